What follows belongs to an exercise in optimizing a design on an open flow for small area, a short achievable clock period and few clock cycles; a production flow would make more cautious choices. The RTL was checked by simulation tests, not by an equivalence proof against the original design. The runs stand in the order in which they began. Some may have run side by side, so a run need not build on the results above it, and the first need not be the original design. Not every run is shown, and edits may drop behaviour that the tests do not exercise. Power and IR drop assume default switching activity.

File: flow/constraint.sdc
create_clock -name core_clock -period 10.0 [get_ports {clk}]
set_input_delay 2.0000 -clock core_clock [delete_from_list [all_inputs] [get_ports {clk}]]
set_output_delay 2.0000 -clock core_clock [all_outputs]
set_load 0.01 [all_outputs]
File: flow/config.mk
export PLATFORM = sky130hd
export DESIGN_NAME = VCU
export DESIGN_NICKNAME = VCU
export VERILOG_FILES = /design/flow/design.v
export SDC_FILE = /design/flow/constraint.sdc
export NUM_CORES = 4
export LEC_CHECK = 0
export CAP_MARGIN = 20
export CORE_MARGIN = 2
export CORE_UTILIZATION = 40
export PLACE_DENSITY = 0.6
export SLEW_MARGIN = 20
File: flow/run.sh
#!/bin/bash
# synth_recipe.tcl (not shown) runs the flow's synth.tcl, then flattens the netlist and writes it again
# the make line also repeats each setting of config.mk as NAME=value (left out here)
make -C /OpenROAD-flow-scripts/flow DESIGN_CONFIG=/design/flow/config.mk WORK_HOME=/design/flow/orfs CLKGATE_MAP_FILE= SYNTH_SCRIPT=/design/flow/synth_recipe.tcl finish
File: flow/design.v
`timescale 1ns / 1ps
module PE (
    input  [15:0] one, two, neg,           
    input  [31:0] a,                       
    output [3:0][31:0] rows                
);
  wire [31:0] pp [0:16];
  wire [31:0] negrow;
  genvar i;
  generate for (i = 0; i < 16; i = i + 1) begin : g_pp
    wire [31:0] mag = ({32{one[i]}} & a) | ({32{two[i]}} & {a[30:0], 1'b0});
    assign pp[i] = ({32{neg[i]}} ^ mag) << (2 * i);
    assign negrow[2*i]   = neg[i];
    assign negrow[2*i+1] = 1'b0;
  end endgenerate
  assign pp[16] = negrow;
  wire [31:0] l1 [0:11];
  wire [31:0] l2 [0:7];
  wire [31:0] l3 [0:5];
  generate for (i = 0; i < 5; i = i + 1) begin : g_l1
  assign l1[2*i] = (pp[3*i]) ^ (pp[3*i+1]) ^ (pp[3*i+2]); 
  assign l1[2*i+1] = (((pp[3*i]) & (pp[3*i+1])) | ((pp[3*i]) & (pp[3*i+2])) | ((pp[3*i+1]) & (pp[3*i+2]))) << 1;
  end endgenerate
  assign l1[10] = pp[15];
  assign l1[11] = pp[16];
  generate for (i = 0; i < 4; i = i + 1) begin : g_l2
  assign l2[2*i] = (l1[3*i]) ^ (l1[3*i+1]) ^ (l1[3*i+2]); 
  assign l2[2*i+1] = (((l1[3*i]) & (l1[3*i+1])) | ((l1[3*i]) & (l1[3*i+2])) | ((l1[3*i+1]) & (l1[3*i+2]))) << 1;
  end endgenerate
  generate for (i = 0; i < 2; i = i + 1) begin : g_l3
  assign l3[2*i] = (l2[3*i]) ^ (l2[3*i+1]) ^ (l2[3*i+2]); 
  assign l3[2*i+1] = (((l2[3*i]) & (l2[3*i+1])) | ((l2[3*i]) & (l2[3*i+2])) | ((l2[3*i+1]) & (l2[3*i+2]))) << 1;
  end endgenerate
  assign l3[4] = l2[6];
  assign l3[5] = l2[7];
  assign rows[0] = (l3[0]) ^ (l3[1]) ^ (l3[2]); 
  assign rows[1] = (((l3[0]) & (l3[1])) | ((l3[0]) & (l3[2])) | ((l3[1]) & (l3[2]))) << 1;
  assign rows[2] = (l3[3]) ^ (l3[4]) ^ (l3[5]); 
  assign rows[3] = (((l3[3]) & (l3[4])) | ((l3[3]) & (l3[5])) | ((l3[4]) & (l3[5]))) << 1;
endmodule
`timescale 1ns / 1ps
module VCU#(
    parameter NoOfElem = 4,
    parameter wordSize = 32,
    parameter memDepthC = 32,
    localparam memDepth = memDepthC - 2,
    localparam insSpace = 8  
)
(
    input clk,
    input RESET,
    input memWRTDone,
    input [wordSize - 1:0] BRAMdataIn,  
    output logic [wordSize-1: 0] BRAMDataOut,  
    output logic [memDepth-1+2:0]BRAMaddrByte,
    output logic [3:0]BRAMWREN,
    output logic BRAMENMEM,
    output logic done
);
    localparam [2:0] C_NOP = 3'd0, C_TERM = 3'd1, C_LDRF = 3'd2, C_LDROW = 3'd3,
                     C_MUL = 3'd4, C_AS = 3'd5, C_JMP = 3'd6;
    logic        mwd_r;      
    logic        run;        
    logic [2:0]  cls;        
    logic [23:0] fld;        
    logic [2:0]  ncls;       
    logic [23:0] nfld;
    logic [6:0]  cnt;        
    logic [3:0]  ph;         
    logic [29:0] pc;
    logic [29:0] addr;       
    logic        we;         
    logic        rf_valid;   
    logic [3:0]  wcnt;       
    logic [2:0]  ldp;        
    logic [31:0] inreg;      
    logic [31:0] dout;       
    logic [15:0] d_one, d_two, d_neg;    
    logic [3:0][31:0] s1;    
    logic [31:0] accA, accB, accC, accD;
    logic [15:0][31:0] rf;   
    assign BRAMaddrByte = {addr, 2'b00};
    assign BRAMWREN = {4{we}};
    assign BRAMENMEM = 1'b1;
    assign BRAMDataOut = dout;
    logic [2:0] in_cls;      
    always_comb begin
        case (inreg[31:24])
            8'h01: in_cls = C_TERM;
            8'h04: in_cls = C_LDRF;
            8'h08: in_cls = C_LDROW;
            8'h0c: in_cls = C_MUL;
            8'h0f: in_cls = C_AS;
            8'h10: in_cls = C_JMP;
            default: in_cls = C_NOP;
        endcase
    end
    wire is_mul = (cls == C_MUL);
    wire is_as  = (cls == C_AS);
    wire [1:0] op = fld[23:22];
    wire [10:0] fr = fld[21:11];
    wire [10:0] fw = fld[10:0];
    wire aligned = is_mul ? (ph[1:0] == 2'd0) : (is_as ? (ph[1:0] == 2'd2) : 1'b1);
    wire stall = run && (cnt == 7'd0) && !aligned;
    logic [6:0] lastc;
    always_comb begin
        case (cls)
            C_LDRF:  lastc = 7'd17;
            C_LDROW: lastc = 7'd4;
            C_MUL:   lastc = 7'd69;
            C_AS:    lastc = 7'd35;
            default: lastc = 7'd3;   
        endcase
    end
    wire last = run && (cls != C_TERM) && (cnt == lastc);
    wire [6:0] mu = cnt - 7'd17;
    wire mul_wr = is_mul && (cnt >= 7'd17) && (cnt <= 7'd69) &&
                  (mu[3:0] == 4'd0 || mu[3:0] == 4'd1 || mu[3:0] == 4'd2 || mu[3:0] == 4'd4);
    wire as_rd = is_as && !stall && (cnt <= 7'd3 || (cnt >= 7'd8 && cnt <= 7'd11) ||
                 (cnt >= 7'd20 && cnt <= 7'd23) || (cnt >= 7'd28 && cnt <= 7'd31));
    wire as_wr = is_as && ((cnt >= 7'd4 && cnt <= 7'd7) || (cnt >= 7'd12 && cnt <= 7'd15) ||
                 (cnt >= 7'd24 && cnt <= 7'd27) || (cnt >= 7'd32 && cnt <= 7'd35));
    wire mul_rd = is_mul && !stall && (cnt[1:0] == 2'd0) && (cnt <= 7'd60);
    wire ldrf_rd = (cls == C_LDRF) && (cnt >= 7'd1) && (cnt <= 7'd16);
    wire ldrow_rd = (cls == C_LDROW) && (cnt >= 7'd1) && (cnt <= 7'd4);
    wire fetch = run && !stall &&
                 ((cnt == 7'd0 && (cls == C_NOP || cls == C_JMP || cls == C_LDRF || cls == C_LDROW)) ||
                  (cnt == 7'd1 && is_mul) || (cnt == 7'd16 && is_as));
    wire nload = run && (((cls == C_LDRF || cls == C_LDROW) && cnt == 7'd3) ||
                         (is_mul && cnt == 7'd4) || (is_as && cnt == 7'd19));
    wire wr = run && (mul_wr || as_wr);
    wire [3:0] e_p3 = ph + 4'd3;
    wire [3:0] e_p2 = ph + 4'd2;
    wire [3:0] e_m2 = ph - 4'd2;
    wire [1:0] jj = ph[3:2] + 2'd1;
    logic [29:0] base;
    logic [5:0]  off;
    always_comb begin
        base = pc;
        off = 6'd0;
        if (run) begin
            if (ldrf_rd) begin
                base = {6'd0, fld};
                off = {e_p3[3:2], 2'b00, e_p3[1:0]};
            end else if (ldrow_rd) begin
                base = {6'd0, fld};
                off = {4'd0, cnt[1:0] - 2'd1};
            end else if (mul_rd) begin
                base = {19'd0, fr};
                off = {cnt[5:4], 2'b00, ~jj};
            end else if (as_rd) begin
                base = {19'd0, fr};
                off = {e_p2[3:2], 2'b00, e_p2[1:0]};
            end else if (mul_wr) begin
                base = {19'd0, fw};
                off = {wcnt[3:2], 2'b00, wcnt[1:0]};
            end else if (as_wr) begin
                base = {19'd0, fw};
                off = {e_m2[3:2], 2'b00, e_m2[1:0]};
            end else if (cls == C_JMP) begin
                base = {20'd0, fld[9:0]};
            end
        end
    end
    always_ff @(posedge clk or negedge RESET) begin
        if (!RESET) begin
            mwd_r <= 1'b0;
            run <= 1'b0;
            done <= 1'b0;
            cls <= C_NOP;
            fld <= 24'd0;
            ncls <= C_NOP;
            nfld <= 24'd0;
            cnt <= 7'd0;
            ph <= 4'd0;
            pc <= 30'd0;
            addr <= 30'd0;
            we <= 1'b0;
            rf_valid <= 1'b0;
            wcnt <= 4'd0;
            ldp <= 3'd0;
        end else begin
            mwd_r <= memWRTDone;
            ph <= ph + 4'd1;
            addr <= base + {24'd0, off};
            we <= wr;
            ldp <= {ldp[1:0], run && ldrf_rd};
            if (!run) begin
                if (!done && mwd_r) begin
                    run <= 1'b1;
                    cls <= C_NOP;
                    cnt <= 7'd3;
                    pc <= 30'd1;
                end
            end else begin
                if (cls == C_TERM) begin
                    done <= 1'b1;
                    run <= 1'b0;
                end
                if (fetch)
                    pc <= base + 30'd1;
                if (nload) begin
                    ncls <= in_cls;
                    nfld <= inreg[23:0];
                end
                if (cls == C_LDRF && cnt == 7'd0)
                    rf_valid <= 1'b1;
                if (mul_wr)
                    wcnt <= wcnt + 4'd1;
                if (last) begin
                    cnt <= 7'd0;
                    wcnt <= 4'd0;
                    if (cls == C_NOP || cls == C_JMP) begin
                        cls <= in_cls;
                        fld <= inreg[23:0];
                    end else begin
                        cls <= ncls;
                        fld <= nfld;
                    end
                end else if (!stall) begin
                    cnt <= cnt + 7'd1;
                end
            end
        end
    end
    wire dig_mul = run && is_mul && (cnt[1:0] == 2'd3) && (cnt <= 7'd63);
    wire dig_as  = run && is_as && (cnt == 7'd0);
    logic [15:0] e_one, e_two, e_neg;
    wire [32:0] bx = {inreg, 1'b0};
    genvar gi;
    generate for (gi = 0; gi < 16; gi = gi + 1) begin : g_enc
        assign e_one[gi] = bx[2*gi+1] ^ bx[2*gi];
        assign e_two[gi] = (bx[2*gi+2] & ~bx[2*gi+1] & ~bx[2*gi]) |
                           (~bx[2*gi+2] & bx[2*gi+1] & bx[2*gi]);
        assign e_neg[gi] = bx[2*gi+2] & ~(bx[2*gi+1] & bx[2*gi]);
    end endgenerate
    always_ff @(posedge clk) begin
        if (dig_mul) begin
            d_one <= rf_valid ? e_one : 16'd0;
            d_two <= rf_valid ? e_two : 16'd0;
            d_neg <= rf_valid ? e_neg : 16'd0;
        end else if (dig_as) begin
            d_one <= {15'd0, rf_valid};
            d_two <= 16'd0;
            d_neg <= {15'd0, op == 2'd1 || op == 2'd2};
        end
    end
    logic [3:0][31:0] s1_d;
    PE pe (.one(d_one), .two(d_two), .neg(d_neg), .a(rf[0]), .rows(s1_d));
    wire [6:0] v = cnt - 7'd5;
    wire first = (v[3:2] == 2'd0);
    wire [31:0] acc_in = is_mul ? (first ? 32'd0 : accD) :
                         (is_as ? (inreg ^ {32{op[0]}}) : 32'd0);
    wire cin = is_as && op[0];
    wire [31:0] t1s = s1[0] ^ s1[1] ^ s1[2];
    wire [31:0] t1c = ((s1[0] & s1[1]) | (s1[0] & s1[2]) | (s1[1] & s1[2])) << 1;
    wire [31:0] t2s = t1s ^ t1c ^ s1[3];
    wire [31:0] t2c = ((t1s & t1c) | (t1s & s1[3]) | (t1c & s1[3])) << 1;
    wire [31:0] t3s = t2s ^ t2c ^ acc_in;
    wire [31:0] t3m = (t2s & t2c) | (t2s & acc_in) | (t2c & acc_in);
    wire [31:0] t3c = {t3m[30:0], cin};
    wire [31:0] s2out = t3s + t3c;
    wire sel_s2 = is_mul && !cnt[2];
    always_ff @(posedge clk) begin
        inreg <= BRAMdataIn;
        s1 <= s1_d;
        accA <= s2out;
        accB <= accA;
        accC <= accB;
        accD <= accC;
        dout <= sel_s2 ? s2out : accA;
        for (int i = 0; i < 15; i = i + 1)
            rf[i] <= rf[i + 1];
        rf[15] <= ldp[2] ? inreg : rf[0];
    end
endmodule
==> impl_metrics.csv, run 1 <==
group,metric,value,unit
outcome,status,"finished clean",
clocking,numCtsBuffers,98,
global_route,grt_pass1_vias,25425,
global_route,grt_overflow_total,0,
clocking,clkTransAtPathRegs,0.07,ns
sta,layout_setup_ws,3.83,ns
detailed_routing,wl,101000,um
final_layout,nets,3908,
min_path,hold_depth,0,
clocking,cts.path.max_buffers,3,
final_layout,mostFrequentLayoutCells,"dfxtp_1, a22oi_1, fa_1, inv_1, xnor2_1",
die,dieHeight,323,um
synthesis,synth_edf_count,48,
die,core_area,101000,um2
synthesis,yosysWarnings,2,
clocking,clock_sink_count,978,
critical_path,cp_top_family,"compound AO/OA/AOI/OAI gates",
power_and_ir_drop,clock_power_share,28.3,%
power_and_ir_drop,p_comb_share,33.0,%
place,placed_area,43100,um2
synthesis,ys_top_cells_by_area,"dfxtp_1, fa_1, dfrtp_1",
clocking,cts_max_level,3,
global_route,grt_util_all_layers,19.5,%
final_layout,layout-drive-gt1-share,10.5,%
sta,rsz0062_at_grt,"no",
power_and_ir_drop,seqPwrFrac,38.8,%
power_and_ir_drop,p_leak,19.0,nW
synthesis,syn_area,40800,um2
clocking,cts_resized,0,
synthesis,yosysUniqueCellTypes,97,
clocking,cts_tree,"built",
final_layout,final_common_cell,"dfxtp_1",
place,gp_congestion,0.892,
sta,hold_violations,0,
sta,final.setup.tns,0,ns
critical_path,slowest_delay,0.69,ns
power_and_ir_drop,intPower,0.00858,W
detailed_routing,ant_nets,0,
place,dp_worst_setup_slack,3.89,ns
sta,fin_crit,6.17,ns
sta,finClkSkew,0.0472,ns
sta,slew_viol_final,0,
run,maxCapViolCount,0,
final_layout,area_delta_synth_final,13.8,%
detailed_routing,viasPerCell,5.14,
detailed_routing,post-route-drc-count,0,
critical_path,cp_num_cells,19,
synthesis,synth_ff_type,"dfxtp_1",
critical_path,critPathLaunchType,"register",
power_and_ir_drop,netSwitchingPower,0.00450,W
global_route,grt_pass1_wl,155000,um
final_layout,num_antenna_cells,0,
critical_path,worstSetupPathType,"reg2reg",
synthesis,synthCells,3475,
synthesis,async_reset_ff_share,14.0,%
sta,finalCritPeriodShare,61.7,%
clocking,hold_buffers,0,
die,initial_core_util,40.2,%
critical_path,crit_chain,"nor3b_1 -> o31ai_1 -> a31oi_2 -> buf_4 -> nand2_1 -> o21ai_0 -> ha_1 -> ha_1 -> fa_1 -> a211oi_1 -> nor2_1 -> o311ai_0 -> a31oi_1 -> a221o_1 -> a21oi_1 -> o21ai_0 -> a21o_1 -> o32a_1 -> a21oi_1",
clocking,cts-root-buf,"clkbuf_16",
die,die_x,323,um
power_and_ir_drop,p_sw_share,34.4,%
sta,slew_headroom,29.8,%
synthesis,post-synth-top-area-fraction,38.9,%
critical_path,worstPathMaxFanout,32,
detailed_routing,wl_per_cell,20.4,um
final_layout,fin_area,46500,um2
detailed_routing,drtIter0Drc,2194,
synthesis,seq_area_frac_synth,50.8,%
global_route,grt_max_degree,90,
synthesis,synth_seq_cells,978,
clocking,cts_setup_buffers,0,
clocking,clk_latency,0.70,ns
power_and_ir_drop,vdd_ir_drop_max,239,uV
die,dieArea,105000,um2
critical_path,cp-end-kind,"register",
sta,worstMarginPinSlew,1.05,ns
final_layout,fillers,9247,
power_and_ir_drop,power_density,281,nW/um2
die,pin_count,105,
critical_path,crit_slowest_cell,"dfrtp_1",
critical_path,cp.buffers_inverters,1,
place,place.port_buffers,101,
global_route,antenna_found_initial,4,
min_path,hold_path.class,"reg2reg",
critical_path,reg2reg_depth,19,
place,dp_hpwl,68400,um
sta,setup_viol,0,
die,floorplan.rows,117,
detailed_routing,drt_first_pass_iters,6,
sta,fmax,162,MHz
final_layout,utilization,45.8,%
critical_path,worstPathArrival,6.78,ns
synthesis,yosysTopAreaCell,"dfxtp_1",
synthesis,synth_area_per_cell,11.7,um2
critical_path,required,10.61,ns
detailed_routing,vias,25498,
power by group through the flow:
stage	sequential, W	combinational, W	clock (W)
final	0.00507	0.00431	0.00370
after global routing	0.00514	0.00483	0.00395
after CTS	0.00508	0.00434	0.00379
after detailed placement	0.00515	0.00431	0
after global placement	0.00515	0.00428	0
after floorplan	0.00496	0.00311	0
layer usage:
layer	global-route usage (%)	share of wire, %
met3	4.60	7.7
met4	7.51	3.4
met2	30.7	46
met1	25.9	43
met5	0	0.0089
final cells by class:
| class | count | area [um2] | share of cell area (%) |
|---|---|---|---|
| sequential | 978 | 20700 | 44.6 |
| multi-input combinational | 2027 | 18300 | 39.3 |
| clock buffer | 138 | 2860 | 6.16 |
| tap | 1368 | 1710 | 3.68 |
| timing repair buffer | 173 | 1560 | 3.36 |
| inverter | 226 | 848 | 1.83 |
| clock inverter | 46 | 465 | 1.00 |
Yosys cell counts, types with 7 or more instances:
cell / number
dfxtp_1: 793
a22oi_1: 275
fa_1: 227
inv_1: 225
xnor2_1: 219
xor2_1: 202
clkbuf_1: 174
ha_1: 142
nand2_1: 138
dfrtp_1: 137
nor2_1: 123
o21ai_0: 98
mux2_2: 90
a21oi_1: 71
nand3_1: 60
edfxtp_1: 48
buf_1: 43
mux2i_1: 29
nor3_1: 26
nor3b_1: 23
and2_1: 22
a21o_1: 19
and3_1: 19
nand4_1: 16
a31oi_1: 15
buf_2: 15
o31ai_1: 13
a22o_1: 12
buf_4: 11
nand2b_1: 11
or3_1: 11
nor2b_1: 10
o21a_1: 10
a211oi_1: 9
o211ai_1: 8
nor4_1: 7
state kept, by name, indices dropped and copies added, names as in the netlist, 3 cells and up:
register,flops
wcnt,4
fld,24
dout,32
cnt,7
d_two,16
ldp,3
accA,32
inreg,32
rf,512
d_one,16
accC,32
d_neg,16
cls,3
nfld,24
ncls,3
accD,32
accB,32
ph,4
s1,89
addr,30
pc,30
path summary, 6_finish.rpt:
check	from	to	slack [ns]
max in group asynchronous	RESET	fld[22]$_DFFE_PN0P_	7.43
min in group asynchronous	RESET	addr[0]$_DFF_PN0_	1.38
max	cls[2]$_DFFE_PN0P_	dout[30]$_DFF_P_	3.83
max reg2reg	cls[2]$_DFFE_PN0P_	dout[30]$_DFF_P_	3.83
min	rf[247]$_DFF_P_	rf[215]$_DFF_P_	0.31
min reg2reg	rf[247]$_DFF_P_	rf[215]$_DFF_P_	0.31
logic make-up after synthesis:
family,Yosys count,share of synthesized area (%)
AO/OA/AOI/OAI,605,10.6
XOR/XNOR,421,9.03
other,2,0.0184
AND/OR/NAND/NOR,510,6.39
buffers and inverters,471,4.51
adder cells (fa/ha/maj),369,15.5
flip-flops,978,50.8
multiplexers,119,3.19
per-stage QoR:
step | hold slack (ns) | power (W) | cells
2_1_floorplan | 0.310 | 0.00807 | 3476
3_3_place_gp | 0.310 | 0.00942 | 4770
3_5_place_dp | 0.312 | 0.00946 | 4770
4_1_cts | 0.314 | 0.0132 | 4954
5_1_grt | 0.323 | 0.0139 | 4956
6_report | 0.315 | 0.0131 | 4956
Testbench counts, summed over its fixed seeds: cycles 42,819.
==> run 2: changes to the inputs <==
--- a/flow/design.v
+++ b/flow/design.v
@@ -59,9 +59,7 @@
 );
-    localparam [2:0] C_NOP = 3'd0, C_TERM = 3'd1, C_LDRF = 3'd2, C_LDROW = 3'd3,
-                     C_MUL = 3'd4, C_AS = 3'd5, C_JMP = 3'd6;
     logic        mwd_r;      
     logic        run;        
-    logic [2:0]  cls;        
+    logic        k_term, k_ldrf, k_ldrow, k_mul, k_as, k_jmp;
     logic [23:0] fld;        
-    logic [2:0]  ncls;       
+    logic [5:0]  nk;         
     logic [23:0] nfld;
@@ -75,2 +73,3 @@
     logic [2:0]  ldp;        
+    logic        sa_acc, sa_x, sa_xinv, sa_cin;   
     logic [31:0] inreg;      
@@ -85,16 +84,6 @@
     assign BRAMDataOut = dout;
-    logic [2:0] in_cls;      
-    always_comb begin
-        case (inreg[31:24])
-            8'h01: in_cls = C_TERM;
-            8'h04: in_cls = C_LDRF;
-            8'h08: in_cls = C_LDROW;
-            8'h0c: in_cls = C_MUL;
-            8'h0f: in_cls = C_AS;
-            8'h10: in_cls = C_JMP;
-            default: in_cls = C_NOP;
-        endcase
-    end
-    wire is_mul = (cls == C_MUL);
-    wire is_as  = (cls == C_AS);
+    wire [7:0] iop = inreg[31:24];
+    wire [5:0] in_k = {iop == 8'h01, iop == 8'h04, iop == 8'h08,
+                       iop == 8'h0c, iop == 8'h0f, iop == 8'h10};
+    wire k_nop = !(k_term || k_ldrf || k_ldrow || k_mul || k_as || k_jmp);
     wire [1:0] op = fld[23:22];
@@ -102,30 +91,23 @@
     wire [10:0] fw = fld[10:0];
-    wire aligned = is_mul ? (ph[1:0] == 2'd0) : (is_as ? (ph[1:0] == 2'd2) : 1'b1);
-    wire stall = run && (cnt == 7'd0) && !aligned;
-    logic [6:0] lastc;
-    always_comb begin
-        case (cls)
-            C_LDRF:  lastc = 7'd17;
-            C_LDROW: lastc = 7'd4;
-            C_MUL:   lastc = 7'd69;
-            C_AS:    lastc = 7'd35;
-            default: lastc = 7'd3;   
-        endcase
-    end
-    wire last = run && (cls != C_TERM) && (cnt == lastc);
-    wire [6:0] mu = cnt - 7'd17;
-    wire mul_wr = is_mul && (cnt >= 7'd17) && (cnt <= 7'd69) &&
-                  (mu[3:0] == 4'd0 || mu[3:0] == 4'd1 || mu[3:0] == 4'd2 || mu[3:0] == 4'd4);
-    wire as_rd = is_as && !stall && (cnt <= 7'd3 || (cnt >= 7'd8 && cnt <= 7'd11) ||
+    wire stall = (cnt == 7'd0) && ((k_mul && ph[1:0] != 2'd0) || (k_as && ph[1:0] != 2'd2));
+    wire last = run && ((k_ldrf && cnt == 7'd17) || (k_ldrow && cnt == 7'd4) ||
+                        (k_mul && cnt == 7'd69) || (k_as && cnt == 7'd35) ||
+                        ((k_nop || k_jmp) && cnt == 7'd3));
+    wire [6:0] mu = cnt - 7'd18;
+    wire mul_wr = k_mul && ((cnt >= 7'd18 && cnt <= 7'd54 &&
+                             (mu[3:0] == 4'd0 || mu[3:0] == 4'd1 || mu[3:0] == 4'd3 || mu[3:0] == 4'd4)) ||
+                            cnt >= 7'd66);
+    wire mul_selB = k_mul && cnt <= 7'd54 && (mu[3:0] == 4'd3 || mu[3:0] == 4'd4);
+    wire mul_rd = k_mul && !stall && (cnt[1:0] == 2'd0) && (cnt <= 7'd60);
+    wire as_rd = k_as && !stall && (cnt <= 7'd3 || (cnt >= 7'd8 && cnt <= 7'd11) ||
                  (cnt >= 7'd20 && cnt <= 7'd23) || (cnt >= 7'd28 && cnt <= 7'd31));
-    wire as_wr = is_as && ((cnt >= 7'd4 && cnt <= 7'd7) || (cnt >= 7'd12 && cnt <= 7'd15) ||
+    wire as_wr = k_as && ((cnt >= 7'd4 && cnt <= 7'd7) || (cnt >= 7'd12 && cnt <= 7'd15) ||
                  (cnt >= 7'd24 && cnt <= 7'd27) || (cnt >= 7'd32 && cnt <= 7'd35));
-    wire mul_rd = is_mul && !stall && (cnt[1:0] == 2'd0) && (cnt <= 7'd60);
-    wire ldrf_rd = (cls == C_LDRF) && (cnt >= 7'd1) && (cnt <= 7'd16);
-    wire ldrow_rd = (cls == C_LDROW) && (cnt >= 7'd1) && (cnt <= 7'd4);
+    wire ldrf_rd = k_ldrf && (cnt >= 7'd1) && (cnt <= 7'd16);
+    wire ldrow_rd = k_ldrow && (cnt >= 7'd1) && (cnt <= 7'd4);
     wire fetch = run && !stall &&
-                 ((cnt == 7'd0 && (cls == C_NOP || cls == C_JMP || cls == C_LDRF || cls == C_LDROW)) ||
-                  (cnt == 7'd1 && is_mul) || (cnt == 7'd16 && is_as));
-    wire nload = run && (((cls == C_LDRF || cls == C_LDROW) && cnt == 7'd3) ||
-                         (is_mul && cnt == 7'd4) || (is_as && cnt == 7'd19));
+                 ((cnt == 7'd0 && (k_nop || k_jmp || k_ldrf || k_ldrow)) ||
+                  (cnt == 7'd1 && k_mul) || (cnt == 7'd16 && k_as));
+    wire nload = ((k_ldrf || k_ldrow) && cnt == 7'd3) || (k_mul && cnt == 7'd4) ||
+                 (k_as && cnt == 7'd19);
     wire wr = run && (mul_wr || as_wr);
@@ -138,3 +120,3 @@
     always_comb begin
-        base = pc;
+        base = run ? pc : 30'd0;
         off = 6'd0;
@@ -159,3 +141,3 @@
                 off = {e_m2[3:2], 2'b00, e_m2[1:0]};
-            end else if (cls == C_JMP) begin
+            end else if (k_jmp) begin
                 base = {20'd0, fld[9:0]};
@@ -169,9 +151,4 @@
             done <= 1'b0;
-            cls <= C_NOP;
-            fld <= 24'd0;
-            ncls <= C_NOP;
-            nfld <= 24'd0;
-            cnt <= 7'd0;
+            {k_term, k_ldrf, k_ldrow, k_mul, k_as, k_jmp} <= 6'd0;
             ph <= 4'd0;
-            pc <= 30'd0;
             addr <= 30'd0;
@@ -179,4 +156,2 @@
             rf_valid <= 1'b0;
-            wcnt <= 4'd0;
-            ldp <= 3'd0;
         end else begin
@@ -186,3 +161,2 @@
             we <= wr;
-            ldp <= {ldp[1:0], run && ldrf_rd};
             if (!run) begin
@@ -190,8 +164,6 @@
                     run <= 1'b1;
-                    cls <= C_NOP;
-                    cnt <= 7'd3;
-                    pc <= 30'd1;
+                    {k_term, k_ldrf, k_ldrow, k_mul, k_as, k_jmp} <= 6'd0;
                 end
             end else begin
-                if (cls == C_TERM) begin
+                if (k_term) begin
                     done <= 1'b1;
@@ -199,30 +171,35 @@
                 end
-                if (fetch)
-                    pc <= base + 30'd1;
-                if (nload) begin
-                    ncls <= in_cls;
-                    nfld <= inreg[23:0];
-                end
-                if (cls == C_LDRF && cnt == 7'd0)
+                if (k_ldrf && cnt == 7'd0)
                     rf_valid <= 1'b1;
-                if (mul_wr)
-                    wcnt <= wcnt + 4'd1;
-                if (last) begin
-                    cnt <= 7'd0;
-                    wcnt <= 4'd0;
-                    if (cls == C_NOP || cls == C_JMP) begin
-                        cls <= in_cls;
-                        fld <= inreg[23:0];
-                    end else begin
-                        cls <= ncls;
-                        fld <= nfld;
-                    end
-                end else if (!stall) begin
-                    cnt <= cnt + 7'd1;
-                end
-            end
-        end
-    end
-    wire dig_mul = run && is_mul && (cnt[1:0] == 2'd3) && (cnt <= 7'd63);
-    wire dig_as  = run && is_as && (cnt == 7'd0);
+                if (last)
+                    {k_term, k_ldrf, k_ldrow, k_mul, k_as, k_jmp} <= (k_nop || k_jmp) ? in_k : nk;
+            end
+        end
+    end
+    always_ff @(posedge clk) begin
+        ldp <= {ldp[1:0], run && ldrf_rd};
+        dout <= mul_selB ? accB : accA;
+        if (!run) begin
+            cnt <= 7'd3;
+            pc <= 30'd1;
+        end else begin
+            if (fetch)
+                pc <= base + 30'd1;
+            if (nload) begin
+                nk <= in_k;
+                nfld <= inreg[23:0];
+            end
+            if (mul_wr)
+                wcnt <= wcnt + 4'd1;
+            if (last) begin
+                cnt <= 7'd0;
+                wcnt <= 4'd0;
+                fld <= (k_nop || k_jmp) ? inreg[23:0] : nfld;
+            end else if (!stall) begin
+                cnt <= cnt + 7'd1;
+            end
+        end
+    end
+    wire dig_mul = k_mul && (cnt[1:0] == 2'd3) && (cnt <= 7'd63);
+    wire dig_as  = k_as && (cnt == 7'd0);
     logic [15:0] e_one, e_two, e_neg;
@@ -249,7 +226,11 @@
     PE pe (.one(d_one), .two(d_two), .neg(d_neg), .a(rf[0]), .rows(s1_d));
-    wire [6:0] v = cnt - 7'd5;
-    wire first = (v[3:2] == 2'd0);
-    wire [31:0] acc_in = is_mul ? (first ? 32'd0 : accD) :
-                         (is_as ? (inreg ^ {32{op[0]}}) : 32'd0);
-    wire cin = is_as && op[0];
+    wire [6:0] v = cnt - 7'd4;
+    always_ff @(posedge clk) begin
+        s1 <= s1_d;
+        sa_acc <= k_mul && (v[3:2] != 2'd0);
+        sa_x <= k_as;
+        sa_xinv <= op[0];
+        sa_cin <= k_as && op[0];
+    end
+    wire [31:0] acc_in = ({32{sa_acc}} & accD) | ({32{sa_x}} & (inreg ^ {32{sa_xinv}}));
     wire [31:0] t1s = s1[0] ^ s1[1] ^ s1[2];
@@ -260,8 +241,6 @@
     wire [31:0] t3m = (t2s & t2c) | (t2s & acc_in) | (t2c & acc_in);
-    wire [31:0] t3c = {t3m[30:0], cin};
+    wire [31:0] t3c = {t3m[30:0], sa_cin};
     wire [31:0] s2out = t3s + t3c;
-    wire sel_s2 = is_mul && !cnt[2];
     always_ff @(posedge clk) begin
         inreg <= BRAMdataIn;
-        s1 <= s1_d;
         accA <= s2out;
@@ -270,3 +249,2 @@
         accD <= accC;
-        dout <= sel_s2 ? s2out : accA;
         for (int i = 0; i < 15; i = i + 1)
==> run 2 against run 1 <==
- setup slack improved by 0.55 ns
- combinational power rose by 100%
- hold slack got worse by 0.013 ns
- final cell count fell by 4.8%
==> impl_metrics.csv, run 2 <==
group,metric,value,unit
critical_path,required,10.60,ns
die,dieArea,103000,um2
global_route,grt_max_degree,74,
place,place.port_buffers,101,
final_layout,fillers,9090,
synthesis,synthCells,3313,
detailed_routing,post-route-drc-count,0,
sta,rsz0062_at_grt,"no",
final_layout,fin_area,45600,um2
critical_path,cp-end-kind,"register",
final_layout,largest_register,"rf",
detailed_routing,wl_per_cell,20.9,um
critical_path,crit_path_frequent_cell,"ha_1",
detailed_routing,wl,98600,um
detailed_routing,ant_nets,0,
sta,final.setup.tns,0,ns
power_and_ir_drop,p_leak,17.9,nW
final_layout,layout-drive-gt1-share,9.72,%
global_route,antenna_found_initial,1,
die,dieHeight,321,um
synthesis,yosysWarnings,2,
detailed_routing,drt_first_pass_iters,5,
clocking,clkTransAtPathRegs,0.07,ns
clocking,clk_latency,0.67,ns
clocking,cts_resized,0,
synthesis,synth_seq_cells,988,
synthesis,synth_area_per_cell,12.2,um2
clocking,cts_setup_buffers,0,
sta,fin_crit,5.62,ns
clocking,cts_max_level,3,
final_layout,regArea,21100,um2
place,gp_congestion,0.893,
power_and_ir_drop,vdd_ir_drop_max,268,uV
final_layout,area_delta_synth_final,13.2,%
min_path,hold_depth,0,
critical_path,crit_chain,"buf_4 -> xor2_1 -> a22o_1 -> ha_1 -> ha_1 -> fa_1 -> a211oi_1 -> o21ai_0 -> and3_1 -> a221o_1 -> a2111oi_0 -> nor4_1 -> o221ai_1 -> o2111ai_1 -> a21oi_1 -> xnor2_1",
synthesis,post-synth-top-area-fraction,41.6,%
final_layout,nets,3746,
die,core_area,100000,um2
synthesis,synth_ff_type,"dfxtp_1",
synthesis,async_reset_ff_share,4.55,%
sta,hold_violations,0,
sta,slew_headroom,19.8,%
critical_path,slowest_delay,1.00,ns
clocking,hold_buffers,0,
final_layout,multi_input_area,17600,um2
sta,finClkSkew,0.0326,ns
clocking,clock_sink_count,988,
final_layout,reg_top3,"rf: 512 flops, s1: 89 flops",
global_route,grt_pass1_wl,151000,um
sta,fmax,178,MHz
synthesis,syn_area,40300,um2
critical_path,worstPathMaxFanout,32,
global_route,grt_pass1_vias,24785,
synthesis,yosysUniqueCellTypes,96,
min_path,hold_path.class,"reg2reg",
critical_path,reg2reg_depth,16,
die,floorplan.rows,116,
synthesis,yosysTopAreaCell,"dfxtp_1",
clocking,cts.path.max_buffers,3,
run,maxCapViolCount,0,
clocking,numCtsBuffers,93,
sta,finalCritPeriodShare,56.2,%
detailed_routing,viasPerCell,5.25,
detailed_routing,vias,24764,
clocking,cts-root-buf,"clkbuf_16",
final_layout,mostFrequentLayoutCells,"dfxtp_1, a22oi_1, fa_1, xor2_1, xnor2_1",
synthesis,synth_common_cells,"dfxtp_1, a22oi_1, fa_1, xor2_1, xnor2_1",
outcome,status,"finished clean",
critical_path,critPathLaunchType,"register",
detailed_routing,drtIter0Drc,2357,
critical_path,worstSetupPathType,"reg2reg",
die,die_x,321,um
sta,setup_viol,0,
final_layout,largest_reg_flops,512,
synthesis,synth_edf_count,106,
global_route,grt_util_all_layers,19.1,%
synthesis,yosysMostFrequentCell,"dfxtp_1",
place,placed_area,42400,um2
final_layout,final_common_cell,"dfxtp_1",
global_route,grt_overflow_total,0,
synthesis,ys_top_cells_by_area,"dfxtp_1, fa_1, edfxtp_1",
synthesis,seq_area_frac_synth,52.3,%
critical_path,worstPathArrival,6.22,ns
clocking,cts_tree,"built",
critical_path,crit_slowest_cell,"a2111oi_0",
sta,slew_viol_final,0,
power_and_ir_drop,power_density,400,nW/um2
die,pin_count,105,
sta,worstMarginPinSlew,1.17,ns
place,dp_hpwl,66700,um
die,initial_core_util,40.3,%
run 2: through the flow:
step / power [W] / hold slack, ns / util, % / cells / setup WS (ns)
2_1_floorplan: 0.0120 / 0.310 / - / 3314 / 5.47
3_3_place_gp: 0.0147 / 0.310 / 42.4 / 4542 / 4.49
3_5_place_dp: 0.0147 / 0.312 / 42.4 / 4542 / 4.51
4_1_cts: 0.0184 / 0.310 / 45.6 / 4714 / 4.45
5_1_grt: 0.0197 / 0.321 / 45.6 / 4714 / 4.13
6_report: 0.0182 / 0.302 / 45.6 / 4716 / 4.38
run 2: worst max-delay path, delay by kind of cell (launching register included):
family	cells	cell delay, ns
compound gates	8	2.98
xor+xnor	2	0.27
fa+ha+maj	3	1.01
buf+inv	1	0.48
flops	1	0.31
simple gates	2	0.46
run 2: logic make-up (layout without fill, tap and decap cells):
group | after synthesis | in the layout | share of synthesized area, %
XOR/XNOR | 422 | 422 | 9.17
multiplexers | 96 | 96 | 2.66
adder cells (fa/ha/maj) | 372 | 372 | 15.8
AO/OA/AOI/OAI | 553 | 553 | 10.0
other | 2 | 5 | 0.0186
AND/OR/NAND/NOR | 470 | 470 | 6.03
buffers and inverters | 410 | 512 | 4.02
flip-flops | 988 | 988 | 52.3
run 2: area by class of cell:
type / instances / area share [%]
diodes: 2 / 0.0110
clock buffers: 123 / 5.62
clock inverters: 49 / 1.31
inverters: 187 / 1.54
multi-input cells: 1916 / 38.7
flip-flops and latches: 988 / 46.2
well taps: 1298 / 3.56
repair buffers: 153 / 3.07
run 2: final timing paths:
kind / startpoint / to / slack, ns
setup / recovery: sa_xinv$_DFF_P_ / accA[30]$_DFF_P_ / 4.38
hold / removal: accC[24]$_DFF_P_ / accD[24]$_DFF_P_ / 0.30
setup reg to reg: sa_xinv$_DFF_P_ / accA[30]$_DFF_P_ / 4.38
hold reg to reg: accC[24]$_DFF_P_ / accD[24]$_DFF_P_ / 0.30
max in group asynchronous: RESET / run$_DFF_PN0_ / 8.16
min in group asynchronous: RESET / addr[20]$_DFF_PN0_ / 1.37
run 2: layer usage:
metal  track usage (%)  wire length (um)
met5                 0                 0
met4              6.27              2750
met3              2.86              6480
met2              28.5             43000
met1              28.4             46400
run 2: where the power goes:
group          leakage [nW]  total, W  internal [W]  switching, W
clock                  1.55   0.00359       0.00206       0.00153
sequential             8.49   0.00598       0.00536      0.000626
combinational          7.82   0.00867       0.00374       0.00493
Testbench counts for the RTL of run 2, summed over its fixed seeds: cycles 42,819.
==> run 3: changes to the inputs <==
==> flow/design.v (replaced) <==
`timescale 1ns / 1ps
module PE (
    input  [15:0] one, two, neg,           
    input  [31:0] a,                       
    output [5:0][31:0] rows                
);
  wire [31:0] pp [0:16];
  wire [31:0] negrow;
  genvar i;
  generate for (i = 0; i < 16; i = i + 1) begin : g_pp
    wire [31:0] mag = ({32{one[i]}} & a) | ({32{two[i]}} & {a[30:0], 1'b0});
    assign pp[i] = ({32{neg[i]}} ^ mag) << (2 * i);
    assign negrow[2*i]   = neg[i];
    assign negrow[2*i+1] = 1'b0;
  end endgenerate
  assign pp[16] = negrow;
  wire [31:0] l1 [0:11];
  wire [31:0] l2 [0:7];
  generate for (i = 0; i < 5; i = i + 1) begin : g_l1
  assign l1[2*i] = (pp[3*i]) ^ (pp[3*i+1]) ^ (pp[3*i+2]); 
  assign l1[2*i+1] = (((pp[3*i]) & (pp[3*i+1])) | ((pp[3*i]) & (pp[3*i+2])) | ((pp[3*i+1]) & (pp[3*i+2]))) << 1;
  end endgenerate
  assign l1[10] = pp[15];
  assign l1[11] = pp[16];
  generate for (i = 0; i < 4; i = i + 1) begin : g_l2
  assign l2[2*i] = (l1[3*i]) ^ (l1[3*i+1]) ^ (l1[3*i+2]); 
  assign l2[2*i+1] = (((l1[3*i]) & (l1[3*i+1])) | ((l1[3*i]) & (l1[3*i+2])) | ((l1[3*i+1]) & (l1[3*i+2]))) << 1;
  end endgenerate
  assign rows[0] = (l2[0]) ^ (l2[1]) ^ (l2[2]); 
  assign rows[1] = (((l2[0]) & (l2[1])) | ((l2[0]) & (l2[2])) | ((l2[1]) & (l2[2]))) << 1;
  assign rows[2] = (l2[3]) ^ (l2[4]) ^ (l2[5]); 
  assign rows[3] = (((l2[3]) & (l2[4])) | ((l2[3]) & (l2[5])) | ((l2[4]) & (l2[5]))) << 1;
  assign rows[4] = l2[6];
  assign rows[5] = l2[7];
endmodule
`timescale 1ns / 1ps
module VCU#(
    parameter NoOfElem = 4,
    parameter wordSize = 32,
    parameter memDepthC = 32,
    localparam memDepth = memDepthC - 2,
    localparam insSpace = 8  
)
(
    input clk,
    input RESET,
    input memWRTDone,
    input [wordSize - 1:0] BRAMdataIn,  
    output logic [wordSize-1: 0] BRAMDataOut,  
    output logic [memDepth-1+2:0]BRAMaddrByte,
    output logic [3:0]BRAMWREN,
    output logic BRAMENMEM,
    output logic done
);
    localparam K_TERM = 5, K_LDRF = 4, K_LDROW = 3, K_MUL = 2, K_AS = 1, K_JMP = 0;
    logic        mwd_r;      
    logic        run;        
    logic [5:0]  k;          
    logic [23:0] fld;        
    logic [5:0]  nk;         
    logic [23:0] nfld;
    logic [6:0]  cnt;        
    logic [3:0]  ph;         
    logic [29:0] pc;
    logic [29:0] addr;       
    logic        we;         
    logic        rf_valid;   
    logic [3:0]  wcnt;       
    logic [2:0]  ldp;        
    logic        p_last, p_stall, p_fetch, p_nload, p_rda, p_rdr, p_wr, p_jmpf;
    logic        p_mulwr, p_selB, p_digm, p_diga, p_ldrd, p_term, p_rfv;
    logic [5:0]  p_off;
    logic        sa_acc;     
    logic [31:0] inreg;      
    logic [31:0] dout;       
    logic [15:0] d_one, d_two, d_neg;    
    logic [5:0][31:0] r1;    
    logic [31:0] r2s, r2c;   
    logic [31:0] accA, accB, accC;
    logic [15:0][31:0] rf;   
    assign BRAMaddrByte = {addr, 2'b00};
    assign BRAMWREN = {4{we}};
    assign BRAMENMEM = 1'b1;
    assign BRAMDataOut = dout;
    wire [7:0] iop = inreg[31:24];
    wire [5:0] in_k = {iop == 8'h01, iop == 8'h04, iop == 8'h08,
                       iop == 8'h0c, iop == 8'h0f, iop == 8'h10};
    wire k_nop = ~|k;
    wire [5:0] newk = (k_nop || k[K_JMP]) ? in_k : nk;
    wire [1:0] op = fld[23:22];
    logic        run_n;
    logic [5:0]  k_n;
    logic [6:0]  cnt_n;
    always_comb begin
        run_n = run;
        k_n = k;
        cnt_n = cnt;
        if (!run) begin
            if (!done && mwd_r) begin
                run_n = 1'b1;
                k_n = 6'd0;
                cnt_n = 7'd3;
            end
        end else begin
            if (p_term)
                run_n = 1'b0;
            if (p_last) begin
                k_n = newk;
                cnt_n = 7'd0;
            end else if (!p_stall) begin
                cnt_n = cnt + 7'd1;
            end
        end
    end
    wire [3:0] wcnt_n = p_last ? 4'd0 : (wcnt + {3'd0, p_mulwr});
    wire [3:0] ph_n = ph + 4'd1;
    wire n_nop = ~|k_n;
    wire n_mul = k_n[K_MUL], n_as = k_n[K_AS], n_ldrf = k_n[K_LDRF];
    wire n_ldrow = k_n[K_LDROW], n_jmp = k_n[K_JMP], n_term = k_n[K_TERM];
    wire c0 = (cnt_n == 7'd0);
    wire stall_n = run_n && c0 && ((n_mul && ph_n[1:0] != 2'd0) ||
                                   (n_as && (ph_n[1:0] != 2'd3 || ldp[0])));
    wire last_n = run_n && ((n_ldrf && cnt_n == 7'd17) || (n_ldrow && cnt_n == 7'd4) ||
                            (n_mul && cnt_n == 7'd70) || (n_as && cnt_n == 7'd35) ||
                            ((n_nop || n_jmp) && cnt_n == 7'd3));
    wire fetch_n = run_n && !stall_n &&
                   ((c0 && (n_nop || n_jmp || n_ldrf || n_ldrow)) ||
                    (cnt_n == 7'd1 && n_mul) || (cnt_n == 7'd16 && n_as));
    wire nload_n = run_n && (((n_ldrf || n_ldrow) && cnt_n == 7'd3) ||
                             (n_mul && cnt_n == 7'd4) || (n_as && cnt_n == 7'd19));
    wire ldrf_rd_n = run_n && n_ldrf && cnt_n >= 7'd1 && cnt_n <= 7'd16;
    wire ldrow_rd_n = run_n && n_ldrow && cnt_n >= 7'd1 && cnt_n <= 7'd4;
    wire mul_rd_n = run_n && n_mul && !stall_n && cnt_n[1:0] == 2'd0 && cnt_n <= 7'd60;
    wire as_rd_n = run_n && n_as && !stall_n &&
                   (cnt_n <= 7'd3 || (cnt_n >= 7'd8 && cnt_n <= 7'd11) ||
                    (cnt_n >= 7'd20 && cnt_n <= 7'd23) || (cnt_n >= 7'd28 && cnt_n <= 7'd31));
    wire as_wr_n = run_n && n_as &&
                   ((cnt_n >= 7'd4 && cnt_n <= 7'd7) || (cnt_n >= 7'd12 && cnt_n <= 7'd15) ||
                    (cnt_n >= 7'd24 && cnt_n <= 7'd27) || (cnt_n >= 7'd32 && cnt_n <= 7'd35));
    wire [6:0] mu_n = cnt_n - 7'd19;
    wire mu_b = (mu_n[3:0] == 4'd2 || mu_n[3:0] == 4'd3 || mu_n[3:0] == 4'd4);
    wire mul_wr_n = run_n && n_mul &&
                    ((cnt_n >= 7'd19 && cnt_n <= 7'd55 && (mu_n[3:0] == 4'd0 || mu_b)) ||
                     cnt_n >= 7'd67);
    wire selB_n = n_mul && cnt_n <= 7'd55 && mu_b;
    wire digm_n = run_n && n_mul && cnt_n[1:0] == 2'd3 && cnt_n <= 7'd63;
    wire diga_n = run_n && n_as && c0;
    wire [3:0] e_ldrf = ph_n + 4'd3;
    wire [3:0] e_asr = ph_n + 4'd1;
    wire [3:0] e_asw = ph_n - 4'd3;
    wire [1:0] jj = ph_n[3:2] + 2'd1;
    logic [5:0] off_n;
    always_comb begin
        off_n = 6'd0;
        if (ldrf_rd_n)
            off_n = {e_ldrf[3:2], 2'b00, e_ldrf[1:0]};
        else if (ldrow_rd_n)
            off_n = {4'd0, cnt_n[1:0] - 2'd1};
        else if (mul_rd_n)
            off_n = {cnt_n[5:4], 2'b00, ~jj};
        else if (as_rd_n)
            off_n = {e_asr[3:2], 2'b00, e_asr[1:0]};
        else if (mul_wr_n)
            off_n = {wcnt_n[3:2], 2'b00, wcnt_n[1:0]};
        else if (as_wr_n)
            off_n = {e_asw[3:2], 2'b00, e_asw[1:0]};
    end
    wire [29:0] fbase = p_jmpf ? {20'd0, fld[9:0]} : pc;
    wire [29:0] base = p_rda ? {6'd0, fld} :
                       p_rdr ? {19'd0, fld[21:11]} :
                       p_wr  ? {19'd0, fld[10:0]} :
                       (run ? fbase : 30'd0);
    always_ff @(posedge clk or negedge RESET) begin
        if (!RESET) begin
            mwd_r <= 1'b0;
            run <= 1'b0;
            done <= 1'b0;
            k <= 6'd0;
            ph <= 4'd0;
            addr <= 30'd0;
            we <= 1'b0;
            rf_valid <= 1'b0;
            {p_last, p_stall, p_fetch, p_nload, p_rda, p_rdr, p_wr, p_jmpf} <= 8'd0;
            {p_mulwr, p_selB, p_digm, p_diga, p_ldrd, p_term, p_rfv} <= 7'd0;
            p_off <= 6'd0;
        end else begin
            mwd_r <= memWRTDone;
            run <= run_n;
            k <= k_n;
            ph <= ph_n;
            addr <= base + {24'd0, p_off};
            we <= p_wr;
            if (p_term)
                done <= 1'b1;
            if (p_rfv)
                rf_valid <= 1'b1;
            p_last <= last_n;
            p_stall <= stall_n;
            p_fetch <= fetch_n;
            p_nload <= nload_n;
            p_rda <= ldrf_rd_n || ldrow_rd_n;
            p_rdr <= mul_rd_n || as_rd_n;
            p_wr <= mul_wr_n || as_wr_n;
            p_jmpf <= fetch_n && n_jmp;
            p_mulwr <= mul_wr_n;
            p_selB <= selB_n;
            p_digm <= digm_n;
            p_diga <= diga_n;
            p_ldrd <= ldrf_rd_n;
            p_term <= run_n && n_term;
            p_rfv <= run_n && n_ldrf && c0;
            p_off <= off_n;
        end
    end
    always_ff @(posedge clk) begin
        cnt <= cnt_n;
        wcnt <= wcnt_n;
        ldp <= {ldp[1:0], p_ldrd};
        dout <= p_selB ? accB : accA;
        if (!run)
            pc <= 30'd1;
        else if (p_fetch)
            pc <= fbase + 30'd1;
        if (p_nload) begin
            nk <= in_k;
            nfld <= inreg[23:0];
        end
        if (p_last)
            fld <= (k_nop || k[K_JMP]) ? inreg[23:0] : nfld;
    end
    logic [15:0] e_one, e_two, e_neg;
    wire [32:0] bx = {inreg, 1'b0};
    genvar gi;
    generate for (gi = 0; gi < 16; gi = gi + 1) begin : g_enc
        assign e_one[gi] = bx[2*gi+1] ^ bx[2*gi];
        assign e_two[gi] = (bx[2*gi+2] & ~bx[2*gi+1] & ~bx[2*gi]) |
                           (~bx[2*gi+2] & bx[2*gi+1] & bx[2*gi]);
        assign e_neg[gi] = bx[2*gi+2] & ~(bx[2*gi+1] & bx[2*gi]);
    end endgenerate
    always_ff @(posedge clk) begin
        if (p_digm) begin
            d_one <= rf_valid ? e_one : 16'd0;
            d_two <= rf_valid ? e_two : 16'd0;
            d_neg <= rf_valid ? e_neg : 16'd0;
        end else if (p_diga) begin
            d_one <= {15'd0, rf_valid};
            d_two <= 16'd0;
            d_neg <= {15'd0, op == 2'd1 || op == 2'd2};
        end
    end
    logic [5:0][31:0] r1_d;
    PE pe (.one(d_one), .two(d_two), .neg(d_neg), .a(rf[0]), .rows(r1_d));
    wire [6:0] v = cnt - 7'd4;
    wire [31:0] acc_in = {32{sa_acc}} & accC;
    wire [31:0] a0 = (r1[0]) ^ (r1[1]) ^ (r1[2]); 
    wire [31:0] a1 = (((r1[0]) & (r1[1])) | ((r1[0]) & (r1[2])) | ((r1[1]) & (r1[2]))) << 1;
    wire [31:0] a2 = (r1[3]) ^ (r1[4]) ^ (r1[5]); 
    wire [31:0] a3 = (((r1[3]) & (r1[4])) | ((r1[3]) & (r1[5])) | ((r1[4]) & (r1[5]))) << 1;
    wire [31:0] b0 = (a0) ^ (a1) ^ (a2); 
    wire [31:0] b1 = (((a0) & (a1)) | ((a0) & (a2)) | ((a1) & (a2))) << 1;
    wire [31:0] c0s = (b0) ^ (b1) ^ (a3); 
    wire [31:0] c1s = (((b0) & (b1)) | ((b0) & (a3)) | ((b1) & (a3))) << 1;
    wire [31:0] r2s_d = (c0s) ^ (c1s) ^ (acc_in); 
    wire [31:0] r2c_d = (((c0s) & (c1s)) | ((c0s) & (acc_in)) | ((c1s) & (acc_in))) << 1;
    wire [31:0] xin = {32{k[K_AS]}} & (inreg ^ {32{op[0]}});
    wire [31:0] d0s = r2s ^ r2c ^ xin;
    wire [31:0] d0m = (r2s & r2c) | (r2s & xin) | (r2c & xin);
    wire [31:0] d0c = {d0m[30:0], k[K_AS] && op[0]};
    wire [31:0] s3out = d0s + d0c;
    always_ff @(posedge clk) begin
        inreg <= BRAMdataIn;
        r1 <= r1_d;
        sa_acc <= k[K_MUL] && (v[3:2] != 2'd0);
        r2s <= r2s_d;
        r2c <= r2c_d;
        accA <= s3out;
        accB <= accA;
        accC <= accB;
        for (int i = 0; i < 15; i = i + 1)
            rf[i] <= rf[i + 1];
        rf[15] <= ldp[2] ? inreg : rf[0];
    end
endmodule
==> run 3 against run 2 <==
- highest routed layer is now met5
- critical path depth fell by 1
- area after synthesis rose by 7.5%
- cell area rose by 8.0%
- sequential cell count rose by 70
- clock power rose by 15%
- sequential power fell by 2%
- non-clock buffer count fell by 3
- global-route usage fell by 0.55 points
- final cell count rose by 10%
==> impl_metrics.csv, run 3 <==
group,metric,value,unit
clocking,cts_resized,0,
final_layout,largest_register,"rf",
detailed_routing,drt_first_pass_iters,8,
critical_path,crit_slowest_cell,"edfxtp_1",
synthesis,yosysTopAreaCell,"dfxtp_1",
final_layout,area_delta_synth_final,13.7,%
die,pin_count,105,
sta,rsz0062_at_grt,"no",
final_layout,layout-drive-gt1-share,9.49,%
place,place.port_buffers,101,
power_and_ir_drop,power_density,298,nW/um2
synthesis,seq_area_frac_synth,52.0,%
critical_path,required,10.57,ns
synthesis,yosysWarnings,2,
die,floorplan.rows,120,
final_layout,num_antenna_cells,0,
synthesis,yosysUniqueCellTypes,96,
final_layout,fillers,9805,
synthesis,synth_seq_cells,1058,
clocking,cts_max_level,3,
place,dp_hpwl,70900,um
outcome,status,"finished clean",
place,gp_congestion,0.859,
sta,fmax,197,MHz
die,dieHeight,333,um
synthesis,synth_area_per_cell,11.8,um2
synthesis,synth_common_cells,"dfxtp_1, inv_1, a22oi_1, fa_1, xor2_1",
detailed_routing,vias,26152,
global_route,grt_overflow_total,0,
critical_path,cp.buffers_inverters,3,
detailed_routing,ant_nets,0,
clocking,clk_latency,0.70,ns
critical_path,critPathLaunchType,"register",
critical_path,slowest_delay,1.08,ns
critical_path,worstPathMaxFanout,21,
sta,slew_viol_final,0,
global_route,antenna_found_initial,4,
final_layout,largest_reg_flops,512,
die,dieArea,111000,um2
synthesis,synth_edf_count,102,
global_route,grt_pass1_vias,26049,
synthesis,ys_top_cells_by_area,"dfxtp_1, fa_1, edfxtp_1",
final_layout,reg_top3,"rf: 512 flops, r1: 112 flops",
synthesis,async_reset_ff_share,6.05,%
final_layout,final_common_cell,"dfxtp_1",
clocking,cts-root-buf,"clkbuf_16",
global_route,grt_util_all_layers,18.6,%
power_and_ir_drop,vdd_ir_drop_max,298,uV
sta,fin_crit,5.07,ns
sta,setup_viol,0,
die,core_area,107000,um2
clocking,cts_setup_buffers,0,
detailed_routing,wl,104000,um
sta,hold_violations,0,
sta,finClkSkew,0.0425,ns
clocking,cts.path.max_buffers,3,
final_layout,mostFrequentLayoutCells,"dfxtp_1, inv_1, a22oi_1, fa_1, xor2_1",
clocking,cts_tree,"built",
sta,worstMarginPinSlew,1.16,ns
critical_path,crit_chain,"buf_4 -> xor2_1 -> nand2_1 -> fa_1 -> inv_1 -> ha_1 -> nand4_1 -> or3_1 -> o311ai_0 -> buf_4 -> nand2_1 -> o21ai_0 -> o31ai_1 -> o21ba_2 -> xnor2_1",
synthesis,syn_area,43300,um2
clocking,hold_buffers,0,
critical_path,cp_top_family,"compound AO/OA/AOI/OAI gates",
detailed_routing,wl_per_cell,20.0,um
synthesis,post-synth-top-area-fraction,41.2,%
detailed_routing,post-route-drc-count,0,
global_route,grt_pass1_wl,159000,um
critical_path,cp-end-kind,"register",
clocking,numCtsBuffers,102,
clocking,clock_sink_count,1058,
final_layout,multi_input_area,18500,um2
detailed_routing,drtIter0Drc,2256,
die,die_x,333,um
critical_path,worstPathArrival,5.64,ns
detailed_routing,viasPerCell,5.04,
min_path,hold_path.class,"reg2reg",
power_and_ir_drop,p_leak,20.3,nW
critical_path,worstSetupPathType,"reg2reg",
synthesis,yosysMostFrequentCell,"dfxtp_1",
sta,finalCritPeriodShare,50.7,%
sta,slew_headroom,22.3,%
clocking,clkTransAtPathRegs,0.07,ns
final_layout,regArea,22500,um2
sta,layout_setup_ws,4.93,ns
synthesis,synth_ff_type,"dfxtp_1",
sta,final.setup.tns,0,ns
synthesis,synthCells,3662,
final_layout,nets,4131,
run,maxCapViolCount,0,
place,dp_worst_setup_slack,4.87,ns
global_route,grt_max_degree,65,
die,initial_core_util,40.4,%
run 3: cell types whose count changed after synthesis, moves of 10 or more:
cell	previous run	this run
a22o_1	35	2
and2_1	12	63
dfrtp_1	45	64
dfxtp_1	837	892
fa_1	227	257
inv_1	187	365
mux2i_1	7	17
nand2_1	131	153
nand3_1	57	38
o21ai_0	46	64
xnor2_1	208	185
run 3: area by class of cell:
class,count,area share (%)
inverters,367,2.80
clock buffers,136,5.90
multi-input cells,2019,37.6
clock inverters,54,1.57
repair buffers,150,2.80
flip-flops and latches,1058,45.7
well taps,1403,3.56
run 3: kinds of logic (layout without fill, tap and decap cells):
group                    count (synthesis)  count (layout)  share of synthesized area (%)
flip-flops                            1058            1058                           52.0
XOR/XNOR                               408             408                           8.25
AO/OA/AOI/OAI                          560             560                           9.19
other                                    2               3                         0.0173
buffers and inverters                  586             707                           5.26
AND/OR/NAND/NOR                        541             541                           6.57
multiplexers                           109             109                           2.78
adder cells (fa/ha/maj)                398             398                           15.9
run 3: per-layer routing:
| metal | GRT usage [%] | share of wire [%] | up-vias |
|---|---|---|---|
| met5 | 0 | 0.014 | - |
| met3 | 3.48 | 6.4 | 161 |
| met2 | 28.8 | 45 | 852 |
| li1 | - | - | 12178 |
| met1 | 26.7 | 47 | 12959 |
| met4 | 4.75 | 2.1 | 2 |
run 3: final timing paths:
path,from,endpoint,slack (ns),cells after the start
min in group asynchronous,RESET,addr[27]$_DFF_PN0_,1.51,2
worst max-delay path,fld[22]$_DFFE_PP_,accA[29]$_DFF_P_,4.93,15
worst min register to register,rf[209]$_DFF_P_,rf[177]$_DFF_P_,0.31,0
worst min-delay path,rf[209]$_DFF_P_,rf[177]$_DFF_P_,0.31,0
worst max register to register,fld[22]$_DFFE_PP_,accA[29]$_DFF_P_,4.93,15
max in group asynchronous,RESET,p_jmpf$_DFF_PN0_,7.88,2
run 3: power by group:
group | internal, W | total, W | switching (W)
logic | 0.00195 | 0.00469 | 0.00274
registers | 0.00537 | 0.00586 | 0.000490
clock network | 0.00245 | 0.00412 | 0.00168
run 3: through the flow:
step | util [%] | hold slack, ns | cells | instance area (um2) | power, W
final | 45.9 | 0.313 | 5187 | 49300 | 0.0147
after global routing | 45.9 | 0.321 | 5187 | 49300 | 0.0156
after floorplan | - | 0.310 | 3663 | 43300 | 0.00892
after global placement | 42.5 | 0.310 | 4996 | 45600 | 0.0106
after detailed placement | 42.5 | 0.312 | 4997 | 45600 | 0.0107
after CTS | 45.9 | 0.306 | 5187 | 49300 | 0.0149
Testbench counts for the RTL of run 3, summed over its fixed seeds: cycles 43,236.
==> run 4: changes to the inputs <==
--- a/flow/config.mk
+++ b/flow/config.mk
@@ -11,2 +11,3 @@
 export PLACE_DENSITY = 0.6
+export SETUP_SLACK_MARGIN = 5
 export SLEW_MARGIN = 20
==> run 4 against run 3 <==
- still clean on timing, DRC and antenna
- clock power hardly changed
- total power hardly changed
- via count is 0.28% higher
- setup slack better by 0.39 ns
- register-to-register slack better by 0.39 ns
- non-clock buffer count is 7 higher
- routed wire length is 0.23% higher
- clock-buffer cell count stayed put
==> impl_metrics.csv, run 4 <==
group,metric,value,unit
power_and_ir_drop,p_leak,20.3,nW
detailed_routing,wl,104000,um
power_and_ir_drop,netSwitchingPower,0.00491,W
detailed_routing,post-route-drc-count,0,
global_route,grt_pass1_vias,26056,
critical_path,cp_top_family,"compound AO/OA/AOI/OAI gates",
die,floorplan.rows,120,
critical_path,worstSetupPathType,"reg2reg",
critical_path,crit_chain,"buf_4 -> nand2_1 -> fa_1 -> inv_1 -> ha_1 -> a211oi_1 -> o21ai_0 -> a211oi_1 -> o311ai_0 -> buf_4 -> nand2_1 -> o21ai_0 -> o31ai_1 -> o211ai_1 -> xnor2_1",
clocking,clk_latency,0.70,ns
synthesis,yosysTopAreaCell,"dfxtp_1",
final_layout,area_delta_synth_final,13.9,%
global_route,grt_util_all_layers,18.6,%
clocking,hold_buffers,0,
detailed_routing,drtIter0Drc,2274,
synthesis,synth_ff_type,"dfxtp_1",
power_and_ir_drop,clock_power_share,28.1,%
die,pin_count,105,
power_and_ir_drop,finalPower,0.0147,W
final_layout,mostFrequentLayoutCells,"dfxtp_1, inv_1, a22oi_1, fa_1, xor2_1",
place,place.port_buffers,101,
synthesis,synthCells,3662,
sta,hold_violations,0,
sta,final.setup.tns,0,ns
synthesis,ys_top_cells_by_area,"dfxtp_1, fa_1, edfxtp_1",
critical_path,critPathLaunchType,"register",
clocking,cts.path.max_buffers,3,
sta,fmax,214,MHz
clocking,numCtsBuffers,102,
synthesis,synth_area_per_cell,11.8,um2
critical_path,worstPathMaxFanout,25,
power_and_ir_drop,p_comb_share,32.0,%
final_layout,layout-drive-gt1-share,9.68,%
critical_path,crit_slowest_cell,"dfrtp_1",
die,initial_core_util,40.4,%
final_layout,nets,4138,
final_layout,largest_register,"rf",
power_and_ir_drop,seqPwrFrac,39.9,%
synthesis,async_reset_ff_share,6.05,%
synthesis,synth_edf_count,102,
global_route,grt_pass1_wl,159000,um
detailed_routing,wl_per_cell,20.0,um
detailed_routing,vias,26226,
synthesis,syn_area,43300,um2
sta,finClkSkew,0.0439,ns
power_and_ir_drop,intPower,0.00978,W
synthesis,yosysMostFrequentCell,"dfxtp_1",
synthesis,seq_area_frac_synth,52.0,%
sta,slew_headroom,22.3,%
sta,finalCritPeriodShare,46.8,%
detailed_routing,viasPerCell,5.05,
synthesis,yosysWarnings,2,
die,die_x,333,um
min_path,hold_path.class,"reg2reg",
critical_path,required,10.57,ns
clocking,clkTransAtPathRegs,0.06,ns
global_route,antenna_found_initial,4,
sta,rsz0062_at_grt,"yes",
global_route,grt_overflow_total,0,
synthesis,synth_common_cells,"dfxtp_1, inv_1, a22oi_1, fa_1, xor2_1",
sta,setup_viol,0,
global_route,grt_max_degree,65,
clocking,cts-root-buf,"clkbuf_16",
critical_path,cp.buffers_inverters,3,
final_layout,reg_top3,"rf: 512 flops, r1: 112 flops",
run,maxCapViolCount,0,
sta,worstMarginPinSlew,1.16,ns
critical_path,worstPathArrival,5.26,ns
sta,slew_viol_final,0,
clocking,clock_sink_count,1058,
sta,fin_crit,4.68,ns
final_layout,largest_reg_flops,512,
critical_path,cp-end-kind,"register",
synthesis,synth_seq_cells,1058,
die,dieArea,111000,um2
final_layout,num_antenna_cells,0,
synthesis,post-synth-top-area-fraction,41.2,%
outcome,status,"finished clean",
die,core_area,107000,um2
final_layout,final_common_cell,"dfxtp_1",
synthesis,yosysUniqueCellTypes,96,
power_and_ir_drop,vdd_ir_drop_max,302,uV
die,dieHeight,333,um
place,gp_congestion,0.859,
detailed_routing,ant_nets,0,
clocking,cts_tree,"built",
critical_path,slowest_delay,0.68,ns
power_and_ir_drop,power_density,298,nW/um2
place,dp_hpwl,70900,um
detailed_routing,drt_first_pass_iters,7,
power_and_ir_drop,p_sw_share,33.4,%
clocking,cts_max_level,3,
==> run 4: changes by cell type in the layout (fill, tap and decap cells not counted) <==
cell / delta
buf_4: +5
buf_12: +1
buf_6: +1
a31oi_2: +1
a31oi_1: -1
==> run 4: worst paths after layout <==
check | cells past startpoint | slack [ns] | to | startpoint
setup / recovery | 15 | 5.32 | accA[31]$_DFF_P_ | k[1]$_DFF_PN0_
hold / removal | 0 | 0.31 | rf[337]$_DFF_P_ | rf[369]$_DFF_P_
setup reg to reg | 15 | 5.32 | accA[31]$_DFF_P_ | k[1]$_DFF_PN0_
hold reg to reg | 0 | 0.31 | rf[337]$_DFF_P_ | rf[369]$_DFF_P_
max in group asynchronous | 2 | 7.87 | p_jmpf$_DFF_PN0_ | RESET
min in group asynchronous | 2 | 1.51 | addr[27]$_DFF_PN0_ | RESET
==> run 4: power groups by stage <==
stage          logic [W]  clock network, W  registers, W
2_1_floorplan    0.00315                 0       0.00576
3_3_place_gp     0.00465                 0       0.00593
3_5_place_dp     0.00474                 0       0.00595
4_1_cts          0.00478           0.00422       0.00587
5_1_grt          0.00530           0.00438       0.00596
6_report         0.00470           0.00412       0.00586
==> run 4: cell families (layout without fill, tap and decap cells) <==
family | Yosys count | count (layout) | share of synthesized area (%)
DFF | 1058 | 1058 | 52.0
buffers and inverters | 586 | 714 | 5.26
AOI/OAI and AO/OA | 560 | 560 | 9.19
and+or+nand+nor | 541 | 541 | 6.57
xor gates and xnor gates | 408 | 408 | 8.25
adders and majority gates | 398 | 398 | 15.9
muxes | 109 | 109 | 2.78
other | 2 | 3 | 0.0173
==> run 4: cell type report <==
class / instances / area, um2
inverters: 367 / 1380
clock inverters: 54 / 773
fillers: 9800 / 57900
clock buffers: 136 / 2900
repair buffers: 157 / 1450
multi-input cells: 2019 / 18500
flip-flops and latches: 1058 / 22500
well taps: 1403 / 1760
==> run 4: what timing repair did <==
action,in CTS,in global routing
endpoints found under the setup margin,2,3
setup buffers,1,6
gates resized for setup,0,1
==> run 4: layer usage <==
layer / global-route usage [%] / share of wire (%)
met1: 26.7 / 47
met2: 28.8 / 45
met3: 3.48 / 6.6
met4: 4.73 / 2.1
met5: 0 / 0.014
==> run 4: through the flow <==
step	cell area [um2]	instances	utilization (%)	worst slack, ns	hold WS [ns]
after CTS	49300	5188	46.0	5.19	0.306
after detailed placement	45600	4997	42.5	4.87	0.312
after global routing	49300	5194	46.0	4.97	0.321
after global placement	45600	4996	42.5	4.94	0.310
final	49300	5194	46.0	5.32	0.312
after floorplan	43300	3663	-	5.79	0.310
==> run 5: changes to the inputs <==
==> flow/flow/run.sh (new file) <==
#!/bin/bash
set -euo pipefail
bash standard.sh SETUP_SLACK_MARGIN=6.5 finish > standard_flow.log 2>&1
==> flow/standard.sh (new file) <==
#!/bin/bash
# synth_recipe.tcl (not shown) runs the flow's synth.tcl, then flattens the netlist and writes it again
# the make line also repeats each setting of config.mk as NAME=value (left out here)
make -C /OpenROAD-flow-scripts/flow DESIGN_CONFIG=/design/flow/config.mk WORK_HOME=/design/flow/orfs CLKGATE_MAP_FILE= SYNTH_SCRIPT=/design/flow/synth_recipe.tcl "${@:-finish}"
--- a/flow/config.mk
+++ b/flow/config.mk
@@ -11,3 +11,2 @@
 export PLACE_DENSITY = 0.6
-export SETUP_SLACK_MARGIN = 5
 export SLEW_MARGIN = 20
removed: flow/run.sh
==> run 5 against run 4 <==
- final cell count up 1.1%
- critical endpoint is now accA[29]$_DFF_P_
- sequential cell count unchanged
- via count up 0.58%
- largest power group unchanged
- non-clock buffer count up 52
==> impl_metrics.csv, run 5 <==
group,metric,value,unit
final_layout,area_delta_synth_final,16.0,%
final_layout,final_common_cell,"dfxtp_1",
sta,finClkSkew,0.0385,ns
critical_path,cp-end-kind,"register",
critical_path,crit_chain,"buf_6 -> bufbuf_16 -> xor2_1 -> nand2_1 -> fa_1 -> inv_1 -> ha_4 -> nand2_1 -> o21ai_2 -> a211oi_2 -> buf_4 -> o311ai_4 -> nand2_1 -> o21ai_2 -> o31ai_2 -> o21ba_2 -> xnor2_1",
final_layout,layout-drive-gt1-share,12.6,%
synthesis,synth_compound_area_share,9.19,%
critical_path,critPathLaunchType,"register",
place,place.port_buffers,101,
final_layout,reg_top3,"rf: 512 flops, r1: 112 flops",
critical_path,cp_num_cells,17,
synthesis,syn_area,43300,um2
die,die_x,333,um
min_path,hold_path.class,"reg2reg",
die,core_area,107000,um2
synthesis,synthCells,3662,
synthesis,ys_top_cells_by_area,"dfxtp_1, fa_1, edfxtp_1",
detailed_routing,wl_per_cell,19.7,um
final_layout,mostFrequentLayoutCells,"dfxtp_1, inv_1, a22oi_1, fa_1, xor2_1",
synthesis,synth_edf_count,102,
power_and_ir_drop,finalPower,0.0147,W
final_layout,nets,4192,
die,initial_core_util,40.4,%
synthesis,synth_xor_area_share,8.25,%
synthesis,synth_top_family_by_area,"adder cells",
synthesis,yosys.area_share.simple,6.57,%
global_route,grt_pass1_vias,26729,
detailed_routing,ant_nets,0,
synthesis,synth_ff_type,"dfxtp_1",
critical_path,required,10.59,ns
detailed_routing,vias,26379,
final_layout,largest_register,"rf",
power_and_ir_drop,p_leak,20.9,nW
sta,finalCritPeriodShare,36.9,%
global_route,grt_util_all_layers,18.5,%
detailed_routing,viasPerCell,5.02,
synthesis,seq_area_frac_synth,52.0,%
run,maxCapViolCount,0,
sta,worstMarginPinSlew,1.24,ns
min_path,hold_depth,0,
sta,final.setup.tns,0,ns
critical_path,cp_top_family,"compound AO/OA/AOI/OAI gates",
die,dieHeight,333,um
synthesis,async_reset_ff_share,6.05,%
final_layout,utilization,46.9,%
critical_path,crit_slowest_cell,"fa_1",
synthesis,synth_common_cells,"dfxtp_1, inv_1, a22oi_1, fa_1, xor2_1",
detailed_routing,wl,103000,um
clocking,numCtsBuffers,103,
synthesis,synthAdderAreaFrac,15.9,%
die,pin_count,105,
detailed_routing,drtIter0Drc,2045,
synthesis,synth.mux.area_fraction,2.78,%
clocking,cts-root-buf,"clkbuf_16",
detailed_routing,drt_first_pass_iters,6,
die,dieArea,111000,um2
power_and_ir_drop,vdd_ir_drop_max,326,uV
synthesis,post-synth-top-area-fraction,41.2,%
final_layout,fillers,9708,
global_route,antenna_found_initial,8,
outcome,status,"finished clean",
synthesis,synth_seq_cells,1058,
clocking,clkTransAtPathRegs,0.06,ns
critical_path,cp.buffers_inverters,4,
detailed_routing,post-route-drc-count,0,
critical_path,crit_path_frequent_cell,"nand2_1",
critical_path,worstSetupPathType,"reg2reg",
final_layout,num_antenna_cells,0,
place,dp_worst_setup_slack,5.38,ns
critical_path,worstPathArrival,4.28,ns
sta,slew_headroom,17.5,%
clocking,cts_max_level,3,
sta,fmax,271,MHz
clocking,cts_tree,"built",
place,dp_hpwl,68600,um
sta,layout_setup_ws,6.31,ns
critical_path,worstPathMaxFanout,6,
final_layout,largest_reg_flops,512,
synthesis,yosysUniqueCellTypes,96,
sta,fin_crit,3.69,ns
clocking,cts.path.max_buffers,3,
synthesis,yosysWarnings,2,
die,floorplan.rows,120,
sta,hold_violations,0,
clocking,clock_sink_count,1058,
synthesis,synth_area_per_cell,11.8,um2
critical_path,slowest_delay,0.50,ns
critical_path,reg2reg_depth,17,
clocking,clk_latency,0.70,ns
sta,slew_viol_final,0,
sta,setup_viol,0,
synthesis,yosysMostFrequentCell,"dfxtp_1",
global_route,grt_overflow_total,0,
place,gp_congestion,0.854,
global_route,grt_max_degree,65,
synthesis,yosysTopAreaCell,"dfxtp_1",
global_route,grt_pass1_wl,158000,um
power_and_ir_drop,power_density,293,nW/um2
sta,rsz0062_at_grt,"yes",
## run 5: cell counts after synthesis
No cell type changed its count.
## run 5: layout make-up
class	instances	area [um2]	area share, %
clock buffers	143	2990	5.96
clock inverters	51	672	1.34
inverters	367	1380	2.74
multi-input cells	2020	19000	37.8
flip-flops and latches	1058	22500	44.9
well taps	1403	1760	3.49
repair buffers	209	1900	3.77
## run 5: final timing paths
check	endpoint	from	slack (ns)
max	accA[29]$_DFF_P_	fld[22]$_DFFE_PP_	6.31
min	rf[326]$_DFF_P_	rf[358]$_DFF_P_	0.30
max reg2reg	accA[29]$_DFF_P_	fld[22]$_DFFE_PP_	6.31
min reg2reg	rf[326]$_DFF_P_	rf[358]$_DFF_P_	0.30
max in group asynchronous	p_rda$_DFF_PN0_	RESET	7.85
min in group asynchronous	addr[27]$_DFF_PN0_	RESET	1.52
## run 5: cell families after synthesis
| kind of cell | after synthesis |
|---|---|
| flip-flops | 1058 |
| buffers and inverters | 586 |
| AO/OA/AOI/OAI | 560 |
| AND/OR/NAND/NOR | 541 |
| XOR/XNOR | 408 |
| adder cells (fa/ha/maj) | 398 |
| multiplexers | 109 |
| other | 2 |
## run 5: layer usage
layer	vias to the layer above	wire (um)	global-route usage (%)
li1	12290	-	-
met1	12959	47000	25.9
met2	935	45800	28.5
met3	195	7310	3.79
met4	0	3200	6.01
met5	-	0	0
## run 5: stage by stage
step / std cells / area [um2] / hold WS, ns
finish: 5251 / 50200 / 0.305
global route: 5251 / 50200 / 0.304
detailed placement: 5007 / 45700 / 0.312
floorplan: 3663 / 43400 / 0.310
CTS: 5225 / 49800 / 0.291
global placement: 5006 / 45700 / 0.310
## run 5: timing repair
item	CTS	global route
gates cloned	2	3
setup endpoints to repair	119	45
hold buffers	0	0
buffers inserted	22	23
gates resized for setup	132	40
pin swaps	23	20
## run 5: power by group
part / total (W) / leakage, nW / switching [W] / internal (W)
combinational: 0.00482 / 9.89 / 0.00276 / 0.00206
clock: 0.00405 / 1.79 / 0.00169 / 0.00236
sequential: 0.00582 / 9.21 / 0.000451 / 0.00537
total: 0.0147 / 20.9 / 0.00491 / 0.00979
==> run 6: changes to the inputs <==
==> flow/flow/run.sh (replaced) <==
#!/bin/bash
set -euo pipefail
bash standard.sh SETUP_SLACK_MARGIN=7.2 finish > standard_flow.log 2>&1
==> run 6 against run 5 <==
- still clean on timing, DRC and antenna
- synthesized cell count stayed put
- routed wire length increased by 4.4%
- clock power shrank 1%
- maximum frequency decreased by 1.4%
- total power up 4.3%
- non-clock buffer count is 160 higher
- sequential cell count unchanged
- first-iteration DRC count grew 4.3%
- die area unchanged
- largest power group unchanged
- highest routed layer unchanged
==> impl_metrics.csv, run 6 <==
group,metric,value,unit
outcome,status,"finished clean",
final_layout,num_antenna_cells,0,
sta,finalCritPeriodShare,37.5,%
critical_path,worstPathMaxFanout,7,
final_layout,largest_reg_flops,512,
power_and_ir_drop,p_leak,22.1,nW
detailed_routing,drt_first_pass_iters,6,
global_route,grt_util_all_layers,19.2,%
detailed_routing,drtIter0Drc,2132,
synthesis,synth_common_cells,"dfxtp_1, inv_1, a22oi_1, fa_1, xor2_1",
die,core_area,107000,um2
critical_path,critPathLaunchType,"register",
power_and_ir_drop,power_density,285,nW/um2
synthesis,synth_seq_cells,1058,
die,pin_count,105,
synthesis,synthCells,3662,
min_path,hold_path.class,"reg2reg",
synthesis,seq_area_frac_synth,52.0,%
die,floorplan.rows,120,
place,place.port_buffers,101,
final_layout,final_common_cell,"dfxtp_1",
detailed_routing,post-route-drc-count,0,
final_layout,area_delta_synth_final,24.0,%
synthesis,async_reset_ff_share,6.05,%
power_and_ir_drop,clock_power_share,26.1,%
synthesis,yosysUniqueCellTypes,96,
power_and_ir_drop,seqPwrFrac,38.2,%
clocking,clkTransAtPathRegs,0.06,ns
sta,whs,0.310,ns
synthesis,ys_top_cells_by_area,"dfxtp_1, fa_1, edfxtp_1",
synthesis,yosysTopAreaCell,"dfxtp_1",
power_and_ir_drop,intPower,0.0102,W
detailed_routing,wl_met3,7510,um
place,gp_congestion,0.851,
detailed_routing,top_layer_used,"met4",
detailed_routing,vias,27293,
synthesis,synth_edf_count,102,
global_route,antenna_found_initial,0,
global_route,grt_overflow_total,0,
detailed_routing,wl_met2,49000,um
run,maxCapViolCount,0,
critical_path,cp-end-kind,"register",
clocking,cts_max_level,3,
die,die_x,333,um
power_and_ir_drop,vdd_ir_drop_max,315,uV
synthesis,yosysWarnings,2,
clocking,cts-root-buf,"clkbuf_16",
clocking,cts.path.max_buffers,3,
sta,hold_violations,0,
die,dieHeight,333,um
sta,fmax,267,MHz
final_layout,layout-drive-gt1-share,25.2,%
power_and_ir_drop,p_comb_share,35.7,%
global_route,grt_max_degree,65,
power_and_ir_drop,netSwitchingPower,0.00516,W
global_route,grt_pass1_wl,165000,um
synthesis,synth_area_per_cell,11.8,um2
sta,slew_headroom,33.6,%
final_layout,largest_register,"rf",
sta,final.setup.tns,0,ns
critical_path,worstSetupPathType,"reg2reg",
clocking,clock_sink_count,1058,
power_and_ir_drop,p_sw_share,33.7,%
final_layout,reg_top3,"rf: 512 flops, r1: 112 flops",
clocking,numCtsBuffers,102,
place,dp_hpwl,68600,um
synthesis,post-synth-top-area-fraction,41.2,%
synthesis,yosysMostFrequentCell,"dfxtp_1",
final_layout,mostFrequentLayoutCells,"dfxtp_1, inv_1, fa_1, xor2_1, a22oi_1",
sta,rsz0062_at_grt,"yes",
critical_path,required,10.57,ns
detailed_routing,wl_met1,48100,um
sta,setup_viol,0,
final_layout,fillers,9364,
detailed_routing,ant_nets,0,
synthesis,syn_area,43300,um2
critical_path,worstPathArrival,4.31,ns
detailed_routing,wl_per_cell,19.9,um
global_route,grt_pass1_vias,28094,
detailed_routing,viasPerCell,5.04,
sta,slew_viol_final,0,
final_layout,nets,4351,
sta,finClkSkew,0.0487,ns
detailed_routing,wl,108000,um
die,dieArea,111000,um2
clocking,clk_latency,0.70,ns
clocking,cts_tree,"built",
die,initial_core_util,40.4,%
synthesis,synth_ff_type,"dfxtp_1",
min_path,hold_depth,0,
sta,worstMarginPinSlew,0.995,ns
critical_path,reg2reg_depth,18,
sta,fin_crit,3.75,ns
run 6: changes by cell type in the layout (fill, tap and decap cells not counted), moves of 31 or more:
cell           delta
buf_6            +63
a22oi_2          +88
inv_1            -35
fa_2             +31
dlygate4sd2_1    -67
buf_4            +71
buf_2            +41
inv_2            +34
fa_1             -31
a22oi_1          -88
buf_12           +33
run 6: final timing paths:
check / from / end / slack [ns]
worst max-delay path: fld[22]$_DFFE_PP_ / accA[14]$_DFF_P_ / 6.25
worst max register to register: fld[22]$_DFFE_PP_ / accA[14]$_DFF_P_ / 6.25
max in group asynchronous: RESET / p_last$_DFF_PN0_ / 7.78
min in group asynchronous: RESET / addr[8]$_DFF_PN0_ / 1.53
worst min register to register: rf[68]$_DFF_P_ / rf[36]$_DFF_P_ / 0.31
worst min-delay path: rf[68]$_DFF_P_ / rf[36]$_DFF_P_ / 0.31
run 6: cells by family after synthesis:
kind of cell | count (synthesis) | synth area share, %
simple gates | 541 | 6.57
flops | 1058 | 52.0
other cells | 2 | 0.0173
fa+ha+maj | 398 | 15.9
xor+xnor | 408 | 8.25
mux | 109 | 2.78
buf+inv | 586 | 5.26
compound gates | 560 | 9.19
run 6: worst max-delay path, stage by stage (launching register included):
cell and delay [ns]:
edfxtp_1 0.38, buf_6 0.16, buf_12 0.15, xor2_2 0.15, nand2_1 0.09, fa_1 0.51
inv_2 0.05, fa_2 0.34, a21o_1 0.19, nand2_2 0.06, a21oi_2 0.06, o41a_1 0.43
buf_4 0.19, buf_6 0.12, a21o_1 0.16, a21oi_2 0.16, o21a_1 0.19, o21bai_1 0.08
xor2_1 0.14
run 6: stage by stage:
| stage | worst slack [ns] | util (%) | power (W) | std cells | cell area, um2 |
|---|---|---|---|---|---|
| 4_1_cts | 6.28 | 48.8 | 0.0152 | 5364 | 52400 |
| 5_1_grt | 6.13 | 50.1 | 0.0164 | 5410 | 53700 |
| 2_1_floorplan | 6.48 | - | 0.00907 | 3663 | 43700 |
| 3_3_place_gp | 5.31 | 42.8 | 0.0105 | 4999 | 45800 |
| 6_report | 6.25 | 50.1 | 0.0153 | 5410 | 53700 |
| 3_5_place_dp | 5.25 | 42.8 | 0.0106 | 4999 | 45800 |
run 6: power groups by stage:
stage	clock [W]	sequential [W]	combinational [W]
6_report	0.00401	0.00585	0.00548
3_3_place_gp	0	0.00593	0.00458
3_5_place_dp	0	0.00595	0.00465
5_1_grt	0.00428	0.00595	0.00615
2_1_floorplan	0	0.00577	0.00330
4_1_cts	0.00410	0.00586	0.00525
run 6: what timing repair did:
item                                    4_1_cts  5_1_grt
buffers inserted                            158       45
gates resized for setup                     582      233
gates cloned                                 14        1
endpoints found under the setup margin      220      189
hold buffers                                  0        0
pin swaps                                   176      180
run 6: layout make-up:
cell class,instances,area (um2),share of cell area [%]
clock buffers,127,2810,5.23
clock inverters,66,779,1.45
inverters,367,1380,2.57
multi-input cells,2020,20600,38.3
flip-flops and latches,1058,22600,42.1
well taps,1403,1760,3.27
repair buffers,369,3850,7.17
run 6: layer usage:
metal,global-route usage [%],up-vias
met3,4.13,216
met1,26.4,13539
met2,30.2,923
met5,0,-
met4,6.00,0
li1,-,12615
==> run 7: changes to the inputs <==
--- a/flow/design.v
+++ b/flow/design.v
@@ -73,2 +73,3 @@
     logic        sa_acc;     
+    logic        sx_x, sx_inv;   
     logic [31:0] inreg;      
@@ -122,3 +123,3 @@
                                    (n_as && (ph_n[1:0] != 2'd3 || ldp[0])));
-    wire last_n = run_n && ((n_ldrf && cnt_n == 7'd17) || (n_ldrow && cnt_n == 7'd4) ||
+    wire last_n = run_n && ((n_ldrf && cnt_n == 7'd16) || (n_ldrow && cnt_n == 7'd4) ||
                             (n_mul && cnt_n == 7'd70) || (n_as && cnt_n == 7'd35) ||
@@ -264,6 +265,6 @@
     wire [31:0] r2c_d = (((c0s) & (c1s)) | ((c0s) & (acc_in)) | ((c1s) & (acc_in))) << 1;
-    wire [31:0] xin = {32{k[K_AS]}} & (inreg ^ {32{op[0]}});
+    wire [31:0] xin = {32{sx_x}} & (inreg ^ {32{sx_inv}});
     wire [31:0] d0s = r2s ^ r2c ^ xin;
     wire [31:0] d0m = (r2s & r2c) | (r2s & xin) | (r2c & xin);
-    wire [31:0] d0c = {d0m[30:0], k[K_AS] && op[0]};
+    wire [31:0] d0c = {d0m[30:0], sx_x && sx_inv};
     wire [31:0] s3out = d0s + d0c;
@@ -273,2 +274,4 @@
         sa_acc <= k[K_MUL] && (v[3:2] != 2'd0);
+        sx_x <= k[K_AS];
+        sx_inv <= op[0];
         r2s <= r2s_d;
==> flow/flow/run.sh (replaced) <==
#!/bin/bash
set -euo pipefail
bash standard.sh SETUP_SLACK_MARGIN=6.5 \
  "CTS_ARGS=-sink_clustering_enable -repair_clock_nets -dont_use_dummy_load -sink_clustering_size 30 -sink_clustering_max_diameter 80" \
  finish > standard_flow.log 2>&1
==> run 7 against run 6 <==
- clock skew rose by 0.019 ns
- sequential power fell by 1%
- synthesized cell count decreased by 0.98%
- die area decreased by 0.26%
- hold slack got worse by 0.027 ns
- global-route usage down 1.2 points
- maximum frequency rose by 6.2%
- combinational power fell by 16%
- register-to-register slack better by 0.22 ns
- first-iteration DRC count up 1.0%
- sequential cell count is 2 higher
- critical endpoint is now accA[29]$_DFF_P_
- largest power group unchanged
==> impl_metrics.csv, run 7 <==
group,metric,value,unit
synthesis,synth.mux.area_fraction,2.70,%
synthesis,synth_area_per_cell,11.9,um2
die,die_x,333,um
sta,final.setup.tns,0,ns
synthesis,yosys.area_share.simple,6.36,%
final_layout,largest_register,"rf",
detailed_routing,post-route-drc-count,0,
clocking,clk_latency,0.66,ns
die,initial_core_util,40.4,%
synthesis,async_reset_ff_share,6.04,%
die,core_area,107000,um2
power_and_ir_drop,vdd_ir_drop_max,179,uV
synthesis,yosysWarnings,2,
synthesis,synth_edf_count,102,
sta,fin_crit,3.53,ns
critical_path,worstPathArrival,4.10,ns
sta,fmax,284,MHz
power_and_ir_drop,p_leak,19.5,nW
synthesis,seq_area_frac_synth,52.2,%
clocking,cts_tree,"built",
power_and_ir_drop,finalPower,0.0125,W
power_and_ir_drop,seqPwrFrac,46.1,%
global_route,grt_pass1_wl,154000,um
global_route,antenna_found_initial,10,
final_layout,reg_top3,"rf: 512 flops, r1: 112 flops",
outcome,status,"finished clean",
clocking,clkTransAtPathRegs,0.10,ns
synthesis,yosysMostFrequentCell,"dfxtp_1",
synthesis,yosysTopAreaCell,"dfxtp_1",
min_path,holdPathEnd,"rf[279]$_DFF_P_",
min_path,holdCritStartpoint,"rf[311]$_DFF_P_",
critical_path,worstPathMaxFanout,6,
run,maxCapViolCount,0,
die,dieHeight,333,um
sta,worstMarginPinSlew,0.954,ns
detailed_routing,ant_nets,0,
global_route,grt_util_all_layers,18.0,%
final_layout,nets,4089,
power_and_ir_drop,clock_power_share,17.1,%
detailed_routing,wl_met2,45700,um
detailed_routing,drtIter0Drc,2154,
power_and_ir_drop,intPower,0.00819,W
clocking,cts.path.max_buffers,3,
place,dp_hpwl,68700,um
global_route,grt_max_degree,65,
detailed_routing,wl_met1,45200,um
synthesis,synth_xor_area_share,8.84,%
clocking,cts-root-buf,"clkbuf_16",
sta,finalCritPeriodShare,35.3,%
critical_path,worstSetupPathType,"reg2reg",
clocking,clock_sink_count,1060,
critical_path,rrSetupSlack,6.47,ns
critical_path,r2r_end,"accA[29]$_DFF_P_",
detailed_routing,vias,25534,
die,dieArea,111000,um2
synthesis,syn_area,43200,um2
synthesis,synthCells,3626,
sta,rsz0062_at_grt,"yes",
final_layout,mostFrequentLayoutCells,"dfxtp_1, inv_1, a22oi_1, fa_1, xor2_1",
synthesis,synth_ff_type,"dfxtp_1",
min_path,hold_path.class,"reg2reg",
place,gp_congestion,0.886,
sta,finClkSkew,0.0676,ns
synthesis,ys_top_cells_by_area,"dfxtp_1, fa_1, edfxtp_1",
synthesis,synth_top_family_by_area,"adder cells",
power_and_ir_drop,power_density,264,nW/um2
power_and_ir_drop,netSwitchingPower,0.00434,W
synthesis,synth_compound_area_share,8.76,%
sta,setup_viol,0,
critical_path,required,10.58,ns
synthesis,post-synth-top-area-fraction,41.4,%
detailed_routing,drt_first_pass_iters,6,
synthesis,yosysUniqueCellTypes,102,
clocking,hold_buffers,0,
detailed_routing,viasPerCell,5.05,
final_layout,final_common_cell,"dfxtp_1",
critical_path,critPathLaunchType,"register",
place,place.port_buffers,101,
detailed_routing,top_layer_used,"met5",
power_and_ir_drop,p_comb_share,36.8,%
detailed_routing,wl_met3,7320,um
die,floorplan.rows,120,
critical_path,r2r-start,"sx_inv$_DFF_P_",
sta,whs,0.282,ns
critical_path,reg2reg_depth,13,
critical_path,cp-end-kind,"register",
sta,slew_headroom,36.4,%
clocking,numCtsBuffers,50,
final_layout,area_delta_synth_final,9.96,%
synthesis,synthAdderAreaFrac,16.0,%
synthesis,synth_seq_cells,1060,
synthesis,synth_common_cells,"dfxtp_1, inv_1, a22oi_1, fa_1, xor2_1",
sta,hold_violations,0,
min_path,hold_depth,0,
clocking,cts_max_level,2,
final_layout,layout-drive-gt1-share,10.0,%
detailed_routing,wl_per_cell,20.0,um
global_route,grt_pass1_vias,25626,
die,pin_count,105,
global_route,grt_overflow_total,0,
sta,slew_viol_final,0,
power_and_ir_drop,p_sw_share,34.6,%
detailed_routing,wl,101000,um
final_layout,largest_reg_flops,512,
run 7: changes by cell type in the layout (fill, tap and decap cells not counted), moves of 53 or more:
cell,change
a22oi_1,+99
clkbuf_16,-53
buf_6,-61
buf_4,-86
dlygate4sd2_1,+62
xnor2_1,+53
a22oi_2,-86
run 7: how the worst max path moves through the flow:
stage | start | endpoint | slack, ns | depth (start not counted)
after global routing | sx_inv$_DFF_P_ | accA[19]$_DFF_P_ | 6.35 | 15
after floorplan | sx_inv$_DFF_P_ | accA[25]$_DFF_P_ | 6.48 | 15
final | sx_inv$_DFF_P_ | accA[29]$_DFF_P_ | 6.47 | 13
after detailed placement | sx_inv$_DFF_P_ | accA[24]$_DFF_P_ | 5.30 | 14
after global placement | sx_inv$_DFF_P_ | accA[24]$_DFF_P_ | 5.33 | 14
after CTS | sx_inv$_DFF_P_ | accA[29]$_DFF_P_ | 6.50 | 13
run 7: per-stage QoR:
step	instance area (um2)	utilization [%]	worst slack, ns	cells
2_1_floorplan	43200	-	6.48	3627
3_3_place_gp	45600	42.6	5.33	4970
3_5_place_dp	45600	42.6	5.30	4970
4_1_cts	47100	44.0	6.50	5035
5_1_grt	47500	44.4	6.35	5059
6_report	47500	44.4	6.47	5061
run 7: per-layer routing:
metal	up-vias	GRT usage, %
li1	11897	-
met1	12672	24.5
met2	789	28.1
met3	170	4.35
met4	6	6.22
met5	-	0
run 7: cell type report:
class / count / area [um2]
multi-input cells: 1989 / 18700
repair inverters: 1 / 5.00
diodes: 3 / 7.51
flip-flops and latches: 1060 / 22600
inverters: 360 / 1360
well taps: 1403 / 1760
clock buffers: 50 / 1250
repair buffers: 195 / 1790
fillers: 9913 / 59500
run 7: logic make-up (layout without fill, tap and decap cells):
| group | after synthesis | after routing |
|---|---|---|
| other | 2 | 6 |
| adders and majority gates | 397 | 397 |
| and+or+nand+nor | 529 | 529 |
| buffers and inverters | 578 | 606 |
| xor gates and xnor gates | 436 | 436 |
| muxes | 104 | 104 |
| DFF | 1060 | 1060 |
| AOI/OAI and AO/OA | 520 | 520 |
run 7: critical path, stage by stage (launching register included):
cell	delay (ns)
dfxtp_4	0.41
buf_6	0.15
xor2_1	0.15
and2_1	0.15
fa_1	0.48
ha_4	0.20
or4_4	0.52
and3_4	0.20
a221o_2	0.47
a21oi_4	0.21
a211oi_4	0.10
a21o_1	0.18
a21oi_2	0.13
xnor2_1	0.12
run 7: timing repair:
action / 4_1_cts / 5_1_grt
gates cloned: 1 / 1
pin swaps: 15 / 24
resized for setup: 115 / 53
buffers inserted: 14 / 21
setup endpoints to repair: 94 / 36
run 7: power by group through the flow:
stage	Combinational (W)	Clock, W	Sequential (W)
6_report	0.00461	0.00215	0.00577
5_1_grt	0.00524	0.00237	0.00588
4_1_cts	0.00452	0.00223	0.00578
3_5_place_dp	0.00443	0	0.00589
3_3_place_gp	0.00439	0	0.00587
2_1_floorplan	0.00303	0	0.00574
Testbench counts for the RTL of run 7, summed over its fixed seeds: cycles 42,677.
==> run 8: changes to the inputs <==
==> flow/flow/run.sh (replaced) <==
#!/bin/bash
set -euo pipefail
bash standard.sh SETUP_SLACK_MARGIN=6.5 finish > standard_flow.log 2>&1
==> run 8 against run 7 <==
- register-to-register slack worse by 0.02 ns
- non-clock buffer count down 7
- setup slack worse by 0.024 ns
- die area unchanged
- total power up 15%
- critical endpoint is now accA[30]$_DFF_P_
- highest routed layer unchanged
==> impl_metrics.csv, run 8 <==
group,metric,value,unit
synthesis,async_reset_ff_share,6.04,%
synthesis,synth_ff_type,"dfxtp_1",
synthesis,synth_common_cells,"dfxtp_1, inv_1, a22oi_1, fa_1, xor2_1",
critical_path,reg2reg_depth,15,
clocking,numCtsBuffers,102,
clocking,cts_max_level,3,
die,initial_core_util,40.4,%
synthesis,synthAdderAreaFrac,16.0,%
sta,finalCritPeriodShare,35.5,%
synthesis,yosysMostFrequentCell,"dfxtp_1",
die,floorplan.rows,120,
synthesis,synthCells,3626,
place,place.port_buffers,101,
detailed_routing,vias,25999,
final_layout,reg_top3,"rf: 512 flops, r1: 112 flops",
die,die_x,333,um
synthesis,synth_seq_cells,1060,
synthesis,yosys.area_share.simple,6.36,%
synthesis,yosysUniqueCellTypes,102,
detailed_routing,viasPerCell,5.01,
detailed_routing,post-route-drc-count,0,
sta,hold_violations,0,
run,maxCapViolCount,0,
final_layout,mostFrequentLayoutCells,"dfxtp_1, inv_1, a22oi_1, fa_1, xor2_1",
critical_path,r2r_end,"accA[30]$_DFF_P_",
min_path,holdPathEnd,"rf[32]$_DFF_P_",
detailed_routing,wl_per_cell,19.8,um
final_layout,largest_reg_flops,512,
global_route,antenna_found_initial,8,
min_path,holdCritStartpoint,"rf[64]$_DFF_P_",
sta,setup_viol,0,
final_layout,area_delta_synth_final,15.5,%
die,dieArea,111000,um2
place,placed_area,45600,um2
final_layout,final_cells,5193,
critical_path,critPathLaunchType,"register",
outcome,status,"finished clean",
critical_path,worstPathMaxFanout,6,
sta,slew_headroom,28.4,%
critical_path,worstPathArrival,4.12,ns
sta,slew_viol_final,0,
synthesis,synth_area_per_cell,11.9,um2
clocking,cts-root-buf,"clkbuf_16",
power_and_ir_drop,power_density,290,nW/um2
critical_path,required,10.57,ns
synthesis,yosysWarnings,2,
synthesis,post-synth-top-area-fraction,41.4,%
synthesis,synth.mux.area_fraction,2.70,%
synthesis,synth_xor_area_share,8.84,%
clocking,cts.path.max_buffers,3,
place,gp_congestion,0.886,
power_and_ir_drop,vdd_ir_drop_max,181,uV
detailed_routing,ant_nets,0,
sta,fmax,282,MHz
power_and_ir_drop,finalPower,0.0145,W
critical_path,r2r-start,"sx_inv$_DFF_P_",
final_layout,layout-drive-gt1-share,12.7,%
clocking,cts_tree,"built",
synthesis,ys_top_cells_by_area,"dfxtp_1, fa_1, edfxtp_1",
sta,final.setup.tns,0,ns
synthesis,seq_area_frac_synth,52.2,%
global_route,grt_max_degree,65,
final_layout,final_common_cell,"dfxtp_1",
detailed_routing,drtIter0Drc,2125,
synthesis,synth_top_family_by_area,"adder cells",
global_route,grt_util_all_layers,18.4,%
detailed_routing,drt_first_pass_iters,6,
clocking,clock_sink_count,1060,
critical_path,rrSetupSlack,6.45,ns
die,dieHeight,333,um
critical_path,worstSetupPathType,"reg2reg",
synthesis,syn_area,43200,um2
synthesis,yosysTopAreaCell,"dfxtp_1",
sta,worstMarginPinSlew,1.07,ns
min_path,hold_depth,0,
power_and_ir_drop,p_leak,20.6,nW
clocking,clkTransAtPathRegs,0.07,ns
global_route,grt_pass1_wl,157000,um
detailed_routing,wl,103000,um
global_route,grt_pass1_vias,26231,
sta,finClkSkew,0.0397,ns
final_layout,utilization,46.6,%
min_path,hold_path.class,"reg2reg",
sta,rsz0062_at_grt,"yes",
sta,fin_crit,3.55,ns
final_layout,nets,4134,
place,placed_cells,4970,
synthesis,synth_compound_area_share,8.76,%
final_layout,fin_area,49900,um2
final_layout,largest_register,"rf",
die,core_area,107000,um2
place,dp_hpwl,68700,um
synthesis,synth_edf_count,102,
critical_path,cp-end-kind,"register",
die,pin_count,105,
global_route,grt_overflow_total,0,
clocking,clk_latency,0.69,ns
run 8: cell types whose count changed in the layout (fill, tap and decap cells not counted), moves of 6 or more:
cell       change
clkbuf_1      +19
clkinv_2      +13
inv_6          +6
clkbuf_16     +55
clkbuf_8      +15
bufinv_16     +14
run 8: worst max-delay path by stage:
| stage | startpoint | to | slack, ns | cells after the start |
|---|---|---|---|---|
| 2_1_floorplan | sx_inv$_DFF_P_ | accA[25]$_DFF_P_ | 6.48 | 15 |
| 3_3_place_gp | sx_inv$_DFF_P_ | accA[24]$_DFF_P_ | 5.33 | 14 |
| 3_5_place_dp | sx_inv$_DFF_P_ | accA[24]$_DFF_P_ | 5.30 | 14 |
| 4_1_cts | sx_inv$_DFF_P_ | accA[29]$_DFF_P_ | 6.49 | 13 |
| 5_1_grt | sx_inv$_DFF_P_ | accA[30]$_DFF_P_ | 6.31 | 15 |
| 6_report | sx_inv$_DFF_P_ | accA[30]$_DFF_P_ | 6.45 | 15 |
run 8: repair_timing:
action                     CTS  global route
buffers inserted            12            16
setup endpoints to repair   99            28
cloned                       1             1
hold buffers                 0             0
pin swaps                   17            26
resized for setup          123            48
run 8: metrics by stage:
stage / worst slack (ns) / hold WS [ns]
finish: 6.45 / 0.296
global route: 6.31 / 0.304
CTS: 6.49 / 0.291
detailed placement: 5.30 / 0.312
global placement: 5.33 / 0.310
floorplan: 6.48 / 0.310
run 8: final cells by class:
class,count,area (um2)
Multi-Input combinational cell,1989,18800
Antenna cell,1,2.50
Inverter,360,1360
Tap cell,1403,1760
Timing Repair Buffer,188,1720
Clock inverter,52,805
Clock buffer,139,2910
Fill cell,9705,57100
Timing Repair inverter,1,5.00
Sequential cell,1060,22600
run 8: worst max-delay path, cell delays in order (launching register included):
cell and delay [ns]:
dfxtp_4 0.39, buf_6 0.15, xor2_1 0.15, and2_1 0.16, fa_1 0.48, ha_4 0.19, buf_6 0.12, o21a_1 0.17
o21a_1 0.21, or2_4 0.28, a31oi_4 0.27, o211ai_1 0.22, nand3_1 0.17, o31a_1 0.26, o21ai_2 0.08, xor2_1 0.14
run 8: cells by family (layout without fill, tap and decap cells):
kind of cell	count (synthesis)	after routing
AOI/OAI and AO/OA	520	520
xor gates and xnor gates	436	436
adders and majority gates	397	397
buffers and inverters	578	740
DFF	1060	1060
muxes	104	104
other	2	4
and+or+nand+nor	529	529
run 8: power breakdown:
part | internal [W] | switching [W]
Sequential | 0.00535 | 0.000436
Clock | 0.00243 | 0.00168
Combinational | 0.00193 | 0.00265
run 8: metal layers:
layer	vias up	global-route usage (%)	part of all wire [%]
met5	-	0	0.031
met4	6	6.17	3.0
met3	191	4.30	7.0
met2	836	28.8	46
met1	12869	25.0	44
li1	12097	-	-
==> run 9: changes to the inputs <==
--- a/flow/design.v
+++ b/flow/design.v
@@ -4,5 +4,6 @@
     input  [31:0] a,                       
+    input  [31:0] acc,                     
     output [5:0][31:0] rows                
 );
-  wire [31:0] pp [0:16];
+  wire [31:0] pp [0:17];
   wire [31:0] negrow;
@@ -16,5 +17,6 @@
   assign pp[16] = negrow;
+  assign pp[17] = acc;
   wire [31:0] l1 [0:11];
   wire [31:0] l2 [0:7];
-  generate for (i = 0; i < 5; i = i + 1) begin : g_l1
+  generate for (i = 0; i < 6; i = i + 1) begin : g_l1
   assign l1[2*i] = (pp[3*i]) ^ (pp[3*i+1]) ^ (pp[3*i+2]); 
@@ -22,4 +24,2 @@
   end endgenerate
-  assign l1[10] = pp[15];
-  assign l1[11] = pp[16];
   generate for (i = 0; i < 4; i = i + 1) begin : g_l2
@@ -72,3 +72,3 @@
     logic [5:0]  p_off;
-    logic        sa_acc;     
+    logic        s1_acc;     
     logic        sx_x, sx_inv;   
@@ -79,3 +79,3 @@
     logic [31:0] r2s, r2c;   
-    logic [31:0] accA, accB, accC;
+    logic [31:0] accA, accB;
     logic [15:0][31:0] rf;   
@@ -252,5 +252,5 @@
     logic [5:0][31:0] r1_d;
-    PE pe (.one(d_one), .two(d_two), .neg(d_neg), .a(rf[0]), .rows(r1_d));
-    wire [6:0] v = cnt - 7'd4;
-    wire [31:0] acc_in = {32{sa_acc}} & accC;
+    wire [31:0] acc_in = {32{s1_acc}} & accB;
+    PE pe (.one(d_one), .two(d_two), .neg(d_neg), .a(rf[0]), .acc(acc_in), .rows(r1_d));
+    wire [6:0] v_n = cnt_n - 7'd4;
     wire [31:0] a0 = (r1[0]) ^ (r1[1]) ^ (r1[2]); 
@@ -261,6 +261,4 @@
     wire [31:0] b1 = (((a0) & (a1)) | ((a0) & (a2)) | ((a1) & (a2))) << 1;
-    wire [31:0] c0s = (b0) ^ (b1) ^ (a3); 
-    wire [31:0] c1s = (((b0) & (b1)) | ((b0) & (a3)) | ((b1) & (a3))) << 1;
-    wire [31:0] r2s_d = (c0s) ^ (c1s) ^ (acc_in); 
-    wire [31:0] r2c_d = (((c0s) & (c1s)) | ((c0s) & (acc_in)) | ((c1s) & (acc_in))) << 1;
+    wire [31:0] r2s_d = (b0) ^ (b1) ^ (a3); 
+    wire [31:0] r2c_d = (((b0) & (b1)) | ((b0) & (a3)) | ((b1) & (a3))) << 1;
     wire [31:0] xin = {32{sx_x}} & (inreg ^ {32{sx_inv}});
@@ -273,3 +271,3 @@
         r1 <= r1_d;
-        sa_acc <= k[K_MUL] && (v[3:2] != 2'd0);
+        s1_acc <= n_mul && (v_n[3:2] != 2'd0);
         sx_x <= k[K_AS];
@@ -280,3 +278,2 @@
         accB <= accA;
-        accC <= accB;
         for (int i = 0; i < 15; i = i + 1)
==> flow/flow/run.sh (replaced) <==
#!/bin/bash
set -euo pipefail
bash standard.sh SETUP_SLACK_MARGIN=6.5 \
  "CTS_ARGS=-sink_clustering_enable -repair_clock_nets -dont_use_dummy_load -sink_clustering_size 30 -sink_clustering_max_diameter 80" \
  finish > standard_flow.log 2>&1
==> run 9 against run 8 <==
- total power is 21% lower
- clock power decreased by 48%
- sequential power barely moved
- still clean on timing, DRC and antenna
- clock-buffer cell count is 90 lower
- largest power group unchanged
- synthesized cell count grew 0.77%
- critical path type unchanged
- non-clock buffer count rose by 20
==> impl_metrics.csv, run 9 <==
group,metric,value,unit
clocking,clk_latency,0.68,ns
detailed_routing,wl,103000,um
place,dp_hpwl,70000,um
place,placed_area,45700,um2
place,gp_congestion,0.857,
clocking,numCtsBuffers,49,
sta,fin_crit,3.90,ns
final_layout,largest_reg_flops,512,
global_route,grt_pass1_vias,25868,
final_layout,final_common_cell,"dfxtp_1",
final_layout,mostFrequentLayoutCells,"dfxtp_1, inv_1, a22oi_1, fa_1, xor2_1",
clocking,cts_tree,"built",
synthesis,syn_area,43300,um2
die,pin_count,105,
critical_path,critPathLaunchType,"register",
sta,worstMarginPinSlew,1.05,ns
min_path,hold_path.class,"reg2reg",
final_layout,largest_register,"rf",
detailed_routing,drt_first_pass_iters,6,
critical_path,worstSetupPathType,"reg2reg",
final_layout,area_delta_synth_final,10.6,%
sta,slew_viol_final,0,
global_route,antenna_found_initial,6,
synthesis,yosysTopAreaCell,"dfxtp_1",
sta,rsz0062_at_grt,"yes",
global_route,grt_pass1_wl,158000,um
synthesis,yosysMostFrequentCell,"dfxtp_1",
final_layout,nets,4149,
die,core_area,107000,um2
synthesis,ys_top_cells_by_area,"dfxtp_1, fa_1, edfxtp_1",
die,die_x,333,um
synthesis,post-synth-top-area-fraction,41.1,%
die,initial_core_util,40.4,%
global_route,grt_max_degree,65,
detailed_routing,drtIter0Drc,2204,
critical_path,required,10.50,ns
synthesis,synth_seq_cells,1055,
sta,slew_headroom,30.1,%
power_and_ir_drop,power_density,238,nW/um2
synthesis,synth_area_per_cell,11.9,um2
critical_path,reg2reg_depth,18,
place,place.port_buffers,101,
clocking,hold_buffers,0,
critical_path,worstPathArrival,4.39,ns
synthesis,async_reset_ff_share,6.07,%
detailed_routing,post-route-drc-count,0,
synthesis,synth_edf_count,102,
sta,hold_violations,0,
final_layout,fillers,10004,
clocking,clkTransAtPathRegs,0.11,ns
critical_path,worstPathMaxFanout,3,
power_and_ir_drop,p_leak,19.7,nW
die,dieArea,111000,um2
synthesis,seq_area_frac_synth,51.8,%
synthesis,yosysWarnings,2,
final_layout,layout-drive-gt1-share,10.1,%
clocking,cts-root-buf,"clkbuf_16",
sta,finClkSkew,0.0898,ns
sta,final.setup.tns,0,ns
clocking,cts.path.max_buffers,3,
min_path,hold_depth,0,
detailed_routing,ant_nets,0,
clocking,cts_max_level,2,
die,dieHeight,333,um
detailed_routing,viasPerCell,5.06,
synthesis,synth_common_cells,"dfxtp_1, inv_1, a22oi_1, fa_1, xor2_1",
synthesis,synthCells,3654,
power_and_ir_drop,vdd_ir_drop_max,130,uV
synthesis,yosysUniqueCellTypes,98,
sta,setup_viol,0,
detailed_routing,vias,25830,
run,maxCapViolCount,0,
synthesis,synth_ff_type,"dfxtp_1",
sta,fmax,257,MHz
clocking,clock_sink_count,1055,
final_layout,fin_area,47900,um2
critical_path,cp-end-kind,"register",
final_layout,reg_top3,"rf: 512 flops, r1: 140 flops",
global_route,grt_overflow_total,0,
outcome,status,"finished clean",
die,floorplan.rows,120,
detailed_routing,wl_per_cell,20.2,um
sta,finalCritPeriodShare,39.0,%
critical_path,rrSetupSlack,6.10,ns
global_route,grt_util_all_layers,18.5,%
run 9: logic make-up after synthesis:
kind of cell             synth area share [%]
AO/OA/AOI/OAI                            8.76
adder cells (fa/ha/maj)                  16.5
buffers and inverters                    5.22
XOR/XNOR                                 8.41
other                                  0.0173
flip-flops                               51.8
multiplexers                             2.89
AND/OR/NAND/NOR                          6.39
run 9: report_power, final:
group	total, W	switching, W	internal [W]
Clock	0.00212	0.00125	0.000876
Combinational	0.00349	0.00199	0.00150
Sequential	0.00578	0.000450	0.00533
Total	0.0114	0.00368	0.00771
run 9: path summary, 6_finish.rpt:
check	startpoint	endpoint
min in group asynchronous	RESET	ph[2]$_DFF_PN0_
max	sx_inv$_DFF_P_	accA[31]$_DFF_P_
max reg2reg	sx_inv$_DFF_P_	accA[31]$_DFF_P_
max in group asynchronous	RESET	p_rda$_DFF_PN0_
min	rf[460]$_DFF_P_	rf[428]$_DFF_P_
min reg2reg	rf[460]$_DFF_P_	rf[428]$_DFF_P_
run 9: what timing repair did:
item,4_1_cts,5_1_grt
endpoints found under the hold margin,0,0
buffers inserted,19,29
cloned,2,1
endpoints found under the setup margin,100,29
gates resized for setup,142,47
pin swaps,23,40
run 9: stage by stage:
| step | power (W) | util (%) | hold slack (ns) | cells | setup WS (ns) |
|---|---|---|---|---|---|
| 3_5_place_dp | 0.00924 | 42.6 | 0.312 | 4998 | 5.57 |
| 3_3_place_gp | 0.00918 | 42.6 | 0.310 | 4998 | 5.58 |
| 6_report | 0.0114 | 44.7 | 0.296 | 5100 | 6.10 |
| 5_1_grt | 0.0122 | 44.7 | 0.292 | 5099 | 5.95 |
| 4_1_cts | 0.0114 | 44.2 | 0.298 | 5068 | 6.07 |
| 2_1_floorplan | 0.00808 | - | 0.310 | 3655 | 6.26 |
run 9: cell type report:
class | instances | area (um2) | area share, %
antenna | 1 | 2.50 | 0.00522
clock buffer | 49 | 1230 | 2.56
inverter | 364 | 1370 | 2.85
multi-input combinational | 2020 | 19200 | 40.0
sequential | 1055 | 22500 | 46.9
tap | 1403 | 1760 | 3.66
timing repair buffer | 208 | 1920 | 4.01
run 9: critical path, stage by stage, from the launching register on:
cell,delay [ns]
dfxtp_4,0.38
buf_12,0.13
buf_16,0.12
buf_12,0.11
xor2_2,0.11
nand2_1,0.08
fa_1,0.50
inv_2,0.05
ha_4,0.15
a2111o_1,0.33
a31o_2,0.22
a221o_1,0.38
or3_4,0.34
o211ai_1,0.17
buf_4,0.17
nand3_4,0.08
a31oi_4,0.17
o31ai_2,0.08
xnor2_1,0.13
run 9: per-layer routing:
layer	wire length (um)	track usage, %
met3	6210	2.85
met5	17	0
met1	47100	26.2
met4	2890	5.33
met2	46600	29.3
Testbench counts for the RTL of run 9, summed over its fixed seeds: cycles 42,677.
==> run 10: changes to the inputs <==
--- a/flow/design.v
+++ b/flow/design.v
@@ -4,6 +4,5 @@
     input  [31:0] a,                       
-    input  [31:0] acc,                     
     output [5:0][31:0] rows                
 );
-  wire [31:0] pp [0:17];
+  wire [31:0] pp [0:16];
   wire [31:0] negrow;
@@ -17,6 +16,5 @@
   assign pp[16] = negrow;
-  assign pp[17] = acc;
   wire [31:0] l1 [0:11];
   wire [31:0] l2 [0:7];
-  generate for (i = 0; i < 6; i = i + 1) begin : g_l1
+  generate for (i = 0; i < 5; i = i + 1) begin : g_l1
   assign l1[2*i] = (pp[3*i]) ^ (pp[3*i+1]) ^ (pp[3*i+2]); 
@@ -24,2 +22,4 @@
   end endgenerate
+  assign l1[10] = pp[15];
+  assign l1[11] = pp[16];
   generate for (i = 0; i < 4; i = i + 1) begin : g_l2
@@ -72,3 +72,3 @@
     logic [5:0]  p_off;
-    logic        s1_acc;     
+    logic        sa_acc;     
     logic        sx_x, sx_inv;   
@@ -79,3 +79,3 @@
     logic [31:0] r2s, r2c;   
-    logic [31:0] accA, accB;
+    logic [31:0] accA, accB, accC;
     logic [15:0][31:0] rf;   
@@ -252,5 +252,5 @@
     logic [5:0][31:0] r1_d;
-    wire [31:0] acc_in = {32{s1_acc}} & accB;
-    PE pe (.one(d_one), .two(d_two), .neg(d_neg), .a(rf[0]), .acc(acc_in), .rows(r1_d));
-    wire [6:0] v_n = cnt_n - 7'd4;
+    PE pe (.one(d_one), .two(d_two), .neg(d_neg), .a(rf[0]), .rows(r1_d));
+    wire [6:0] v = cnt - 7'd4;
+    wire [31:0] acc_in = {32{sa_acc}} & accC;
     wire [31:0] a0 = (r1[0]) ^ (r1[1]) ^ (r1[2]); 
@@ -261,4 +261,6 @@
     wire [31:0] b1 = (((a0) & (a1)) | ((a0) & (a2)) | ((a1) & (a2))) << 1;
-    wire [31:0] r2s_d = (b0) ^ (b1) ^ (a3); 
-    wire [31:0] r2c_d = (((b0) & (b1)) | ((b0) & (a3)) | ((b1) & (a3))) << 1;
+    wire [31:0] c0s = (b0) ^ (b1) ^ (a3); 
+    wire [31:0] c1s = (((b0) & (b1)) | ((b0) & (a3)) | ((b1) & (a3))) << 1;
+    wire [31:0] r2s_d = (c0s) ^ (c1s) ^ (acc_in); 
+    wire [31:0] r2c_d = (((c0s) & (c1s)) | ((c0s) & (acc_in)) | ((c1s) & (acc_in))) << 1;
     wire [31:0] xin = {32{sx_x}} & (inreg ^ {32{sx_inv}});
@@ -271,3 +273,3 @@
         r1 <= r1_d;
-        s1_acc <= n_mul && (v_n[3:2] != 2'd0);
+        sa_acc <= k[K_MUL] && (v[3:2] != 2'd0);
         sx_x <= k[K_AS];
@@ -278,2 +280,3 @@
         accB <= accA;
+        accC <= accB;
         for (int i = 0; i < 15; i = i + 1)
--- a/flow/config.mk
+++ b/flow/config.mk
@@ -9,4 +9,4 @@
 export CORE_MARGIN = 2
-export CORE_UTILIZATION = 40
-export PLACE_DENSITY = 0.6
+export CORE_UTILIZATION = 60
+export PLACE_DENSITY = 0.72
 export SLEW_MARGIN = 20
==> run 10 against run 9 <==
- still clean
- non-clock buffer count is 13 lower
- combinational power is 38% higher
- routed wire length is 0.53% lower
- global-route usage is 8.9 points higher
- critical endpoint is now accA[28]$_DFF_P_
- highest routed layer unchanged
==> impl_metrics.csv, run 10 <==
group,metric,value,unit
critical_path,crit_chain,"buf_12 -> buf_6 -> xor2_1 -> nand2_1 -> fa_1 -> inv_2 -> ha_4 -> and3_4 -> and4_4 -> a31oi_4 -> o211ai_1 -> nand3_1 -> o31a_1 -> o21ai_1 -> xnor2_1",
synthesis,synthCells,3626,
clocking,hold_buffers,0,
sta,slew_headroom,26.1,%
synthesis,synth_area_per_cell,11.9,um2
detailed_routing,post-route-drc-count,0,
synthesis,synth_edf_count,102,
global_route,antenna_found_initial,3,
sta,setup_viol,0,
sta,fmax,274,MHz
die,die_x,272,um
synthesis,synth_ff_type,"dfxtp_1",
final_layout,fillers,5430,
synthesis,async_reset_ff_share,6.04,%
power_and_ir_drop,vdd_ir_drop_max,238,uV
critical_path,reg2reg_depth,15,
final_layout,area_delta_synth_final,8.93,%
detailed_routing,wl,102000,um
final_layout,num_antenna_cells,0,
final_layout,layout-drive-gt1-share,10.6,%
clocking,numCtsBuffers,47,
critical_path,required,10.51,ns
place,place.port_buffers,101,
final_layout,largest_reg_flops,512,
run,maxCapViolCount,0,
synthesis,synth_common_cells,"dfxtp_1, inv_1, a22oi_1, fa_1, xor2_1",
sta,hold_violations,0,
synthesis,post-synth-top-area-fraction,41.4,%
critical_path,worstPathArrival,4.17,ns
detailed_routing,vias,26286,
global_route,grt_pass1_vias,26902,
power_and_ir_drop,p_leak,19.5,nW
critical_path,slowest_delay,0.50,ns
synthesis,ys_top_cells_by_area,"dfxtp_1, fa_1, edfxtp_1",
sta,final.setup.tns,0,ns
critical_path,cp.buffers_inverters,3,
synthesis,yosysWarnings,2,
critical_path,rrSetupSlack,6.35,ns
die,core_area,71400,um2
sta,slew_viol_final,0,
detailed_routing,wl_per_cell,22.2,um
final_layout,fin_area,47100,um2
die,initial_core_util,60.5,%
synthesis,synth_seq_cells,1060,
final_layout,reg_top3,"rf: 512 flops, r1: 112 flops",
final_layout,largest_register,"rf",
die,dieHeight,272,um
sta,whs,0.254,ns
sta,fin_crit,3.65,ns
critical_path,critPathLaunchType,"register",
critical_path,r2r_end,"accA[28]$_DFF_P_",
outcome,status,"finished clean",
min_path,hold_depth,0,
clocking,clkTransAtPathRegs,0.10,ns
critical_path,cp_top_family,"compound AO/OA/AOI/OAI gates",
sta,finalCritPeriodShare,36.5,%
sta,rsz0062_at_grt,"yes",
clocking,cts_tree,"built",
global_route,grt_pass1_wl,156000,um
die,dieArea,74200,um2
global_route,grt_overflow_total,0,
final_layout,utilization,66.0,%
min_path,holdCritStartpoint,"rf[128]$_DFF_P_",
critical_path,worstPathMaxFanout,7,
sta,finClkSkew,0.0874,ns
die,pin_count,105,
detailed_routing,drt_first_pass_iters,6,
die,floorplan.rows,98,
global_route,grt_util_all_layers,27.3,%
place,dp_hpwl,70300,um
synthesis,yosysMostFrequentCell,"dfxtp_1",
synthesis,yosysTopAreaCell,"dfxtp_1",
clocking,cts_max_level,2,
clocking,cts.path.max_buffers,3,
critical_path,crit_slowest_cell,"fa_1",
synthesis,yosysUniqueCellTypes,102,
clocking,cts-root-buf,"clkbuf_16",
power_and_ir_drop,power_density,269,nW/um2
critical_path,cp-end-kind,"register",
place,gp_congestion,0.888,
clocking,clk_latency,0.64,ns
place,placed_area,44900,um2
final_layout,mostFrequentLayoutCells,"dfxtp_1, inv_1, a22oi_1, fa_1, xor2_1",
critical_path,r2r-start,"sx_inv$_DFF_P_",
critical_path,worstSetupPathType,"reg2reg",
detailed_routing,ant_nets,0,
synthesis,syn_area,43200,um2
detailed_routing,drtIter0Drc,2264,
detailed_routing,viasPerCell,5.71,
synthesis,seq_area_frac_synth,52.2,%
min_path,holdPathEnd,"rf[96]$_DFF_P_",
min_path,hold_path.class,"reg2reg",
clocking,clock_sink_count,1060,
sta,worstMarginPinSlew,1.11,ns
global_route,grt_max_degree,65,
final_layout,nets,4086,
final_layout,final_common_cell,"dfxtp_1",
run 10: through the flow:
step / setup slack [ns] / power [W] / cells
floorplan: 6.48 / 0.00876 / 3627
global placement: 5.50 / 0.0102 / 4504
detailed placement: 5.35 / 0.0104 / 4504
CTS: 6.40 / 0.0126 / 4571
global route: 6.18 / 0.0135 / 4602
finish: 6.35 / 0.0127 / 4602
run 10: timing repair:
action | in CTS | in global routing
buffers inserted | 19 | 30
pin swaps | 15 | 37
hold endpoints to repair | 0 | 0
endpoints found under the setup margin | 99 | 44
gates cloned | 1 | 1
gates resized for setup | 121 | 78
run 10: cells by family (layout without fill, tap and decap cells):
family | Yosys count | in the layout | synth area share (%)
AOI/OAI and AO/OA | 520 | 520 | 8.76
and+or+nand+nor | 529 | 529 | 6.36
DFF | 1060 | 1060 | 52.2
other | 2 | 3 | 0.0174
buffers and inverters | 578 | 603 | 5.15
adders and majority gates | 397 | 397 | 16.0
muxes | 104 | 104 | 2.70
xor gates and xnor gates | 436 | 436 | 8.84
run 10: how the worst max path moves through the flow:
stage,endpoint,startpoint,cells past startpoint
after floorplan,accA[25]$_DFF_P_,sx_inv$_DFF_P_,15
after global placement,accA[24]$_DFF_P_,sx_inv$_DFF_P_,14
after detailed placement,accA[24]$_DFF_P_,sx_inv$_DFF_P_,14
after CTS,accA[31]$_DFF_P_,sx_inv$_DFF_P_,16
after global routing,accA[28]$_DFF_P_,sx_inv$_DFF_P_,15
final,accA[28]$_DFF_P_,sx_inv$_DFF_P_,15
run 10: final cells by class:
cell class	instances	area (um2)	share of cell area [%]
clock buffer	47	1180	2.50
inverter	360	1360	2.89
multi-input combinational	1989	18900	40.2
sequential	1060	22600	48.0
tap	950	1190	2.53
timing repair buffer	195	1810	3.85
timing repair inverter	1	5.00	0.0106
run 10: per-layer routing:
metal  global-route usage, %  up-vias  wire (um)
li1                        -    11897          -
met1                    36.5    13080      42800
met2                    45.1     1057      48500
met3                    4.65      250       7070
met4                    9.72        2       3900
met5                       0        -         16
run 10: power by group:
part           internal (W)  total, W  switching [W]
Clock              0.000842   0.00206        0.00122
Combinational       0.00206   0.00481        0.00275
Sequential          0.00534   0.00581       0.000469
Total               0.00824    0.0127        0.00444
Testbench counts for the RTL of run 10, summed over its fixed seeds: cycles 42,677.
==> run 11: changes to the inputs <==
--- a/flow/design.v
+++ b/flow/design.v
@@ -4,5 +4,6 @@
     input  [31:0] a,                       
+    input  [31:0] acc,                     
     output [5:0][31:0] rows                
 );
-  wire [31:0] pp [0:16];
+  wire [31:0] pp [0:17];
   wire [31:0] negrow;
@@ -16,5 +17,6 @@
   assign pp[16] = negrow;
+  assign pp[17] = acc;
   wire [31:0] l1 [0:11];
   wire [31:0] l2 [0:7];
-  generate for (i = 0; i < 5; i = i + 1) begin : g_l1
+  generate for (i = 0; i < 6; i = i + 1) begin : g_l1
   assign l1[2*i] = (pp[3*i]) ^ (pp[3*i+1]) ^ (pp[3*i+2]); 
@@ -22,4 +24,2 @@
   end endgenerate
-  assign l1[10] = pp[15];
-  assign l1[11] = pp[16];
   generate for (i = 0; i < 4; i = i + 1) begin : g_l2
@@ -72,4 +72,3 @@
     logic [5:0]  p_off;
-    logic        sa_acc;     
-    logic        sx_x, sx_inv;   
+    logic        s1_acc;     
     logic [31:0] inreg;      
@@ -79,3 +78,3 @@
     logic [31:0] r2s, r2c;   
-    logic [31:0] accA, accB, accC;
+    logic [31:0] accA, accB;
     logic [15:0][31:0] rf;   
@@ -252,5 +251,5 @@
     logic [5:0][31:0] r1_d;
-    PE pe (.one(d_one), .two(d_two), .neg(d_neg), .a(rf[0]), .rows(r1_d));
-    wire [6:0] v = cnt - 7'd4;
-    wire [31:0] acc_in = {32{sa_acc}} & accC;
+    wire [31:0] acc_in = {32{s1_acc}} & accB;
+    PE pe (.one(d_one), .two(d_two), .neg(d_neg), .a(rf[0]), .acc(acc_in), .rows(r1_d));
+    wire [6:0] v_n = cnt_n - 7'd4;
     wire [31:0] a0 = (r1[0]) ^ (r1[1]) ^ (r1[2]); 
@@ -263,9 +262,7 @@
     wire [31:0] c1s = (((b0) & (b1)) | ((b0) & (a3)) | ((b1) & (a3))) << 1;
-    wire [31:0] r2s_d = (c0s) ^ (c1s) ^ (acc_in); 
-    wire [31:0] r2c_d = (((c0s) & (c1s)) | ((c0s) & (acc_in)) | ((c1s) & (acc_in))) << 1;
-    wire [31:0] xin = {32{sx_x}} & (inreg ^ {32{sx_inv}});
-    wire [31:0] d0s = r2s ^ r2c ^ xin;
-    wire [31:0] d0m = (r2s & r2c) | (r2s & xin) | (r2c & xin);
-    wire [31:0] d0c = {d0m[30:0], sx_x && sx_inv};
-    wire [31:0] s3out = d0s + d0c;
+    wire [31:0] xin = {32{k[K_AS]}} & (BRAMdataIn ^ {32{op[0]}});
+    wire [31:0] d0m = (c0s & c1s) | (c0s & xin) | (c1s & xin);
+    wire [31:0] r2s_d = c0s ^ c1s ^ xin;
+    wire [31:0] r2c_d = {d0m[30:0], k[K_AS] && op[0]};
+    wire [31:0] s3out = r2s + r2c;
     always_ff @(posedge clk) begin
@@ -273,5 +270,3 @@
         r1 <= r1_d;
-        sa_acc <= k[K_MUL] && (v[3:2] != 2'd0);
-        sx_x <= k[K_AS];
-        sx_inv <= op[0];
+        s1_acc <= n_mul && (v_n[3:2] != 2'd0);
         r2s <= r2s_d;
@@ -280,3 +275,2 @@
         accB <= accA;
-        accC <= accB;
         for (int i = 0; i < 15; i = i + 1)
--- a/flow/config.mk
+++ b/flow/config.mk
@@ -9,4 +9,4 @@
 export CORE_MARGIN = 2
-export CORE_UTILIZATION = 60
-export PLACE_DENSITY = 0.72
+export CORE_UTILIZATION = 40
+export PLACE_DENSITY = 0.6
 export SLEW_MARGIN = 20
==> run 11 against run 10 <==
- clock skew decreased by 0.0066 ns
- first-iteration DRC count fell by 14%
- sequential power barely moved
- highest routed layer unchanged
- register-to-register slack improved by 0.22 ns
- non-clock buffer count shrank 38
- sequential cell count fell by 5
- combinational power is 13% lower
==> impl_metrics.csv, run 11 <==
group,metric,value,unit
clocking,clock_sink_count,1055,
synthesis,ys_top_cells_by_area,"dfxtp_1, fa_1, edfxtp_1",
sta,whs,0.270,ns
final_layout,utilization,43.8,%
detailed_routing,wl_per_cell,20.0,um
sta,rsz0062_at_grt,"yes",
synthesis,yosysWarnings,2,
place,place.port_buffers,101,
global_route,grt_util_all_layers,18.1,%
final_layout,reg_top3,"rf: 512 flops, r1: 140 flops",
detailed_routing,wl_met2,44600,um
detailed_routing,wl_met3,5510,um
sta,finalCritPeriodShare,34.4,%
sta,fmax,291,MHz
clocking,clk_latency,0.67,ns
critical_path,crit_start,"cnt[0]$_DFF_P_",
final_layout,largest_reg_flops,512,
die,initial_core_util,40.2,%
final_layout,fillers,9946,
critical_path,worstPathArrival,3.99,ns
sta,hold_violations,0,
critical_path,reg2reg_depth,11,
power_and_ir_drop,vdd_ir_drop_max,156,uV
critical_path,r2r-start,"cnt[0]$_DFF_P_",
min_path,holdCritStartpoint,"rf[97]$_DFF_P_",
power_and_ir_drop,power_density,261,nW/um2
die,dieArea,110000,um2
min_path,hold_depth,0,
min_path,holdPathEnd,"rf[65]$_DFF_P_",
synthesis,synth_seq_cells,1055,
sta,final.setup.tns,0,ns
die,core_area,107000,um2
die,floorplan.rows,120,
synthesis,synth_area_per_cell,12.1,um2
outcome,status,"finished clean",
die,pin_count,105,
place,dp_worst_setup_slack,5.66,ns
sta,slew_headroom,28.3,%
global_route,grt_pass1_wl,152000,um
final_layout,area_delta_synth_final,9.10,%
clocking,numCtsBuffers,51,
clocking,hold_buffers,0,
final_layout,mostFrequentLayoutCells,"dfxtp_1, inv_1, a22oi_1, fa_1, xnor2_1",
critical_path,crit_slowest_cell,"dfxtp_1",
final_layout,regArea,22500,um2
detailed_routing,wl_met1,47100,um
detailed_routing,post-route-drc-count,0,
clocking,cts_tree,"built",
synthesis,synth_edf_count,102,
global_route,antenna_found_initial,3,
synthesis,synth_ff_type,"dfxtp_1",
final_layout,nets,4008,
critical_path,cp.buffers_inverters,0,
detailed_routing,viasPerCell,5.07,
critical_path,required,10.56,ns
synthesis,yosysUniqueCellTypes,94,
sta,slew_viol_final,0,
synthesis,yosysTopAreaCell,"dfxtp_1",
critical_path,cp_top_family,"simple AND/OR/NAND/NOR gates",
clocking,cts_max_level,2,
sta,finClkSkew,0.0808,ns
sta,worstMarginPinSlew,1.07,ns
final_layout,largest_register,"rf",
final_layout,layout-drive-gt1-share,7.88,%
critical_path,r2r_end,"p_off[1]$_DFF_PN0_",
critical_path,crit_chain,"ha_1 -> and2b_1 -> nand2_1 -> o311ai_4 -> nand2_2 -> or3_4 -> nand2b_4 -> and3_4 -> or2_0 -> a221o_1 -> a41o_1",
synthesis,synth_common_cells,"dfxtp_1, inv_1, a22oi_1, fa_1, xnor2_1",
final_layout,final_common_cell,"dfxtp_1",
global_route,grt_pass1_vias,24868,
synthesis,synthCells,3547,
clocking,clkTransAtPathRegs,0.10,ns
synthesis,post-synth-top-area-fraction,41.6,%
detailed_routing,ant_nets,0,
sta,setup_viol,0,
final_layout,multi_input_area,18800,um2
synthesis,syn_area,42800,um2
global_route,grt_max_degree,65,
critical_path,worstSetupPathType,"reg2reg",
power_and_ir_drop,finalPower,0.0122,W
sta,fin_crit,3.44,ns
critical_path,critPathLaunchType,"register",
detailed_routing,vias,25159,
synthesis,async_reset_ff_share,6.07,%
detailed_routing,drt_first_pass_iters,8,
critical_path,cp-end-kind,"register",
global_route,grt_overflow_total,0,
synthesis,yosysMostFrequentCell,"dfxtp_1",
place,dp_hpwl,69400,um
synthesis,seq_area_frac_synth,52.5,%
critical_path,rrSetupSlack,6.56,ns
detailed_routing,wl,99400,um
die,die_x,331,um
detailed_routing,top_layer_used,"met5",
min_path,hold_path.class,"reg2reg",
critical_path,cp_num_cells,11,
place,gp_congestion,0.847,
clocking,cts-root-buf,"clkbuf_16",
clocking,cts.path.max_buffers,3,
critical_path,slowest_delay,0.47,ns
die,dieHeight,331,um
detailed_routing,drtIter0Drc,1948,
power_and_ir_drop,p_leak,19.1,nW
critical_path,worstPathMaxFanout,7,
run,maxCapViolCount,0,
sta,layout_setup_ws,6.56,ns
run 11: kinds of logic (layout without fill, tap and decap cells):
kind of cell	count (synthesis)	count (layout)	share of synthesized area (%)
AND/OR/NAND/NOR	540	541	6.37
flip-flops	1055	1055	52.5
adder cells (fa/ha/maj)	416	416	16.7
buffers and inverters	482	488	4.34
other	2	5	0.0175
multiplexers	108	108	2.79
XOR/XNOR	427	427	8.74
AO/OA/AOI/OAI	517	517	8.61
run 11: final cells by class:
type                            count  area share (%)
Antenna cell                        2          0.0107
Sequential cell                  1055            48.1
Inverter                          279            2.25
Clock buffer                       51            2.73
Multi-Input combinational cell   2012            40.2
Timing Repair inverter              1          0.0107
Timing Repair Buffer              157            2.95
Tap cell                         1403            3.76
run 11: per-stage QoR:
step                instances  instance area [um2]
global route             4958                46700
CTS                      4947                46400
global placement         4890                45100
detailed placement       4890                45100
floorplan                3548                42800
finish                   4960                46700
run 11: worst max path at each step:
| stage | end | slack, ns |
|---|---|---|
| final | p_off[1]$_DFF_PN0_ | 6.56 |
| after global routing | p_off[1]$_DFF_PN0_ | 6.46 |
| after CTS | p_off[1]$_DFF_PN0_ | 6.41 |
| after detailed placement | p_off[1]$_DFF_PN0_ | 5.66 |
| after global placement | p_off[1]$_DFF_PN0_ | 5.76 |
| after floorplan | pc[28]$_SDFFE_PN0P_ | 6.57 |
run 11: metal layers:
layer | up-vias | global-route usage, %
li1 | 11724 | -
met1 | 12599 | 26.3
met2 | 704 | 28.2
met3 | 130 | 2.84
met4 | 2 | 4.79
met5 | - | 0
run 11: what timing repair did:
item,in CTS,in global routing
pin swaps,4,7
endpoints found under the hold margin,0,0
endpoints found under the setup margin,107,34
gates cloned,2,0
resized for setup,82,41
setup buffers,4,10
run 11: worst register-to-register path: stages (launching register included):
cell,delay [ns]
dfxtp_1,0.47
ha_1,0.24
and2b_1,0.28
nand2_1,0.15
o311ai_4,0.45
nand2_2,0.13
or3_4,0.43
nand2b_4,0.17
and3_4,0.18
or2_0,0.24
a221o_1,0.33
a41o_1,0.24
run 11: power breakdown:
| group | switching (W) | internal, W | total, W |
|---|---|---|---|
| clock network | 0.00127 | 0.000909 | 0.00218 |
| logic | 0.00238 | 0.00181 | 0.00419 |
| registers | 0.000480 | 0.00532 | 0.00580 |
| total | 0.00414 | 0.00804 | 0.0122 |
Testbench counts for the RTL of run 11, summed over its fixed seeds: cycles 42,677.
==> run 12: changes to the inputs <==
--- a/flow/design.v
+++ b/flow/design.v
@@ -222,3 +222,3 @@
         else if (p_fetch)
-            pc <= fbase + 30'd1;
+            pc <= p_jmpf ? {20'd0, fld[9:0]} + 30'd1 : pc + 30'd1;
         if (p_nload) begin
==> flow/flow/run.sh (replaced) <==
#!/bin/bash
# Standard layout (standard.sh, standard synthesis), with:
#  - a clock tree without dummy loads, in larger sink clusters;
#  - every input and output port buffered with a plain buffer rather than a
#    delay cell.
# The SDC, clock period and I/O constraints are unchanged.
set -euo pipefail
bash standard.sh SETUP_SLACK_MARGIN=6.5 \
  "CTS_ARGS=-sink_clustering_enable -repair_clock_nets -dont_use_dummy_load -sink_clustering_size 30 -sink_clustering_max_diameter 80" \
  "BUFFER_PORTS_ARGS=-buffer_cell sky130_fd_sc_hd__buf_2" \
  finish > standard_flow.log 2>&1
==> run 12 against run 11 <==
- maximum frequency increased by 2.0%
- highest routed layer is now met4
- via count decreased by 1.7%
- critical path depth is 1 lower
==> impl_metrics.csv, run 12 <==
group,metric,value,unit
outcome,status,"finished clean",
clocking,cts_max_level,2,
sta,finalCritPeriodShare,33.7,%
sta,fin_crit,3.37,ns
detailed_routing,drtIter0Drc,1985,
sta,fmax,297,MHz
final_layout,fillers,9978,
critical_path,r2r-start,"run$_DFF_PN0_",
final_layout,largest_reg_flops,512,
sta,rsz0062_at_grt,"no",
sta,final.setup.tns,0,ns
die,core_area,107000,um2
die,dieHeight,331,um
synthesis,synth_common_cells,"dfxtp_1, a22oi_1, inv_1, fa_1, xnor2_1",
detailed_routing,post-route-drc-count,0,
final_layout,mostFrequentLayoutCells,"dfxtp_1, a22oi_1, inv_1, fa_1, xnor2_1",
die,initial_core_util,40.2,%
global_route,antenna_found_initial,4,
sta,finClkSkew,0.0888,ns
detailed_routing,wl,97500,um
detailed_routing,viasPerCell,5.02,
die,pin_count,105,
global_route,grt_pass1_vias,24154,
final_layout,area_delta_synth_final,7.05,%
critical_path,crit_chain,"buf_4 -> nor2b_1 -> a21oi_1 -> nor2_1 -> o21ai_0 -> a2111oi_0 -> a211oi_2 -> nand2b_4 -> o311a_1 -> o22ai_1",
run,maxCapViolCount,0,
critical_path,worstSetupPathType,"reg2reg",
sta,slew_viol_final,0,
synthesis,ys_top_cells_by_area,"dfxtp_1, fa_1, edfxtp_1",
detailed_routing,ant_nets,0,
clocking,cts.path.max_buffers,3,
synthesis,synth_seq_cells,1055,
die,floorplan.rows,120,
global_route,grt_overflow_total,0,
critical_path,crit_slowest_cell,"a2111oi_0",
final_layout,final_common_cell,"dfxtp_1",
power_and_ir_drop,vdd_ir_drop_max,160,uV
synthesis,syn_area,42800,um2
critical_path,reg2reg_depth,10,
synthesis,synth_area_per_cell,12.1,um2
place,place.port_buffers,101,
place,gp_congestion,0.866,
synthesis,yosysUniqueCellTypes,98,
detailed_routing,drt_first_pass_iters,5,
global_route,grt_max_degree,65,
critical_path,rrSetupSlack,6.63,ns
critical_path,worstPathArrival,3.88,ns
synthesis,seq_area_frac_synth,52.4,%
clocking,clk_latency,0.65,ns
clocking,cts-root-buf,"clkbuf_16",
power_and_ir_drop,p_leak,18.9,nW
final_layout,largest_register,"rf",
place,placed_cells,4870,
detailed_routing,wl_per_cell,19.8,um
critical_path,crit_start,"run$_DFF_PN0_",
sta,slew_headroom,30.1,%
critical_path,required,10.51,ns
clocking,clkTransAtPathRegs,0.12,ns
critical_path,worstPathMaxFanout,9,
min_path,hold_path.class,"reg2reg",
synthesis,async_reset_ff_share,6.07,%
place,dp_hpwl,69400,um
synthesis,synth_ff_type,"dfxtp_1",
clocking,clock_sink_count,1055,
power_and_ir_drop,power_density,264,nW/um2
critical_path,cp-end-kind,"register",
final_layout,layout-drive-gt1-share,9.95,%
place,dp_worst_setup_slack,6.02,ns
final_layout,num_antenna_cells,0,
final_layout,reg_top3,"rf: 512 flops, r1: 140 flops",
sta,hold_violations,0,
global_route,grt_pass1_wl,148000,um
critical_path,endpoint,"p_off[0]$_DFF_PN0_",
synthesis,synth_edf_count,102,
synthesis,synthCells,3536,
critical_path,critPathLaunchType,"register",
clocking,cts_tree,"built",
critical_path,r2r_end,"p_off[0]$_DFF_PN0_",
die,die_x,331,um
critical_path,slowest_delay,0.68,ns
sta,setup_viol,0,
synthesis,yosysTopAreaCell,"dfxtp_1",
sta,worstMarginPinSlew,1.05,ns
die,dieArea,110000,um2
final_layout,final_cells,4932,
min_path,hold_depth,0,
clocking,numCtsBuffers,46,
global_route,grt_util_all_layers,17.4,%
clocking,hold_buffers,0,
final_layout,nets,3984,
sta,layout_setup_ws,6.63,ns
synthesis,post-synth-top-area-fraction,41.5,%
synthesis,yosysWarnings,2,
synthesis,yosysMostFrequentCell,"dfxtp_1",
detailed_routing,vias,24743,
-- run 12: changes by cell type in the layout (fill, tap and decap cells not counted), sizes merged, moves of 8 or more --
cell,delta
mux2i,-9
a22oi,+8
nor3,+26
nand2,-17
dlygate4sd2,-64
buf,+93
nor2,-8
clkdlybuf4s50,-35
-- run 12: worst min-delay path by stage --
stage | start | to | slack (ns)
final | rf[110]$_DFF_P_ | rf[78]$_DFF_P_ | 0.28
after global routing | rf[110]$_DFF_P_ | rf[78]$_DFF_P_ | 0.27
after CTS | rf[110]$_DFF_P_ | rf[78]$_DFF_P_ | 0.28
after detailed placement | rf[132]$_DFF_P_ | rf[100]$_DFF_P_ | 0.31
after global placement | rf[228]$_DFF_P_ | rf[196]$_DFF_P_ | 0.31
after floorplan | ldp[1]$_DFF_P_ | ldp[2]$_DFF_P_ | 0.31
-- run 12: power by group --
group / leakage, nW / switching (W) / internal (W) / total [W]
logic: 9.17 / 0.00241 / 0.00180 / 0.00422
clock network: 0.567 / 0.00122 / 0.000827 / 0.00205
registers: 9.17 / 0.000500 / 0.00534 / 0.00584
-- run 12: worst max-delay path, delay by kind of cell, from the launching register on --
family                 cells  cell delay, ns
AO/OA/AOI/OAI              6            1.69
AND/OR/NAND/NOR            3            0.89
buffers and inverters      1            0.15
flip-flops                 1            0.53
-- run 12: area by class of cell --
class / count / area [um2] / area share (%)
flip-flops and latches: 1055 / 22500 / 49.0
well taps: 1403 / 1760 / 3.83
clock buffers: 46 / 1150 / 2.51
inverters: 282 / 1060 / 2.32
repair buffers: 151 / 900 / 1.96
multi-input cells: 1995 / 18500 / 40.4
-- run 12: layer usage --
layer  up-vias  track usage (%)  routed length (um)
li1      11681                -                   -
met1     12240             26.1               47400
met2       701             26.2               42400
met3       121             2.69                5490
met4         0             4.40                2190
met5         -                0                   0
-- run 12: logic make-up after synthesis --
family / share of synthesized area, %
multiplexers: 2.63
adder cells (fa/ha/maj): 16.7
flip-flops: 52.4
other: 0.0175
AND/OR/NAND/NOR: 6.22
XOR/XNOR: 8.77
AO/OA/AOI/OAI: 8.71
buffers and inverters: 4.52
-- run 12: metrics by stage --
stage | utilization (%) | instance area, um2 | power, W | hold WS, ns
after floorplan | - | 42800 | 0.00878 | 0.310
after global placement | 41.7 | 44500 | 0.0101 | 0.310
after detailed placement | 41.7 | 44500 | 0.0102 | 0.312
after CTS | 42.9 | 45700 | 0.0123 | 0.277
after global routing | 43.0 | 45900 | 0.0131 | 0.267
final | 43.0 | 45900 | 0.0121 | 0.275
-- run 12: repair_timing --
item,4_1_cts,5_1_grt
buffers inserted,2,14
gates resized for setup,9,17
endpoints found under the setup margin,22,20
pin swaps,0,2
endpoints found under the hold margin,0,0
Testbench counts for the RTL of run 12, summed over its fixed seeds: cycles 42,677.
==> run 13: changes to the inputs <==
--- a/flow/flow/run.sh
+++ b/flow/flow/run.sh
@@ -7,3 +7,3 @@
 set -euo pipefail
-bash standard.sh SETUP_SLACK_MARGIN=6.5 \
+bash standard.sh SETUP_SLACK_MARGIN=6.8 \
   "CTS_ARGS=-sink_clustering_enable -repair_clock_nets -dont_use_dummy_load -sink_clustering_size 30 -sink_clustering_max_diameter 80" \
==> run 13 against run 12 <==
- now fails the layout checks on antenna violations
- critical path type is now reg2out
- largest cell class unchanged
- routed wire length up 2.9%
- clock skew up 0.023 ns
- register-to-register slack better by 0.19 ns
- critical endpoint is now BRAMaddrByte[11]
- sequential share of layout area down 0.75 points
- global-route usage up 0.58 points
- area after synthesis unchanged
==> impl_metrics.csv, run 13 <==
group,metric,value,unit
detailed_routing,wl_per_cell,20.1,um
detailed_routing,wl_met2,43500,um
place,placed_cells,4874,
place,place.port_buffers,101,
outcome,violations,"antenna violations",
power_and_ir_drop,intPower,0.00806,W
critical_path,worstPathArrival,1.18,ns
critical_path,cp-end-kind,"output port",
clocking,hold_buffers,0,
detailed_routing,top_layer_used,"met4",
detailed_routing,wl,100000,um
final_layout,multi_input_area,18700,um2
clocking,clock_sink_count,1055,
power_and_ir_drop,p_sw_share,34.2,%
final_layout,largest_register,"rf",
global_route,grt_pass1_vias,25001,
die,floorplan.rows,120,
sta,fin_crit,3.18,ns
synthesis,seq_area_frac_synth,52.4,%
global_route,antenna_found_initial,1,
synthesis,synth_seq_cells,1055,
place,dp_worst_setup_slack,6.10,ns
clocking,cts-root-buf,"clkbuf_16",
synthesis,syn_area,42800,um2
power_and_ir_drop,power_density,263,nW/um2
final_layout,regArea,22500,um2
critical_path,reg2reg_depth,10,
clocking,clk_latency,0.67,ns
clocking,cts_max_level,2,
global_route,grt_util_all_layers,18.0,%
sta,finalCritPeriodShare,31.8,%
global_route,grt_overflow_total,0,
synthesis,ys_top_cells_by_area,"dfxtp_1, fa_1, edfxtp_1",
critical_path,worstPathMaxFanout,1,
synthesis,synth_area_per_cell,12.1,um2
die,die_x,331,um
die,core_area,107000,um2
sta,setup_viol,0,
clocking,numCtsBuffers,49,
synthesis,synth_ff_type,"dfxtp_1",
detailed_routing,drt_first_pass_iters,5,
critical_path,r2r-start,"run$_DFF_PN0_",
critical_path,critPathLaunchType,"register",
synthesis,synth_top_family_by_area,"adder cells",
synthesis,yosysMostFrequentCell,"dfxtp_1",
synthesis,yosysUniqueCellTypes,98,
final_layout,final_cells,4991,
min_path,hold_depth,0,
power_and_ir_drop,seqPwrFrac,47.7,%
power_and_ir_drop,p_leak,19.3,nW
critical_path,slowest_delay,0.41,ns
clocking,cts_tree,"built",
synthesis,synth_common_cells,"dfxtp_1, a22oi_1, inv_1, fa_1, xnor2_1",
detailed_routing,vias,25140,
final_layout,largest_reg_flops,512,
min_path,hold_path.class,"reg2reg",
detailed_routing,post-route-drc-count,0,
power_and_ir_drop,netSwitchingPower,0.00418,W
synthesis,synth_xor_area_share,8.77,%
min_path,holdCritStartpoint,"rf[108]$_DFF_P_",
synthesis,yosysTopAreaCell,"dfxtp_1",
synthesis,synth_edf_count,102,
final_layout,fin_area,46600,um2
sta,final.setup.tns,0,ns
final_layout,area_delta_synth_final,8.76,%
synthesis,async_reset_ff_share,6.07,%
power_and_ir_drop,clock_power_share,17.4,%
sta,slew_headroom,41.7,%
place,placed_area,44500,um2
sta,finClkSkew,0.112,ns
critical_path,required,8.00,ns
final_layout,mostFrequentLayoutCells,"dfxtp_1, a22oi_1, inv_1, fa_1, xnor2_1",
synthesis,synthCells,3536,
critical_path,cp_top_family,"flip-flops",
die,pin_count,105,
critical_path,cp.buffers_inverters,1,
die,initial_core_util,40.2,%
sta,worstMarginPinSlew,0.875,ns
critical_path,worstSetupPathType,"reg2out",
final_layout,nets,4038,
power_and_ir_drop,p_comb_share,34.8,%
final_layout,final_common_cell,"dfxtp_1",
place,dp_hpwl,68900,um
synthesis,yosys.area_share.simple,6.22,%
min_path,holdPathEnd,"rf[76]$_DFF_P_",
sta,hold_violations,0,
critical_path,crit_chain,"buf_2",
detailed_routing,drtIter0Drc,2179,
detailed_routing,wl_met3,7260,um
final_layout,fillers,9986,
synthesis,post-synth-top-area-fraction,41.5,%
power_and_ir_drop,vdd_ir_drop_max,162,uV
die,dieHeight,331,um
critical_path,r2r_end,"p_off[5]$_DFF_PN0_",
synthesis,synth_compound_area_share,8.71,%
place,gp_congestion,0.868,
sta,slew_viol_final,0,
clocking,clkTransAtPathRegs,0.10,ns
critical_path,rrSetupSlack,6.82,ns
detailed_routing,viasPerCell,5.04,
global_route,grt_pass1_wl,153000,um
outcome,status,"failed layout checks",
sta,fmax,314,MHz
final_layout,layout-drive-gt1-share,12.1,%
sta,rsz0062_at_grt,"yes",
run,maxCapViolCount,0,
final_layout,utilization,43.7,%
detailed_routing,ant_nets,1,
final_layout,reg_top3,"rf: 512 flops, r1: 140 flops",
synthesis,synth.mux.area_fraction,2.63,%
clocking,cts.path.max_buffers,3,
critical_path,crit_slowest_cell,"dfrtp_1",
synthesis,yosysWarnings,2,
die,dieArea,110000,um2
global_route,grt_max_degree,65,
detailed_routing,wl_met1,47100,um
synthesis,synthAdderAreaFrac,16.7,%
sta,layout_setup_ws,6.82,ns
==> run 13: cell families (layout without fill, tap and decap cells) <==
| family | Yosys count | after routing |
|---|---|---|
| buffers and inverters | 487 | 531 |
| other | 2 | 8 |
| DFF | 1055 | 1055 |
| and+or+nand+nor | 523 | 524 |
| AOI/OAI and AO/OA | 521 | 522 |
| adders and majority gates | 418 | 418 |
| xor gates and xnor gates | 429 | 429 |
| muxes | 101 | 101 |
==> run 13: power groups by stage <==
stage	Clock, W	Sequential, W	Combinational (W)
floorplan	0	0.00575	0.00303
CTS	0.00221	0.00585	0.00424
detailed placement	0	0.00593	0.00418
global placement	0	0.00591	0.00412
finish	0.00214	0.00585	0.00427
global route	0.00235	0.00595	0.00488
==> run 13: what timing repair did <==
item | 4_1_cts | 5_1_grt
endpoints found under the setup margin | 100 | 59
buffers inserted | 28 | 33
resized for setup | 25 | 52
pin swaps | 0 | 6
gates cloned | 0 | 2
==> run 13: worst max path at each step <==
| stage | from | endpoint | slack (ns) | cells past startpoint |
|---|---|---|---|---|
| 2_1_floorplan | p_last$_DFF_PN0_ | p_off[5]$_DFF_PN0_ | 6.80 | 14 |
| 3_3_place_gp | run$_DFF_PN0_ | p_off[5]$_DFF_PN0_ | 6.22 | 12 |
| 3_5_place_dp | run$_DFF_PN0_ | p_off[5]$_DFF_PN0_ | 6.10 | 12 |
| 4_1_cts | cnt[0]$_DFF_P_ | p_off[5]$_DFF_PN0_ | 6.68 | 13 |
| 5_1_grt | run$_DFF_PN0_ | p_off[5]$_DFF_PN0_ | 6.72 | 10 |
| 6_report | addr[9]$_DFF_PN0_ | BRAMaddrByte[11] | 6.82 | 1 |
==> run 13: final cells by class <==
cell class              instances  area share, %
diodes                          5         0.0269
clock buffers                  49           2.63
inverters                     282           2.28
multi-input cells            1997           40.1
flip-flops and latches       1055           48.3
well taps                    1403           3.77
repair buffers                200           2.91
==> run 13: per-stage QoR <==
stage | power (W) | hold WS, ns
after floorplan | 0.00878 | 0.310
after global placement | 0.0100 | 0.310
after detailed placement | 0.0101 | 0.312
after CTS | 0.0123 | 0.266
after global routing | 0.0132 | 0.261
final | 0.0122 | 0.264
==> run 13: per-layer routing <==
metal / track usage, % / vias to the layer above
met5: 0 / -
met4: 5.01 / 0
met3: 4.07 / 134
met2: 27.1 / 702
met1: 25.9 / 12515
li1: - / 11789
==> run 14: changes to the inputs <==
--- a/flow/design.v
+++ b/flow/design.v
@@ -68,3 +68,3 @@
     logic [3:0]  wcnt;       
-    logic [2:0]  ldp;        
+    logic [1:0]  ldp;        
     logic        p_last, p_stall, p_fetch, p_nload, p_rda, p_rdr, p_wr, p_jmpf;
@@ -73,3 +73,2 @@
     logic        s1_acc;     
-    logic [31:0] inreg;      
     logic [31:0] dout;       
@@ -84,3 +83,3 @@
     assign BRAMDataOut = dout;
-    wire [7:0] iop = inreg[31:24];
+    wire [7:0] iop = BRAMdataIn[31:24];
     wire [5:0] in_k = {iop == 8'h01, iop == 8'h04, iop == 8'h08,
@@ -88,3 +87,3 @@
     wire k_nop = ~|k;
-    wire [5:0] newk = (k_nop || k[K_JMP]) ? in_k : nk;
+    wire [5:0] newk = nk;
     wire [1:0] op = fld[23:22];
@@ -120,6 +119,6 @@
     wire c0 = (cnt_n == 7'd0);
-    wire stall_n = run_n && c0 && ((n_mul && ph_n[1:0] != 2'd0) ||
-                                   (n_as && (ph_n[1:0] != 2'd3 || ldp[0])));
+    wire stall_n = run_n && c0 && ((n_mul && ph_n[1:0] != 2'd1) ||
+                                   (n_as && (ph_n[1:0] != 2'd3 || p_ldrd)));
     wire last_n = run_n && ((n_ldrf && cnt_n == 7'd16) || (n_ldrow && cnt_n == 7'd4) ||
-                            (n_mul && cnt_n == 7'd70) || (n_as && cnt_n == 7'd35) ||
+                            (n_mul && cnt_n == 7'd69) || (n_as && cnt_n == 7'd35) ||
                             ((n_nop || n_jmp) && cnt_n == 7'd3));
@@ -128,4 +127,4 @@
                     (cnt_n == 7'd1 && n_mul) || (cnt_n == 7'd16 && n_as));
-    wire nload_n = run_n && (((n_ldrf || n_ldrow) && cnt_n == 7'd3) ||
-                             (n_mul && cnt_n == 7'd4) || (n_as && cnt_n == 7'd19));
+    wire nload_n = run_n && (((n_ldrf || n_ldrow || n_nop || n_jmp) && cnt_n == 7'd2) ||
+                             (n_mul && cnt_n == 7'd3) || (n_as && cnt_n == 7'd18));
     wire ldrf_rd_n = run_n && n_ldrf && cnt_n >= 7'd1 && cnt_n <= 7'd16;
@@ -139,11 +138,12 @@
                     (cnt_n >= 7'd24 && cnt_n <= 7'd27) || (cnt_n >= 7'd32 && cnt_n <= 7'd35));
-    wire [6:0] mu_n = cnt_n - 7'd19;
-    wire mu_b = (mu_n[3:0] == 4'd2 || mu_n[3:0] == 4'd3 || mu_n[3:0] == 4'd4);
+    wire [6:0] mu_n = cnt_n - 7'd18;
+    wire mu_b = (mu_n[3:0] == 4'd3 || mu_n[3:0] == 4'd4);
     wire mul_wr_n = run_n && n_mul &&
-                    ((cnt_n >= 7'd19 && cnt_n <= 7'd55 && (mu_n[3:0] == 4'd0 || mu_b)) ||
-                     cnt_n >= 7'd67);
-    wire selB_n = n_mul && cnt_n <= 7'd55 && mu_b;
-    wire digm_n = run_n && n_mul && cnt_n[1:0] == 2'd3 && cnt_n <= 7'd63;
+                    ((cnt_n >= 7'd18 && cnt_n <= 7'd54 &&
+                      (mu_n[3:0] == 4'd0 || mu_n[3:0] == 4'd1 || mu_b)) ||
+                     cnt_n >= 7'd66);
+    wire selB_n = n_mul && cnt_n <= 7'd54 && mu_b;
+    wire digm_n = run_n && n_mul && cnt_n[1:0] == 2'd2 && cnt_n <= 7'd62;
     wire diga_n = run_n && n_as && c0;
-    wire [3:0] e_ldrf = ph_n + 4'd3;
+    wire [3:0] e_ldrf = ph_n + 4'd2;
     wire [3:0] e_asr = ph_n + 4'd1;
@@ -217,3 +217,3 @@
         wcnt <= wcnt_n;
-        ldp <= {ldp[1:0], p_ldrd};
+        ldp <= {ldp[0], p_ldrd};
         dout <= p_selB ? accB : accA;
@@ -223,11 +223,11 @@
             pc <= p_jmpf ? {20'd0, fld[9:0]} + 30'd1 : pc + 30'd1;
-        if (p_nload) begin
+        if (p_nload || (!run && !done && mwd_r)) begin
             nk <= in_k;
-            nfld <= inreg[23:0];
+            nfld <= BRAMdataIn[23:0];
         end
         if (p_last)
-            fld <= (k_nop || k[K_JMP]) ? inreg[23:0] : nfld;
+            fld <= nfld;
     end
     logic [15:0] e_one, e_two, e_neg;
-    wire [32:0] bx = {inreg, 1'b0};
+    wire [32:0] bx = {BRAMdataIn, 1'b0};
     genvar gi;
@@ -253,3 +253,3 @@
     PE pe (.one(d_one), .two(d_two), .neg(d_neg), .a(rf[0]), .acc(acc_in), .rows(r1_d));
-    wire [6:0] v_n = cnt_n - 7'd4;
+    wire [6:0] v_n = cnt_n - 7'd3;
     wire [31:0] a0 = (r1[0]) ^ (r1[1]) ^ (r1[2]); 
@@ -268,3 +268,2 @@
     always_ff @(posedge clk) begin
-        inreg <= BRAMdataIn;
         r1 <= r1_d;
@@ -277,3 +276,3 @@
             rf[i] <= rf[i + 1];
-        rf[15] <= ldp[2] ? inreg : rf[0];
+        rf[15] <= ldp[1] ? BRAMdataIn : rf[0];
     end
--- a/flow/flow/run.sh
+++ b/flow/flow/run.sh
@@ -7,3 +7,3 @@
 set -euo pipefail
-bash standard.sh SETUP_SLACK_MARGIN=6.8 \
+bash standard.sh SETUP_SLACK_MARGIN=6.5 \
   "CTS_ARGS=-sink_clustering_enable -repair_clock_nets -dont_use_dummy_load -sink_clustering_size 30 -sink_clustering_max_diameter 80" \
==> run 14 against run 13 <==
- the run now finishes clean
- core utilization barely moved
- total power is 46% higher
- critical endpoint is now p_off[4]$_DFF_PN0_
- combinational power rose by 110%
==> impl_metrics.csv, run 14 <==
group,metric,value,unit
critical_path,reg2reg_depth,13,
clocking,cts-root-buf,"clkbuf_16",
synthesis,synth_ff_type,"dfxtp_1",
detailed_routing,vias,24546,
place,gp_congestion,0.864,
sta,finClkSkew,0.122,ns
critical_path,slowest_delay,0.55,ns
detailed_routing,wl_met2,42900,um
sta,setup_viol,0,
detailed_routing,top_layer_used,"met5",
clocking,clk_latency,0.68,ns
place,place.port_buffers,101,
detailed_routing,ant_nets,0,
detailed_routing,viasPerCell,5.06,
clocking,cts_tree,"built",
synthesis,async_reset_ff_share,6.26,%
place,dp_worst_setup_slack,5.78,ns
detailed_routing,wl_met3,5650,um
synthesis,synth_edf_count,102,
min_path,holdPathEnd,"rf[391]$_DFF_P_",
critical_path,worstPathArrival,3.95,ns
die,die_x,328,um
critical_path,crit_chain,"or2b_4 -> o22ai_2 -> a21oi_4 -> inv_2 -> ha_1 -> o211ai_1 -> a211oi_2 -> or3_4 -> o41a_4 -> clkinv_2 -> or3_1 -> a311oi_1 -> a211o_1",
die,floorplan.rows,118,
final_layout,mostFrequentLayoutCells,"dfxtp_1, inv_1, a22oi_1, fa_1, xor2_1",
synthesis,synthCells,3445,
sta,worstMarginPinSlew,0.977,ns
detailed_routing,wl,96200,um
synthesis,yosysWarnings,2,
sta,fin_crit,3.42,ns
die,pin_count,105,
detailed_routing,wl_met1,44400,um
final_layout,largest_register,"rf",
min_path,hold_path.class,"reg2reg",
synthesis,synth_seq_cells,1022,
sta,slew_viol_final,0,
critical_path,rrSetupSlack,6.58,ns
die,dieArea,107000,um2
critical_path,crit_slowest_cell,"dfrtp_4",
die,dieHeight,328,um
detailed_routing,wl_per_cell,19.9,um
final_layout,area_delta_synth_final,8.04,%
outcome,status,"finished clean",
sta,finalCritPeriodShare,34.2,%
critical_path,cp.buffers_inverters,2,
synthesis,ys_top_cells_by_area,"dfxtp_1, fa_1, edfxtp_1",
critical_path,worstPathMaxFanout,8,
critical_path,cp_top_family,"compound AO/OA/AOI/OAI gates",
critical_path,r2r-start,"run$_DFF_PN0_",
die,initial_core_util,40.4,%
detailed_routing,drt_first_pass_iters,6,
detailed_routing,drtIter0Drc,1822,
power_and_ir_drop,finalPower,0.0178,W
sta,rsz0062_at_grt,"yes",
synthesis,synth_area_per_cell,12.2,um2
clocking,cts.path.max_buffers,3,
clocking,clkTransAtPathRegs,0.11,ns
global_route,grt_overflow_total,0,
sta,final.setup.tns,0,ns
detailed_routing,post-route-drc-count,0,
run,maxCapViolCount,0,
synthesis,synth_common_cells,"dfxtp_1, inv_1, a22oi_1, fa_1, xor2_1",
synthesis,yosysUniqueCellTypes,99,
synthesis,post-synth-top-area-fraction,40.8,%
clocking,clock_sink_count,1022,
critical_path,required,10.53,ns
sta,hold_violations,0,
critical_path,worstSetupPathType,"reg2reg",
min_path,hold_depth,0,
critical_path,cp-end-kind,"register",
sta,layout_setup_ws,6.58,ns
synthesis,seq_area_frac_synth,52.0,%
final_layout,largest_reg_flops,512,
power_and_ir_drop,power_density,394,nW/um2
final_layout,layout-drive-gt1-share,10.2,%
die,core_area,104000,um2
global_route,antenna_found_initial,18,
clocking,numCtsBuffers,50,
sta,fmax,292,MHz
synthesis,syn_area,42000,um2
critical_path,critPathLaunchType,"register",
global_route,grt_max_degree,65,
clocking,cts_max_level,2,
sta,slew_headroom,34.8,%
final_layout,reg_top3,"rf: 512 flops, r1: 140 flops",
power_and_ir_drop,p_leak,18.3,nW
power_and_ir_drop,vdd_ir_drop_max,189,uV
global_route,grt_pass1_vias,24840,
min_path,holdCritStartpoint,"rf[423]$_DFF_P_",
global_route,grt_pass1_wl,148000,um
clocking,hold_buffers,0,
critical_path,r2r_end,"p_off[4]$_DFF_PN0_",
place,dp_hpwl,66800,um
final_layout,final_common_cell,"dfxtp_1",
global_route,grt_util_all_layers,18.0,%
final_layout,nets,3925,
synthesis,yosysMostFrequentCell,"dfxtp_1",
synthesis,yosysTopAreaCell,"dfxtp_1",
## run 14: changes by cell type after synthesis, sizes merged, moves of 7 or more
cell	before	now
and2	42	68
o211ai	3	13
clkbuf	140	148
nand3b	3	10
xor2	194	213
mux2	93	67
dfxtp	889	856
a21o	21	12
nor3	42	16
buf	65	52
nor2	159	109
xnor2	235	204
## run 14: kinds of logic after synthesis
kind of cell               share of synthesized area [%]
AOI/OAI and AO/OA                                   9.20
buffers and inverters                               4.50
muxes                                               2.13
and+or+nand+nor                                     6.22
xor gates and xnor gates                            8.71
adders and majority gates                           17.2
DFF                                                 52.0
other                                             0.0179
## run 14: layout make-up
class,instances,area [um2]
sequential,1022,21800
tap,1380,1730
inverter,279,1050
timing repair buffer,168,1070
multi-input combinational,1945,18400
clock buffer,50,1250
fill,9643,58500
antenna,4,10.0
## run 14: through the flow
stage	utilization [%]	hold slack [ns]	area, um2	cells
floorplan	-	0.310	42000	3446
global placement	42.1	0.310	43700	4768
detailed placement	42.1	0.312	43700	4768
CTS	43.4	0.273	45000	4826
global route	43.7	0.272	45300	4846
finish	43.7	0.267	45300	4848
## run 14: repair_timing
action	4_1_cts	5_1_grt
resized for setup	12	28
pin swaps	3	4
setup endpoints to repair	31	26
buffers inserted	8	17
## run 14: where the power goes
part	switching, W	internal [W]
combinational	0.00512	0.00388
sequential	0.000748	0.00598
clock	0.00122	0.000891
total	0.00709	0.0107
## run 14: worst max path at each step
stage / start / cells after the start / endpoint / slack (ns)
floorplan: p_last$_DFF_PN0_ / 14 / p_off[4]$_DFF_PN0_ / 6.53
CTS: p_last$_DFF_PN0_ / 12 / p_off[4]$_DFF_PN0_ / 6.41
detailed placement: run$_DFF_PN0_ / 13 / p_off[4]$_DFF_PN0_ / 5.78
finish: run$_DFF_PN0_ / 13 / p_off[4]$_DFF_PN0_ / 6.58
global placement: run$_DFF_PN0_ / 13 / p_off[4]$_DFF_PN0_ / 5.72
global route: run$_DFF_PN0_ / 13 / p_off[4]$_DFF_PN0_ / 6.42
## run 14: per-layer routing
layer	global-route usage [%]	vias to the layer above
li1	-	11459
met1	25.2	12279
met2	27.9	664
met3	2.90	136
met4	6.94	8
met5	0	-
## run 14: worst reg2reg max path, delay by kind of cell (launching register included)
family,cells,cell delay (ns)
AO/OA/AOI/OAI,7,1.56
adder cells (fa/ha/maj),1,0.20
AND/OR/NAND/NOR,3,0.79
flip-flops,1,0.55
buffers and inverters,2,0.18
Testbench counts for the RTL of run 14, summed over its fixed seeds: cycles 42,337.
==> run 15: changes to the inputs <==
--- a/flow/flow/run.sh
+++ b/flow/flow/run.sh
@@ -7,3 +7,3 @@
 set -euo pipefail
-bash standard.sh SETUP_SLACK_MARGIN=6.5 \
+bash standard.sh SETUP_SLACK_MARGIN=6.8 \
   "CTS_ARGS=-sink_clustering_enable -repair_clock_nets -dont_use_dummy_load -sink_clustering_size 30 -sink_clustering_max_diameter 80" \
==> run 15 against run 14 <==
- still clean on timing, DRC and antenna
- area after synthesis unchanged
- routed wire length up 0.94%
- global-route usage up 0.14 points
- non-clock buffer count up 47
- final cell count up 1.1%
- critical path depth down 12
==> impl_metrics.csv, run 15 <==
group,metric,value,unit
outcome,status,"finished clean",
critical_path,worstSetupPathType,"reg2out",
power_and_ir_drop,vdd_ir_drop_max,207,uV
global_route,grt_max_degree,65,
critical_path,endpoint,"BRAMaddrByte[29]",
global_route,grt_overflow_total,0,
die,core_area,104000,um2
critical_path,cp.buffers_inverters,1,
sta,setup_viol,0,
sta,rsz0062_at_grt,"yes",
final_layout,largest_register,"rf",
critical_path,cp-end-kind,"output port",
sta,finalCritPeriodShare,32.0,%
final_layout,largest_reg_flops,512,
detailed_routing,wl,97100,um
synthesis,yosysUniqueCellTypes,99,
synthesis,yosysTopAreaCell,"dfxtp_1",
critical_path,required,8.00,ns
sta,hold_violations,0,
clocking,hold_buffers,0,
sta,slew_viol_final,0,
critical_path,crit_chain,"buf_2",
sta,finClkSkew,0.105,ns
die,die_x,328,um
final_layout,final_common_cell,"dfxtp_1",
synthesis,ys_top_cells_by_area,"dfxtp_1, fa_1, edfxtp_1",
synthesis,async_reset_ff_share,6.26,%
critical_path,cp_num_cells,1,
clocking,numCtsBuffers,52,
final_layout,mostFrequentLayoutCells,"dfxtp_1, a22oi_1, inv_1, fa_1, xor2_1",
clocking,cts_max_level,2,
critical_path,crit_slowest_cell,"dfrtp_1",
global_route,grt_pass1_wl,150000,um
critical_path,slowest_delay,0.40,ns
critical_path,r2r-start,"d_one[5]$_SDFFCE_PN0P_",
final_layout,area_delta_synth_final,9.67,%
global_route,antenna_found_initial,20,
sta,final.setup.tns,0,ns
critical_path,r2r_end,"r1[51]$_DFF_P_",
synthesis,synth_edf_count,102,
clocking,cts-root-buf,"clkbuf_16",
sta,fin_crit,3.20,ns
clocking,cts.path.max_buffers,3,
sta,fmax,313,MHz
detailed_routing,drt_first_pass_iters,6,
place,place.port_buffers,101,
critical_path,reg2reg_depth,7,
clocking,cts_tree,"built",
clocking,clock_sink_count,1022,
detailed_routing,viasPerCell,5.08,
synthesis,synth_area_per_cell,12.2,um2
min_path,hold_path.class,"reg2reg",
synthesis,yosysWarnings,2,
detailed_routing,vias,24889,
clocking,clk_latency,0.65,ns
detailed_routing,post-route-drc-count,0,
critical_path,rrSetupSlack,6.90,ns
die,floorplan.rows,118,
die,pin_count,105,
die,dieArea,107000,um2
sta,worstMarginPinSlew,1.06,ns
global_route,grt_util_all_layers,18.1,%
synthesis,synth_seq_cells,1022,
synthesis,syn_area,42000,um2
critical_path,critPathLaunchType,"register",
power_and_ir_drop,p_leak,18.6,nW
run,maxCapViolCount,0,
detailed_routing,drtIter0Drc,1824,
global_route,grt_pass1_vias,24931,
detailed_routing,wl_per_cell,19.8,um
die,dieHeight,328,um
critical_path,worstPathMaxFanout,1,
synthesis,seq_area_frac_synth,52.0,%
final_layout,utilization,44.3,%
detailed_routing,ant_nets,0,
final_layout,nets,3975,
critical_path,cp_top_family,"flip-flops",
critical_path,worstPathArrival,1.20,ns
clocking,clkTransAtPathRegs,0.10,ns
sta,slew_headroom,29.2,%
die,initial_core_util,40.4,%
synthesis,synth_common_cells,"dfxtp_1, inv_1, a22oi_1, fa_1, xor2_1",
place,dp_hpwl,66400,um
critical_path,crit_start,"addr[27]$_DFF_PN0_",
place,gp_congestion,0.860,
final_layout,layout-drive-gt1-share,12.4,%
synthesis,synth_ff_type,"dfxtp_1",
synthesis,synthCells,3445,
synthesis,post-synth-top-area-fraction,40.8,%
power_and_ir_drop,power_density,391,nW/um2
final_layout,reg_top3,"rf: 512 flops, r1: 140 flops",
synthesis,yosysMostFrequentCell,"dfxtp_1",
run 15: how the worst min path moves through the flow:
stage / startpoint / endpoint / cells after the start
final: rf[281]$_DFF_P_ / rf[249]$_DFF_P_ / 0
after global routing: rf[345]$_DFF_P_ / rf[313]$_DFF_P_ / 0
after CTS: rf[281]$_DFF_P_ / rf[249]$_DFF_P_ / 0
after detailed placement: ldp[0]$_DFF_P_ / ldp[1]$_DFF_P_ / 0
after global placement: rf[223]$_DFF_P_ / rf[191]$_DFF_P_ / 0
after floorplan: ldp[0]$_DFF_P_ / ldp[1]$_DFF_P_ / 0
run 15: cells by family after synthesis:
| logic type | after synthesis | share of synthesized area (%) |
|---|---|---|
| other cells | 2 | 0.0179 |
| flops | 1022 | 52.0 |
| compound gates | 527 | 9.20 |
| mux | 81 | 2.13 |
| fa+ha+maj | 424 | 17.2 |
| buf+inv | 479 | 4.50 |
| simple gates | 493 | 6.22 |
| xor+xnor | 417 | 8.71 |
run 15: timing repair:
item                                    4_1_cts  5_1_grt
pin swaps                                    15       19
cloned                                        0        1
resized for setup                            52       44
setup buffers                                58       18
endpoints found under the setup margin       80       55
run 15: area by class of cell:
cell class / instances / area [um2]
Inverter: 279 / 1050
Tap cell: 1380 / 1730
Fill cell: 9474 / 57800
Multi-Input combinational cell: 1946 / 18600
Timing Repair Buffer: 215 / 1480
Antenna cell: 5 / 12.5
Clock buffer: 52 / 1300
Sequential cell: 1022 / 21800
run 15: per-stage QoR:
step	hold WS, ns	instances	setup WS [ns]	instance area (um2)	power [W]
6_report	0.253	4899	6.80	46000	0.0180
5_1_grt	0.258	4897	6.74	46000	0.0199
4_1_cts	0.256	4875	6.75	45700	0.0182
3_5_place_dp	0.312	4765	5.90	43700	0.0158
3_3_place_gp	0.310	4765	5.93	43700	0.0156
2_1_floorplan	0.310	3446	6.82	42000	0.0131
run 15: power by group:
part / internal (W) / switching, W / total [W]
combinational: 0.00397 / 0.00520 / 0.00917
sequential: 0.00598 / 0.000698 / 0.00668
clock: 0.000924 / 0.00121 / 0.00213
total: 0.0109 / 0.00711 / 0.0180
run 15: layer usage:
metal / GRT usage, % / part of all wire, % / wire length [um]
met3: 2.57 / 6.3 / 6120
met4: 6.10 / 3.6 / 3510
met2: 28.3 / 44 / 43000
met5: 0 / 0.036 / 35
met1: 25.8 / 46 / 44500
==> run 16: changes to the inputs <==
--- a/flow/flow/run.sh
+++ b/flow/flow/run.sh
@@ -7,3 +7,3 @@
 set -euo pipefail
-bash standard.sh SETUP_SLACK_MARGIN=6.8 \
+bash standard.sh SETUP_SLACK_MARGIN=7.1 \
   "CTS_ARGS=-sink_clustering_enable -repair_clock_nets -dont_use_dummy_load -sink_clustering_size 30 -sink_clustering_max_diameter 80" \
==> run 16 against run 15 <==
- core utilization rose by 2.7 points
- clock skew rose by 0.015 ns
- hold slack improved by 0.030 ns
- area after synthesis did not move
- clock power barely moved
- non-clock buffer count rose by 104
- routed wire length rose by 5.5%
- setup slack got worse by 0.016 ns
- via count rose by 2.9%
- critical path depth did not move
==> impl_metrics.csv, run 16 <==
group,metric,value,unit
outcome,status,"finished clean",
power_and_ir_drop,power_density,385,nW/um2
critical_path,rrSetupSlack,6.84,ns
detailed_routing,drtIter0Drc,1972,
clocking,numCtsBuffers,51,
synthesis,synth_common_cells,"dfxtp_1, inv_1, a22oi_1, fa_1, xor2_1",
sta,fmax,311,MHz
critical_path,cp.buffers_inverters,1,
critical_path,reg2reg_depth,12,
sta,worstMarginPinSlew,0.987,ns
final_layout,area_delta_synth_final,16.2,%
critical_path,worstSetupPathType,"reg2out",
detailed_routing,drt_first_pass_iters,6,
critical_path,endpoint,"BRAMWREN[2]",
die,dieHeight,328,um
critical_path,r2r-start,"run$_DFF_PN0_",
die,core_area,104000,um2
synthesis,synthCells,3445,
critical_path,required,8.00,ns
critical_path,critPathLaunchType,"register",
final_layout,nets,4078,
clocking,cts_max_level,2,
final_layout,layout-drive-gt1-share,21.8,%
sta,setup_viol,0,
critical_path,crit_slowest_cell,"dfrtp_1",
critical_path,crit_start,"we$_DFF_PN0_",
die,floorplan.rows,118,
critical_path,cp-end-kind,"output port",
global_route,grt_util_all_layers,18.3,%
synthesis,post-synth-top-area-fraction,40.8,%
synthesis,synth_ff_type,"dfxtp_1",
sta,finalCritPeriodShare,32.1,%
detailed_routing,viasPerCell,5.12,
critical_path,slowest_delay,0.42,ns
clocking,cts-root-buf,"clkbuf_16",
critical_path,r2r_end,"p_off[4]$_DFF_PN0_",
synthesis,synth_area_per_cell,12.2,um2
synthesis,yosysWarnings,2,
critical_path,worstPathArrival,1.21,ns
sta,hold_violations,0,
sta,rsz0062_at_grt,"yes",
global_route,grt_pass1_wl,151000,um
final_layout,regArea,21900,um2
clocking,cts_tree,"built",
synthesis,yosysTopAreaCell,"dfxtp_1",
final_layout,multi_input_area,19700,um2
sta,finClkSkew,0.119,ns
final_layout,reg_top3,"rf: 512 flops, r1: 140 flops",
sta,final.setup.tns,0,ns
synthesis,seq_area_frac_synth,52.0,%
detailed_routing,wl_per_cell,20.5,um
place,gp_congestion,0.882,
clocking,clkTransAtPathRegs,0.10,ns
final_layout,largest_reg_flops,512,
synthesis,synth_seq_cells,1022,
global_route,grt_pass1_vias,25468,
global_route,grt_max_degree,65,
global_route,antenna_found_initial,13,
final_layout,mostFrequentLayoutCells,"dfxtp_1, inv_1, fa_1, xor2_1, a22oi_1",
clocking,hold_buffers,0,
synthesis,ys_top_cells_by_area,"dfxtp_1, fa_1, edfxtp_1",
final_layout,fin_area,48800,um2
final_layout,fillers,9243,
detailed_routing,post-route-drc-count,0,
sta,slew_headroom,34.2,%
sta,fin_crit,3.21,ns
detailed_routing,wl,102000,um
global_route,grt_overflow_total,0,
critical_path,cp_top_family,"flip-flops",
place,placed_area,43700,um2
place,place.port_buffers,101,
clocking,clk_latency,0.66,ns
critical_path,crit_chain,"buf_2",
clocking,cts.path.max_buffers,3,
die,die_x,328,um
synthesis,synth_edf_count,102,
run,maxCapViolCount,0,
min_path,hold_depth,0,
die,pin_count,105,
power_and_ir_drop,p_leak,19.8,nW
sta,slew_viol_final,0,
critical_path,cp_num_cells,1,
min_path,hold_path.class,"reg2reg",
die,dieArea,107000,um2
final_layout,largest_register,"rf",
synthesis,yosysUniqueCellTypes,99,
detailed_routing,ant_nets,0,
min_path,holdCritStartpoint,"rf[490]$_DFF_P_",
final_layout,final_common_cell,"dfxtp_1",
synthesis,syn_area,42000,um2
die,initial_core_util,40.4,%
detailed_routing,vias,25612,
place,dp_hpwl,67000,um
power_and_ir_drop,vdd_ir_drop_max,218,uV
synthesis,async_reset_ff_share,6.26,%
critical_path,worstPathMaxFanout,4,
clocking,clock_sink_count,1022,
synthesis,yosysMostFrequentCell,"dfxtp_1",
-- run 16: cell type report --
type,count,area share (%)
antenna,5,0.0257
clock buffer,51,2.62
inverter,279,2.18
multi-input combinational,1946,40.4
sequential,1022,44.9
tap,1380,3.54
timing repair buffer,319,6.34
-- run 16: cell families (layout without fill, tap and decap cells) --
group / Yosys count / count (layout) / share of synthesized area [%]
buf+inv: 479 / 649 / 4.50
xor+xnor: 417 / 417 / 8.71
other cells: 2 / 8 / 0.0179
compound gates: 527 / 527 / 9.20
simple gates: 493 / 494 / 6.22
flops: 1022 / 1022 / 52.0
fa+ha+maj: 424 / 424 / 17.2
mux: 81 / 81 / 2.13
-- run 16: worst min path at each step --
stage                                 end  slack (ns)
after floorplan            ldp[1]$_DFF_P_        0.31
after global placement    rf[257]$_DFF_P_        0.31
after detailed placement  rf[113]$_DFF_P_        0.31
after CTS                 rf[458]$_DFF_P_        0.28
after global routing      rf[458]$_DFF_P_        0.29
final                     rf[458]$_DFF_P_        0.28
-- run 16: what timing repair did --
action / in CTS / in global routing
resized for setup: 156 / 316
buffers inserted: 101 / 66
cloned: 3 / 11
pin swaps: 62 / 203
endpoints found under the setup margin: 183 / 153
-- run 16: through the flow --
step           instances  setup slack, ns  utilization (%)  hold slack, ns  total power [W]
3_5_place_dp        4765             6.10             42.1           0.312           0.0159
5_1_grt             5001             6.72             47.0           0.294           0.0206
4_1_cts             4920             6.73             44.9           0.282           0.0183
2_1_floorplan       3446             6.91                -           0.310           0.0131
6_report            5002             6.79             47.0           0.284           0.0188
3_3_place_gp        4765             6.19             42.1           0.310           0.0156
-- run 16: report_power, final --
part / leakage [nW] / switching [W] / internal, W
registers: 8.83 / 0.000735 / 0.00599
clock network: 0.629 / 0.00122 / 0.000908
logic: 10.4 / 0.00545 / 0.00447
-- run 16: metal layers --
| metal | track usage, % | vias up | part of all wire (%) |
|---|---|---|---|
| li1 | - | 11759 | - |
| met5 | 0 | - | 0.025 |
| met2 | 27.8 | 869 | 44 |
| met4 | 7.65 | 4 | 4.6 |
| met3 | 2.77 | 202 | 6.5 |
| met1 | 25.9 | 12778 | 45 |
==> run 17: changes to the inputs <==
--- a/flow/flow/run.sh
+++ b/flow/flow/run.sh
@@ -7,3 +7,3 @@
 set -euo pipefail
-bash standard.sh SETUP_SLACK_MARGIN=7.1 \
+bash standard.sh SETUP_SLACK_MARGIN=6.8 \
   "CTS_ARGS=-sink_clustering_enable -repair_clock_nets -dont_use_dummy_load -sink_clustering_size 30 -sink_clustering_max_diameter 80" \
--- a/flow/config.mk
+++ b/flow/config.mk
@@ -7,2 +7,3 @@
 export LEC_CHECK = 0
+export ABC_AREA = 1
 export CAP_MARGIN = 20
==> run 17 against run 16 <==
- via count is 3.2% higher
- die area is 0.11% higher
- core utilization is 3.2 points lower
- register-to-register slack better by 0.02 ns
- sequential power is 7.1% lower
- first-iteration DRC count is 20% higher
- clock power is 4% lower
- critical endpoint is now BRAMWREN[0]
- highest routed layer unchanged
==> impl_metrics.csv, run 17 <==
group,metric,value,unit
outcome,status,"finished clean",
place,dp_worst_setup_slack,6.50,ns
die,pin_count,105,
synthesis,synth_common_cells,"dfxtp_1, inv_1, xor2_1, nand2_1, o22ai_1",
detailed_routing,ant_nets,0,
power_and_ir_drop,p_leak,19.8,nW
synthesis,yosysUniqueCellTypes,58,
power_and_ir_drop,power_density,334,nW/um2
die,floorplan.rows,118,
clocking,cts-root-buf,"clkbuf_16",
synthesis,synth_seq_cells,1022,
synthesis,yosys.area_share.simple,7.26,%
detailed_routing,drtIter0Drc,2375,
clocking,cts_max_level,2,
critical_path,worstPathArrival,1.16,ns
synthesis,synthAdderAreaFrac,17.2,%
synthesis,synth_ff_type,"dfxtp_1",
synthesis,synth_area_per_cell,10.9,um2
final_layout,largest_reg_flops,512,
critical_path,slowest_delay,0.39,ns
clocking,numCtsBuffers,47,
detailed_routing,wl_per_cell,19.5,um
power_and_ir_drop,vdd_ir_drop_max,224,uV
final_layout,mostFrequentLayoutCells,"dfxtp_1, inv_1, xor2_1, nand2_1, o22ai_1",
critical_path,cp_num_cells,1,
die,core_area,104000,um2
critical_path,cp_top_family,"flip-flops",
final_layout,nets,4355,
die,initial_core_util,40.5,%
sta,final.setup.tns,0,ns
final_layout,final_common_cell,"dfxtp_1",
critical_path,worstPathMaxFanout,4,
critical_path,required,8.00,ns
clocking,cts.path.max_buffers,3,
critical_path,worstSetupPathType,"reg2out",
sta,rsz0062_at_grt,"yes",
global_route,grt_pass1_vias,25809,
global_route,grt_util_all_layers,18.9,%
global_route,grt_pass1_wl,156000,um
synthesis,synth.mux.area_fraction,0.885,%
critical_path,reg2reg_depth,7,
sta,finalCritPeriodShare,31.6,%
sta,fmax,316,MHz
detailed_routing,viasPerCell,5.01,
place,gp_congestion,0.937,
global_route,grt_max_degree,65,
detailed_routing,wl,103000,um
sta,slew_viol_final,0,
min_path,hold_path.class,"reg2reg",
synthesis,seq_area_frac_synth,51.9,%
synthesis,ys_top_cells_by_area,"dfxtp_1, fa_1, edfxtp_1",
clocking,clk_latency,0.65,ns
die,die_x,328,um
die,dieHeight,328,um
final_layout,largest_register,"rf",
final_layout,layout-drive-gt1-share,8.83,%
global_route,grt_overflow_total,0,
die,dieArea,108000,um2
place,place.port_buffers,101,
sta,fin_crit,3.16,ns
synthesis,post-synth-top-area-fraction,40.8,%
final_layout,fillers,9763,
final_layout,area_delta_synth_final,8.17,%
sta,slew_headroom,38.2,%
synthesis,synth_top_family_by_area,"adder cells",
critical_path,cp-end-kind,"output port",
synthesis,synth_compound_area_share,8.08,%
final_layout,fin_area,45400,um2
sta,worstMarginPinSlew,0.926,ns
clocking,clock_sink_count,1022,
sta,finClkSkew,0.0828,ns
run,maxCapViolCount,0,
sta,setup_viol,0,
final_layout,reg_top3,"rf: 512 flops, r1: 140 flops",
critical_path,critPathLaunchType,"register",
synthesis,yosysWarnings,2,
place,dp_hpwl,73900,um
synthesis,yosysMostFrequentCell,"dfxtp_1",
detailed_routing,drt_first_pass_iters,5,
place,placed_area,43800,um2
sta,layout_setup_ws,6.84,ns
clocking,clkTransAtPathRegs,0.10,ns
critical_path,cp.buffers_inverters,1,
synthesis,synth_xor_area_share,7.95,%
global_route,antenna_found_initial,5,
synthesis,synth_edf_count,102,
detailed_routing,post-route-drc-count,0,
detailed_routing,vias,26440,
synthesis,async_reset_ff_share,6.26,%
critical_path,crit_chain,"buf_2",
clocking,cts_tree,"built",
critical_path,crit_slowest_cell,"dfrtp_1",
synthesis,synthCells,3846,
synthesis,yosysTopAreaCell,"dfxtp_1",
min_path,hold_depth,0,
synthesis,syn_area,42000,um2
sta,hold_violations,0,
run 17: logic make-up (layout without fill, tap and decap cells):
kind of cell    Yosys count  in the layout
other cells               2              6
mux                      33             33
simple gates            687            687
xor+xnor                381            381
flops                  1022           1022
fa+ha+maj               424            424
buf+inv                 734            781
compound gates          563            563
run 17: what timing repair did:
action	in CTS	in global routing
resized for setup	25	39
setup buffers	2	19
endpoints found under the setup margin	101	87
cloned	3	6
pin swaps	0	0
hold buffers	0	0
run 17: per-stage QoR:
| step | hold slack [ns] | util, % | cells | power [W] |
|---|---|---|---|---|
| finish | 0.276 | 43.8 | 5277 | 0.0152 |
| floorplan | 0.310 | - | 3847 | 0.0107 |
| CTS | 0.277 | 43.4 | 5249 | 0.0152 |
| global route | 0.274 | 43.8 | 5274 | 0.0165 |
| detailed placement | 0.312 | 42.2 | 5197 | 0.0132 |
| global placement | 0.309 | 42.2 | 5197 | 0.0129 |
run 17: final cells by class:
type / instances / area (um2) / area share [%]
clock buffer: 47 / 1180 / 2.59
tap: 1380 / 1730 / 3.80
inverter: 582 / 2280 / 5.02
sequential: 1022 / 21800 / 48.0
antenna: 3 / 7.51 / 0.0165
multi-input combinational: 2091 / 17400 / 38.4
timing repair buffer: 143 / 936 / 2.06
timing repair inverter: 9 / 67.6 / 0.149
run 17: metal layers:
metal  global-route usage (%)  vias up  share of wire, %
li1                         -    12442                 -
met1                     27.7    12815                46
met2                     28.1      965                42
met3                     2.69      212               6.7
met4                     7.63        6               4.6
met5                        0        -             0.033
run 17: path summary, 6_finish.rpt:
| check | from | end | slack (ns) |
|---|---|---|---|
| worst min-delay path | rf[104]$_DFF_P_ | rf[72]$_DFF_P_ | 0.28 |
| max in group asynchronous | RESET | run$_DFF_PN0_ | 7.78 |
| worst min register to register | rf[104]$_DFF_P_ | rf[72]$_DFF_P_ | 0.28 |
| worst max register to register | d_two[5]$_SDFFCE_PN0P_ | r1[27]$_DFF_P_ | 6.86 |
| min in group asynchronous | RESET | we$_DFF_PN0_ | 1.55 |
| worst max-delay path | we$_DFF_PN0_ | BRAMWREN[0] | 6.84 |
run 17: power by group:
part	leakage [nW]	internal, W	switching (W)
Clock	0.579	0.000842	0.00120
Combinational	10.3	0.00269	0.00421
Sequential	8.88	0.00570	0.000543
Total	19.8	0.00923	0.00596
==> run 18: changes to the inputs <==
--- a/flow/config.mk
+++ b/flow/config.mk
@@ -10,4 +10,4 @@
 export CORE_MARGIN = 2
-export CORE_UTILIZATION = 40
-export PLACE_DENSITY = 0.6
+export CORE_UTILIZATION = 55
+export PLACE_DENSITY = 0.7
 export SLEW_MARGIN = 20
==> run 18 against run 17 <==
- area after synthesis stayed put
- still clean on timing, DRC and antenna
- clock-buffer cell count did not move
- sequential power about the same
- via count grew 1.3%
- total power decreased by 1.6%
- sequential share of layout area up 0.33 points
- first-iteration DRC count is 0.46% higher
- die area fell by 27%
- hold slack about the same
- non-clock buffer count rose by 25
- combinational power is 3.0% lower
- synthesized cell count is the same
==> impl_metrics.csv, run 18 <==
group,metric,value,unit
critical_path,critPathLaunchType,"register",
place,dp_hpwl,70000,um
critical_path,crit_chain,"clkinvlp_4 -> xor2_1 -> fa_1 -> fa_1 -> inv_1 -> fa_1",
global_route,grt_max_degree,65,
synthesis,synth_edf_count,102,
sta,fin_crit,3.19,ns
critical_path,crit_slowest_cell,"edfxtp_1",
synthesis,synth_ff_type,"dfxtp_1",
critical_path,crit_path_frequent_cell,"fa_1",
critical_path,cp.buffers_inverters,2,
place,placed_cells,4800,
synthesis,yosysWarnings,2,
synthesis,post-synth-top-area-fraction,40.8,%
detailed_routing,vias,26771,
global_route,grt_pass1_wl,151000,um
global_route,antenna_found_initial,10,
sta,fmax,314,MHz
sta,worstMarginPinSlew,1.09,ns
synthesis,yosysUniqueCellTypes,58,
synthesis,ys_top_cells_by_area,"dfxtp_1, fa_1, edfxtp_1",
critical_path,worstSetupPathType,"reg2reg",
final_layout,final_common_cell,"dfxtp_1",
sta,final.setup.tns,0,ns
synthesis,syn_area,42000,um2
final_layout,reg_top3,"rf: 512 flops, r1: 140 flops",
synthesis,synth_seq_cells,1022,
final_layout,final_cells,4902,
detailed_routing,post-route-drc-count,0,
die,dieHeight,280,um
sta,hold_violations,0,
clocking,clk_latency,0.65,ns
clocking,cts.path.max_buffers,3,
critical_path,slowest_delay,0.62,ns
synthesis,synth_common_cells,"dfxtp_1, inv_1, xor2_1, nand2_1, o22ai_1",
power_and_ir_drop,power_density,331,nW/um2
global_route,gr-usage-met2,37.9,%
final_layout,area_delta_synth_final,7.44,%
detailed_routing,drt_first_pass_iters,6,
sta,slew_headroom,27.0,%
clocking,clock_sink_count,1022,
synthesis,seq_area_frac_synth,51.9,%
outcome,status,"finished clean",
final_layout,fin_area,45100,um2
final_layout,layout-drive-gt1-share,9.70,%
clocking,cts_max_level,2,
critical_path,required,10.46,ns
critical_path,cp_num_cells,6,
sta,rsz0062_at_grt,"yes",
die,core_area,75800,um2
sta,finalCritPeriodShare,31.9,%
detailed_routing,drtIter0Drc,2386,
global_route,grt_pass1_vias,26138,
final_layout,largest_reg_flops,512,
final_layout,nets,4380,
place,placed_area,43300,um2
sta,finClkSkew,0.0689,ns
die,initial_core_util,55.4,%
synthesis,async_reset_ff_share,6.26,%
clocking,cts_tree,"built",
power_and_ir_drop,vdd_ir_drop_max,196,uV
die,floorplan.rows,101,
min_path,hold_depth,0,
die,pin_count,105,
critical_path,worstPathMaxFanout,11,
global_route,grt_util_all_layers,25.0,%
detailed_routing,wl_per_cell,20.0,um
global_route,grt-busiest-layer,"met2",
clocking,numCtsBuffers,47,
detailed_routing,wl,97900,um
global_route,grtUsageMet1,35.2,%
detailed_routing,ant_nets,0,
die,die_x,280,um
critical_path,cp_top_family,"adder cells",
synthesis,synth_area_per_cell,10.9,um2
global_route,grt_overflow_total,0,
min_path,hold_path.class,"reg2reg",
run,maxCapViolCount,0,
final_layout,largest_register,"rf",
power_and_ir_drop,p_leak,19.9,nW
clocking,cts-root-buf,"clkbuf_16",
die,dieArea,78600,um2
critical_path,cp-end-kind,"register",
place,gp_congestion,0.932,
final_layout,mostFrequentLayoutCells,"dfxtp_1, inv_1, xor2_1, nand2_1, o22ai_1",
sta,slew_viol_final,0,
place,place.port_buffers,101,
synthesis,yosysMostFrequentCell,"dfxtp_1",
synthesis,yosysTopAreaCell,"dfxtp_1",
detailed_routing,viasPerCell,5.46,
critical_path,worstPathArrival,3.65,ns
clocking,clkTransAtPathRegs,0.11,ns
synthesis,synthCells,3846,
critical_path,reg2reg_depth,6,
global_route,met3_usage,5.02,%
sta,setup_viol,0,
-- run 18: cell types whose count changed in the layout (fill, tap and decap cells not counted), moves of 3 or more --
cell / change
clkinv_2: -5
buf_4: +30
buf_12: -4
clkinvlp_4: +5
nor2_1: -3
o21ai_2: +3
-- run 18: cell families (layout without fill, tap and decap cells) --
kind of cell	count (synthesis)	count (layout)	synth area share, %
compound gates	563	563	8.08
xor+xnor	381	381	7.95
fa+ha+maj	424	424	17.2
buf+inv	734	806	6.67
flops	1022	1022	51.9
mux	33	33	0.885
other cells	2	8	0.0179
simple gates	687	687	7.26
-- run 18: repair_timing --
action,in CTS,in global routing
buffers inserted,2,39
hold buffers,0,0
endpoints found under the setup margin,77,83
cloned,6,3
endpoints found under the hold margin,0,0
gates resized for setup,29,47
-- run 18: where the power goes --
| part | switching [W] | internal (W) |
|---|---|---|
| Combinational | 0.00408 | 0.00261 |
| Clock | 0.00120 | 0.000841 |
| Sequential | 0.000506 | 0.00570 |
| Total | 0.00579 | 0.00915 |
-- run 18: final cells by class --
class                      count  area (um2)
clock buffer                  47        1180
fill                        6308       30700
sequential                  1022       21800
timing repair inverter         9        67.6
inverter                     582        2290
tap                          978        1220
timing repair buffer         168        1070
multi-input combinational   2091       17500
antenna                        5        12.5
-- run 18: metal layers --
metal / routed length [um] / vias up
met5: 7 / -
met2: 42100 / 1143
met1: 43600 / 12911
met3: 7790 / 232
li1: - / 12483
met4: 4410 / 2
-- run 18: final timing paths --
check                                  startpoint         endpoint  slack, ns
hold reg to reg                   rf[307]$_DFF_P_  rf[275]$_DFF_P_       0.28
min in group asynchronous                   RESET  p_rdr$_DFF_PN0_       1.56
setup / recovery           d_neg[5]$_SDFFCE_PN0P_   r1[25]$_DFF_P_       6.81
max in group asynchronous                   RESET    run$_DFF_PN0_       7.85
hold / removal                    rf[307]$_DFF_P_  rf[275]$_DFF_P_       0.28
setup reg to reg           d_neg[5]$_SDFFCE_PN0P_   r1[25]$_DFF_P_       6.81
-- run 18: per-stage QoR --
| stage | util, % | setup slack [ns] | hold WS, ns | total power (W) |
|---|---|---|---|---|
| 4_1_cts | 58.8 | 6.73 | 0.289 | 0.0149 |
| 3_5_place_dp | 57.1 | 6.41 | 0.312 | 0.0128 |
| 3_3_place_gp | 57.1 | 6.43 | 0.310 | 0.0126 |
| 6_report | 59.5 | 6.81 | 0.275 | 0.0149 |
| 2_1_floorplan | - | 6.91 | 0.310 | 0.0107 |
| 5_1_grt | 59.5 | 6.68 | 0.289 | 0.0162 |
==> run 19: changes to the inputs <==
--- a/flow/config.mk
+++ b/flow/config.mk
@@ -10,4 +10,5 @@
 export CORE_MARGIN = 2
-export CORE_UTILIZATION = 55
-export PLACE_DENSITY = 0.7
+export CORE_UTILIZATION = 40
+export PLACE_DENSITY = 0.6
 export SLEW_MARGIN = 20
+export TNS_END_PERCENT = 20
==> run 19 against run 18 <==
- first-iteration DRC count grew 1.2%
- die area grew 37%
- global-route usage shrank 6.1 points
- highest routed layer unchanged
- largest cell class unchanged
- via count shrank 1.7%
- setup slack lost 0.0098 ns
- register-to-register slack is essentially flat
- cell area grew 0.39%
- still clean
==> impl_metrics.csv, run 19 <==
group,metric,value,unit
clocking,cts.path.max_buffers,3,
synthesis,synth_edf_count,102,
critical_path,rrSetupSlack,6.80,ns
synthesis,synth_ff_type,"dfxtp_1",
min_path,hold_path.class,"reg2reg",
min_path,hold_depth,0,
synthesis,synth_compound_area_share,8.08,%
final_layout,final_common_cell,"dfxtp_1",
synthesis,yosysMostFrequentCell,"dfxtp_1",
final_layout,final_cells,5267,
synthesis,yosys.area_share.simple,7.26,%
die,floorplan.rows,118,
synthesis,seq_area_frac_synth,51.9,%
synthesis,synth_seq_cells,1022,
die,die_x,328,um
detailed_routing,wl,102000,um
critical_path,cp-end-kind,"register",
final_layout,area_delta_synth_final,7.86,%
power_and_ir_drop,seqPwrFrac,41.2,%
clocking,clock_sink_count,1022,
critical_path,r2r_end,"r1[52]$_DFF_P_",
die,dieArea,108000,um2
final_layout,layout-drive-gt1-share,8.57,%
sta,finalCritPeriodShare,32.0,%
power_and_ir_drop,p_sw_share,39.1,%
critical_path,worstSetupPathType,"reg2reg",
synthesis,syn_area,42000,um2
detailed_routing,ant_nets,0,
clocking,cts_tree,"built",
power_and_ir_drop,clock_power_share,13.5,%
sta,slew_headroom,35.7,%
global_route,grt_util_all_layers,18.9,%
final_layout,largest_register,"rf",
global_route,grt_overflow_total,0,
sta,finClkSkew,0.0840,ns
place,placed_cells,5197,
synthesis,synth_common_cells,"dfxtp_1, inv_1, xor2_1, nand2_1, o22ai_1",
place,place.port_buffers,101,
sta,hold_violations,0,
final_layout,regArea,21800,um2
place,gp_congestion,0.937,
sta,setup_viol,0,
critical_path,worstPathMaxFanout,24,
power_and_ir_drop,power_density,334,nW/um2
detailed_routing,vias,26321,
synthesis,ys_top_cells_by_area,"dfxtp_1, fa_1, edfxtp_1",
power_and_ir_drop,netSwitchingPower,0.00592,W
global_route,grt_max_degree,65,
critical_path,critPathLaunchType,"register",
clocking,cts_max_level,2,
synthesis,synthAdderAreaFrac,17.2,%
synthesis,synth_xor_area_share,7.95,%
detailed_routing,drtIter0Drc,2414,
power_and_ir_drop,finalPower,0.0151,W
synthesis,synthCells,3846,
global_route,grt_pass1_wl,156000,um
power_and_ir_drop,vdd_ir_drop_max,224,uV
detailed_routing,wl_per_cell,19.3,um
sta,worstMarginPinSlew,0.964,ns
synthesis,yosysUniqueCellTypes,58,
synthesis,synth_top_family_by_area,"adder cells",
synthesis,async_reset_ff_share,6.26,%
synthesis,yosysWarnings,2,
die,initial_core_util,40.5,%
critical_path,reg2reg_depth,7,
run,maxCapViolCount,0,
synthesis,synth.mux.area_fraction,0.885,%
final_layout,multi_input_area,17400,um2
die,core_area,104000,um2
detailed_routing,viasPerCell,5.00,
synthesis,yosysTopAreaCell,"dfxtp_1",
global_route,antenna_found_initial,5,
synthesis,post-synth-top-area-fraction,40.8,%
power_and_ir_drop,p_comb_share,45.3,%
global_route,grt_pass1_vias,25806,
clocking,clkTransAtPathRegs,0.10,ns
power_and_ir_drop,intPower,0.00922,W
clocking,clk_latency,0.65,ns
power_and_ir_drop,p_leak,19.7,nW
clocking,numCtsBuffers,47,
die,dieHeight,328,um
final_layout,reg_top3,"rf: 512 flops, r1: 140 flops",
sta,fin_crit,3.20,ns
final_layout,largest_reg_flops,512,
critical_path,required,10.47,ns
final_layout,mostFrequentLayoutCells,"dfxtp_1, inv_1, xor2_1, nand2_1, o22ai_1",
die,pin_count,105,
sta,fmax,313,MHz
critical_path,r2r-start,"rf[9]$_DFF_P_",
sta,final.setup.tns,0,ns
detailed_routing,post-route-drc-count,0,
final_layout,nets,4346,
synthesis,synth_area_per_cell,10.9,um2
critical_path,worstPathArrival,3.66,ns
sta,rsz0062_at_grt,"yes",
min_path,holdPathEnd,"rf[72]$_DFF_P_",
detailed_routing,drt_first_pass_iters,6,
final_layout,fillers,9774,
clocking,cts-root-buf,"clkbuf_16",
place,dp_hpwl,73900,um
sta,slew_viol_final,0,
min_path,holdCritStartpoint,"rf[104]$_DFF_P_",
outcome,status,"finished clean",
-- run 19: logic make-up after synthesis --
logic type      after synthesis
xor+xnor                    381
compound gates              563
simple gates                687
flops                      1022
mux                          33
fa+ha+maj                   424
buf+inv                     734
other cells                   2
-- run 19: critical path, cell delays in order (launching register included) --
cell and delay [ns]:
dfxtp_1 0.37, clkinvlp_4 0.50, o22ai_1 0.40, xor2_1 0.26, fa_1 0.45, fa_1 0.52, inv_1 0.06, fa_1 0.48
-- run 19: routing by layer --
layer / track usage, % / vias up / wire length (um)
met1: 27.7 / 12757 / 47000
met2: 28.1 / 956 / 43200
met3: 2.69 / 198 / 6890
li1: - / 12404 / -
met5: 0 / - / 34
met4: 7.63 / 6 / 4410
-- run 19: power by group through the flow --
stage | clock (W) | combinational (W) | sequential, W
floorplan | 0 | 0.00457 | 0.00615
global placement | 0 | 0.00663 | 0.00631
detailed placement | 0 | 0.00680 | 0.00635
CTS | 0.00212 | 0.00684 | 0.00627
global route | 0.00225 | 0.00788 | 0.00638
finish | 0.00204 | 0.00687 | 0.00624
-- run 19: worst max path at each step --
stage | startpoint | end | slack [ns]
after floorplan | d_neg[0]$_DFFE_PP_ | r1[11]$_DFF_P_ | 6.91
after global placement | d_neg[3]$_SDFFCE_PN0P_ | r1[31]$_DFF_P_ | 6.49
after detailed placement | p_rdr$_DFF_PN0_ | addr[25]$_DFF_PN0_ | 6.50
after CTS | d_one[4]$_SDFFCE_PN0P_ | r1[52]$_DFF_P_ | 6.77
after global routing | d_neg[2]$_SDFFCE_PN0P_ | r1[31]$_DFF_P_ | 6.65
final | rf[9]$_DFF_P_ | r1[52]$_DFF_P_ | 6.80
-- run 19: final cells by class --
class	instances	area share (%)
sequential	1022	48.2
multi-input combinational	2091	38.5
inverter	582	5.01
tap	1380	3.81
clock buffer	47	2.60
timing repair buffer	138	1.86
timing repair inverter	5	0.0829
antenna	2	0.0110
-- run 19: repair_timing --
item,in CTS,in global routing
setup buffers,2,14
gates cloned,3,2
gates resized for setup,23,31
hold buffers,0,0
setup endpoints to repair,101,87
-- run 19: per-stage QoR --
stage               cell area (um2)  worst slack (ns)  hold slack, ns  util, %
detailed placement            43800              6.50           0.312     42.2
finish                        45300              6.80           0.279     43.6
CTS                           45100              6.77           0.277     43.4
global placement              43800              6.49           0.309     42.2
global route                  45300              6.65           0.272     43.6
floorplan                     42000              6.91           0.310        -
==> run 20: changes to the inputs <==
--- a/flow/config.mk
+++ b/flow/config.mk
@@ -8,3 +8,3 @@
 export ABC_AREA = 1
-export CAP_MARGIN = 20
+export CAP_MARGIN = 10
 export CORE_MARGIN = 2
@@ -12,3 +12,2 @@
 export PLACE_DENSITY = 0.6
-export SLEW_MARGIN = 20
-export TNS_END_PERCENT = 20
+export SLEW_MARGIN = 10
==> run 20 against run 19 <==
- non-clock buffer count is 17 higher
- combinational power is essentially flat
- critical path type is now reg2out
- sequential share of layout area fell by 0.28 points
- sequential power about the same
- first-iteration DRC count decreased by 2.1%
- clock skew is 0.0078 ns higher
- critical path depth decreased by 6
- sequential cell count unchanged
- maximum frequency rose by 1.4%
- cell area up 0.57%
- clock power about the same
- via count grew 0.46%
==> impl_metrics.csv, run 20 <==
group,metric,value,unit
critical_path,cp.buffers_inverters,1,
critical_path,slowest_delay,0.39,ns
sta,fmax,317,MHz
detailed_routing,viasPerCell,5.00,
critical_path,crit_chain,"buf_2",
synthesis,synth_common_cells,"dfxtp_1, inv_1, xor2_1, nand2_1, o22ai_1",
power_and_ir_drop,vdd_ir_drop_max,218,uV
sta,worstMarginPinSlew,0.904,ns
sta,final.setup.tns,0,ns
critical_path,worstPathArrival,1.15,ns
clocking,cts.path.max_buffers,3,
critical_path,critPathLaunchType,"register",
clocking,cts-root-buf,"clkbuf_16",
global_route,antenna_found_initial,7,
place,dp_hpwl,74000,um
critical_path,r2r-start,"d_two[5]$_SDFFCE_PN0P_",
synthesis,post-synth-top-area-fraction,40.8,%
power_and_ir_drop,p_leak,19.8,nW
final_layout,layout-drive-gt1-share,9.21,%
clocking,hold_buffers,0,
die,initial_core_util,40.5,%
synthesis,synthCells,3846,
power_and_ir_drop,seqPwrFrac,41.1,%
die,die_x,328,um
sta,fin_crit,3.15,ns
detailed_routing,drtIter0Drc,2363,
synthesis,synth_ff_type,"dfxtp_1",
critical_path,cp_top_family,"flip-flops",
critical_path,crit_start,"we$_DFF_PN0_",
sta,finalCritPeriodShare,31.5,%
sta,finClkSkew,0.0918,ns
final_layout,reg_top3,"rf: 512 flops, r1: 140 flops",
power_and_ir_drop,intPower,0.00925,W
die,dieHeight,328,um
clocking,cts_max_level,2,
synthesis,yosysMostFrequentCell,"dfxtp_1",
detailed_routing,drt_first_pass_iters,6,
detailed_routing,ant_nets,0,
sta,slew_viol_final,0,
power_and_ir_drop,clock_power_share,13.6,%
final_layout,final_common_cell,"dfxtp_1",
die,core_area,104000,um2
min_path,hold_path.class,"reg2reg",
sta,layout_setup_ws,6.85,ns
die,pin_count,105,
clocking,clkTransAtPathRegs,0.11,ns
clocking,clock_sink_count,1022,
critical_path,required,8.00,ns
sta,whs,0.271,ns
critical_path,worstSetupPathType,"reg2out",
detailed_routing,wl,103000,um
final_layout,regArea,21800,um2
detailed_routing,vias,26441,
synthesis,async_reset_ff_share,6.26,%
synthesis,seq_area_frac_synth,51.9,%
place,place.port_buffers,101,
synthesis,synth_area_per_cell,10.9,um2
global_route,grt_util_all_layers,19.0,%
critical_path,crit_slowest_cell,"dfrtp_1",
global_route,grt_overflow_total,0,
die,dieArea,108000,um2
sta,hold_violations,0,
die,floorplan.rows,118,
sta,slew_headroom,39.7,%
synthesis,synth_edf_count,102,
global_route,grt_pass1_vias,25817,
place,gp_congestion,0.937,
synthesis,syn_area,42000,um2
global_route,grt_pass1_wl,157000,um
power_and_ir_drop,netSwitchingPower,0.00596,W
power_and_ir_drop,p_sw_share,39.2,%
final_layout,largest_reg_flops,512,
final_layout,largest_register,"rf",
final_layout,nets,4369,
clocking,cts_tree,"built",
synthesis,yosysWarnings,2,
sta,setup_viol,0,
global_route,grt_max_degree,65,
clocking,clk_latency,0.65,ns
critical_path,cp-end-kind,"output port",
final_layout,area_delta_synth_final,8.48,%
power_and_ir_drop,power_density,334,nW/um2
synthesis,synth_seq_cells,1022,
final_layout,mostFrequentLayoutCells,"dfxtp_1, inv_1, xor2_1, nand2_1, o22ai_1",
final_layout,fillers,9742,
power_and_ir_drop,p_comb_share,45.3,%
detailed_routing,wl_per_cell,19.6,um
synthesis,yosysUniqueCellTypes,58,
place,dp_worst_setup_slack,6.46,ns
run,maxCapViolCount,0,
min_path,holdCritStartpoint,"rf[191]$_DFF_P_",
sta,rsz0062_at_grt,"yes",
synthesis,ys_top_cells_by_area,"dfxtp_1, fa_1, edfxtp_1",
synthesis,yosysTopAreaCell,"dfxtp_1",
final_layout,multi_input_area,17400,um2
detailed_routing,post-route-drc-count,0,
clocking,numCtsBuffers,48,
critical_path,worstPathMaxFanout,4,
outcome,status,"finished clean",
[run 20: cell counts after synthesis]
No cell type changed its count.
[run 20: timing repair]
| action | 4_1_cts | 5_1_grt |
|---|---|---|
| gates resized for setup | 30 | 35 |
| setup endpoints to repair | 101 | 79 |
| cloned | 4 | 6 |
| hold endpoints to repair | 0 | 0 |
| buffers inserted | 5 | 28 |
[run 20: routing by layer]
| layer | global-route usage, % | vias up | routed length [um] |
|---|---|---|---|
| met1 | 27.9 | 12787 | 47600 |
| li1 | - | 12446 | - |
| met2 | 28.2 | 983 | 43800 |
| met3 | 2.68 | 215 | 7250 |
| met4 | 7.48 | 10 | 4700 |
| met5 | 0 | - | 69 |
[run 20: logic make-up (layout without fill, tap and decap cells)]
kind of cell,count (synthesis),count (layout),synth area share [%]
adder cells (fa/ha/maj),424,424,17.2
flip-flops,1022,1022,51.9
AND/OR/NAND/NOR,687,687,7.26
XOR/XNOR,381,381,7.95
buffers and inverters,734,795,6.67
AO/OA/AOI/OAI,563,563,8.08
other,2,6,0.0179
multiplexers,33,33,0.885
[run 20: power groups by stage]
stage               combinational (W)  clock [W]  sequential [W]
floorplan                     0.00457          0         0.00615
global placement              0.00663          0         0.00631
detailed placement            0.00678          0         0.00635
CTS                           0.00683    0.00214         0.00627
global route                  0.00791    0.00228         0.00639
finish                        0.00689    0.00207         0.00625
[run 20: final timing paths]
| path | cells past startpoint | to | slack, ns |
|---|---|---|---|
| worst max-delay path | 1 | BRAMWREN[0] | 6.85 |
| worst min register to register | 0 | rf[159]$_DFF_P_ | 0.27 |
| worst max register to register | 7 | r1[60]$_DFF_P_ | 6.86 |
| min in group asynchronous | 2 | we$_DFF_PN0_ | 1.55 |
| max in group asynchronous | 2 | run$_DFF_PN0_ | 7.77 |
| worst min-delay path | 0 | rf[159]$_DFF_P_ | 0.27 |
[run 20: worst register-to-register path, cell delays in order (launching register included)]
cell	delay (ns)
edfxtp_1	0.41
clkinvlp_4	0.44
o22ai_1	0.39
xor2_1	0.21
fa_1	0.46
fa_1	0.51
inv_1	0.09
fa_1	0.47
[run 20: metrics by stage]
stage / std cells / total power (W) / cell area [um2] / utilization (%)
after floorplan: 3847 / 0.0107 / 42000 / -
after global placement: 5197 / 0.0129 / 43800 / 42.2
after detailed placement: 5197 / 0.0131 / 43800 / 42.2
after CTS: 5254 / 0.0152 / 45100 / 43.5
after global routing: 5288 / 0.0166 / 45600 / 43.9
final: 5291 / 0.0152 / 45600 / 43.9
[run 20: final cells by class]
type / count / share of cell area [%]
Antenna cell: 3 / 0.0165
Clock buffer: 48 / 2.64
Inverter: 582 / 5.00
Multi-Input combinational cell: 2091 / 38.3
Sequential cell: 1022 / 47.9
Tap cell: 1380 / 3.79
Timing Repair Buffer: 155 / 2.25
Timing Repair inverter: 10 / 0.165
==> run 21: changes to the inputs <==
==> flow/run.sh (new file) <==
#!/bin/bash
# synth_recipe.tcl (not shown) runs the flow's synth.tcl, then flattens the netlist and writes it again
# the make line also repeats each setting of config.mk as NAME=value (left out here)
make -C /OpenROAD-flow-scripts/flow DESIGN_CONFIG=/design/flow/config.mk WORK_HOME=/design/flow/orfs CLKGATE_MAP_FILE= SYNTH_SCRIPT=/design/flow/synth_recipe.tcl finish
--- a/flow/config.mk
+++ b/flow/config.mk
@@ -8,6 +8,9 @@
 export ABC_AREA = 1
-export CAP_MARGIN = 10
+export CAP_MARGIN = 20
 export CORE_MARGIN = 2
 export CORE_UTILIZATION = 40
+export CTS_CLUSTER_DIAMETER = 80
+export CTS_CLUSTER_SIZE = 30
 export PLACE_DENSITY = 0.6
-export SLEW_MARGIN = 10
+export SETUP_SLACK_MARGIN = 5
+export SLEW_MARGIN = 20
removed: flow/flow/run.sh
removed: flow/standard.sh
==> run 21 against run 20 <==
- still clean
- total power rose by 2.0%
- hold slack improved by 0.049 ns
- sequential cell count did not move
- clock skew fell by 0.048 ns
- sequential share of layout area fell by 0.40 points
- final cell count fell by 0.15%
- clock power rose by 14%
- global-route usage rose by 0.080 points
- combinational power barely moved
- area after synthesis did not move
- via count fell by 0.26%
- largest power group unchanged
- highest routed layer unchanged
==> impl_metrics.csv, run 21 <==
group,metric,value,unit
synthesis,yosysMostFrequentCell,"dfxtp_1",
outcome,status,"finished clean",
min_path,hold_path.class,"reg2reg",
place,dp_hpwl,75000,um
sta,final.setup.tns,0,ns
clocking,hold_buffers,0,
sta,worstMarginPinSlew,1.16,ns
global_route,antenna_found_initial,6,
detailed_routing,wl_per_cell,19.6,um
global_route,grt_max_degree,65,
final_layout,mostFrequentLayoutCells,"dfxtp_1, inv_1, xor2_1, nand2_1, o22ai_1",
sta,setup_viol,0,
die,dieArea,108000,um2
detailed_routing,viasPerCell,4.99,
final_layout,reg_top3,"rf: 512 flops, r1: 140 flops",
die,floorplan.rows,118,
synthesis,seq_area_frac_synth,51.9,%
die,pin_count,105,
synthesis,ys_top_cells_by_area,"dfxtp_1, fa_1, edfxtp_1",
critical_path,cp-end-kind,"register",
synthesis,syn_area,42000,um2
synthesis,yosysTopAreaCell,"dfxtp_1",
global_route,grt_pass1_vias,25832,
synthesis,synth_area_per_cell,10.9,um2
detailed_routing,vias,26373,
final_layout,largest_register,"rf",
clocking,clkTransAtPathRegs,0.12,ns
place,place.port_buffers,101,
die,core_area,104000,um2
die,initial_core_util,40.5,%
critical_path,worstPathMaxFanout,14,
synthesis,synthCells,3846,
synthesis,post-synth-top-area-fraction,40.8,%
sta,finalCritPeriodShare,36.0,%
final_layout,largest_reg_flops,512,
final_layout,layout-drive-gt1-share,5.28,%
sta,layout_setup_ws,6.40,ns
power_and_ir_drop,vdd_ir_drop_max,232,uV
power_and_ir_drop,p_leak,19.9,nW
global_route,grt_pass1_wl,157000,um
critical_path,required,10.51,ns
sta,fin_crit,3.60,ns
sta,hold_violations,0,
sta,fmax,278,MHz
detailed_routing,ant_nets,0,
global_route,grt_overflow_total,0,
place,gp_congestion,0.905,
synthesis,synth_seq_cells,1022,
synthesis,async_reset_ff_share,6.26,%
sta,finClkSkew,0.0436,ns
detailed_routing,drt_first_pass_iters,5,
synthesis,yosysUniqueCellTypes,58,
final_layout,final_common_cell,"dfxtp_1",
synthesis,synth_edf_count,102,
synthesis,yosysWarnings,2,
sta,slew_viol_final,0,
sta,rsz0062_at_grt,"no",
synthesis,synth_common_cells,"dfxtp_1, inv_1, xor2_1, nand2_1, o22ai_1",
synthesis,synth_ff_type,"dfxtp_1",
final_layout,final_cells,5283,
power_and_ir_drop,finalPower,0.0155,W
clocking,cts_tree,"built",
power_and_ir_drop,power_density,338,nW/um2
final_layout,fillers,9694,
critical_path,worstPathArrival,4.11,ns
detailed_routing,wl,103000,um
die,dieHeight,328,um
clocking,cts_setup_buffers,0,
critical_path,worstSetupPathType,"reg2reg",
place,placed_cells,5203,
clocking,cts_max_level,2,
place,dp_worst_setup_slack,6.08,ns
sta,slew_headroom,22.7,%
final_layout,nets,4332,
clocking,clock_sink_count,1022,
clocking,clk_latency,0.64,ns
detailed_routing,post-route-drc-count,0,
die,die_x,328,um
run,maxCapViolCount,0,
clocking,numCtsBuffers,48,
clocking,cts_resized,0,
global_route,grt_util_all_layers,19.1,%
clocking,cts-root-buf,"clkbuf_16",
clocking,cts.path.max_buffers,3,
detailed_routing,drtIter0Drc,2020,
critical_path,critPathLaunchType,"register",
sta,whs,0.319,ns
final_layout,area_delta_synth_final,9.34,%
==> run 21: cell counts after synthesis <==
No cell type changed its count.
==> run 21: worst max-delay path: stages, from the launching register on <==
cell and delay (ns):
edfxtp_1 0.69, clkinv_1 0.78, xor2_1 0.48, fa_1 0.48
fa_1 0.52, inv_1 0.05, fa_1 0.45
==> run 21: logic make-up (layout without fill, tap and decap cells) <==
family          after synthesis  count (layout)  share of synthesized area [%]
xor+xnor                    381             381                           7.95
simple gates                687             687                           7.26
compound gates              563             563                           8.08
buf+inv                     734             788                           6.67
flops                      1022            1022                           51.9
other cells                   2               5                         0.0179
mux                          33              33                          0.885
fa+ha+maj                   424             424                           17.2
==> run 21: metal layers <==
layer  GRT usage (%)  share of wire, %  vias up
met5               0             0.040        -
met4            5.79               2.8        6
met3            4.43               8.4      144
met2            28.0                42      967
met1            27.9                47    12850
li1                -                 -    12406
==> run 21: final cells by class <==
cell class              count  area [um2]  share of cell area (%)
repair buffers            128        1210                    2.63
flip-flops and latches   1022       21800                    47.5
inverters                 582        2190                    4.76
multi-input cells        2091       17400                    37.9
clock inverters            21         299                   0.651
clock buffers              57        1290                    2.80
diodes                      2        5.00                  0.0109
well taps                1380        1730                    3.76
==> run 21: final timing paths <==
path | slack, ns | endpoint | depth (start not counted) | start
worst max-delay path | 6.40 | r1[27]$_DFF_P_ | 6 | d_neg[6]$_SDFFCE_PN0P_
min in group asynchronous | 1.53 | we$_DFF_PN0_ | 2 | RESET
worst min register to register | 0.32 | rf[97]$_DFF_P_ | 0 | rf[129]$_DFF_P_
worst max register to register | 6.40 | r1[27]$_DFF_P_ | 6 | d_neg[6]$_SDFFCE_PN0P_
max in group asynchronous | 7.93 | p_nload$_DFF_PN0_ | 2 | RESET
worst min-delay path | 0.32 | rf[97]$_DFF_P_ | 0 | rf[129]$_DFF_P_
==> run 21: stage by stage <==
stage | util [%] | area, um2
3_3_place_gp | 42.7 | 44300
6_report | 44.2 | 45900
4_1_cts | 44.2 | 45900
5_1_grt | 44.2 | 45900
3_5_place_dp | 42.7 | 44300
2_1_floorplan | - | 42000
==> run 21: where the power goes <==
part | internal, W | switching [W] | total (W)
clock | 0.000985 | 0.00138 | 0.00237
sequential | 0.00570 | 0.000560 | 0.00626
combinational | 0.00272 | 0.00417 | 0.00689

-- separate check: timing with driven ports --
The results above use ideal ports. As a check the final layouts listed here were re-extracted and re-timed, cells and wires unchanged. Step 1 sets driving cells, clkbuf_16 on the clock port and buf_2 on the other inputs (assumed; they add their load-dependent delay and slew). Step 2 also shifts input and output timing later by t, the mid clock arrival at the registers, as if the neighbouring blocks saw the same clock. Slacks: ideal / step 1 / step 2; pairs: ideal / step 1.
| run | shift t [ns] | slack for setup (ns) | hold slack, ns | worst slew at a driven data input, ns |
|---|---|---|---|---|
| run 1 | 0.744 | 3.832 / 3.832 / 3.832 | 0.315 / 0.315 / 0.315 | 0.04 |
| run 2 | 0.724 | 4.383 / 4.383 / 4.383 | 0.302 / 0.302 / 0.302 | 0.05 |
| run 3 | 0.748 | 4.925 / 4.925 / 4.925 | 0.313 / 0.313 / 0.313 | 0.05 |
| run 4 | 0.750 | 5.318 / 5.318 / 5.318 | 0.312 / 0.312 / 0.312 | 0.05 |
| run 5 | 0.752 | 6.309 / 6.309 / 6.309 | 0.305 / 0.305 / 0.305 | 0.05 |
| run 6 | 0.741 | 6.255 / 6.255 / 6.255 | 0.310 / 0.310 / 0.310 | 0.05 |
| run 7 | 0.691 | 6.474 / 6.472 / 6.474 | 0.282 / 0.282 / 0.282 | 0.07 |
| run 8 | 0.743 | 6.450 / 6.450 / 6.450 | 0.296 / 0.296 / 0.296 | 0.06 |
| run 9 | 0.703 | 6.102 / 6.102 / 6.102 | 0.296 / 0.296 / 0.296 | 0.09 |
| run 10 | 0.666 | 6.346 / 6.346 / 6.346 | 0.254 / 0.254 / 0.254 | 0.13 |
| run 11 | 0.708 | 6.563 / 6.510 / 6.264 | 0.270 / 0.270 / 0.270 | 0.05 |
| run 12 | 0.679 | 6.630 / 6.630 / 6.447 | 0.275 / 0.275 / 0.275 | 0.06 |
| run 13 | 0.686 | 6.820 / 6.750 / 6.443 | 0.264 / 0.264 / 0.264 | 0.06 |
| run 14 | 0.683 | 6.578 / 6.578 / 6.451 | 0.267 / 0.267 / 0.267 | 0.18 |
| run 15 | 0.666 | 6.804 / 6.740 / 6.370 | 0.253 / 0.253 / 0.253 | 0.15 |
| run 16 | 0.669 | 6.789 / 6.720 / 6.443 | 0.284 / 0.284 / 0.284 | 0.16 |
| run 17 | 0.684 | 6.838 / 6.761 / 6.525 | 0.276 / 0.276 / 0.276 | 0.12 |
| run 18 | 0.675 | 6.812 / 6.784 / 6.411 | 0.275 / 0.275 / 0.275 | 0.14 |
| run 19 | 0.686 | 6.803 / 6.758 / 6.547 | 0.279 / 0.279 / 0.279 | 0.11 |
| run 20 | 0.677 | 6.846 / 6.769 / 6.546 | 0.271 / 0.271 / 0.271 | 0.12 |
| run 21 | 0.701 | 6.402 / 6.345 / 5.998 | 0.319 / 0.319 / 0.319 | 0.12 |
The setup slack of run 15, which loses most, moves by -0.064 ns with the drivers and by -0.434 ns with both steps.
